What follows belongs to an exercise in optimizing a design on an open flow for a short achievable clock period and few clock cycles; a production flow would make more cautious choices.
Only simulation tests tie the RTL to the original design; equivalence was not proved.
Order is by start time. A run may have started before the one above it ended, and the first run may already hold edits.
Not every run is shown, and edits may drop behaviour that the tests do not exercise.
No activity file was given, so power comes from the tool's default toggle rates.

===== design.v =====
localparam logic [4:0] LOAD     = 5'b00000;
localparam logic [4:0] STORE    = 5'b01000;
localparam logic [4:0] BRANCH   = 5'b11000;
localparam logic [4:0] JALR     = 5'b11001;
localparam logic [4:0] MISC_MEM = 5'b00011;
localparam logic [4:0] JAL      = 5'b11011;
localparam logic [4:0] OP_IMM   = 5'b00100;
localparam logic [4:0] OP       = 5'b01100;
localparam logic [4:0] SYSTEM   = 5'b11100;
localparam logic [4:0] AUIPC    = 5'b00101;
localparam logic [4:0] LUI      = 5'b01101;
module alu #(
    parameter XLEN = 32
)(
    input [2:0] funct3,
    input [6:0] funct7,
    input [XLEN-1:0] operand_1,
    input [XLEN-1:0] operand_2,
    output logic [XLEN-1:0] result
);
    localparam BASEOP = 7'b0000000;
    localparam ADD = 3'b000;  
    localparam SL = 3'b001;  
    localparam SLT = 3'b010;  
    localparam SLTU = 3'b011;  
    localparam XOR = 3'b100;  
    localparam SRL = 3'b101;  
    localparam OR = 3'b110;  
    localparam AND = 3'b111;  
    localparam ALTOP = 7'b0100000;
    localparam SUB = 3'b000;
    localparam SRA = 3'b101;
    localparam shamt_len = XLEN == 32 ? 5 : 6;
    always @(*) begin
        case({funct7, funct3})
        {BASEOP, ADD}: result = operand_1 + operand_2;
        {BASEOP, SL}: result = operand_1 << operand_2[shamt_len-1:0];
        {BASEOP, SLT}: result = {{(XLEN-1){1'b0}}, $signed(operand_1) < $signed(operand_2)};
        {BASEOP, SLTU}: result = {{(XLEN-1){1'b0}}, operand_1 < operand_2};
        {BASEOP, XOR}: result = operand_1 ^ operand_2;
        {BASEOP, SRL}: result = operand_1>>operand_2[shamt_len-1:0];
        {BASEOP, OR}: result = operand_1 | operand_2;
        {BASEOP, AND}: result = operand_1 & operand_2;
        {ALTOP, SUB}: result = operand_1 - operand_2;
        {ALTOP, SRA}: result = $unsigned($signed(operand_1)>>>operand_2[shamt_len-1:0]);
        default: result = 'x;
        endcase
    end
endmodule
module idu #(
    parameter XLEN = 32
)(
    input logic [31:2] instr,
    output logic [XLEN-1:0] imm,
    output logic [2:0] funct3,
    output logic [6:0] funct7,
    output logic op1_pc,
    output logic op1_zero,
    output logic op2_imm
);
localparam logic [4:0] LOAD     = 5'b00000;
localparam logic [4:0] STORE    = 5'b01000;
localparam logic [4:0] BRANCH   = 5'b11000;
localparam logic [4:0] JALR     = 5'b11001;
localparam logic [4:0] MISC_MEM = 5'b00011;
localparam logic [4:0] JAL      = 5'b11011;
localparam logic [4:0] OP_IMM   = 5'b00100;
localparam logic [4:0] OP       = 5'b01100;
localparam logic [4:0] SYSTEM   = 5'b11100;
localparam logic [4:0] AUIPC    = 5'b00101;
localparam logic [4:0] LUI      = 5'b01101;
    logic [4:0] opcode;
    assign opcode = instr[6:2];
    always @(*) begin
        op1_pc = 0;
        op1_zero = 0;
        op2_imm = 0;
        funct3 = instr[14:12];
        funct7 = 0;
        imm = 'x;
        case(opcode)
        LOAD: begin
            op2_imm = 1;
            funct3 = 'b000;  
            imm = {{(XLEN-11){instr[31]}}, instr[30:20]};
        end
        STORE: begin
            op2_imm = 1;
            funct3 = 'b000;  
            imm = {{(XLEN-11){instr[31]}}, instr[30:25], instr[11:7]};
        end
        BRANCH: begin
            op1_pc = 1;
            op2_imm = 1;
            funct3 = 'b000;  
            imm = {{(XLEN-12){instr[31]}}, instr[7], instr[30:25], instr[11:8], 1'b0};
        end
        JALR: begin
            op2_imm = 1;
            funct3 = 'b000;  
            imm = {{(XLEN-11){instr[31]}}, instr[30:20]};
        end
        MISC_MEM: ;  
        JAL: begin
            op1_pc = 1;
            op2_imm = 1;
            funct3 = 'b000;  
            imm = {{(XLEN-20){instr[31]}}, instr[19:12], instr[20], instr[30:21], 1'b0};
        end
        OP_IMM: begin
            op2_imm = 1;
            imm = {{(XLEN-11){instr[31]}}, instr[30:20]};
            if(funct3 == 'b101 | funct3 == 'b001) begin
                funct7 = XLEN==32?instr[31:25]:{instr[31:26], 1'b0};
                imm = XLEN==32?{{(XLEN-5){1'b0}}, instr[24:20]}:{{(XLEN-6){1'b0}}, instr[25:20]};
            end
        end
        OP: begin
            funct7 = instr[31:25];
        end
        SYSTEM: ;  
        AUIPC: begin
            op1_pc = 1;
            op2_imm = 1;
            funct3 = 'b000;  
            imm = {{(XLEN-31){instr[31]}}, instr[30:12], {12{1'b0}}};
        end
        LUI: begin
            op1_zero = 1;
            op2_imm = 1;
            funct3 = 'b000;  
            imm = {{(XLEN-31){instr[31]}}, instr[30:12], {12{1'b0}}};
        end
        default: ;
        endcase
    end
endmodule
module ieu #(
    parameter XLEN = 32
) (
    input logic clk,
    input logic [31:2] instr,
    input logic stall,
    input logic [XLEN-1:0] curr_pc,  
    input logic [XLEN-1:0] rs1_data,
    input logic [XLEN-1:0] rs2_data,
    output logic [XLEN-1:0] result
);
    logic [XLEN-1:0] imm_0, imm_1, operand_1, operand_2;
    logic [2:0] funct3_0, funct3_1;
    logic [6:0] funct7_0, funct7_1;
    logic op1_pc_0, op1_pc_1, op1_zero_0, op1_zero_1, op2_imm_0, op2_imm_1;
    assign operand_1 = op1_pc_1 ? curr_pc : (op1_zero_1 ? '0 : rs1_data);
    assign operand_2 = op2_imm_1 ? imm_1 : rs2_data;
    always @(posedge clk) begin
        if(!stall) begin
            imm_1 <= imm_0;
            funct3_1 <= funct3_0;
            funct7_1 <= funct7_0;
            op1_pc_1 <= op1_pc_0;
            op1_zero_1 <= op1_zero_0;
            op2_imm_1 <= op2_imm_0;
        end
    end
    idu #(
        .XLEN(XLEN)
    ) idu (
        .instr,
        .imm(imm_0),
        .funct3(funct3_0),
        .funct7(funct7_0),
        .op1_pc(op1_pc_0),
        .op1_zero(op1_zero_0),
        .op2_imm(op2_imm_0)
    );
    alu #(
        .XLEN(XLEN)
    ) alu (
        .funct3(funct3_1),
        .funct7(funct7_1),
        .operand_1,
        .operand_2,
        .result
    );
endmodule
module jbu #(
    parameter XLEN = 32
) (
    input logic [31:2] instr,
    input logic [XLEN-1:0] rs1_data,
    input logic [XLEN-1:0] rs2_data,
    output logic jack,
    output logic je
);
    localparam BEQ = 3'b000;
    localparam BNE = 3'b001;
    localparam BLT = 3'b100;
    localparam BGE = 3'b101;
    localparam BLTU = 3'b110;
    localparam BGEU = 3'b111;
localparam logic [4:0] LOAD     = 5'b00000;
localparam logic [4:0] STORE    = 5'b01000;
localparam logic [4:0] BRANCH   = 5'b11000;
localparam logic [4:0] JALR     = 5'b11001;
localparam logic [4:0] MISC_MEM = 5'b00011;
localparam logic [4:0] JAL      = 5'b11011;
localparam logic [4:0] OP_IMM   = 5'b00100;
localparam logic [4:0] OP       = 5'b01100;
localparam logic [4:0] SYSTEM   = 5'b11100;
localparam logic [4:0] AUIPC    = 5'b00101;
localparam logic [4:0] LUI      = 5'b01101;
    logic [4:0] opcode;
    logic [2:0] funct3;
    assign opcode = instr[6:2];
    assign funct3 = instr[14:12];
    always @(*) begin
        jack = 0;
        je = 0;
        case(opcode)
        BRANCH: begin
            jack = 1;
            case(funct3)
            BEQ: je = rs1_data == rs2_data;
            BNE: je = rs1_data != rs2_data;
            BLT: je = $signed(rs1_data) < $signed(rs2_data);
            BGE: je = $signed(rs1_data) >= $signed(rs2_data);
            BLTU: je = rs1_data < rs2_data;
            BGEU: je = rs1_data >= rs2_data;
            default: ;
            endcase
        end
        JALR: begin
            jack = 1;
            je = 1;
        end
        JAL: begin
            jack = 1;
            je = 1;
        end
        default: ;
        endcase
    end
endmodule
module hc #(
    parameter pipeline_length = 4
) (
    input logic [31:2] instr_1,
    input logic [31:2] instr_2,
    input logic [31:2] instr_3,
    output logic stall
);
localparam logic [4:0] LOAD     = 5'b00000;
localparam logic [4:0] STORE    = 5'b01000;
localparam logic [4:0] BRANCH   = 5'b11000;
localparam logic [4:0] JALR     = 5'b11001;
localparam logic [4:0] MISC_MEM = 5'b00011;
localparam logic [4:0] JAL      = 5'b11011;
localparam logic [4:0] OP_IMM   = 5'b00100;
localparam logic [4:0] OP       = 5'b01100;
localparam logic [4:0] SYSTEM   = 5'b11100;
localparam logic [4:0] AUIPC    = 5'b00101;
localparam logic [4:0] LUI      = 5'b01101;
    logic [4:0] rs1;
    logic [4:0] rs2;
    always @(*) begin
        rs1 = instr_1[19:15];
        rs2 = instr_1[24:20];
        case(instr_1[6:2])
        LOAD: begin
            rs2 = 0;
        end
        JALR: begin
            rs2 = 0;
        end
        OP_IMM: begin
            rs2 = 0;
        end
        SYSTEM: begin
            rs1 = 0;
            rs2 = 0;
        end
        AUIPC: begin
            rs1 = 0;
            rs2 = 0;
        end
        LUI: begin
            rs1 = 0;
            rs2 = 0;
        end
        default: ;
        endcase
    end
    logic [pipeline_length-1:2] hit;
    generate
        for (genvar i = 2; i < pipeline_length; i++) begin : gen_hazard
            logic [31:2] ins;
            logic [4:0] op, rd;
            assign ins = (i == 2) ? instr_2 : instr_3;
            assign op = ins[6:2];
            assign rd = ins[11:7];
            assign hit[i] = (op == LOAD | op == JALR | op == JAL | op == OP_IMM | op == OP | op == AUIPC | op == LUI)
                & (rd == rs1 | rd == rs2) & (rd != 0);
        end
    endgenerate
    assign stall = |hit;
endmodule
module sync_sram #(
    parameter XLEN = 32,
    parameter depth = 5
) (
    input logic clk,
    input logic rs_hold,
    input logic [depth-1:0] rs1_addr,
    input logic [depth-1:0] rs2_addr,
    input logic rd_we,
    input logic [depth-1:0] rd_addr,
    input logic [XLEN-1:0] rd_data,
    output logic [XLEN-1:0] rs1_data,
    output logic [XLEN-1:0] rs2_data
);
    logic [XLEN-1:0] ram [(1<<depth)-1:1];
    always @(posedge clk) begin
        if(rd_we && rd_addr != 0) ram[rd_addr] <= rd_data;
        if(!rs_hold) begin
            if(rs1_addr != 0) rs1_data <= ram[rs1_addr];
            else rs1_data <= 0;
            if(rs2_addr != 0) rs2_data <= ram[rs2_addr];
            else rs2_data <= 0;
        end
    end
endmodule
module rf #(
    parameter XLEN = 32
) (
    input logic clk,
    input logic rs_hold,
    input logic [31:2] rs_instr,
    input logic [31:2] rd_instr,
    input logic [XLEN-1:0] ieu_result,
    input logic [XLEN-1:0] lsu_data,
    input logic [XLEN-1:0] inc_pc,
    output logic [XLEN-1:0] rs1_data,
    output logic [XLEN-1:0] rs2_data
);
    logic rd_we;
localparam logic [4:0] LOAD     = 5'b00000;
localparam logic [4:0] STORE    = 5'b01000;
localparam logic [4:0] BRANCH   = 5'b11000;
localparam logic [4:0] JALR     = 5'b11001;
localparam logic [4:0] MISC_MEM = 5'b00011;
localparam logic [4:0] JAL      = 5'b11011;
localparam logic [4:0] OP_IMM   = 5'b00100;
localparam logic [4:0] OP       = 5'b01100;
localparam logic [4:0] SYSTEM   = 5'b11100;
localparam logic [4:0] AUIPC    = 5'b00101;
localparam logic [4:0] LUI      = 5'b01101;
    logic [4:0] rd_opcode;
    logic [XLEN-1:0] rd_data;
    logic [4:0] rs1_addr;
    logic [4:0] rs2_addr;
    logic [4:0] rd_addr;
    assign rd_opcode = rd_instr[6:2];
    assign rs1_addr = rs_instr[19:15];
    assign rs2_addr = rs_instr[24:20];
    assign rd_addr = rd_instr[11:7];
    always @(*) begin
        rd_we = 0;
        rd_data = 'x;
        case(rd_opcode)
        LOAD: begin
            rd_we = 1;
            rd_data = lsu_data;
        end
        JALR: begin
            rd_we = 1;
            rd_data = inc_pc;
        end
        JAL: begin
            rd_we = 1;
            rd_data = inc_pc;
        end
        OP_IMM: begin
            rd_we = 1;
            rd_data = ieu_result;
        end
        OP: begin
            rd_we = 1;
            rd_data = ieu_result;
        end
        AUIPC: begin
            rd_we = 1;
            rd_data = ieu_result;
        end
        LUI: begin
            rd_we = 1;
            rd_data = ieu_result;
        end
        default: ;
        endcase
    end
    sync_sram #(
        .XLEN(XLEN)
    ) irf (
        .clk,
        .rs_hold,
        .rs1_addr,
        .rs2_addr,
        .rd_we,
        .rd_addr,
        .rd_data,
        .rs1_data,
        .rs2_data
    );
endmodule
module decomp (
    input logic [31:0] instr_in,
    output logic compressed,
    output logic [31:2] instr_out
);
    always @(*) begin
        compressed = 0;
        if(instr_in[1:0] == 'b11) instr_out = instr_in[31:2];
        else begin
            compressed = 1;
            instr_out = 30'h4;  
        end
    end
endmodule
module pc #(
    parameter XLEN = 32
) (
    input logic clk,
    input logic rst,
    input logic stall,
    input logic compressed,
    input logic je,
    input logic [XLEN-1:0] ja,
    output logic [XLEN-1:0] curr_pc,
    output logic [XLEN-1:0] inc_pc,
    output logic [XLEN-1:0] next_pc
);
    assign inc_pc = curr_pc + (compressed?2:4);
    always_comb begin
        next_pc = inc_pc;
        if(je) begin
            next_pc = ja;
        end
        if(stall) begin
            next_pc = curr_pc;
        end
    end
    always @(posedge clk) begin
        if(rst) curr_pc <= 0;
        else curr_pc <= next_pc;
    end
endmodule
module ifu #(
    parameter XLEN = 32
) (
    input logic clk,
    input logic rst,
    output logic [XLEN-1:0] i_adr,
    output logic i_stb,
    input logic [XLEN-1:0] i_dat_r,
    input logic i_ack,
    input logic stall,
    input logic jack,
    input logic je,
    input logic [XLEN-1:0] ja,
    output logic stalled,
    output logic [31:2] instr_out,
    output logic [XLEN-1:0] curr_pc,
    output logic [XLEN-1:0] inc_pc
);
localparam logic [4:0] LOAD     = 5'b00000;
localparam logic [4:0] STORE    = 5'b01000;
localparam logic [4:0] BRANCH   = 5'b11000;
localparam logic [4:0] JALR     = 5'b11001;
localparam logic [4:0] MISC_MEM = 5'b00011;
localparam logic [4:0] JAL      = 5'b11011;
localparam logic [4:0] OP_IMM   = 5'b00100;
localparam logic [4:0] OP       = 5'b01100;
localparam logic [4:0] SYSTEM   = 5'b11100;
localparam logic [4:0] AUIPC    = 5'b00101;
localparam logic [4:0] LUI      = 5'b01101;
    localparam logic RUNNING = 1'b0;  
    localparam logic JUMP = 1'b1;  
    logic curr_state;
    logic next_state;
    logic [31:2] instr_decomp;
    logic [4:0] opcode;
    assign opcode = instr_out[6:2];
    logic compressed, pc_stall;
    always @(*) begin
        next_state = curr_state;
        stalled = 0;
        instr_out = instr_decomp;
        i_stb = 1;
        pc_stall = stall;
        if(!i_ack) begin
            pc_stall = 1;
            instr_out = 'h4;
        end
        case(curr_state)
        RUNNING: begin
            if((opcode == BRANCH | opcode == JALR | opcode == JAL) & !stall) begin
                pc_stall = 1;
                next_state = JUMP;
            end
        end
        JUMP: begin
            pc_stall = 1;
            instr_out = 'h4;
            if(jack) begin
                pc_stall = 0;
                next_state = RUNNING;
            end
        end
        endcase
    end
    always @(posedge clk) begin
        if(rst) curr_state <= RUNNING;
        else curr_state <= next_state;
    end
    pc #(
        .XLEN(XLEN)
    ) pc (
        .clk,
        .rst,
        .stall(pc_stall),
        .compressed(compressed & i_ack & (curr_state == RUNNING)),
        .je(je & (curr_state == JUMP)),
        .ja({ja[XLEN-1:1], 1'b0}),
        .curr_pc,
        .inc_pc,
        .next_pc(i_adr)
    );
    decomp decomp (
        .instr_in(i_dat_r),
        .compressed,
        .instr_out(instr_decomp)
    );
endmodule
module lsu #(
    parameter XLEN = 32
) (
    input logic clk,
    input logic rst,
    output logic [XLEN-1:0] d_adr,
    output logic [XLEN-1:0] d_dat_w,
    output logic [XLEN/8-1:0] d_sel,
    output logic d_we,
    output logic d_stb,
    input logic [XLEN-1:0] d_dat_r,
    input logic d_ack,
    input logic [31:2] instr,
    input logic [XLEN-1:0] ieu_result,
    input logic [XLEN-1:0] rs2_data,
    output logic stalled,
    output logic [XLEN-1:0] data
);
localparam logic [4:0] LOAD     = 5'b00000;
localparam logic [4:0] STORE    = 5'b01000;
localparam logic [4:0] BRANCH   = 5'b11000;
localparam logic [4:0] JALR     = 5'b11001;
localparam logic [4:0] MISC_MEM = 5'b00011;
localparam logic [4:0] JAL      = 5'b11011;
localparam logic [4:0] OP_IMM   = 5'b00100;
localparam logic [4:0] OP       = 5'b01100;
localparam logic [4:0] SYSTEM   = 5'b11100;
localparam logic [4:0] AUIPC    = 5'b00101;
localparam logic [4:0] LUI      = 5'b01101;
    localparam logic [1:0] IDLE = 2'd0;
    localparam logic [1:0] READ = 2'd1;
    localparam logic [1:0] WRITE = 2'd2;
    localparam BYTE = 2'b00;
    localparam HALF = 2'b01;
    localparam WORD = 2'b10;
    localparam SIGNED = 1'b0;
    localparam UNSIGNED = 1'b1;
    logic [1:0] curr_state;
    logic [1:0] next_state;
    logic [2:0] funct3;
    assign funct3 = instr[14:12];
    logic [XLEN-1:0] dat_r;
    assign dat_r = d_dat_r >> {ieu_result[1:0], 3'b000};
    assign d_adr = ieu_result;
    always @(*) begin
        case(funct3[1:0])
        BYTE: begin
            d_dat_w = {4{rs2_data[7:0]}};
            d_sel = 4'b0001 << ieu_result[1:0];
        end
        HALF: begin
            d_dat_w = {2{rs2_data[15:0]}};
            d_sel = ieu_result[1] ? 4'b1100 : 4'b0011;
        end
        default: begin
            d_dat_w = rs2_data;
            d_sel = 4'b1111;
        end
        endcase
    end
    always @(*) begin
        next_state = curr_state;
        stalled = 0;
        data = 'x;
        d_we = 0;
        d_stb = 0;
        case(curr_state)
        IDLE: begin
            stalled = 0;
            data = 'x;
            d_we = 0;
            d_stb = 0;
            if(instr[6:2] == LOAD) begin
                next_state = READ;
                stalled = 1;
                d_stb = 1;
            end
            if(instr[6:2] == STORE) begin
                next_state = WRITE;
                d_we = 1;
                stalled = 1;
                d_stb = 1;
            end
        end
        READ: begin
            stalled = 1;
            case(funct3)
                {SIGNED, BYTE}: data = {{(XLEN-7){dat_r[7]}}, dat_r[6:0]};
                {SIGNED, HALF}: data = {{(XLEN-15){dat_r[15]}}, dat_r[14:0]};
                {SIGNED, WORD}: data = {{(XLEN-31){dat_r[31]}}, dat_r[30:0]};
                {UNSIGNED, BYTE}: data = {{(XLEN-8){1'b0}}, dat_r[7:0]};
                {UNSIGNED, HALF}: data = {{(XLEN-16){1'b0}}, dat_r[15:0]};
                {UNSIGNED, WORD}: data = {{(XLEN-32){1'b0}}, dat_r[31:0]};
                default: data = 'x;
            endcase
            d_we = 0;
            d_stb = 1;
            if(d_ack) begin
                next_state = IDLE;
                stalled = 0;
                d_we = 0;
                d_stb = 0;
            end
        end
        WRITE: begin
            stalled = 1;
            data = 'x;
            d_we = 1;
            d_stb = 1;
            if(d_ack) begin
                next_state = IDLE;
                stalled = 0;
                d_we = 0;
                d_stb = 0;
            end
        end
        default: ;
        endcase
    end
    always @(posedge clk) begin
        if(rst) curr_state <= IDLE;
        else curr_state <= next_state;
    end
endmodule
/*verilator lint_off UNOPTFLAT*/
module core #(
    parameter XLEN = 32
) (
    input logic clk,
    input logic rst,
    output logic [XLEN-1:0] i_adr,
    output logic i_stb,
    input logic [XLEN-1:0] i_dat_r,
    input logic i_ack,
    output logic [XLEN-1:0] d_adr,
    output logic [XLEN-1:0] d_dat_w,
    output logic [XLEN/8-1:0] d_sel,
    output logic d_we,
    output logic d_stb,
    input logic [XLEN-1:0] d_dat_r,
    input logic d_ack
);
    localparam pipeline_length = 4;
    localparam NOP = 30'h4;
    logic [pipeline_length-1:0][31:2] instr;
    logic [pipeline_length-1:0][XLEN-1:0] curr_pc;
    logic [pipeline_length-1:0][XLEN-1:0] inc_pc;
    logic [XLEN-1:0] rs1_data_2, rs2_data_2, ieu_result_2;
    logic [XLEN-1:0] rs1_data_3, rs2_data_3, ieu_result_3, lsu_data;
    logic [pipeline_length-1:0] stalled;
    logic [pipeline_length-1:0] stall;
    logic je, jack;
    assign stalled[2] = 1'b0;
    generate
        for (genvar i = 0; i < pipeline_length; i++) begin : gen_stall
            if (i == pipeline_length - 1) begin: gen_final_stall
                assign stall[i] = stalled[i];
            end else begin: gen_prop_stall
                assign stall[i] = stalled[i] | stall[i+1];
            end
        end
    endgenerate
    generate
        for (genvar i = 1; i < pipeline_length; i++) begin : gen_pipe_regs
            always @(posedge clk) begin
                if (!stall[i]) begin
                    instr[i]   <= instr[i-1];
                    inc_pc[i]  <= inc_pc[i-1];
                    curr_pc[i] <= curr_pc[i-1];
                end
                if (stall[i-1] && !stall[i]) begin
                    instr[i] <= NOP;
                end
                if (rst) begin
                    instr[i] <= NOP;
                end
            end
        end
    endgenerate
    always @(posedge clk) begin
        if(!stall[3]) begin
            ieu_result_3 <= ieu_result_2;
            rs1_data_3 <= rs1_data_2;
            rs2_data_3 <= rs2_data_2;
        end
    end
    hc #(
        .pipeline_length(pipeline_length)
    ) hc (
        .instr_1(instr[1]),
        .instr_2(instr[2]),
        .instr_3(instr[3]),
        .stall(stalled[1])
    );
    rf #(
        .XLEN(XLEN)
    ) rf (
        .clk,
        .rs_hold(stall[2]),
        .rs_instr(instr[1]),
        .rd_instr(instr[3]),
        .ieu_result(ieu_result_3),
        .lsu_data,
        .inc_pc(inc_pc[3]),
        .rs1_data(rs1_data_2),
        .rs2_data(rs2_data_2)
    );
    ifu #(
        .XLEN(XLEN)
    ) ifu (
        .clk,
        .rst,
        .i_adr,
        .i_stb,
        .i_dat_r,
        .i_ack,
        .stall(stall[0]),
        .jack,
        .je,
        .ja(ieu_result_2),
        .stalled(stalled[0]),
        .instr_out(instr[0]),
        .curr_pc(curr_pc[0]),
        .inc_pc(inc_pc[0])
    );
    ieu #(
        .XLEN(XLEN)
    ) ieu (
        .clk,
        .instr(instr[1]),
        .stall(stall[2]),
        .curr_pc(curr_pc[2]),
        .rs1_data(rs1_data_2),
        .rs2_data(rs2_data_2),
        .result(ieu_result_2)
    );
    jbu #(
        .XLEN(XLEN)
    ) jbu (
        .instr(instr[2]),
        .rs1_data(rs1_data_2),
        .rs2_data(rs2_data_2),
        .jack,
        .je
    );
    lsu #(
        .XLEN(XLEN)
    ) lsu (
        .clk,
        .rst,
        .d_adr,
        .d_dat_w,
        .d_sel,
        .d_we,
        .d_stb,
        .d_dat_r,
        .d_ack,
        .instr(instr[3]),
        .ieu_result(ieu_result_3),
        .rs2_data(rs2_data_3),
        .stalled(stalled[3]),
        .data(lsu_data)
    );
endmodule
/*verilator lint_on UNOPTFLAT*/
module riscv_core #(
    parameter XLEN = 32
) (
    input logic clk,
    input logic rst,
    output logic [XLEN-1:0] i_adr,
    output logic i_stb,
    input logic [XLEN-1:0] i_dat_r,
    input logic i_ack,
    output logic [XLEN-1:0] d_adr,
    output logic [XLEN-1:0] d_dat_w,
    output logic [XLEN/8-1:0] d_sel,
    output logic d_we,
    output logic d_stb,
    input logic [XLEN-1:0] d_dat_r,
    input logic d_ack
);
    logic [XLEN-1:0] i_dat_r_q, d_dat_r_q;
    logic i_ack_q, d_ack_q;
    always @(posedge clk) begin
        i_dat_r_q <= i_dat_r;
        d_dat_r_q <= d_dat_r;
        if(rst) begin
            i_ack_q <= 0;
            d_ack_q <= 0;
        end else begin
            i_ack_q <= i_ack;
            d_ack_q <= d_ack;
        end
    end
    core #(
        .XLEN(XLEN)
    ) core (
        .clk,
        .rst,
        .i_adr,
        .i_stb,
        .i_dat_r(i_dat_r_q),
        .i_ack(i_ack_q),
        .d_adr,
        .d_dat_w,
        .d_sel,
        .d_we,
        .d_stb,
        .d_dat_r(d_dat_r_q),
        .d_ack(d_ack_q)
    );
endmodule

===== run.sh =====
#!/bin/bash
# synth_recipe.tcl (not shown) runs the flow's synth.tcl, then flattens the netlist and writes it again
# the make line also repeats each setting of config.mk as NAME=value (left out here)
make -C /OpenROAD-flow-scripts/flow DESIGN_CONFIG=/design/flow/config.mk WORK_HOME=/design/flow/orfs CLKGATE_MAP_FILE= SYNTH_SCRIPT=/design/flow/synth_recipe.tcl finish

===== config.mk =====
export PLATFORM = sky130hd
export DESIGN_NAME = riscv_core
export DESIGN_NICKNAME = riscv_core
export VERILOG_FILES = /design/flow/design.v
export SDC_FILE = /design/flow/constraint.sdc
export NUM_CORES = 4
export LEC_CHECK = 0
export CAP_MARGIN = 20
export CORE_MARGIN = 2
export CORE_UTILIZATION = 40
export PLACE_DENSITY = 0.6
export SLEW_MARGIN = 20

===== constraint.sdc =====
create_clock -name core_clock -period 10.0 [get_ports {clk}]
set_input_delay 2.0000 -clock core_clock [delete_from_list [all_inputs] [get_ports {clk}]]
set_output_delay 2.0000 -clock core_clock [all_outputs]
set_load 0.01 [all_outputs]

==> results.toml, run 1 <==
[synth]
synth_ff_type = "edfxtp_1"
yosysWarningCount = 13
async_flop_share_pct = 0
syn_inst = 5275
synth-seq-cells = 1480
synth_area_sq_um = 75400
synth_edf_count = 1323
yosysTopAreaCell = "edfxtp_1"
synth_top_area_share_pct = 52.7
seq_area_frac_synth_pct = 56.8
synth_area_leaders = "edfxtp_1 53%, mux4_2 17%, dfxtp_1 4.2%"
syn_area_per_cell_sq_um = 14.3
synth_cell_types = 99

[critical_path]
path_buf_inv = 4
r2r_start = "core.ieu.op2_imm_1$_DFFE_PN_"
crit_path_frequent_cell = "buf_4"
rr_worst_depth = 13
critical_path_required_ns = 8.00
slowest_delay_ns = 0.73
crit_arrival_ns = 6.96
crit_path_end_kind = "output pin"
reg2reg_slack_ns = 4.13
regToRegEndpoint = "core.ieu_result_3[0]$_DFFE_PN_"
path_depth = 17
crit_family = "compound AO/OA/AOI/OAI gates"
crit_path_end = "i_adr[30]"
cp_cell_sequence = "buf_4 > mux2i_4 > inv_6 > ha_1 > fa_1 > nor2b_1 > o21ai_0 > a31oi_1 > a221oi_1 > buf_4 > o21a_1 > o21ba_2 > nor2_1 > mux2i_1 > o221ai_1 > a221o_1 > clkdlybuf4s50_1"
slowest_stage = "mux2i_4"
path_class = "flip-flop to output pin"
start_kind = "flip-flop"
worstSetupStartpoint = "core.ieu.op2_imm_1$_DFFE_PN_"
cp_max_fo = 58

[timing]
max_slew.worst_pin.slew_ns = 1.15
skew_ns = 0.0676
slew_headroom_pct = 23.1
setup_ws_ns = 1.04
fin_crit_sh_pct = 89.6
min_period_ns = 8.96
fmax_ghz = 0.112
rsz0062_at_grt = "false"
slew_violations = 0
finalHoldViolCount = 0
fin_setup_tns_ns = 0
finalSetupViolCount = 0

[run_status]
status = "finished clean"

[final_layout]
finalNetCount = 5566
area_growth_pct = 13.4
drive_gt1_share_pct = 20.4
final_cell_mix = "1323 x edfxtp_1, 582 x mux4_2, 365 x nor2_1, 348 x nand2_1, 319 x a21oi_1"
design_area_sq_um = 85500
final_common_cell = "edfxtp_1"

[placed_design]
placed_cell_area_sq_um = 80200
globalplace.congestion = 0.972
hpwl_mm = 181
numPortBuffers = 169
place_ws_ns = 1.97

[die]
start_util_pct = 40.2
coreArea_sq_um = 188000
die-width_um = 438
die_area_sq_um = 192000
die_h_um = 438
ios = 171
num_rows = 159

[detailed_routing]
drtPass1Iterations = 6
drt-wirelength-per-cell_um = 34.3
viasPerCell = 6.36
drt.antenna.violating_nets = 0
vias = 50800
initialDrtViolationCount = 6453
drcViolationCount = 0
wirelength_mm = 274

[pwr]
leakage_nw = 27.7
p_per_area_nw_per_um2 = 295
irDropWorstVdd_mv = 0.265

[grt]
antenna_found_initial = 15
grt_max_degree = 175
grt_usage_pct = 28.1
grt_pass1_vias = 49100
grt_pass1_wl_mm = 381
grt_overflow = 0

[clocking]
clkTransAtPathRegs_ns = 0.06
insertion_delay_ns = 0.84
cts_root_buffer = "clkbuf_16"
hold_buffers = 0
cts_setup_buffers = 0
cts.repair.resized = 0
numCtsBuffers = 158
clockBufferDepth = 3
clock_sinks = 1480
cts_tree = "yes"
cts_max_level = 4

[hold_path]
worstHoldPathCells = 0
hp-class = "flip-flop to flip-flop"

[flow_run]
cap_viol_max_count = 0
==> sequential cells by signal, indices dropped and copies added (netlist names), 32 cells and up <==
signal / flops
core.rf.irf.ram: 992
core.inc_pc: 96
core.curr_pc: 62
core.instr: 56
core.ieu.imm_1: 32
core.ieu_result_3: 32
core.ifu.pc.curr_pc: 32
core.rf.irf.rs1_data: 32
core.rf.irf.rs2_data: 32
core.rs2_data_3: 32
d_dat_r_q: 32
i_dat_r_q: 32
==> area by class of cell <==
cell class,count,area (sq um)
Antenna cell,3,7.51
Multi-Input combinational cell,3246,30800
Sequential cell,1480,42900
Timing Repair Buffer,315,2840
Clock buffer,200,4240
Fill cell,16300,102000
Inverter,160,607
Tap cell,2495,3120
Clock inverter,80,1000
==> synthesized netlist by cell type (10+ instances only) <==
library cell,instances
o21bai_1,15
a31oi_1,36
nand2_1,348
clkbuf_1,256
nor3_1,79
a211oi_1,27
or2_2,13
and2_1,36
xnor2_1,31
and3_1,25
o31ai_1,14
buf_1,85
a221oi_1,15
nand4_1,23
a211o_1,10
o211ai_1,37
ha_1,134
o21a_1,29
a21o_1,30
o221ai_1,33
buf_2,33
dfxtp_1,157
inv_1,155
a22o_1,23
nor2b_1,61
edfxtp_1,1323
a221o_1,46
or3_1,14
o22ai_1,45
buf_4,11
mux2_2,45
xor2_1,22
mux2i_1,249
nand3_1,86
nor4_1,25
o21ai_0,184
nor2_1,398
a22oi_1,33
mux4_2,582
nand2b_1,24
a21oi_1,319
==> metal layers <==
| layer | GRT usage, % | part of all wire [%] | wire length (um) | vias up |
|---|---|---|---|---|
| li1 | - | - | - | 21100 |
| met2 | 44.8 | 47 | 129000 | 2573 |
| met3 | 5.51 | 8.4 | 23100 | 538 |
| met1 | 37.3 | 39 | 108000 | 26500 |
| met5 | 0 | 0.016 | 45 | - |
| met4 | 12.3 | 4.9 | 13500 | 6 |
==> stage by stage <==
step	total power [W]	util (%)	instances	hold WS, ns
floorplan	0.0137	-	5275	0.400
global placement	0.0191	42.8	7695	0.400
detailed placement	0.0191	42.8	7695	0.405
CTS	0.0251	45.6	7975	0.410
global route	0.0261	45.6	7976	0.421
finish	0.0252	45.6	7979	0.408
==> kinds of logic (layout without fill, tap and decap cells) <==
kind of cell / Yosys count / count (layout) / share of synthesized area [%]
simple gates: 1171 / 1171 / 7.11
compound gates: 1002 / 1002 / 8.70
other cells: 1 / 4 / 0.00497
flops: 1480 / 1480 / 56.8
fa+ha+maj: 137 / 137 / 2.30
buf+inv: 549 / 755 / 2.88
mux: 882 / 882 / 21.6
xor+xnor: 53 / 53 / 0.615
==> worst min path at each step <==
stage / start / to / slack, ns
floorplan: core.curr_pc[33]$_DFFE_PN_ / core.curr_pc[65]$_DFFE_PN_ / 0.40
global placement: core.inc_pc[55]$_DFFE_PN_ / core.inc_pc[87]$_DFFE_PN_ / 0.40
detailed placement: core.curr_pc[43]$_DFFE_PN_ / core.curr_pc[75]$_DFFE_PN_ / 0.40
CTS: core.inc_pc[92]$_DFFE_PN_ / core.inc_pc[124]$_DFFE_PN_ / 0.41
global route: core.inc_pc[95]$_DFFE_PN_ / core.inc_pc[127]$_DFFE_PN_ / 0.42
finish: core.inc_pc[70]$_DFFE_PN_ / core.inc_pc[102]$_DFFE_PN_ / 0.41
==> power by group <==
| group | leakage [nW] | internal [W] | switching, W |
|---|---|---|---|
| Clock | 2.55 | 0.00344 | 0.00252 |
| Combinational | 11.2 | 0.00290 | 0.00683 |
| Sequential | 13.9 | 0.00870 | 0.000838 |
Testbench counts, summed over its fixed seeds: cycles 42,610.
==> run 2, diff against run 1 <==
==> design.v (replaced) <==
localparam logic [4:0] LOAD     = 5'b00000;
localparam logic [4:0] STORE    = 5'b01000;
localparam logic [4:0] BRANCH   = 5'b11000;
localparam logic [4:0] JALR     = 5'b11001;
localparam logic [4:0] MISC_MEM = 5'b00011;
localparam logic [4:0] JAL      = 5'b11011;
localparam logic [4:0] OP_IMM   = 5'b00100;
localparam logic [4:0] OP       = 5'b01100;
localparam logic [4:0] SYSTEM   = 5'b11100;
localparam logic [4:0] AUIPC    = 5'b00101;
localparam logic [4:0] LUI      = 5'b01101;
module riscv_core #(
    parameter XLEN = 32
) (
    input logic clk,
    input logic rst,
    output logic [XLEN-1:0] i_adr,
    output logic i_stb,
    input logic [XLEN-1:0] i_dat_r,
    input logic i_ack,
    output logic [XLEN-1:0] d_adr,
    output logic [XLEN-1:0] d_dat_w,
    output logic [XLEN/8-1:0] d_sel,
    output logic d_we,
    output logic d_stb,
    input logic [XLEN-1:0] d_dat_r,
    input logic d_ack
);
localparam logic [4:0] LOAD     = 5'b00000;
localparam logic [4:0] STORE    = 5'b01000;
localparam logic [4:0] BRANCH   = 5'b11000;
localparam logic [4:0] JALR     = 5'b11001;
localparam logic [4:0] MISC_MEM = 5'b00011;
localparam logic [4:0] JAL      = 5'b11011;
localparam logic [4:0] OP_IMM   = 5'b00100;
localparam logic [4:0] OP       = 5'b01100;
localparam logic [4:0] SYSTEM   = 5'b11100;
localparam logic [4:0] AUIPC    = 5'b00101;
localparam logic [4:0] LUI      = 5'b01101;
    logic [31:2] pc_f;
    logic        v_d;
    logic [31:0] ir_d;
    logic [31:2] pc_d;
    logic        ex_wr, ex_load, ex_store, ex_branch, ex_jalr, ex_pred;
    logic [4:0]  ex_rd;
    logic [2:0]  ex_f3;
    logic [31:0] ex_a, ex_b, ex_sd, ex_link;
    logic [31:2] ex_alt;
    logic        ex_fa_m, ex_fa_w, ex_fb_m, ex_fb_w, ex_fs_m, ex_fs_w;
    logic        ex_inv, ex_s_sum, ex_s_slt, ex_s_sltu, ex_s_xor, ex_s_or, ex_s_and,
                 ex_s_sll, ex_s_sr, ex_arith, ex_s_link;
    logic        mem_wr, mem_load, mem_memop;
    logic [4:0]  mem_rd;
    logic [2:0]  mem_f3;
    logic [31:0] mem_res, mem_sd;
    logic [3:0]  mem_sel;
    logic        wb_wr;
    logic [4:0]  wb_rd;
    logic [31:0] wb_res;
    logic [31:0] rf [1:31];
    assign i_adr   = {pc_f, 2'b00};
    assign i_stb   = 1'b1;
    assign d_adr   = mem_res;
    assign d_dat_w = mem_sd;
    assign d_sel   = mem_sel;
    assign d_we    = !mem_load;
    assign d_stb   = mem_memop;
    logic freeze;
    assign freeze = mem_memop & !d_ack;
    logic [4:0] opc_d, rs1_d, rs2_d, rd_d;
    logic [2:0] f3_d;
    assign opc_d = ir_d[6:2];
    assign rs1_d = ir_d[19:15];
    assign rs2_d = ir_d[24:20];
    assign rd_d  = ir_d[11:7];
    assign f3_d  = ir_d[14:12];
    logic d_lui, d_auipc, d_jal, d_jalr, d_branch, d_load, d_store, d_opimm, d_op;
    assign d_lui    = opc_d == LUI;
    assign d_auipc  = opc_d == AUIPC;
    assign d_jal    = opc_d == JAL;
    assign d_jalr   = opc_d == JALR;
    assign d_branch = opc_d == BRANCH;
    assign d_load   = opc_d == LOAD;
    assign d_store  = opc_d == STORE;
    assign d_opimm  = opc_d == OP_IMM;
    assign d_op     = opc_d == OP;
    logic use1_d, use2_d, wr_d;
    assign use1_d = d_jalr | d_branch | d_load | d_store | d_opimm | d_op;
    assign use2_d = d_branch | d_store | d_op;
    assign wr_d   = (d_lui | d_auipc | d_jal | d_jalr | d_load | d_opimm | d_op) & (rd_d != 5'd0);
    logic [31:0] imm_i, imm_s, imm_b, imm_u, imm_j;
    assign imm_i = {{21{ir_d[31]}}, ir_d[30:20]};
    assign imm_s = {{21{ir_d[31]}}, ir_d[30:25], ir_d[11:7]};
    assign imm_b = {{20{ir_d[31]}}, ir_d[7], ir_d[30:25], ir_d[11:8], 1'b0};
    assign imm_u = {ir_d[31:12], 12'b0};
    assign imm_j = {{12{ir_d[31]}}, ir_d[19:12], ir_d[20], ir_d[30:21], 1'b0};
    logic [31:2] tgt_d, pc4_d;
    logic        b_next_d;       
    assign tgt_d = pc_d + (d_jal ? imm_j[31:2] : imm_b[31:2]);
    assign pc4_d = pc_d + 30'd1;
    assign b_next_d = imm_b == 32'd4;
    logic br_d, pred_d;
    assign br_d   = d_branch & !b_next_d;
    assign pred_d = br_d & ir_d[31];           
    logic [31:0] r1_d, r2_d;
    always_comb begin
        r1_d = (rs1_d == 5'd0) ? 32'd0 : rf[rs1_d];
        r2_d = (rs2_d == 5'd0) ? 32'd0 : rf[rs2_d];
        if (wb_wr && wb_rd == rs1_d) r1_d = wb_res;
        if (wb_wr && wb_rd == rs2_d) r2_d = wb_res;
    end
    logic fa_m, fa_w, fb_m, fb_w, f1_m, f1_w, f2_m, f2_w;
    assign f1_m = ex_wr && !ex_load && ex_rd == rs1_d;
    assign f1_w = mem_wr && mem_rd == rs1_d;
    assign f2_m = ex_wr && !ex_load && ex_rd == rs2_d;
    assign f2_w = mem_wr && mem_rd == rs2_d;
    logic ld_stall;
    assign ld_stall = v_d && ex_load && ex_wr &&
                      ((use1_d && ex_rd == rs1_d) || (use2_d && ex_rd == rs2_d));
    logic a_rs1_d, b_rs2_d;
    logic [31:0] a_d, b_d, imm_d;
    assign a_rs1_d = !(d_lui | d_auipc);
    assign b_rs2_d = d_op | d_branch;
    always_comb begin
        if (d_lui | d_auipc) imm_d = imm_u;
        else if (d_store) imm_d = imm_s;
        else imm_d = imm_i;
        if (d_lui) a_d = 32'd0;
        else if (d_auipc) a_d = {pc_d, 2'b00};
        else a_d = r1_d;
        b_d = b_rs2_d ? r2_d : imm_d;
    end
    logic s_sum, s_slt, s_sltu, s_xor, s_or, s_and, s_sll, s_sr, inv_d, arith_d, s_link;
    always_comb begin
        s_sum = 0; s_slt = 0; s_sltu = 0; s_xor = 0; s_or = 0; s_and = 0;
        s_sll = 0; s_sr = 0; inv_d = 0; arith_d = ir_d[30]; s_link = 0;
        if (d_op | d_opimm) begin
            case (f3_d)
            3'b000: begin s_sum = 1; inv_d = d_op & ir_d[30]; end
            3'b001: s_sll = 1;
            3'b010: begin s_slt = 1; inv_d = 1; end
            3'b011: begin s_sltu = 1; inv_d = 1; end
            3'b100: s_xor = 1;
            3'b101: s_sr = 1;
            3'b110: s_or = 1;
            default: s_and = 1;
            endcase
        end else if (d_jal | d_jalr) begin
            s_link = 1;
        end else if (d_branch) begin
            inv_d = 1;
        end else begin
            s_sum = 1;
        end
    end
    logic ex_redirect;
    logic [31:2] ex_tgt;
    logic id_ok;          
    logic id_redirect;
    assign id_ok = v_d && !ld_stall && !ex_redirect;
    assign id_redirect = v_d && !ld_stall && (d_jal || pred_d);
    always @(posedge clk) begin
        if (rst) begin
            pc_f <= '0;
            v_d <= 1'b0;
        end else if (!freeze) begin
            if (ex_redirect) begin
                pc_f <= ex_tgt;
                v_d <= 1'b0;
            end else if (ld_stall) begin
            end else if (id_redirect) begin
                pc_f <= tgt_d;
                v_d <= 1'b0;
            end else begin
                v_d <= i_ack;
                ir_d <= i_dat_r;
                pc_d <= pc_f;
                if (i_ack) pc_f <= pc_f + 30'd1;
            end
        end
    end
    always @(posedge clk) begin
        if (rst) begin
            ex_wr <= 0; ex_load <= 0; ex_store <= 0; ex_branch <= 0; ex_jalr <= 0;
        end else if (!freeze) begin
            ex_wr     <= id_ok & wr_d;
            ex_load   <= id_ok & d_load;
            ex_store  <= id_ok & d_store;
            ex_branch <= id_ok & br_d;
            ex_jalr   <= id_ok & d_jalr;
        end
        if (!freeze) begin
            ex_pred  <= pred_d;
            ex_rd    <= rd_d;
            ex_f3    <= f3_d;
            ex_a     <= a_d;
            ex_b     <= b_d;
            ex_sd    <= r2_d;
            ex_link  <= {pc4_d, 2'b00};
            ex_alt   <= pred_d ? pc4_d : tgt_d;
            ex_fa_m  <= a_rs1_d & f1_m;
            ex_fa_w  <= a_rs1_d & !f1_m & f1_w;
            ex_fb_m  <= b_rs2_d & f2_m;
            ex_fb_w  <= b_rs2_d & !f2_m & f2_w;
            ex_fs_m  <= f2_m;
            ex_fs_w  <= !f2_m & f2_w;
            ex_inv   <= inv_d;
            ex_s_sum <= s_sum;
            ex_s_slt <= s_slt;
            ex_s_sltu <= s_sltu;
            ex_s_xor <= s_xor;
            ex_s_or  <= s_or;
            ex_s_and <= s_and;
            ex_s_sll <= s_sll;
            ex_s_sr  <= s_sr;
            ex_arith <= arith_d;
            ex_s_link <= s_link;
        end
    end
    logic [31:0] a, b, sd;
    assign a  = ex_fa_m ? mem_res : (ex_fa_w ? wb_res : ex_a);
    assign b  = ex_fb_m ? mem_res : (ex_fb_w ? wb_res : ex_b);
    assign sd = ex_fs_m ? mem_res : (ex_fs_w ? wb_res : ex_sd);
    logic [32:0] sum;
    assign sum = {1'b0, a} + {1'b0, ex_inv ? ~b : b} + {32'd0, ex_inv};
    logic ltu, lt, eq;
    assign ltu = !sum[32];
    assign lt  = (a[31] ^ b[31]) ? a[31] : sum[31];
    assign eq  = a == b;
    logic [31:0] sll, sr;
    assign sll = a << b[4:0];
    assign sr  = $unsigned($signed({ex_arith & a[31], a}) >>> b[4:0]);
    logic [31:0] res;
    assign res = ({32{ex_s_sum}} & sum[31:0])
               | ({32{ex_s_slt}} & {31'd0, lt})
               | ({32{ex_s_sltu}} & {31'd0, ltu})
               | ({32{ex_s_xor}} & (a ^ b))
               | ({32{ex_s_or}} & (a | b))
               | ({32{ex_s_and}} & (a & b))
               | ({32{ex_s_sll}} & sll)
               | ({32{ex_s_sr}} & sr)
               | ({32{ex_s_link}} & ex_link);
    logic taken;
    always_comb begin
        case (ex_f3)
        3'b000: taken = eq;
        3'b001: taken = !eq;
        3'b100: taken = lt;
        3'b101: taken = !lt;
        3'b110: taken = ltu;
        default: taken = !ltu;
        endcase
    end
    assign ex_redirect = (ex_branch & (taken ^ ex_pred)) | ex_jalr;
    assign ex_tgt = ex_jalr ? sum[31:2] : ex_alt;
    logic [31:0] sd_w;
    logic [3:0]  sel_w;
    always_comb begin
        case (ex_f3[1:0])
        2'b00: begin sd_w = {4{sd[7:0]}};  sel_w = 4'b0001 << sum[1:0]; end
        2'b01: begin sd_w = {2{sd[15:0]}}; sel_w = sum[1] ? 4'b1100 : 4'b0011; end
        default: begin sd_w = sd;          sel_w = 4'b1111; end
        endcase
    end
    always @(posedge clk) begin
        if (rst) begin
            mem_wr <= 0; mem_load <= 0; mem_memop <= 0;
        end else if (!freeze) begin
            mem_wr    <= ex_wr;
            mem_load  <= ex_load;
            mem_memop <= ex_load | ex_store;
        end
        if (!freeze) begin
            mem_rd  <= ex_rd;
            mem_f3  <= ex_f3;
            mem_res <= res;
            mem_sd  <= sd_w;
            mem_sel <= sel_w;
        end
    end
    logic [31:0] ld_sh, ld_v;
    assign ld_sh = d_dat_r >> {mem_res[1:0], 3'b000};
    always_comb begin
        case (mem_f3)
        3'b000: ld_v = {{24{ld_sh[7]}}, ld_sh[7:0]};
        3'b001: ld_v = {{16{ld_sh[15]}}, ld_sh[15:0]};
        3'b100: ld_v = {24'd0, ld_sh[7:0]};
        3'b101: ld_v = {16'd0, ld_sh[15:0]};
        default: ld_v = ld_sh;
        endcase
    end
    always @(posedge clk) begin
        if (rst) begin
            wb_wr <= 0;
        end else if (!freeze) begin
            wb_wr <= mem_wr;
        end
        if (!freeze) begin
            wb_rd  <= mem_rd;
            wb_res <= mem_load ? ld_v : mem_res;
        end
    end
    always @(posedge clk) begin
        if (wb_wr) rf[wb_rd] <= wb_res;
    end
endmodule
==> run 2 against run 1 <==
Net effect:
- design area shrank 1.3%
- utilization down 0.082 points
- worst hold slack improved by 0.051 ns
- largest cell class unchanged
- largest power group is now sequential cells
- synthesized cell count increased by 0.78%
- wire length fell by 3.6%
- final cell count is 0.21% higher
- global-route usage decreased by 0.85 points
- sequential share of layout area is 1.0 points lower
- via count about the same
==> results.toml, run 2 <==
[clocking]
insertion_delay_ns = 0.85
cts_max_level = 4
cts_root_buffer = "clkbuf_16"
cts.repair.resized = 0
clkTransAtPathRegs_ns = 0.06
clockBufferDepth = 3
clock_sinks = 1397
cts_tree = "yes"
cts_setup_buffers = 0
hold_buffers = 0
numCtsBuffers = 152

[synth]
synth_area_leaders = "edfxtp_1 54%, mux4_2 17%, mux2i_1 4.4%"
seq_area_frac_synth_pct = 55.6
synth_edf_count = 1347
synthTopCellsByCount = "1347 x edfxtp_1, 553 x mux4_2, 413 x nor2_1, 401 x nand2_1, 327 x mux2i_1"
synth_ff_type = "edfxtp_1"
synth.most_common_cell = "edfxtp_1"
syn_inst = 5316
yosys.area_share.adder_pct = 2.18
synthMuxAreaShare_pct = 21.6
yosysTopAreaCell = "edfxtp_1"
synth-seq-cells = 1397
synth_cell_types = 88
yosysWarningCount = 1
synth_area_sq_um = 74600
syn_area_per_cell_sq_um = 14.0
async_flop_share_pct = 0
synth_top_area_share_pct = 54.2
synthSimpleGateAreaFrac_pct = 6.57
synth_compound_area_share_pct = 9.25
synth_xor_area_share_pct = 2.07
synth_top_family_by_area = "multiplexers"

[final_layout]
regMostFlops = "rf"
final_cell_mix = "1347 x edfxtp_1, 553 x mux4_2, 401 x nand2_1, 380 x nor2_1, 327 x mux2i_1"
area_growth_pct = 13.1
final_cells = 7996
design_area_sq_um = 84400
largest_reg_flops = 992
drive_gt1_share_pct = 19.0
final_common_cell = "edfxtp_1"
finalNetCount = 5583

[placed_design]
hpwl_mm = 172
placed_cells = 7712
placed_cell_area_sq_um = 79300
numPortBuffers = 165
globalplace.congestion = 0.967
place_ws_ns = 2.92

[hold_path]
min_to = "ex_store$_SDFFE_PP0N_"
worstHoldPathCells = 2
hp-class = "flip-flop to flip-flop"
worstHoldStart = "ex_store$_SDFFE_PP0N_"

[grt]
use_met1_pct = 37.6
use_met2_pct = 41.9
antenna_found_initial = 14
grt_pass1_wl_mm = 369
grt_most_used_layer = "met2"
grt_use_met3_pct = 5.54
grt_max_degree = 161
grt_overflow = 0
grt_usage_pct = 27.2
grt_pass1_vias = 48200

[die]
die_area_sq_um = 190000
ios = 171
start_util_pct = 40.2
num_rows = 158
coreArea_sq_um = 185000
die-width_um = 436
die_h_um = 436

[flow_run]
cap_viol_max_count = 0

[timing]
skew_ns = 0.0820
finalHoldViolCount = 0
max_slew.worst_pin.slew_ns = 1.18
finalSetupViolCount = 0
fin_crit_sh_pct = 73.6
slew_violations = 0
fmax_ghz = 0.136
min_period_ns = 7.36
fin_setup_tns_ns = 0
setup_ws_ns = 2.64
rsz0062_at_grt = "false"
slew_headroom_pct = 21.3

[critical_path]
reg2reg_slack_ns = 2.64
crit_path_end_kind = "flip-flop"
crit_path_frequent_cell = "buf_4"
crit_arrival_ns = 8.02
path_buf_inv = 4
rr_worst_depth = 18
slowest_stage = "buf_4"
crit_family = "compound AO/OA/AOI/OAI gates"
path_class = "flip-flop to flip-flop"
cp_cell_sequence = "buf_4 > mux2i_1 > o21ai_0 > inv_1 > ha_1 > nor4_1 > nand4_1 > nor2_1 > xnor2_1 > xnor2_1 > o21ai_0 > a32oi_1 > o41ai_4 > buf_4 > o21a_4 > nor4bb_4 > buf_4 > mux2_1"
r2r_start = "ex_fa_w$_DFFE_PN_"
start_kind = "flip-flop"
slowest_delay_ns = 0.85
cp_max_fo = 71
critical_path_required_ns = 10.66

[detailed_routing]
drcViolationCount = 0
drtPass1Iterations = 6
viasPerCell = 6.35
initialDrtViolationCount = 6963
vias = 50800
drt.antenna.violating_nets = 0
wirelength_mm = 264
drt-wirelength-per-cell_um = 33.0

[pwr]
irDropWorstVdd_mv = 0.189
p_per_area_nw_per_um2 = 213
leakage_nw = 28.3

[run_status]
status = "finished clean"
==> run 2: cell types whose count changed after synthesis, moves of 45 or more <==
cell	before	now
dfxtp_1	157	50
mux2i_1	249	327
xnor2_1	31	122
a211oi_1	27	106
nand2_1	348	401
o21ai_0	184	265
nor3_1	79	34
==> run 2: worst max path at each step <==
stage | slack (ns) | startpoint | cells past startpoint | to
6_report | 2.64 | ex_fa_w$_DFFE_PN_ | 18 | flip-flop
5_1_grt | 2.48 | ex_fa_w$_DFFE_PN_ | 18 | flip-flop
4_1_cts | 2.83 | ex_fa_w$_DFFE_PN_ | 18 | flip-flop
3_5_place_dp | 2.92 | ex_fa_w$_DFFE_PN_ | 18 | flip-flop
3_3_place_gp | 3.05 | ex_fa_w$_DFFE_PN_ | 18 | flip-flop
2_1_floorplan | 2.86 | d_ack | 6 | v_d$_SDFFE_PP0P_
==> run 2: through the flow <==
stage	utilization [%]	total power (W)	hold slack [ns]
6_report	45.5	0.0179	0.458
4_1_cts	45.5	0.0179	0.458
5_1_grt	45.5	0.0184	0.476
3_3_place_gp	42.8	0.0122	0.446
2_1_floorplan	-	0.0101	0.424
3_5_place_dp	42.8	0.0122	0.445
==> run 2: power breakdown <==
part           switching (W)  internal, W  total (W)
Combinational        0.00291      0.00142    0.00433
Sequential          0.000505      0.00741    0.00792
Clock                0.00250      0.00320    0.00570
==> run 2: final cells by class <==
cell class / count / area [sq um]
Fill cell: 16400 / 101000
Sequential cell: 1397 / 41500
Multi-Input combinational cell: 3401 / 31400
Clock buffer: 197 / 4040
Tap cell: 2480 / 3100
Timing Repair Buffer: 316 / 2870
Clock inverter: 85 / 1020
Inverter: 118 / 450
Antenna cell: 2 / 5.00
==> run 2: logic make-up after synthesis <==
logic type	after synthesis
AO/OA/AOI/OAI	1065
XOR/XNOR	176
adder cells (fa/ha/maj)	129
buffers and inverters	519
flip-flops	1397
multiplexers	915
other	2
AND/OR/NAND/NOR	1113
==> run 2: worst min-delay path, stage by stage, from the launching register on <==
cell and delay [ns]:
dfxtp_1 0.32, nand2_1 0.05, o21ai_0 0.06
==> run 2: routing by layer <==
layer | share of wire (%) | wire length, um
met1 | 40 | 104000
met2 | 46 | 120000
met3 | 10 | 26300
met4 | 4.9 | 12900
met5 | 0.020 | 52
Testbench counts for the RTL of run 2, summed over its fixed seeds: cycles 24,431.
==> run 3, diff against run 2 <==
--- a/config.mk
+++ b/config.mk
@@ -5,8 +5,10 @@
 export SDC_FILE = /design/flow/constraint.sdc
 export NUM_CORES = 4
 export LEC_CHECK = 0
+export ABC_CLOCK_PERIOD_IN_PS = 3000
 export CAP_MARGIN = 20
 export CORE_MARGIN = 2
 export CORE_UTILIZATION = 40
 export PLACE_DENSITY = 0.6
+export SETUP_SLACK_MARGIN = 5
 export SLEW_MARGIN = 20
==> run 3 against run 2 <==
Net effect:
- still clean on timing, DRC and antenna
- first-iteration DRC count grew 4.6%
- via count increased by 2.3%
- global-route usage up 0.51 points
- design area increased by 2.9%
- largest cell class unchanged
- wire length grew 2.4%
==> results.toml, run 3 <==
[synth]
async_flop_share_pct = 0
synth.most_common_cell = "edfxtp_1"
synth_top_area_share_pct = 54.2
seq_area_frac_synth_pct = 55.6
synth_edf_count = 1347
synth_area_leaders = "edfxtp_1 54%, mux4_2 17%, mux2i_1 4.4%"
syn_area_per_cell_sq_um = 14.0
synthTopCellsByCount = "1347 x edfxtp_1, 553 x mux4_2, 413 x nor2_1, 401 x nand2_1, 327 x mux2i_1"
synth_area_sq_um = 74600
synth_cell_types = 88
synth_ff_type = "edfxtp_1"
synth-seq-cells = 1397
yosysWarningCount = 1
syn_inst = 5316
yosysTopAreaCell = "edfxtp_1"

[critical_path]
r2r_start = "ex_fb_w$_DFFE_PN_"
slowest_delay_ns = 0.54
start_kind = "flip-flop"
critical_path_required_ns = 10.66
cp_max_fo = 8
rr_worst_depth = 23
cp_cell_sequence = "buf_6 > buf_6 > buf_16 > mux2i_2 > nor2_2 > a21oi_4 > buf_12 > xnor2_2 > ha_2 > nand2_1 > nor3_1 > inv_1 > o21ai_2 > a21oi_4 > a32oi_2 > o41ai_4 > buf_12 > o21a_4 > nor4bb_4 > buf_6 > buf_12 > buf_12 > mux2_4"
crit_path_frequent_cell = "buf_12"
path_class = "flip-flop to flip-flop"
crit_path_end_kind = "flip-flop"
slowest_stage = "nor3_1"
reg2reg_slack_ns = 4.94
crit_arrival_ns = 5.72

[pwr]
irDropWorstVdd_mv = 0.165
finalPower_w = 0.0183
leakage_nw = 29.3
p_per_area_nw_per_um2 = 211

[detailed_routing]
wirelength_mm = 270
viasPerCell = 6.41
drtPass1Iterations = 6
drt-wirelength-per-cell_um = 33.3
vias = 52000
initialDrtViolationCount = 7283
drcViolationCount = 0
drt.antenna.violating_nets = 0

[clocking]
clkTransAtPathRegs_ns = 0.06
cts_tree = "yes"
clock_sinks = 1397
numCtsBuffers = 148
cts_max_level = 4
insertion_delay_ns = 0.82
cts_root_buffer = "clkbuf_16"
clockBufferDepth = 3

[final_layout]
final_common_cell = "edfxtp_1"
regMostFlops = "rf"
post-route-util_pct = 46.8
final_cell_mix = "1347 x edfxtp_1, 553 x mux4_2, 400 x nand2_1, 370 x nor2_1, 314 x mux2i_1"
final_cells = 8107
finalNetCount = 5702
largest_reg_flops = 992
drive_gt1_share_pct = 23.2
area_growth_pct = 16.3

[timing]
slew_headroom_pct = 19.0
fmax_ghz = 0.198
finalSetupViolCount = 0
fin_crit_sh_pct = 50.6
max_slew.worst_pin.slew_ns = 1.21
fin_setup_tns_ns = 0
skew_ns = 0.0642
rsz0062_at_grt = "true"
min_period_ns = 5.06
finalHoldViolCount = 0
slew_violations = 0

[die]
start_util_pct = 40.2
die-width_um = 436
die_h_um = 436
coreArea_sq_um = 185000
die_area_sq_um = 190000
ios = 171
num_rows = 158

[placed_design]
globalplace.congestion = 0.979
placed_cells = 7712
numPortBuffers = 165
hpwl_mm = 171

[grt]
grt_pass1_wl_mm = 376
grt_pass1_vias = 49600
antenna_found_initial = 14
grt_max_degree = 195
grt_overflow = 0
grt_usage_pct = 27.7

[hold_path]
worstHoldPathCells = 2
worstHoldStart = "ex_store$_SDFFE_PP0N_"
min_to = "ex_store$_SDFFE_PP0N_"
hp-class = "flip-flop to flip-flop"

[run_status]
status = "finished clean"

[flow_run]
cap_viol_max_count = 0
run 3: cell counts after synthesis:
No cell type changed its count.
run 3: area by class of cell:
type	count	area, sq um
fill	16200	98600
inverter	118	454
clock buffer	184	3860
sequential	1397	41500
tap	2480	3100
timing repair buffer	436	4410
antenna	6	15.0
clock inverter	82	1020
multi-input combinational	3404	32400
run 3: worst max-delay path by stage:
| stage | end | slack, ns | depth (start not counted) | from |
|---|---|---|---|---|
| final | flip-flop | 4.94 | 23 | ex_fb_w$_DFFE_PN_ |
| after global placement | flip-flop | 3.45 | 18 | wb_res[0]$_DFFE_PN_ |
| after CTS | flip-flop | 4.98 | 21 | ex_fb_w$_DFFE_PN_ |
| after detailed placement | flip-flop | 3.43 | 17 | ex_fb_m$_DFFE_PN_ |
| after floorplan | v_d$_SDFFE_PP0P_ | 5.00 | 6 | d_ack |
| after global routing | flip-flop | 4.84 | 24 | ex_fb_w$_DFFE_PN_ |
run 3: stage by stage:
stage	cell area (sq um)	worst slack (ns)	hold WS, ns
floorplan	74600	5.00	0.424
global placement	79300	3.45	0.446
detailed placement	79300	3.43	0.455
CTS	86000	4.98	0.469
global route	86800	4.84	0.516
finish	86800	4.94	0.470
run 3: cells by family (layout without fill, tap and decap cells):
logic type | Yosys count | after routing | share of synthesized area, %
adders and majority gates | 129 | 129 | 2.18
other | 2 | 9 | 0.0101
muxes | 915 | 915 | 21.6
DFF | 1397 | 1397 | 55.6
xor gates and xnor gates | 176 | 176 | 2.07
buffers and inverters | 519 | 820 | 2.74
and+or+nand+nor | 1113 | 1113 | 6.57
AOI/OAI and AO/OA | 1065 | 1068 | 9.25
run 3: power by group:
group	internal (W)	total, W	switching, W
Combinational	0.00166	0.00476	0.00311
Sequential	0.00741	0.00794	0.000535
Clock	0.00314	0.00559	0.00244
run 3: what timing repair did:
action / 4_1_cts / 5_1_grt
gates resized for setup: 211 / 83
hold endpoints to repair: 0 / 0
hold buffers: 0 / 0
setup endpoints to repair: 119 / 110
pin swaps: 55 / 46
cloned: 14 / 4
buffers inserted: 74 / 31
run 3: layer usage:
layer / vias to the layer above / GRT usage, % / part of all wire, % / wire length [um]
met2: 3229 / 42.5 / 45 / 122000
met5: - / 0 / 0.012 / 32
li1: 21400 / - / - / -
met4: 6 / 12.6 / 5.4 / 14500
met1: 26700 / 38.2 / 39 / 106000
met3: 579 / 5.58 / 10 / 28000
run 3: critical path: cells and delay by family, from the launching register on:
kind                       cells  cell delay [ns]
buffers and inverters          9             1.32
adders and majority gates      1             0.42
and+or+nand+nor                4             1.11
muxes                          2             0.46
DFF                            1             0.44
xor gates and xnor gates       1             0.13
AOI/OAI and AO/OA              6             1.02
==> run 4, diff against run 3 <==
--- a/design.v
+++ b/design.v
@@ -41,7 +41,8 @@
     logic        v_d;
     logic [31:0] ir_d;
     logic [31:2] pc_d;
-    logic        ex_wr, ex_load, ex_store, ex_branch, ex_jalr, ex_pred;
+    logic        ex_wr, ex_load, ex_store, ex_jalr;
+    logic        ex_c_eq, ex_c_ne, ex_c_lt, ex_c_ge, ex_c_ltu, ex_c_geu;
     logic [4:0]  ex_rd;
     logic [2:0]  ex_f3;
     logic [31:0] ex_a, ex_b, ex_sd, ex_link;
@@ -153,44 +154,72 @@
             s_sum = 1;
         end
     end
+    logic c_eq, c_ne, c_lt, c_ge, c_ltu, c_geu;
+    always_comb begin
+        c_eq = 0; c_ne = 0; c_lt = 0; c_ge = 0; c_ltu = 0; c_geu = 0;
+        case (f3_d)
+        3'b000: if (pred_d) c_ne = 1; else c_eq = 1;
+        3'b001: if (pred_d) c_eq = 1; else c_ne = 1;
+        3'b100: if (pred_d) c_ge = 1; else c_lt = 1;
+        3'b101: if (pred_d) c_lt = 1; else c_ge = 1;
+        3'b110: if (pred_d) c_geu = 1; else c_ltu = 1;
+        3'b111: if (pred_d) c_ltu = 1; else c_geu = 1;
+        default: ;
+        endcase
+    end
     logic ex_redirect;
     logic [31:2] ex_tgt;
     logic id_ok;          
     logic id_redirect;
     assign id_ok = v_d && !ld_stall && !ex_redirect;
     assign id_redirect = v_d && !ld_stall && (d_jal || pred_d);
+    logic [31:2] pc_nx_id, pc_nx;
+    always_comb begin
+        if (ld_stall) pc_nx_id = pc_f;
+        else if (id_redirect) pc_nx_id = tgt_d;
+        else if (i_ack) pc_nx_id = pc_f + 30'd1;
+        else pc_nx_id = pc_f;
+    end
+    assign pc_nx = ex_redirect ? ex_tgt : pc_nx_id;
+    always @(posedge clk) begin
+        if (rst) pc_f <= '0;
+        else if (!freeze) pc_f <= pc_nx;
+    end
     always @(posedge clk) begin
         if (rst) begin
-            pc_f <= '0;
             v_d <= 1'b0;
         end else if (!freeze) begin
             if (ex_redirect) begin
-                pc_f <= ex_tgt;
                 v_d <= 1'b0;
             end else if (ld_stall) begin
             end else if (id_redirect) begin
-                pc_f <= tgt_d;
                 v_d <= 1'b0;
             end else begin
                 v_d <= i_ack;
-                ir_d <= i_dat_r;
-                pc_d <= pc_f;
-                if (i_ack) pc_f <= pc_f + 30'd1;
             end
         end
+        if (!freeze && !ld_stall) begin
+            ir_d <= i_dat_r;
+            pc_d <= pc_f;
+        end
     end
     always @(posedge clk) begin
         if (rst) begin
-            ex_wr <= 0; ex_load <= 0; ex_store <= 0; ex_branch <= 0; ex_jalr <= 0;
+            ex_wr <= 0; ex_load <= 0; ex_store <= 0; ex_jalr <= 0;
+            ex_c_eq <= 0; ex_c_ne <= 0; ex_c_lt <= 0; ex_c_ge <= 0; ex_c_ltu <= 0; ex_c_geu <= 0;
         end else if (!freeze) begin
             ex_wr     <= id_ok & wr_d;
             ex_load   <= id_ok & d_load;
             ex_store  <= id_ok & d_store;
-            ex_branch <= id_ok & br_d;
+            ex_c_eq   <= id_ok & br_d & c_eq;
+            ex_c_ne   <= id_ok & br_d & c_ne;
+            ex_c_lt   <= id_ok & br_d & c_lt;
+            ex_c_ge   <= id_ok & br_d & c_ge;
+            ex_c_ltu  <= id_ok & br_d & c_ltu;
+            ex_c_geu  <= id_ok & br_d & c_geu;
             ex_jalr   <= id_ok & d_jalr;
         end
         if (!freeze) begin
-            ex_pred  <= pred_d;
             ex_rd    <= rd_d;
             ex_f3    <= f3_d;
             ex_a     <= a_d;
@@ -223,10 +252,28 @@
     assign sd = ex_fs_m ? mem_res : (ex_fs_w ? wb_res : ex_sd);
     logic [32:0] sum;
     assign sum = {1'b0, a} + {1'b0, ex_inv ? ~b : b} + {32'd0, ex_inv};
-    logic ltu, lt, eq;
-    assign ltu = !sum[32];
-    assign lt  = (a[31] ^ b[31]) ? a[31] : sum[31];
-    assign eq  = a == b;
+    logic [30:0] lt_l0, eq_l0;
+    logic lt_lo, eq_lo;
+    assign lt_l0 = ~a[30:0] & b[30:0];
+    assign eq_l0 = ~(a[30:0] ^ b[30:0]);
+    always_comb begin
+        logic [31:0] l, e;
+        l = {1'b0, lt_l0};
+        e = {1'b1, eq_l0};
+        for (int w = 1; w < 32; w = w * 2) begin
+            for (int i = 0; i < 32; i += 2 * w) begin
+                l[i] = l[i + w] | (e[i + w] & l[i]);
+                e[i] = e[i + w] & e[i];
+            end
+        end
+        lt_lo = l[0];
+        eq_lo = e[0];
+    end
+    logic ltu, lt, eq, eq31;
+    assign eq31 = a[31] ~^ b[31];
+    assign ltu = (!a[31] & b[31]) | (eq31 & lt_lo);
+    assign lt  = (a[31] & !b[31]) | (eq31 & lt_lo);
+    assign eq  = eq31 & eq_lo;
     logic [31:0] sll, sr;
     assign sll = a << b[4:0];
     assign sr  = $unsigned($signed({ex_arith & a[31], a}) >>> b[4:0]);
@@ -240,18 +287,8 @@
                | ({32{ex_s_sll}} & sll)
                | ({32{ex_s_sr}} & sr)
                | ({32{ex_s_link}} & ex_link);
-    logic taken;
-    always_comb begin
-        case (ex_f3)
-        3'b000: taken = eq;
-        3'b001: taken = !eq;
-        3'b100: taken = lt;
-        3'b101: taken = !lt;
-        3'b110: taken = ltu;
-        default: taken = !ltu;
-        endcase
-    end
-    assign ex_redirect = (ex_branch & (taken ^ ex_pred)) | ex_jalr;
+    assign ex_redirect = ex_jalr | (ex_c_eq & eq) | (ex_c_ne & !eq) | (ex_c_lt & lt) | (ex_c_ge & !lt)
+                       | (ex_c_ltu & ltu) | (ex_c_geu & !ltu);
     assign ex_tgt = ex_jalr ? sum[31:2] : ex_alt;
     logic [31:0] sd_w;
     logic [3:0]  sel_w;
==> run 4 against run 3 <==
Net effect:
- fmax grew 1.5%
- design area fell by 1.6%
- area after synthesis is 0.49% higher
- first-iteration DRC count fell by 8.2%
- clock-buffer cell count grew 2
- non-clock buffer count shrank 103
- clock skew is essentially flat
- via count down 1.7%
- worst setup slack improved by 0.074 ns
- worst hold slack worse by 0.047 ns
==> results.toml, run 4 <==
[die]
num_rows = 158
die_area_sq_um = 191000
ios = 171
die-width_um = 437
start_util_pct = 40.3
die_h_um = 437
coreArea_sq_um = 186000

[clocking]
clockBufferDepth = 3
insertion_delay_ns = 0.84
cts_max_level = 4
hold_buffers = 0
cts_tree = "yes"
cts_root_buffer = "clkbuf_16"
numCtsBuffers = 152
clkTransAtPathRegs_ns = 0.06
clock_sinks = 1401

[synth]
synth_area_leaders = "edfxtp_1 54%, mux4_2 17%, mux2i_1 4.9%"
synthTopCellsByCount = "1346 x edfxtp_1, 552 x mux4_2, 439 x nand2_1, 420 x nor2_1, 390 x a21oi_1"
seq_area_frac_synth_pct = 55.4
synth_area_sq_um = 75000
syn_inst = 5385
synth_top_area_share_pct = 53.9
synth_ff_type = "edfxtp_1"
syn_area_per_cell_sq_um = 13.9
synth_edf_count = 1346
yosysTopAreaCell = "edfxtp_1"
async_flop_share_pct = 0
synth_cell_types = 79
yosysWarningCount = 1
synth.most_common_cell = "edfxtp_1"
synth-seq-cells = 1401

[detailed_routing]
drt.antenna.violating_nets = 0
wirelength_mm = 267
drcViolationCount = 0
drtPass1Iterations = 6
viasPerCell = 6.32
drt-wirelength-per-cell_um = 33.0
initialDrtViolationCount = 6686
vias = 51100

[critical_path]
rr_worst_depth = 16
critical_path_required_ns = 10.69
path_class = "flip-flop to flip-flop"
crit_path_end_kind = "flip-flop"
start_kind = "flip-flop"
regToRegEndpoint = "pc_f[29]$_SDFFE_PP0P_"
r2r_start = "ex_fa_w$_DFFE_PN_"
crit_family = "compound AO/OA/AOI/OAI gates"
reg2reg_slack_ns = 5.01
path_buf_inv = 3
slowest_stage = "or3_1"
crit_path_frequent_cell = "or3_1"
crit_arrival_ns = 5.67
cp_cell_sequence = "buf_12 > mux2_2 > mux2i_4 > inv_1 > ha_1 > nand2_1 > or3_1 > or3_1 > o211a_1 > o21a_1 > o211ai_1 > buf_4 > a41oi_1 > xnor2_2 > a211oi_1 > a2111oi_0"
slowest_delay_ns = 0.45
cp_max_fo = 32

[pwr]
irDropWorstVdd_mv = 0.167
leakage_nw = 29.4
p_per_area_nw_per_um2 = 202

[final_layout]
regMostFlops = "rf"
final_cell_mix = "1346 x edfxtp_1, 552 x mux4_2, 439 x nand2_1, 386 x nor2_1, 382 x a21oi_1"
drive_gt1_share_pct = 18.9
largest_reg_flops = 992
finalNetCount = 5705
area_growth_pct = 13.9
final_common_cell = "edfxtp_1"
design_area_sq_um = 85400

[timing]
max_slew.worst_pin.slew_ns = 1.05
slew_headroom_pct = 28.2
min_period_ns = 4.99
finalHoldViolCount = 0
rsz0062_at_grt = "true"
finalSetupViolCount = 0
fin_setup_tns_ns = 0
setup_ws_ns = 5.01
skew_ns = 0.0637
fin_crit_sh_pct = 49.9
fmax_ghz = 0.201
slew_violations = 0

[grt]
grt_usage_pct = 27.4
grt_max_degree = 149
grt_pass1_wl_mm = 372
antenna_found_initial = 9
grt_overflow = 0
grt_pass1_vias = 49500

[hold_path]
worstHoldStart = "ex_f3[2]$_DFFE_PN_"
min_to = "mem_f3[2]$_DFFE_PN_"
worstHoldPathCells = 0
hp-class = "flip-flop to flip-flop"

[run_status]
status = "finished clean"

[placed_design]
numPortBuffers = 165
hpwl_mm = 171
globalplace.congestion = 0.996
place_ws_ns = 3.63
placed_cell_area_sq_um = 79700

[flow_run]
cap_viol_max_count = 0
-- run 4: cell type report --
type	count	area (sq um)
Fill cell	16400	100000
Sequential cell	1401	41600
Multi-Input combinational cell	3477	32000
Clock buffer	186	3970
Timing Repair Buffer	333	3120
Tap cell	2480	3100
Clock inverter	91	1180
Inverter	111	429
Antenna cell	5	12.5
-- run 4: logic make-up (layout without fill, tap and decap cells) --
family | after synthesis | in the layout | synth area share (%)
xor gates and xnor gates | 175 | 175 | 2.04
AOI/OAI and AO/OA | 1061 | 1062 | 8.95
and+or+nand+nor | 1134 | 1135 | 6.48
DFF | 1401 | 1401 | 55.4
other | 2 | 8 | 0.0100
muxes | 941 | 941 | 21.8
buffers and inverters | 510 | 721 | 2.60
adders and majority gates | 161 | 161 | 2.71
-- run 4: what timing repair did --
action                                  4_1_cts  5_1_grt
pin swaps                                     7        4
resized for setup                            48       30
buffers inserted                              8       12
gates cloned                                  1        1
endpoints found under the setup margin       61       50
-- run 4: power by group --
| part | internal [W] | switching (W) | leakage, nW | total, W |
|---|---|---|---|---|
| Clock | 0.00333 | 0.00251 | 2.46 | 0.00584 |
| Sequential | 0.00735 | 0.000455 | 13.3 | 0.00780 |
| Combinational | 0.00118 | 0.00247 | 13.6 | 0.00365 |
-- run 4: stage by stage --
step                      instances  hold slack (ns)  total power (W)  utilization [%]
after detailed placement       7779            0.406           0.0114             42.9
final                          8084            0.423           0.0173             46.0
after floorplan                5386            0.400          0.00955                -
after global routing           8080            0.428           0.0177             46.0
after global placement         7776            0.406           0.0113             42.9
after CTS                      8065            0.425           0.0172             45.8
-- run 4: worst max path at each step --
stage | from | to | slack, ns | cells after the start
after global routing | ex_fb_w$_DFFE_PN_ | pc_f[29]$_SDFFE_PP0P_ | 4.88 | 19
after global placement | ex_fb_w$_DFFE_PN_ | ex_jalr$_SDFFE_PP0N_ | 3.69 | 16
after CTS | ex_fb_w$_DFFE_PN_ | ex_jalr$_SDFFE_PP0N_ | 4.95 | 18
after detailed placement | ex_fb_w$_DFFE_PN_ | ex_jalr$_SDFFE_PP0N_ | 3.63 | 16
after floorplan | ex_fb_w$_DFFE_PN_ | ex_jalr$_SDFFE_PP0N_ | 5.03 | 18
final | ex_fa_w$_DFFE_PN_ | pc_f[29]$_SDFFE_PP0P_ | 5.01 | 16
-- run 4: routing by layer --
metal / wire (um) / GRT usage, %
met5: 13 / 0
met4: 14500 / 13.1
met3: 24200 / 5.11
met2: 122000 / 42.6
met1: 106000 / 37.0
Testbench counts for the RTL of run 4, summed over its fixed seeds: cycles 24,431.
==> run 5, diff against run 4 <==
--- a/design.v
+++ b/design.v
@@ -47,7 +47,6 @@
     logic [2:0]  ex_f3;
     logic [31:0] ex_a, ex_b, ex_sd, ex_link;
     logic [31:2] ex_alt;
-    logic        ex_fa_m, ex_fa_w, ex_fb_m, ex_fb_w, ex_fs_m, ex_fs_w;
     logic        ex_inv, ex_s_sum, ex_s_slt, ex_s_sltu, ex_s_xor, ex_s_or, ex_s_and,
                  ex_s_sll, ex_s_sr, ex_arith, ex_s_link;
     logic        mem_wr, mem_load, mem_memop;
@@ -110,11 +109,16 @@
         if (wb_wr && wb_rd == rs1_d) r1_d = wb_res;
         if (wb_wr && wb_rd == rs2_d) r2_d = wb_res;
     end
-    logic fa_m, fa_w, fb_m, fb_w, f1_m, f1_w, f2_m, f2_w;
+    logic f1_m, f1_w, f2_m, f2_w;
+    logic [31:0] res, wbv, r1_f, r2_f;
     assign f1_m = ex_wr && !ex_load && ex_rd == rs1_d;
     assign f1_w = mem_wr && mem_rd == rs1_d;
     assign f2_m = ex_wr && !ex_load && ex_rd == rs2_d;
     assign f2_w = mem_wr && mem_rd == rs2_d;
+    always_comb begin
+        r1_f = f1_m ? res : (f1_w ? wbv : r1_d);
+        r2_f = f2_m ? res : (f2_w ? wbv : r2_d);
+    end
     logic ld_stall;
     assign ld_stall = v_d && ex_load && ex_wr &&
                       ((use1_d && ex_rd == rs1_d) || (use2_d && ex_rd == rs2_d));
@@ -128,8 +132,8 @@
         else imm_d = imm_i;
         if (d_lui) a_d = 32'd0;
         else if (d_auipc) a_d = {pc_d, 2'b00};
-        else a_d = r1_d;
-        b_d = b_rs2_d ? r2_d : imm_d;
+        else a_d = r1_f;
+        b_d = b_rs2_d ? r2_f : imm_d;
     end
     logic s_sum, s_slt, s_sltu, s_xor, s_or, s_and, s_sll, s_sr, inv_d, arith_d, s_link;
     always_comb begin
@@ -224,15 +228,9 @@
             ex_f3    <= f3_d;
             ex_a     <= a_d;
             ex_b     <= b_d;
-            ex_sd    <= r2_d;
+            ex_sd    <= r2_f;
             ex_link  <= {pc4_d, 2'b00};
             ex_alt   <= pred_d ? pc4_d : tgt_d;
-            ex_fa_m  <= a_rs1_d & f1_m;
-            ex_fa_w  <= a_rs1_d & !f1_m & f1_w;
-            ex_fb_m  <= b_rs2_d & f2_m;
-            ex_fb_w  <= b_rs2_d & !f2_m & f2_w;
-            ex_fs_m  <= f2_m;
-            ex_fs_w  <= !f2_m & f2_w;
             ex_inv   <= inv_d;
             ex_s_sum <= s_sum;
             ex_s_slt <= s_slt;
@@ -247,11 +245,25 @@
         end
     end
     logic [31:0] a, b, sd;
-    assign a  = ex_fa_m ? mem_res : (ex_fa_w ? wb_res : ex_a);
-    assign b  = ex_fb_m ? mem_res : (ex_fb_w ? wb_res : ex_b);
-    assign sd = ex_fs_m ? mem_res : (ex_fs_w ? wb_res : ex_sd);
-    logic [32:0] sum;
-    assign sum = {1'b0, a} + {1'b0, ex_inv ? ~b : b} + {32'd0, ex_inv};
+    assign a  = ex_a;
+    assign b  = ex_b;
+    assign sd = ex_sd;
+    logic [31:0] sum;
+    always_comb begin
+        logic [31:0] bb, p0, g, p;
+        bb = ex_inv ? ~b : b;
+        p0 = a ^ bb;
+        g = a & bb;
+        g[0] = g[0] | (p0[0] & ex_inv);
+        p = p0;
+        for (int d = 1; d < 32; d = d * 2) begin
+            for (int i = 31; i >= d; i--) begin
+                g[i] = g[i] | (p[i] & g[i - d]);
+                p[i] = p[i] & p[i - d];
+            end
+        end
+        sum = p0 ^ {g[30:0], ex_inv};
+    end
     logic [30:0] lt_l0, eq_l0;
     logic lt_lo, eq_lo;
     assign lt_l0 = ~a[30:0] & b[30:0];
@@ -277,8 +289,7 @@
     logic [31:0] sll, sr;
     assign sll = a << b[4:0];
     assign sr  = $unsigned($signed({ex_arith & a[31], a}) >>> b[4:0]);
-    logic [31:0] res;
-    assign res = ({32{ex_s_sum}} & sum[31:0])
+    assign res = ({32{ex_s_sum}} & sum)
                | ({32{ex_s_slt}} & {31'd0, lt})
                | ({32{ex_s_sltu}} & {31'd0, ltu})
                | ({32{ex_s_xor}} & (a ^ b))
@@ -326,6 +337,7 @@
         default: ld_v = ld_sh;
         endcase
     end
+    assign wbv = mem_load ? ld_v : mem_res;
     always @(posedge clk) begin
         if (rst) begin
             wb_wr <= 0;
@@ -334,7 +346,7 @@
         end
         if (!freeze) begin
             wb_rd  <= mem_rd;
-            wb_res <= mem_load ? ld_v : mem_res;
+            wb_res <= wbv;
         end
     end
     always @(posedge clk) begin
==> flow/run.sh (new file) <==
#!/bin/bash
set -e
export SETUP_SLACK_MARGIN=7
bash standard.sh > standard.log 2>&1
==> standard.sh (new file) <==
#!/bin/bash
# synth_recipe.tcl (not shown) runs the flow's synth.tcl, then flattens the netlist and writes it again
# the make line also repeats each setting of config.mk as NAME=value (left out here)
make -C /OpenROAD-flow-scripts/flow DESIGN_CONFIG=/design/flow/config.mk WORK_HOME=/design/flow/orfs CLKGATE_MAP_FILE= SYNTH_SCRIPT=/design/flow/synth_recipe.tcl "${@:-finish}"
--- a/config.mk
+++ b/config.mk
@@ -10,5 +10,4 @@
 export CORE_MARGIN = 2
 export CORE_UTILIZATION = 40
 export PLACE_DENSITY = 0.6
-export SETUP_SLACK_MARGIN = 5
 export SLEW_MARGIN = 20
removed: run.sh
==> run 5 against run 4 <==
Net effect:
- worst setup slack better by 0.77 ns
- power is 4.6% higher
- combinational power is about 20% higher
- still clean on timing, DRC and antenna
- clock-buffer cell count is 4 higher
- fmax is 18% higher
- largest cell class unchanged
- non-clock buffer count is 393 higher
==> results.toml, run 5 <==
[pwr]
leakage_nw = 32.5
p_int_w = 0.0125
power_frac_clock_pct = 31.7
irDropWorstVdd_mv = 0.146
p_per_area_nw_per_um2 = 195
comb_power_share_pct = 24.1
p_sw_w = 0.00563
finalPower_w = 0.0181
power_frac_seq_pct = 44.2
power.share.switching_pct = 31.1

[placed_design]
numPortBuffers = 165
globalplace.congestion = 0.975
placed_cell_area_sq_um = 79400
hpwl_mm = 166

[final_layout]
final_common_cell = "edfxtp_1"
design_area_sq_um = 92900
post-route-util_pct = 50.2
regMostFlops = "rf"
largest_reg_flops = 992
finalNetCount = 5843
final_cell_mix = "1340 x edfxtp_1, 622 x mux4_2, 331 x buf_4, 322 x nand2_1, 305 x nor2_1"
drive_gt1_share_pct = 37.0
fillers = 15400
area_growth_pct = 24.9

[detailed_routing]
drt.antenna.violating_nets = 0
initialDrtViolationCount = 6492
drtPass1Iterations = 6
drt-wirelength-per-cell_um = 34.4
wirelength_mm = 283
drcViolationCount = 0
vias = 52900
viasPerCell = 6.43

[critical_path]
crit_path_end = "ex_b[30]$_DFFE_PN_"
cp_cell_sequence = "buf_12 > mux2_4 > fa_2 > a21o_1 > a311o_1 > a211o_1 > o21ai_4 > o31ai_4 > a41o_4 > a41oi_4 > xor2_4 > o21bai_4 > o2bb2ai_4 > o21a_1"
slowest_stage = "edfxtp_1"
reg2reg_slack_ns = 5.79
worstSetupStartpoint = "ex_inv$_DFFE_PN_"
rr_worst_depth = 14
slowest_delay_ns = 0.47
regToRegEndpoint = "ex_b[30]$_DFFE_PN_"
crit_path_end_kind = "flip-flop"
start_kind = "flip-flop"
critical_path_required_ns = 10.54
crit_arrival_ns = 4.75
r2r_start = "ex_inv$_DFFE_PN_"
path_class = "flip-flop to flip-flop"
cp_max_fo = 5

[synth]
synth.most_common_cell = "edfxtp_1"
synth-seq-cells = 1395
syn_area_per_cell_sq_um = 14.5
synth_area_leaders = "edfxtp_1 54%, mux4_2 19%, ha_1 2.7%"
synth_top_area_share_pct = 54.1
synth_edf_count = 1340
synth_cell_types = 81
synth_area_sq_um = 74400
seq_area_frac_synth_pct = 55.6
async_flop_share_pct = 0
synth_ff_type = "edfxtp_1"
synthTopCellsByCount = "1340 x edfxtp_1, 622 x mux4_2, 367 x nor2_1, 355 x nand2_1, 319 x a21oi_1"
yosysTopAreaCell = "edfxtp_1"
syn_inst = 5117
yosysWarningCount = 1

[flow_run]
cap_viol_max_count = 0

[timing]
fmax_ghz = 0.237
finalHoldViolCount = 0
rsz0062_at_grt = "true"
finalSetupViolCount = 0
min_period_ns = 4.21
slew_violations = 0
max_slew.worst_pin.slew_ns = 1.11
fin_setup_tns_ns = 0
skew_ns = 0.0617
holdWs_ns = 0.423
slew_headroom_pct = 26.3
fin_crit_sh_pct = 42.1

[clocking]
hold_buffers = 0
numCtsBuffers = 153
cts_tree = "yes"
clock_sinks = 1395
clockBufferDepth = 3
cts_root_buffer = "clkbuf_16"
insertion_delay_ns = 0.81
cts_max_level = 4
clkTransAtPathRegs_ns = 0.06

[die]
ios = 171
die_h_um = 435
die-width_um = 435
start_util_pct = 40.2
die_area_sq_um = 189000
coreArea_sq_um = 185000
num_rows = 158

[grt]
grt_usage_pct = 29.0
grt_pass1_wl_mm = 390
grt_max_degree = 69
antenna_found_initial = 8
grt_pass1_vias = 51500
grt_overflow = 0

[run_status]
status = "finished clean"

[hold_path]
hp-class = "flip-flop to flip-flop"
run 5: changes by cell type after synthesis, moves of 36 or more:
cell      change
mux2i_1     -169
nand2_1      -84
a21oi_1      -71
mux4_2       +70
o211ai_1     +57
nor2_1       -53
buf_1        -40
xnor2_1      -36
run 5: how the worst min path moves through the flow:
stage                                endpoint  cells past startpoint          startpoint
after CTS                 mem_f3[2]$_DFFE_PN_                      0  ex_f3[2]$_DFFE_PN_
after detailed placement  mem_f3[2]$_DFFE_PN_                      0  ex_f3[2]$_DFFE_PN_
after global placement    mem_f3[2]$_DFFE_PN_                      0  ex_f3[2]$_DFFE_PN_
after global routing      mem_f3[2]$_DFFE_PN_                      0  ex_f3[2]$_DFFE_PN_
final                     mem_f3[2]$_DFFE_PN_                      0  ex_f3[2]$_DFFE_PN_
after floorplan           mem_f3[2]$_DFFE_PN_                      0  ex_f3[2]$_DFFE_PN_
run 5: kinds of logic (layout without fill, tap and decap cells):
logic type,Yosys count,after routing,synth area share (%)
buffers and inverters,500,1118,2.63
adders and majority gates,161,161,2.73
other,2,4,0.0101
and+or+nand+nor,986,987,5.84
xor gates and xnor gates,172,172,2.03
muxes,872,872,22.3
DFF,1395,1395,55.6
AOI/OAI and AO/OA,1029,1029,8.90
run 5: final cells by class:
| type | count | area, sq um | share of cell area, % |
|---|---|---|---|
| timing repair buffer | 726 | 8230 | 8.86 |
| clock inverter | 88 | 1010 | 1.09 |
| inverter | 112 | 454 | 0.489 |
| clock buffer | 190 | 4020 | 4.33 |
| multi-input combinational | 3224 | 34600 | 37.2 |
| tap | 2480 | 3100 | 3.34 |
| antenna | 1 | 2.50 | 0.00269 |
| timing repair inverter | 2 | 16.3 | 0.0175 |
| sequential | 1395 | 41500 | 44.6 |
run 5: power by group through the flow:
stage	Combinational [W]	Clock [W]	Sequential (W)
floorplan	0.00164	0	0.00791
global placement	0.00266	0	0.00842
detailed placement	0.00267	0	0.00845
CTS	0.00353	0.00579	0.00825
global route	0.00452	0.00602	0.00800
finish	0.00437	0.00573	0.00799
run 5: worst max-delay path, delay by kind of cell (launching register included):
family,cells,cell delay [ns]
xor gates and xnor gates,1,0.25
adders and majority gates,1,0.37
buffers and inverters,1,0.18
AOI/OAI and AO/OA,10,2.36
DFF,1,0.47
muxes,1,0.29
run 5: stage by stage:
stage | setup WS, ns | cells
2_1_floorplan | 3.00 | 5118
3_3_place_gp | 4.44 | 7485
3_5_place_dp | 4.37 | 7485
4_1_cts | 5.86 | 8089
5_1_grt | 5.74 | 8217
6_report | 5.79 | 8218
run 5: layer usage:
metal | share of wire [%] | vias up | track usage [%] | wire (um)
met5 | 0.0088 | - | 0 | 25
met1 | 35 | 27400 | 34.6 | 97900
met2 | 48 | 3137 | 47.4 | 136000
met4 | 8.6 | 4 | 21.0 | 24300
met3 | 8.7 | 800 | 5.33 | 24500
li1 | - | 21500 | - | -
run 5: what timing repair did:
item                       4_1_cts  5_1_grt
setup endpoints to repair      774      430
buffers inserted               276      102
resized for setup             1104      232
gates cloned                    50        4
pin swaps                      162      150
Testbench counts for the RTL of run 5, summed over its fixed seeds: cycles 24,431.
==> run 6, diff against run 5 <==
--- a/design.v
+++ b/design.v
@@ -39,6 +39,8 @@
 localparam logic [4:0] LUI      = 5'b01101;
     logic [31:2] pc_f;
     logic        v_d;
+    logic        hit_d;          
+    logic [31:2] off_d;          
     logic [31:0] ir_d;
     logic [31:2] pc_d;
     logic        ex_wr, ex_load, ex_store, ex_jalr;
@@ -96,7 +98,7 @@
     assign imm_j = {{12{ir_d[31]}}, ir_d[19:12], ir_d[20], ir_d[30:21], 1'b0};
     logic [31:2] tgt_d, pc4_d;
     logic        b_next_d;       
-    assign tgt_d = pc_d + (d_jal ? imm_j[31:2] : imm_b[31:2]);
+    assign tgt_d = pc_d + off_d;
     assign pc4_d = pc_d + 30'd1;
     assign b_next_d = imm_b == 32'd4;
     logic br_d, pred_d;
@@ -116,14 +118,18 @@
     assign f2_m = ex_wr && !ex_load && ex_rd == rs2_d;
     assign f2_w = mem_wr && mem_rd == rs2_d;
     always_comb begin
-        r1_f = f1_m ? res : (f1_w ? wbv : r1_d);
-        r2_f = f2_m ? res : (f2_w ? wbv : r2_d);
+        r1_f = f1_m ? res : (f1_w ? mem_res : r1_d);
+        r2_f = f2_m ? res : (f2_w ? mem_res : r2_d);
     end
     logic ld_stall;
     assign ld_stall = v_d && ex_load && ex_wr &&
                       ((use1_d && ex_rd == rs1_d) || (use2_d && ex_rd == rs2_d));
     logic a_rs1_d, b_rs2_d;
-    logic [31:0] a_d, b_d, imm_d;
+    logic [31:0] a_d, b_d, sd_d, imm_d;
+    logic ld1_d, ld2_d;         
+    logic [31:0] ld_v;
+    assign ld1_d = a_rs1_d && !f1_m && f1_w && mem_load;
+    assign ld2_d = !f2_m && f2_w && mem_load;
     assign a_rs1_d = !(d_lui | d_auipc);
     assign b_rs2_d = d_op | d_branch;
     always_comb begin
@@ -134,6 +140,12 @@
         else if (d_auipc) a_d = {pc_d, 2'b00};
         else a_d = r1_f;
         b_d = b_rs2_d ? r2_f : imm_d;
+        sd_d = r2_f;
+        if (ld1_d) a_d = ld_v;
+        if (ld2_d) begin
+            sd_d = ld_v;
+            if (b_rs2_d) b_d = ld_v;
+        end
     end
     logic s_sum, s_slt, s_sltu, s_xor, s_or, s_and, s_sll, s_sr, inv_d, arith_d, s_link;
     always_comb begin
@@ -176,12 +188,48 @@
     logic id_ok;          
     logic id_redirect;
     assign id_ok = v_d && !ld_stall && !ex_redirect;
-    assign id_redirect = v_d && !ld_stall && (d_jal || pred_d);
+    logic take_d;
+    logic [31:2] nx_d;
+    assign take_d = d_jal || pred_d;
+    assign nx_d = take_d ? tgt_d : pc4_d;
+    assign id_redirect = v_d && !ld_stall && (hit_d ^ take_d);
+    localparam NBTB = 4;
+    logic [NBTB-1:0] btb_v;
+    logic [31:2] btb_tag [NBTB];
+    logic [31:2] btb_tgt [NBTB];
+    logic [1:0] btb_ptr;
+    logic btb_hit;
+    logic [31:2] btb_t;
+    always_comb begin
+        btb_hit = 0;
+        btb_t = '0;
+        for (int i = 0; i < NBTB; i++) begin
+            if (btb_v[i] && btb_tag[i] == pc_f) begin
+                btb_hit = 1;
+                btb_t = btb_t | btb_tgt[i];
+            end
+        end
+    end
+    logic btb_wr;
+    assign btb_wr = v_d && !ld_stall && take_d && !hit_d;
+    always @(posedge clk) begin
+        if (rst) begin
+            btb_v <= '0;
+            btb_ptr <= '0;
+        end else if (btb_wr) begin
+            btb_v[btb_ptr] <= 1'b1;
+            btb_ptr <= btb_ptr + 1'b1;
+        end
+        if (btb_wr) begin
+            btb_tag[btb_ptr] <= pc_d;
+            btb_tgt[btb_ptr] <= tgt_d;
+        end
+    end
     logic [31:2] pc_nx_id, pc_nx;
     always_comb begin
         if (ld_stall) pc_nx_id = pc_f;
-        else if (id_redirect) pc_nx_id = tgt_d;
-        else if (i_ack) pc_nx_id = pc_f + 30'd1;
+        else if (id_redirect) pc_nx_id = nx_d;
+        else if (i_ack) pc_nx_id = btb_hit ? btb_t : pc_f + 30'd1;
         else pc_nx_id = pc_f;
     end
     assign pc_nx = ex_redirect ? ex_tgt : pc_nx_id;
@@ -203,7 +251,10 @@
             end
         end
         if (!freeze && !ld_stall) begin
+            hit_d <= btb_hit;
             ir_d <= i_dat_r;
+            off_d <= (i_dat_r[6:2] == JAL) ? {{12{i_dat_r[31]}}, i_dat_r[19:12], i_dat_r[20], i_dat_r[30:22]}
+                                           : {{20{i_dat_r[31]}}, i_dat_r[7], i_dat_r[30:25], i_dat_r[11:9]};
             pc_d <= pc_f;
         end
     end
@@ -228,7 +279,7 @@
             ex_f3    <= f3_d;
             ex_a     <= a_d;
             ex_b     <= b_d;
-            ex_sd    <= r2_f;
+            ex_sd    <= sd_d;
             ex_link  <= {pc4_d, 2'b00};
             ex_alt   <= pred_d ? pc4_d : tgt_d;
             ex_inv   <= inv_d;
@@ -326,7 +377,7 @@
             mem_sel <= sel_w;
         end
     end
-    logic [31:0] ld_sh, ld_v;
+    logic [31:0] ld_sh;
     assign ld_sh = d_dat_r >> {mem_res[1:0], 3'b000};
     always_comb begin
         case (mem_f3)
==> run 6 against run 5 <==
Net effect:
- still clean on timing, DRC and antenna
- design area increased by 18%
- combinational power grew 59%
- power is 27% higher
- utilization grew 0.70 points
- synthesized cell count up 15%
- worst hold slack improved by 0.0024 ns
- first-iteration DRC count grew 47%
- flip-flop and latch count up 259
- non-clock buffer count up 237
- final cell count increased by 17%
- critical endpoint is now pc_f[23]$_SDFFE_PP0P_
==> results.toml, run 6 <==
[final_layout]
largest_reg_flops = 992
final_cell_mix = "1593 x edfxtp_1, 623 x mux4_2, 510 x buf_4, 345 x nand2_1, 329 x nor2_1"
final_cells = 9638
drive_gt1_share_pct = 37.8
finalNetCount = 6861
top_regs = "rf x992, btb_tag x120, btb_tgt x120"
seq_area_sq_um = 49200
area_growth_pct = 26.5
multi_input_area_sq_um = 39500
fillers = 17600
regMostFlops = "rf"
final_common_cell = "edfxtp_1"
post-route-util_pct = 50.9

[synth]
synthTopCellsByCount = "1593 x edfxtp_1, 623 x mux4_2, 394 x nor2_1, 361 x nand2_1, 279 x a21oi_1"
seq_area_frac_synth_pct = 56.8
synth.most_common_cell = "edfxtp_1"
syn_inst = 5903
synth_ff_type = "edfxtp_1"
yosysWarningCount = 1
syn_area_per_cell_sq_um = 14.6
synth_area_leaders = "edfxtp_1 55%, mux4_2 16%, ha_1 2.4%"
synth_top_area_share_pct = 55.4
synth-seq-cells = 1654
synth_cell_types = 105
synth_area_sq_um = 86400
yosysTopAreaCell = "edfxtp_1"
async_flop_share_pct = 0
synth_edf_count = 1593

[detailed_routing]
vias = 63100
drt.antenna.violating_nets = 0
drtPass1Iterations = 6
viasPerCell = 6.54
drt-wirelength-per-cell_um = 36.8
drcViolationCount = 0
initialDrtViolationCount = 9517
wirelength_mm = 354

[clocking]
insertion_delay_ns = 0.85
cts_tree = "yes"
clock_sinks = 1654
hold_buffers = 0
clkTransAtPathRegs_ns = 0.07
cts_max_level = 4
clockBufferDepth = 3
numCtsBuffers = 177
cts_root_buffer = "clkbuf_16"

[timing]
slew_headroom_pct = 17.1
finalSetupViolCount = 0
fin_crit_sh_pct = 41.1
max_slew.worst_pin.slew_ns = 1.24
min_period_ns = 4.11
rsz0062_at_grt = "true"
finalHoldViolCount = 0
slew_violations = 0
skew_ns = 0.0670
fin_setup_tns_ns = 0
fmax_ghz = 0.243

[grt]
grt_max_degree = 67
grt_overflow = 0
grt_usage_pct = 31.4
grt_pass1_vias = 60200
antenna_found_initial = 27
grt_pass1_wl_mm = 480

[placed_design]
placed_cells = 8668
numPortBuffers = 165
hpwl_mm = 209
globalplace.congestion = 1.00

[pwr]
leakage_nw = 37.6
finalPower_w = 0.0230
p_per_area_nw_per_um2 = 210
irDropWorstVdd_mv = 0.163

[critical_path]
path_buf_inv = 11
rr_worst_depth = 20
slowest_delay_ns = 0.60
start_kind = "flip-flop"
crit_path_end_kind = "flip-flop"
path_class = "flip-flop to flip-flop"
reg2reg_slack_ns = 5.89
crit_family = "buffers and inverters"
path_depth = 20
cp_cell_sequence = "buf_4 > buf_4 > inv_1 > ha_4 > inv_1 > a21oi_2 > a21oi_4 > a2111oi_4 > o31a_1 > buf_4 > a2111oi_4 > or3b_4 > buf_12 > a41oi_4 > buf_6 > buf_8 > buf_4 > buf_12 > buf_16 > a311oi_2"
crit_arrival_ns = 4.80
cp_max_fo = 5
r2r_start = "ex_b[3]$_DFFE_PN_"
regToRegEndpoint = "pc_f[23]$_SDFFE_PP0P_"
crit_path_frequent_cell = "buf_4"
slowest_stage = "edfxtp_1"
critical_path_required_ns = 10.69

[run_status]
status = "finished clean"

[die]
die_h_um = 469
die-width_um = 469
num_rows = 170
start_util_pct = 40.3
die_area_sq_um = 220000
coreArea_sq_um = 215000
ios = 171

[hold_path]
min_to = "mem_f3[2]$_DFFE_PN_"
hp-class = "flip-flop to flip-flop"
worstHoldStart = "ex_f3[2]$_DFFE_PN_"
worstHoldPathCells = 0

[flow_run]
cap_viol_max_count = 0
## run 6: changes by cell type after synthesis, moves of 44 or more
cell and change:
xnor2_1 +129, buf_2 +83, edfxtp_1 +253, nand3_1 +45
clkbuf_1 -45, nand4_1 +50, inv_1 +44
## run 6: power breakdown
group	total [W]	switching (W)	internal [W]	leakage, nW
clock	0.00653	0.00290	0.00364	2.77
combinational	0.00694	0.00403	0.00291	19.3
sequential	0.00952	0.000748	0.00877	15.6
total	0.0230	0.00767	0.0153	37.6
## run 6: layout make-up
type / count / area share (%)
Antenna cell: 19 / 0.0435
Clock inverter: 114 / 0.983
Inverter: 160 / 0.625
Timing Repair inverter: 3 / 0.0309
Multi-Input combinational cell: 3667 / 36.1
Clock buffer: 220 / 4.28
Tap cell: 2838 / 3.25
Sequential cell: 1654 / 45.0
Timing Repair Buffer: 963 / 9.68
## run 6: what timing repair did
| item | 4_1_cts | 5_1_grt |
|---|---|---|
| resized for setup | 1461 | 277 |
| pin swaps | 200 | 142 |
| setup buffers | 415 | 114 |
| endpoints found under the setup margin | 1049 | 883 |
| hold endpoints to repair | 0 | 0 |
| cloned | 64 | 7 |
## run 6: cell families after synthesis
kind of cell	after synthesis	share of synthesized area (%)
flip-flops	1654	56.8
AND/OR/NAND/NOR	1209	6.64
AO/OA/AOI/OAI	1086	8.61
multiplexers	894	19.5
buffers and inverters	596	3.04
XOR/XNOR	295	3.00
adder cells (fa/ha/maj)	167	2.44
other	2	0.00869
## run 6: metal layers
layer	vias to the layer above	GRT usage (%)	wire, um
met5	-	0	96
met1	32400	40.9	128000
met2	4459	47.3	157000
li1	25200	-	-
met3	1068	7.24	40900
met4	14	20.5	28600
## run 6: worst max-delay path by stage
stage,slack [ns],start,endpoint
2_1_floorplan,5.54,d_ack,pc_f[10]$_SDFFE_PP0P_
3_3_place_gp,3.99,d_dat_r[31],ex_b[21]$_DFFE_PN_
6_report,5.89,ex_b[3]$_DFFE_PN_,pc_f[23]$_SDFFE_PP0P_
3_5_place_dp,3.92,d_ack,pc_f[24]$_SDFFE_PP0P_
5_1_grt,5.82,ex_b[4]$_DFFE_PN_,pc_f[4]$_SDFFE_PP0P_
4_1_cts,6.03,ex_b[19]$_DFFE_PN_,pc_f[25]$_SDFFE_PP0P_
## run 6: worst reg2reg max path, cell delays in order, from the launching register on
cell	delay, ns
edfxtp_1	0.60
buf_4	0.20
buf_4	0.11
inv_1	0.07
ha_4	0.29
inv_1	0.05
a21oi_2	0.18
a21oi_4	0.08
a2111oi_4	0.31
o31a_1	0.35
buf_4	0.18
a2111oi_4	0.06
or3b_4	0.45
buf_12	0.16
a41oi_4	0.20
buf_6	0.14
buf_8	0.09
buf_4	0.11
buf_12	0.11
buf_16	0.13
a311oi_2	0.09
## run 6: through the flow
step	setup slack (ns)	instance area (sq um)	hold WS (ns)
floorplan	5.54	86500	0.400
global placement	3.99	91600	0.411
detailed placement	3.92	91600	0.405
CTS	6.03	107000	0.420
global route	5.82	109000	0.437
finish	5.89	109000	0.426
Testbench counts for the RTL of run 6, summed over its fixed seeds: cycles 23,919.
==> run 7, diff against run 6 <==
--- a/design.v
+++ b/design.v
@@ -40,10 +40,14 @@
     logic [31:2] pc_f;
     logic        v_d;
     logic        hit_d;          
+    logic [2:0]  idx_d;          
     logic [31:2] off_d;          
     logic [31:0] ir_d;
     logic [31:2] pc_d;
     logic        ex_wr, ex_load, ex_store, ex_jalr;
+    logic        ex_fnt, ex_ft;              
+    logic [2:0]  ex_idx;
+    logic [31:2] ex_pc;
     logic        ex_c_eq, ex_c_ne, ex_c_lt, ex_c_ge, ex_c_ltu, ex_c_geu;
     logic [4:0]  ex_rd;
     logic [2:0]  ex_f3;
@@ -103,7 +107,7 @@
     assign b_next_d = imm_b == 32'd4;
     logic br_d, pred_d;
     assign br_d   = d_branch & !b_next_d;
-    assign pred_d = br_d & ir_d[31];           
+    assign pred_d = br_d & (ir_d[31] | hit_d);
     logic [31:0] r1_d, r2_d;
     always_comb begin
         r1_d = (rs1_d == 5'd0) ? 32'd0 : rf[rs1_d];
@@ -155,8 +159,8 @@
             case (f3_d)
             3'b000: begin s_sum = 1; inv_d = d_op & ir_d[30]; end
             3'b001: s_sll = 1;
-            3'b010: begin s_slt = 1; inv_d = 1; end
-            3'b011: begin s_sltu = 1; inv_d = 1; end
+            3'b010: s_slt = 1;
+            3'b011: s_sltu = 1;
             3'b100: s_xor = 1;
             3'b101: s_sr = 1;
             3'b110: s_or = 1;
@@ -165,7 +169,6 @@
         end else if (d_jal | d_jalr) begin
             s_link = 1;
         end else if (d_branch) begin
-            inv_d = 1;
         end else begin
             s_sum = 1;
         end
@@ -194,33 +197,46 @@
     assign nx_d = take_d ? tgt_d : pc4_d;
     assign id_redirect = v_d && !ld_stall && (hit_d ^ take_d);
     localparam NBTB = 4;
+    localparam BW = 2;    
     logic [NBTB-1:0] btb_v;
     logic [31:2] btb_tag [NBTB];
     logic [31:2] btb_tgt [NBTB];
-    logic [1:0] btb_ptr;
+    logic [BW-1:0] btb_ptr;
     logic btb_hit;
     logic [31:2] btb_t;
+    logic [BW-1:0] btb_idx;
     always_comb begin
         btb_hit = 0;
         btb_t = '0;
+        btb_idx = '0;
         for (int i = 0; i < NBTB; i++) begin
             if (btb_v[i] && btb_tag[i] == pc_f) begin
                 btb_hit = 1;
                 btb_t = btb_t | btb_tgt[i];
+                btb_idx = btb_idx | BW'(i);
             end
         end
     end
+    logic        u_ins, u_del;
+    logic [BW-1:0] u_idx;
+    logic [31:2] u_pc, u_tgt;
     logic btb_wr;
     assign btb_wr = v_d && !ld_stall && take_d && !hit_d;
     always @(posedge clk) begin
         if (rst) begin
             btb_v <= '0;
             btb_ptr <= '0;
-        end else if (btb_wr) begin
-            btb_v[btb_ptr] <= 1'b1;
-            btb_ptr <= btb_ptr + 1'b1;
+        end else begin
+            if (u_del) btb_v[u_idx] <= 1'b0;
+            if (u_ins || btb_wr) begin
+                btb_v[btb_ptr] <= 1'b1;
+                btb_ptr <= btb_ptr + 1'b1;
+            end
         end
-        if (btb_wr) begin
+        if (u_ins) begin
+            btb_tag[btb_ptr] <= u_pc;
+            btb_tgt[btb_ptr] <= u_tgt;
+        end else if (btb_wr) begin
             btb_tag[btb_ptr] <= pc_d;
             btb_tgt[btb_ptr] <= tgt_d;
         end
@@ -252,6 +268,7 @@
         end
         if (!freeze && !ld_stall) begin
             hit_d <= btb_hit;
+            idx_d <= btb_idx;
             ir_d <= i_dat_r;
             off_d <= (i_dat_r[6:2] == JAL) ? {{12{i_dat_r[31]}}, i_dat_r[19:12], i_dat_r[20], i_dat_r[30:22]}
                                            : {{20{i_dat_r[31]}}, i_dat_r[7], i_dat_r[30:25], i_dat_r[11:9]};
@@ -261,11 +278,14 @@
     always @(posedge clk) begin
         if (rst) begin
             ex_wr <= 0; ex_load <= 0; ex_store <= 0; ex_jalr <= 0;
+            ex_fnt <= 0; ex_ft <= 0;
             ex_c_eq <= 0; ex_c_ne <= 0; ex_c_lt <= 0; ex_c_ge <= 0; ex_c_ltu <= 0; ex_c_geu <= 0;
         end else if (!freeze) begin
             ex_wr     <= id_ok & wr_d;
             ex_load   <= id_ok & d_load;
             ex_store  <= id_ok & d_store;
+            ex_fnt    <= id_ok & br_d & !ir_d[31] & !hit_d;
+            ex_ft     <= id_ok & br_d & !ir_d[31] & hit_d;
             ex_c_eq   <= id_ok & br_d & c_eq;
             ex_c_ne   <= id_ok & br_d & c_ne;
             ex_c_lt   <= id_ok & br_d & c_lt;
@@ -277,10 +297,12 @@
         if (!freeze) begin
             ex_rd    <= rd_d;
             ex_f3    <= f3_d;
-            ex_a     <= a_d;
+            ex_a     <= inv_d ? ~a_d : a_d;    
             ex_b     <= b_d;
             ex_sd    <= sd_d;
             ex_link  <= {pc4_d, 2'b00};
+            ex_pc    <= pc_d;
+            ex_idx   <= idx_d;
             ex_alt   <= pred_d ? pc4_d : tgt_d;
             ex_inv   <= inv_d;
             ex_s_sum <= s_sum;
@@ -301,11 +323,10 @@
     assign sd = ex_sd;
     logic [31:0] sum;
     always_comb begin
-        logic [31:0] bb, p0, g, p;
-        bb = ex_inv ? ~b : b;
-        p0 = a ^ bb;
-        g = a & bb;
-        g[0] = g[0] | (p0[0] & ex_inv);
+        logic [31:0] aa, p0, g, p;
+        aa = a;
+        p0 = aa ^ b;
+        g = aa & b;
         p = p0;
         for (int d = 1; d < 32; d = d * 2) begin
             for (int i = 31; i >= d; i--) begin
@@ -313,7 +334,7 @@
                 p[i] = p[i] & p[i - d];
             end
         end
-        sum = p0 ^ {g[30:0], ex_inv};
+        sum = p0 ^ {g[30:0], 1'b0} ^ {32{ex_inv}};
     end
     logic [30:0] lt_l0, eq_l0;
     logic lt_lo, eq_lo;
@@ -363,6 +384,17 @@
     end
     always @(posedge clk) begin
         if (rst) begin
+            u_ins <= 0; u_del <= 0;
+        end else begin
+            u_ins <= !freeze && ex_fnt && ex_redirect;
+            u_del <= !freeze && ex_ft && ex_redirect;
+        end
+        u_idx <= ex_idx;
+        u_pc  <= ex_pc;
+        u_tgt <= ex_alt;
+    end
+    always @(posedge clk) begin
+        if (rst) begin
             mem_wr <= 0; mem_load <= 0; mem_memop <= 0;
         end else if (!freeze) begin
             mem_wr    <= ex_wr;
==> run 7 against run 6 <==
Net effect:
- global-route usage down 0.051 points
- power down 4.0%
- worst hold slack worse by 0.13 ns
- flip-flop and latch count up 100
- critical path type unchanged
- largest cell class unchanged
==> results.toml, run 7 <==
[pwr]
power_frac_clock_pct = 32.0
comb_power_share_pct = 24.5
finalPower_w = 0.0221
irDropWorstVdd_mv = 0.198
power.share.switching_pct = 31.0
p_int_w = 0.0152
p_per_area_nw_per_um2 = 190
p_sw_w = 0.00683
leakage_nw = 40.6
power_frac_seq_pct = 43.5

[synth]
async_flop_share_pct = 0
synth_area_leaders = "edfxtp_1 54%, mux4_2 16%, dfxtp_1 2.8%"
synth_edf_count = 1627
synth_top_area_share_pct = 54.5
synth_cell_types = 89
synth_ff_type = "edfxtp_1"
yosysWarningCount = 1
seq_area_frac_synth_pct = 57.3
syn_area_per_cell_sq_um = 14.2
synth-seq-cells = 1754
synth.most_common_cell = "edfxtp_1"
synth_area_sq_um = 89700
synthTopCellsByCount = "1627 x edfxtp_1, 636 x mux4_2, 477 x nand2_1, 410 x nor2_1, 383 x a21oi_1"
syn_inst = 6320
yosysTopAreaCell = "edfxtp_1"

[critical_path]
start_kind = "flip-flop"
cp_max_fo = 8
crit_arrival_ns = 4.72
critical_path_required_ns = 10.79
path_class = "flip-flop to flip-flop"
crit_path_end_kind = "flip-flop"

[die]
die_area_sq_um = 228000
num_rows = 173
ios = 171
die-width_um = 478
coreArea_sq_um = 223000
start_util_pct = 40.3
die_h_um = 478

[grt]
grt_pass1_vias = 63400
grt_pass1_wl_mm = 503
grt_overflow = 0
antenna_found_initial = 16
grt_usage_pct = 31.4
grt_max_degree = 67

[detailed_routing]
drcViolationCount = 0
drt-wirelength-per-cell_um = 35.8
viasPerCell = 6.43
initialDrtViolationCount = 8923
drt.antenna.violating_nets = 0
drtPass1Iterations = 9
vias = 66000
wirelength_mm = 368

[clocking]
cts_root_buffer = "clkbuf_16"
insertion_delay_ns = 0.89
clkTransAtPathRegs_ns = 0.06
clock_sinks = 1754
clockBufferDepth = 3
cts_tree = "yes"
hold_buffers = 0
numCtsBuffers = 185
cts_max_level = 4

[final_layout]
top_regs = "rf x992, btb_tag x120, btb_tgt x120"
largest_reg_flops = 992
regMostFlops = "rf"
final_cell_mix = "1627 x edfxtp_1, 636 x mux4_2, 553 x buf_4, 431 x nand2_1, 334 x nor2_1"
drive_gt1_share_pct = 38.7
finalNetCount = 7343
final_common_cell = "edfxtp_1"
area_growth_pct = 29.5

[hold_path]
hp-class = "flip-flop to flip-flop"

[timing]
skew_ns = 0.0960
fmax_ghz = 0.254
slew_headroom_pct = 20.0
slew_violations = 0
min_period_ns = 3.94
finalSetupViolCount = 0
finalHoldViolCount = 0
setup_ws_ns = 6.06
rsz0062_at_grt = "true"
fin_setup_tns_ns = 0
fin_crit_sh_pct = 39.4
max_slew.worst_pin.slew_ns = 1.19

[placed_design]
numPortBuffers = 165
hpwl_mm = 212
globalplace.congestion = 0.973
place_ws_ns = 4.13

[run_status]
status = "finished clean"

[flow_run]
cap_viol_max_count = 0
run 7: cell types whose count changed after synthesis, sizes merged, moves of 39 or more:
cell / previous run / this run
a22oi: 39 / 78
a21oi: 281 / 383
dfxtp: 61 / 127
o21ai: 215 / 295
clkbuf: 227 / 268
nand2: 361 / 477
run 7: worst paths after layout:
check / start / endpoint / slack (ns) / cells after the start
worst max-delay path: ex_b[18]$_DFFE_PN_ / pc_f[19]$_SDFFE_PP0P_ / 6.06 / 16
worst min register to register: ex_pc[24]$_DFFE_PN_ / u_pc[24]$_DFF_P_ / 0.30 / 0
worst max register to register: ex_b[18]$_DFFE_PN_ / pc_f[19]$_SDFFE_PP0P_ / 6.06 / 16
worst min-delay path: ex_pc[24]$_DFFE_PN_ / u_pc[24]$_DFF_P_ / 0.30 / 0
run 7: cells by family after synthesis:
kind of cell    Yosys count  share of synthesized area (%)
compound gates         1252                           8.90
mux                     891                           18.9
buf+inv                 633                           2.98
fa+ha+maj               135                           1.90
xor+xnor                323                           3.21
other cells               2                        0.00837
flops                  1754                           57.3
simple gates           1330                           6.79
run 7: through the flow:
stage | instances | instance area (sq um) | util [%] | hold slack (ns)
4_1_cts | 10100 | 113000 | 50.6 | 0.289
3_5_place_dp | 9150 | 95000 | 42.7 | 0.327
6_report | 10300 | 116000 | 52.2 | 0.296
5_1_grt | 10300 | 116000 | 52.2 | 0.317
3_3_place_gp | 9150 | 95000 | 42.7 | 0.324
2_1_floorplan | 6321 | 90200 | - | 0.323
run 7: worst max-delay path, stage by stage, from the launching register on:
cell      delay, ns
edfxtp_1       0.57
inv_2          0.09
ha_4           0.27
nor4_4         0.33
nand4_1        0.17
buf_6          0.17
nor4_4         0.55
mux2i_1        0.19
nor3b_2        0.20
mux2i_4        0.24
nor2_4         0.07
buf_12         0.16
buf_12         0.14
buf_12         0.15
a211oi_1       0.27
a211oi_2       0.07
a211oi_1       0.19
run 7: layout make-up:
class | instances | area, sq um
well taps | 2975 | 3720
clock inverters | 99 | 1190
inverters | 152 | 703
clock buffers | 238 | 4990
repair inverters | 6 | 56.3
fillers | 18300 | 106000
flip-flops and latches | 1754 | 51500
repair buffers | 1103 | 12900
diodes | 7 | 17.5
multi-input cells | 3938 | 41000
run 7: what timing repair did:
| action | in CTS | in global routing |
|---|---|---|
| endpoints found under the hold margin | 0 | 0 |
| gates resized for setup | 1643 | 359 |
| pin swaps | 225 | 193 |
| setup buffers | 507 | 164 |
| endpoints found under the setup margin | 1231 | 938 |
| gates cloned | 81 | 8 |
run 7: power by group through the flow:
stage | Combinational [W] | Clock (W) | Sequential (W)
global placement | 0.00316 | 0 | 0.00999
floorplan | 0.00184 | 0 | 0.00958
detailed placement | 0.00317 | 0 | 0.0100
global route | 0.00556 | 0.00740 | 0.00961
CTS | 0.00449 | 0.00712 | 0.00979
finish | 0.00540 | 0.00707 | 0.00960
run 7: routing by layer:
| layer | vias to the layer above | wire length [um] | track usage (%) | share of wire [%] |
|---|---|---|---|---|
| met2 | 4364 | 168000 | 48.7 | 46 |
| met5 | - | 32 | 0 | 0.0087 |
| li1 | 26600 | - | - | - |
| met3 | 1049 | 39800 | 7.47 | 11 |
| met1 | 33900 | 131000 | 39.3 | 36 |
| met4 | 4 | 29500 | 20.8 | 8.0 |
Testbench counts for the RTL of run 7, summed over its fixed seeds: cycles 23,492.
==> run 8, diff against run 7 <==
--- a/design.v
+++ b/design.v
@@ -44,7 +44,9 @@
     logic [31:2] off_d;          
     logic [31:0] ir_d;
     logic [31:2] pc_d;
-    logic        ex_wr, ex_load, ex_store, ex_jalr;
+    logic        ex_v;                       
+    logic        ex_kill;                    
+    logic        ex_wr, ex_load, ex_store, ex_jalr, ex_auipc;
     logic        ex_fnt, ex_ft;              
     logic [2:0]  ex_idx;
     logic [31:2] ex_pc;
@@ -166,7 +168,7 @@
             3'b110: s_or = 1;
             default: s_and = 1;
             endcase
-        end else if (d_jal | d_jalr) begin
+        end else if (d_jal | d_jalr | d_auipc) begin
             s_link = 1;
         end else if (d_branch) begin
         end else begin
@@ -190,12 +192,20 @@
     logic [31:2] ex_tgt;
     logic id_ok;          
     logic id_redirect;
-    assign id_ok = v_d && !ld_stall && !ex_redirect;
+    assign id_ok = v_d && !ld_stall;
     logic take_d;
     logic [31:2] nx_d;
-    assign take_d = d_jal || pred_d;
-    assign nx_d = take_d ? tgt_d : pc4_d;
+    logic fuse_d;
+    logic [31:2] jtgt_d;
+    logic [31:0] jsum_d;
+    assign fuse_d = d_jalr && ex_auipc && ex_rd == rs1_d;
+    assign jsum_d = ex_link + imm_i;
+    assign jtgt_d = jsum_d[31:2];
+    assign take_d = d_jal || pred_d || fuse_d;
+    assign nx_d = fuse_d ? jtgt_d : (take_d ? tgt_d : pc4_d);
     assign id_redirect = v_d && !ld_stall && (hit_d ^ take_d);
+    logic [31:0] link_d;
+    assign link_d = d_auipc ? {pc_d[31:12] + ir_d[31:12], pc_d[11:2], 2'b00} : {pc4_d, 2'b00};
     localparam NBTB = 4;
     localparam BW = 2;    
     logic [NBTB-1:0] btb_v;
@@ -221,7 +231,7 @@
     logic [BW-1:0] u_idx;
     logic [31:2] u_pc, u_tgt;
     logic btb_wr;
-    assign btb_wr = v_d && !ld_stall && take_d && !hit_d;
+    assign btb_wr = v_d && !ld_stall && (d_jal || pred_d) && !hit_d;
     always @(posedge clk) begin
         if (rst) begin
             btb_v <= '0;
@@ -248,15 +258,20 @@
         else if (i_ack) pc_nx_id = btb_hit ? btb_t : pc_f + 30'd1;
         else pc_nx_id = pc_f;
     end
-    assign pc_nx = ex_redirect ? ex_tgt : pc_nx_id;
+    logic [31:2] restart, pc_nx_nf;
+    assign restart = (ex_v && !ex_kill) ? ex_pc : (v_d ? pc_d : pc_f);
+    assign pc_nx_nf = freeze ? restart : pc_nx_id;
+    logic [31:2] tgt_nf;
+    assign tgt_nf = freeze ? restart : ex_tgt;
+    assign pc_nx = ex_redirect ? tgt_nf : pc_nx_nf;
     always @(posedge clk) begin
         if (rst) pc_f <= '0;
-        else if (!freeze) pc_f <= pc_nx;
+        else pc_f <= pc_nx;
     end
     always @(posedge clk) begin
-        if (rst) begin
+        if (rst || freeze) begin
             v_d <= 1'b0;
-        end else if (!freeze) begin
+        end else begin
             if (ex_redirect) begin
                 v_d <= 1'b0;
             end else if (ld_stall) begin
@@ -266,7 +281,7 @@
                 v_d <= i_ack;
             end
         end
-        if (!freeze && !ld_stall) begin
+        if (!ld_stall) begin
             hit_d <= btb_hit;
             idx_d <= btb_idx;
             ir_d <= i_dat_r;
@@ -277,10 +292,20 @@
     end
     always @(posedge clk) begin
         if (rst) begin
-            ex_wr <= 0; ex_load <= 0; ex_store <= 0; ex_jalr <= 0;
+            ex_v <= 0;
+            ex_kill <= 0;
+            ex_wr <= 0; ex_load <= 0; ex_store <= 0; ex_jalr <= 0; ex_auipc <= 0;
             ex_fnt <= 0; ex_ft <= 0;
             ex_c_eq <= 0; ex_c_ne <= 0; ex_c_lt <= 0; ex_c_ge <= 0; ex_c_ltu <= 0; ex_c_geu <= 0;
-        end else if (!freeze) begin
+        end else if (freeze) begin
+            ex_v <= 0;
+            ex_kill <= 0;
+            ex_wr <= 0; ex_load <= 0; ex_store <= 0; ex_jalr <= 0; ex_auipc <= 0;
+            ex_fnt <= 0; ex_ft <= 0;
+            ex_c_eq <= 0; ex_c_ne <= 0; ex_c_lt <= 0; ex_c_ge <= 0; ex_c_ltu <= 0; ex_c_geu <= 0;
+        end else begin
+            ex_v      <= id_ok;
+            ex_kill   <= ex_redirect;
             ex_wr     <= id_ok & wr_d;
             ex_load   <= id_ok & d_load;
             ex_store  <= id_ok & d_store;
@@ -292,15 +317,16 @@
             ex_c_ge   <= id_ok & br_d & c_ge;
             ex_c_ltu  <= id_ok & br_d & c_ltu;
             ex_c_geu  <= id_ok & br_d & c_geu;
-            ex_jalr   <= id_ok & d_jalr;
+            ex_jalr   <= id_ok & d_jalr & !fuse_d;
+            ex_auipc  <= id_ok & d_auipc & wr_d;
         end
-        if (!freeze) begin
+        begin
             ex_rd    <= rd_d;
             ex_f3    <= f3_d;
             ex_a     <= inv_d ? ~a_d : a_d;    
             ex_b     <= b_d;
             ex_sd    <= sd_d;
-            ex_link  <= {pc4_d, 2'b00};
+            ex_link  <= link_d;
             ex_pc    <= pc_d;
             ex_idx   <= idx_d;
             ex_alt   <= pred_d ? pc4_d : tgt_d;
@@ -370,8 +396,8 @@
                | ({32{ex_s_sll}} & sll)
                | ({32{ex_s_sr}} & sr)
                | ({32{ex_s_link}} & ex_link);
-    assign ex_redirect = ex_jalr | (ex_c_eq & eq) | (ex_c_ne & !eq) | (ex_c_lt & lt) | (ex_c_ge & !lt)
-                       | (ex_c_ltu & ltu) | (ex_c_geu & !ltu);
+    assign ex_redirect = !ex_kill & (ex_jalr | (ex_c_eq & eq) | (ex_c_ne & !eq) | (ex_c_lt & lt) | (ex_c_ge & !lt)
+                                     | (ex_c_ltu & ltu) | (ex_c_geu & !ltu));
     assign ex_tgt = ex_jalr ? sum[31:2] : ex_alt;
     logic [31:0] sd_w;
     logic [3:0]  sel_w;
@@ -397,9 +423,9 @@
         if (rst) begin
             mem_wr <= 0; mem_load <= 0; mem_memop <= 0;
         end else if (!freeze) begin
-            mem_wr    <= ex_wr;
-            mem_load  <= ex_load;
-            mem_memop <= ex_load | ex_store;
+            mem_wr    <= ex_wr & !ex_kill;
+            mem_load  <= ex_load & !ex_kill;
+            mem_memop <= (ex_load | ex_store) & !ex_kill;
         end
         if (!freeze) begin
             mem_rd  <= ex_rd;
==> run 8 against run 7 <==
Net effect:
- combinational power down 6.5%
- clock skew decreased by 0.0028 ns
- first-iteration DRC count is 18% higher
- flip-flop and latch count increased by 3
- global-route usage increased by 0.93 points
- wire length is 4.7% higher
- power is 1.6% lower
- design area is 3.3% higher
- clock-buffer cell count grew 10
==> results.toml, run 8 <==
[run_status]
status = "finished clean"

[grt]
grt_pass1_vias = 66800
grt_overflow = 0
grt_pass1_wl_mm = 524
antenna_found_initial = 26
grt_max_degree = 78
grt_usage_pct = 32.3

[timing]
min_period_ns = 3.71
finalHoldViolCount = 0
skew_ns = 0.0932
fin_setup_tns_ns = 0
setup_ws_ns = 6.29
finalSetupViolCount = 0
max_slew.worst_pin.slew_ns = 1.20
slew_headroom_pct = 17.7
fin_crit_sh_pct = 37.1
slew_violations = 0
holdWs_ns = 0.300
fmax_ghz = 0.270
rsz0062_at_grt = "true"

[clocking]
cts_root_buffer = "clkbuf_16"
clkTransAtPathRegs_ns = 0.07
clockBufferDepth = 3
insertion_delay_ns = 0.90
numCtsBuffers = 191
cts_max_level = 4
clock_sinks = 1757
cts_tree = "yes"

[detailed_routing]
vias = 70400
drtPass1Iterations = 6
wirelength_mm = 385
drt.antenna.violating_nets = 0
initialDrtViolationCount = 10600
viasPerCell = 6.56
drcViolationCount = 0
drt-wirelength-per-cell_um = 35.9

[synth]
yosysWarningCount = 1
synth_xor_area_share_pct = 3.46
synth_area_sq_um = 90900
synthMuxAreaShare_pct = 19.4
synth_compound_area_share_pct = 10.1
synth_top_area_share_pct = 46.9
synthSimpleGateAreaFrac_pct = 7.11
synthTopCellsByCount = "1420 x edfxtp_1, 619 x mux4_2, 511 x nor2_1, 395 x a21oi_1, 358 x nand2_1"
syn_inst = 6693
yosys.area_share.adder_pct = 2.58
async_flop_share_pct = 0
yosysTopAreaCell = "edfxtp_1"
synth_edf_count = 1420
synth.most_common_cell = "edfxtp_1"
synth-seq-cells = 1757
synth_top_family_by_area = "multiplexers"
synth_area_leaders = "edfxtp_1 47%, mux4_2 15%, dfxtp_1 7.4%"
seq_area_frac_synth_pct = 54.3
synth_cell_types = 100
syn_area_per_cell_sq_um = 13.6
synth_ff_type = "edfxtp_1"

[pwr]
irDropWorstVdd_mv = 0.166
leakage_nw = 42.5
p_per_area_nw_per_um2 = 181

[die]
num_rows = 174
die-width_um = 481
coreArea_sq_um = 225000
start_util_pct = 40.3
ios = 171
die_h_um = 481
die_area_sq_um = 231000

[critical_path]
path_buf_inv = 1
slowest_stage = "edfxtp_1"
cp_cell_sequence = "buf_2"
cp_max_fo = 3
start_kind = "flip-flop"
crit_arrival_ns = 1.71
slowest_delay_ns = 0.60
path_class = "flip-flop to output pin"
crit_family = "flip-flops"
crit_path_end_kind = "output pin"
critical_path_required_ns = 8.00

[final_layout]
top_regs = "rf x992, btb_tag x120, btb_tgt x120"
final_common_cell = "edfxtp_1"
final_cells = 10700
final_cell_mix = "1420 x edfxtp_1, 619 x mux4_2, 536 x buf_4, 437 x nor2_1, 311 x nand2_1"
finalNetCount = 7822
largest_reg_flops = 992
drive_gt1_share_pct = 39.3
regMostFlops = "rf"
area_growth_pct = 32.0

[placed_design]
place_ws_ns = 4.65
hpwl_mm = 221
placed_cells = 9503
globalplace.congestion = 1.01
numPortBuffers = 165

[hold_path]
hp-class = "flip-flop to flip-flop"

[flow_run]
cap_viol_max_count = 0
## run 8: per-stage QoR
stage | total power (W) | instance area, sq um | util, %
floorplan | 0.0111 | 91900 | -
finish | 0.0217 | 120000 | 53.3
global placement | 0.0127 | 96300 | 42.7
global route | 0.0222 | 120000 | 53.3
CTS | 0.0211 | 117000 | 51.7
detailed placement | 0.0127 | 96300 | 42.8
## run 8: logic make-up after synthesis
kind of cell | count (synthesis)
compound gates | 1406
xor+xnor | 359
simple gates | 1371
flops | 1757
fa+ha+maj | 185
buf+inv | 640
other cells | 2
mux | 973
## run 8: repair_timing
item / CTS / global route
endpoints found under the hold margin: 0 / 0
setup buffers: 550 / 167
pin swaps: 305 / 231
endpoints found under the setup margin: 1062 / 945
resized for setup: 1850 / 350
cloned: 114 / 13
hold buffers: 0 / 0
## run 8: report_power, final
part / switching [W] / internal, W / total [W]
logic: 0.00290 / 0.00215 / 0.00505
clock network: 0.00315 / 0.00423 / 0.00738
registers: 0.000570 / 0.00871 / 0.00928
total: 0.00661 / 0.0151 / 0.0217
## run 8: metal layers
layer	up-vias	wire, um	part of all wire [%]	global-route usage (%)
met5	-	80	0.021	0
met4	12	28100	7.3	19.0
met3	1156	46000	12	7.76
met2	5090	171000	44	49.1
met1	35900	140000	36	42.1
li1	28200	-	-	-
## run 8: layout make-up
cell class              count  area (sq um)
repair buffers           1171         14300
clock buffers             248          5270
clock inverters           111          1240
inverters                 130           611
well taps                2992          3740
fillers                 18000        105000
repair inverters            6          51.3
multi-input cells        4312         45100
flip-flops and latches   1757         49700
diodes                      9          22.5
## run 8: final timing paths
check | to | from | cells past startpoint | slack, ns
setup / recovery | d_adr[7] | mem_res[7]$_DFFE_PN_ | 1 | 6.29
hold / removal | u_tgt[13]$_DFF_P_ | ex_alt[13]$_DFF_P_ | 0 | 0.30
setup reg to reg | pc_f[25]$_SDFFE_PP0P_ | ex_a[8]$_DFF_P_ | 15 | 6.30
hold reg to reg | u_tgt[13]$_DFF_P_ | ex_alt[13]$_DFF_P_ | 0 | 0.30
Testbench counts for the RTL of run 8, summed over its fixed seeds: cycles 23,244.
==> run 9, diff against run 8 <==
--- a/design.v
+++ b/design.v
@@ -38,7 +38,10 @@
 localparam logic [4:0] AUIPC    = 5'b00101;
 localparam logic [4:0] LUI      = 5'b01101;
     logic [31:2] pc_f;
+    logic [31:0] d_adr_q;        
     logic        v_d;
+    logic        hitf_d;         
+    logic [31:14] hi_d;          
     logic        hit_d;          
     logic [2:0]  idx_d;          
     logic [31:2] off_d;          
@@ -47,6 +50,8 @@
     logic        ex_v;                       
     logic        ex_kill;                    
     logic        ex_wr, ex_load, ex_store, ex_jalr, ex_auipc;
+    logic        jr_q;
+    logic [31:2] jt_q;
     logic        ex_fnt, ex_ft;              
     logic [2:0]  ex_idx;
     logic [31:2] ex_pc;
@@ -68,7 +73,7 @@
     logic [31:0] rf [1:31];
     assign i_adr   = {pc_f, 2'b00};
     assign i_stb   = 1'b1;
-    assign d_adr   = mem_res;
+    assign d_adr   = d_adr_q;
     assign d_dat_w = mem_sd;
     assign d_sel   = mem_sel;
     assign d_we    = !mem_load;
@@ -203,7 +208,8 @@
     assign jtgt_d = jsum_d[31:2];
     assign take_d = d_jal || pred_d || fuse_d;
     assign nx_d = fuse_d ? jtgt_d : (take_d ? tgt_d : pc4_d);
-    assign id_redirect = v_d && !ld_stall && (hit_d ^ take_d);
+    assign hit_d = hitf_d && (hi_d == pc_d[31:14]);
+    assign id_redirect = v_d && !ld_stall && (hitf_d ? !(hit_d && take_d) : take_d);
     logic [31:0] link_d;
     assign link_d = d_auipc ? {pc_d[31:12] + ir_d[31:12], pc_d[11:2], 2'b00} : {pc4_d, 2'b00};
     localparam NBTB = 4;
@@ -215,14 +221,17 @@
     logic btb_hit;
     logic [31:2] btb_t;
     logic [BW-1:0] btb_idx;
+    logic [31:14] btb_hi;
     always_comb begin
         btb_hit = 0;
         btb_t = '0;
         btb_idx = '0;
+        btb_hi = '0;
         for (int i = 0; i < NBTB; i++) begin
-            if (btb_v[i] && btb_tag[i] == pc_f) begin
+            if (btb_v[i] && btb_tag[i][13:2] == pc_f[13:2]) begin
                 btb_hit = 1;
                 btb_t = btb_t | btb_tgt[i];
+                btb_hi = btb_hi | btb_tag[i][31:14];
                 btb_idx = btb_idx | BW'(i);
             end
         end
@@ -260,19 +269,22 @@
     end
     logic [31:2] restart, pc_nx_nf;
     assign restart = (ex_v && !ex_kill) ? ex_pc : (v_d ? pc_d : pc_f);
-    assign pc_nx_nf = freeze ? restart : pc_nx_id;
+    assign pc_nx_nf = freeze ? restart : (jr_q ? jt_q : pc_nx_id);
     logic [31:2] tgt_nf;
     assign tgt_nf = freeze ? restart : ex_tgt;
     assign pc_nx = ex_redirect ? tgt_nf : pc_nx_nf;
     always @(posedge clk) begin
         if (rst) pc_f <= '0;
         else pc_f <= pc_nx;
+        if (rst) jr_q <= 1'b0;
+        else jr_q <= ex_jalr && !ex_kill && !freeze;
+        jt_q <= sum[31:2];
     end
     always @(posedge clk) begin
         if (rst || freeze) begin
             v_d <= 1'b0;
         end else begin
-            if (ex_redirect) begin
+            if (ex_redirect || jr_q) begin
                 v_d <= 1'b0;
             end else if (ld_stall) begin
             end else if (id_redirect) begin
@@ -282,7 +294,8 @@
             end
         end
         if (!ld_stall) begin
-            hit_d <= btb_hit;
+            hitf_d <= btb_hit;
+            hi_d <= btb_hi;
             idx_d <= btb_idx;
             ir_d <= i_dat_r;
             off_d <= (i_dat_r[6:2] == JAL) ? {{12{i_dat_r[31]}}, i_dat_r[19:12], i_dat_r[20], i_dat_r[30:22]}
@@ -305,7 +318,7 @@
             ex_c_eq <= 0; ex_c_ne <= 0; ex_c_lt <= 0; ex_c_ge <= 0; ex_c_ltu <= 0; ex_c_geu <= 0;
         end else begin
             ex_v      <= id_ok;
-            ex_kill   <= ex_redirect;
+            ex_kill   <= ex_redirect || (ex_jalr && !ex_kill) || jr_q;
             ex_wr     <= id_ok & wr_d;
             ex_load   <= id_ok & d_load;
             ex_store  <= id_ok & d_store;
@@ -396,9 +409,9 @@
                | ({32{ex_s_sll}} & sll)
                | ({32{ex_s_sr}} & sr)
                | ({32{ex_s_link}} & ex_link);
-    assign ex_redirect = !ex_kill & (ex_jalr | (ex_c_eq & eq) | (ex_c_ne & !eq) | (ex_c_lt & lt) | (ex_c_ge & !lt)
+    assign ex_redirect = !ex_kill & ((ex_c_eq & eq) | (ex_c_ne & !eq) | (ex_c_lt & lt) | (ex_c_ge & !lt)
                                      | (ex_c_ltu & ltu) | (ex_c_geu & !ltu));
-    assign ex_tgt = ex_jalr ? sum[31:2] : ex_alt;
+    assign ex_tgt = ex_alt;
     logic [31:0] sd_w;
     logic [3:0]  sel_w;
     always_comb begin
@@ -431,6 +444,7 @@
             mem_rd  <= ex_rd;
             mem_f3  <= ex_f3;
             mem_res <= res;
+            d_adr_q <= (ex_load | ex_store) ? res : 32'd0;
             mem_sd  <= sd_w;
             mem_sel <= sel_w;
         end
==> run 9 against run 8 <==
Net effect:
- still clean on timing, DRC and antenna
- flip-flop and latch count increased by 81
- worst hold slack is essentially flat
- register-to-register slack lost 0.17 ns
- critical path type is now flip-flop to flip-flop
==> results.toml, run 9 <==
[run_status]
status = "finished clean"

[synth]
synth.most_common_cell = "edfxtp_1"
synth_area_sq_um = 93000
synth_cell_types = 97
async_flop_share_pct = 0
synth-seq-cells = 1838
synth_edf_count = 1470
synthTopCellsByCount = "1470 x edfxtp_1, 634 x mux4_2, 524 x nand2_1, 512 x nor2_1, 368 x dfxtp_1"
synth_ff_type = "edfxtp_1"
synth_area_leaders = "edfxtp_1 47%, mux4_2 15%, dfxtp_1 7.9%"
syn_area_per_cell_sq_um = 13.5
yosysWarningCount = 1
yosysTopAreaCell = "edfxtp_1"
seq_area_frac_synth_pct = 55.4
syn_inst = 6874
synth_top_area_share_pct = 47.5

[clocking]
cts_tree = "yes"
cts_max_level = 4
cts_root_buffer = "clkbuf_16"
insertion_delay_ns = 0.91
hold_buffers = 0
clkTransAtPathRegs_ns = 0.06
clockBufferDepth = 3
numCtsBuffers = 194
clock_sinks = 1838

[final_layout]
seq_area_sq_um = 51800
regMostFlops = "rf"
largest_reg_flops = 992
final_common_cell = "edfxtp_1"
fillers = 18800
final_cell_mix = "1470 x edfxtp_1, 634 x mux4_2, 450 x buf_4, 436 x nor2_1, 390 x nand2_1"
top_regs = "rf x992, btb_tag x120, btb_tgt x120"
multi_input_area_sq_um = 44900
finalNetCount = 7926
drive_gt1_share_pct = 37.6
area_growth_pct = 29.9

[timing]
slew_headroom_pct = 21.1
fin_crit_sh_pct = 38.7
holdWs_ns = 0.300
skew_ns = 0.108
rsz0062_at_grt = "true"
slew_violations = 0
max_slew.worst_pin.slew_ns = 1.18
finalHoldViolCount = 0
fin_setup_tns_ns = 0
finalSetupViolCount = 0
min_period_ns = 3.87
fmax_ghz = 0.258

[critical_path]
critical_path_required_ns = 10.77
slowest_delay_ns = 0.43
crit_path_frequent_cell = "buf_6"
slowest_stage = "dfxtp_4"
cp_cell_sequence = "inv_1 > ha_2 > nor3_4 > nand3_4 > a31oi_4 > o41ai_4 > a211o_2 > a2111oi_4 > buf_6 > buf_6 > o31ai_4 > nor2_4 > buf_12 > nand2_2 > a311oi_1"
path_class = "flip-flop to flip-flop"
start_kind = "flip-flop"
crit_arrival_ns = 4.64
cp_max_fo = 10
crit_path_end_kind = "flip-flop"

[pwr]
p_sw_w = 0.00778
leakage_nw = 43.1
p_per_area_nw_per_um2 = 200
irDropWorstVdd_mv = 0.202
p_int_w = 0.0164
comb_power_share_pct = 27.0
power.share.switching_pct = 32.2
power_frac_seq_pct = 42.4
power_frac_clock_pct = 30.7

[flow_run]
cap_viol_max_count = 0

[die]
die-width_um = 486
die_h_um = 486
ios = 171
coreArea_sq_um = 232000
start_util_pct = 40.1
num_rows = 177
die_area_sq_um = 236000

[detailed_routing]
wirelength_mm = 382
initialDrtViolationCount = 10300
drcViolationCount = 0
drt.antenna.violating_nets = 0
vias = 70800
viasPerCell = 6.51
drt-wirelength-per-cell_um = 35.1
drtPass1Iterations = 8

[grt]
antenna_found_initial = 22
use_met2_pct = 48.6
grt_use_met3_pct = 6.60
grt_pass1_wl_mm = 514
use_met1_pct = 38.6
grt_overflow = 0
grt_max_degree = 67
grt_pass1_vias = 66900
grt_most_used_layer = "met2"
grt_usage_pct = 30.7

[placed_design]
hpwl_mm = 222
numPortBuffers = 165
globalplace.congestion = 0.998

[hold_path]
hp-class = "flip-flop to flip-flop"
==> run 9: cell count changes after synthesis, moves of 26 or more <==
cell,previous run,this run
a21oi_1,395,359
a22oi_1,61,93
a311oi_1,6,32
buf_2,128,98
clkbuf_1,285,343
dfxtp_1,337,368
edfxtp_1,1420,1470
inv_1,124,152
mux2_2,93,45
nand2_1,358,524
nand4_1,86,44
xnor2_1,275,202
==> run 9: through the flow <==
step	area (sq um)	utilization, %	power, W	setup WS, ns	instances
floorplan	93800	-	0.0125	6.28	6875
global placement	98600	42.5	0.0145	4.46	9746
detailed placement	98600	42.5	0.0145	4.43	9747
CTS	116000	49.9	0.0232	6.22	10600
global route	121000	52.1	0.0248	6.06	10900
finish	121000	52.1	0.0242	6.13	10900
==> run 9: cells by family (layout without fill, tap and decap cells) <==
| logic type | Yosys count | in the layout | share of synthesized area, % |
|---|---|---|---|
| flops | 1838 | 1838 | 55.4 |
| simple gates | 1501 | 1521 | 7.24 |
| compound gates | 1442 | 1442 | 10.4 |
| mux | 933 | 933 | 18.6 |
| buf+inv | 682 | 1622 | 3.05 |
| xor+xnor | 291 | 291 | 2.74 |
| fa+ha+maj | 185 | 185 | 2.52 |
| other cells | 2 | 11 | 0.00807 |
==> run 9: worst paths after layout <==
check	cells after the start	start	endpoint	slack [ns]
hold / removal	0	ex_pc[19]$_DFF_P_	u_pc[19]$_DFF_P_	0.30
setup / recovery	15	ex_a[11]$_DFF_P_	pc_f[17]$_SDFFE_PP0P_	6.13
setup reg to reg	15	ex_a[11]$_DFF_P_	pc_f[17]$_SDFFE_PP0P_	6.13
hold reg to reg	0	ex_pc[19]$_DFF_P_	u_pc[19]$_DFF_P_	0.30
==> run 9: cell type report <==
class	count	area share, %
Timing Repair inverter	6	0.0404
Multi-Input combinational cell	4375	37.2
Clock inverter	110	1.05
Timing Repair Buffer	1101	10.8
Sequential cell	1838	42.9
Inverter	157	0.549
Tap cell	3043	3.15
Antenna cell	8	0.0166
Clock buffer	248	4.33
==> run 9: metal layers <==
layer	vias up	wire, um
met5	-	89
met4	12	30400
met3	1268	41900
met2	4995	175000
met1	36000	135000
li1	28600	-
==> run 9: power by group through the flow <==
stage	registers [W]	clock network (W)	logic [W]
finish	0.0102	0.00741	0.00652
global route	0.0103	0.00777	0.00673
CTS	0.0104	0.00746	0.00533
detailed placement	0.0107	0	0.00386
global placement	0.0106	0	0.00382
floorplan	0.0100	0	0.00252
==> run 9: timing repair <==
item | in CTS | in global routing
pin swaps | 242 | 283
setup buffers | 430 | 212
gates resized for setup | 1706 | 564
endpoints found under the setup margin | 1099 | 819
gates cloned | 82 | 29
==> run 9: critical path, delay by kind of cell, from the launching register on <==
| family | cells | cell delay, ns |
|---|---|---|
| flops | 1 | 0.43 |
| fa+ha+maj | 1 | 0.37 |
| buf+inv | 4 | 0.55 |
| simple gates | 4 | 0.80 |
| compound gates | 6 | 1.61 |
Testbench counts for the RTL of run 9, summed over its fixed seeds: cycles 23,244.
==> run 10, diff against run 9 <==
--- a/design.v
+++ b/design.v
@@ -123,40 +123,33 @@
         if (wb_wr && wb_rd == rs2_d) r2_d = wb_res;
     end
     logic f1_m, f1_w, f2_m, f2_w;
-    logic [31:0] res, wbv, r1_f, r2_f;
+    logic [31:0] res, wbv;
     assign f1_m = ex_wr && !ex_load && ex_rd == rs1_d;
     assign f1_w = mem_wr && mem_rd == rs1_d;
     assign f2_m = ex_wr && !ex_load && ex_rd == rs2_d;
     assign f2_w = mem_wr && mem_rd == rs2_d;
-    always_comb begin
-        r1_f = f1_m ? res : (f1_w ? mem_res : r1_d);
-        r2_f = f2_m ? res : (f2_w ? mem_res : r2_d);
-    end
     logic ld_stall;
     assign ld_stall = v_d && ex_load && ex_wr &&
                       ((use1_d && ex_rd == rs1_d) || (use2_d && ex_rd == rs2_d));
-    logic a_rs1_d, b_rs2_d;
-    logic [31:0] a_d, b_d, sd_d, imm_d;
+    logic b_rs2_d;
+    logic [31:0] b_d, sd_d, imm_d;
     logic ld1_d, ld2_d;         
     logic [31:0] ld_v;
-    assign ld1_d = a_rs1_d && !f1_m && f1_w && mem_load;
-    assign ld2_d = !f2_m && f2_w && mem_load;
-    assign a_rs1_d = !(d_lui | d_auipc);
+    assign ld1_d = f1_w && mem_load;
+    assign ld2_d = f2_w && mem_load;
     assign b_rs2_d = d_op | d_branch;
+    logic [31:0] a_o, b_o, sd_o;
+    logic fa_m, fb_m;
+    assign fa_m = f1_m;
+    assign fb_m = b_rs2_d && f2_m;
     always_comb begin
-        if (d_lui | d_auipc) imm_d = imm_u;
-        else if (d_store) imm_d = imm_s;
+        if (d_store) imm_d = imm_s;
         else imm_d = imm_i;
-        if (d_lui) a_d = 32'd0;
-        else if (d_auipc) a_d = {pc_d, 2'b00};
-        else a_d = r1_f;
-        b_d = b_rs2_d ? r2_f : imm_d;
-        sd_d = r2_f;
-        if (ld1_d) a_d = ld_v;
-        if (ld2_d) begin
-            sd_d = ld_v;
-            if (b_rs2_d) b_d = ld_v;
-        end
+        a_o = ld1_d ? ld_v : (f1_w ? mem_res : r1_d);
+        sd_o = ld2_d ? ld_v : (f2_w ? mem_res : r2_d);
+        b_o = b_rs2_d ? sd_o : imm_d;
+        b_d = fb_m ? res : b_o;
+        sd_d = f2_m ? res : sd_o;
     end
     logic s_sum, s_slt, s_sltu, s_xor, s_or, s_and, s_sll, s_sr, inv_d, arith_d, s_link;
     always_comb begin
@@ -173,7 +166,7 @@
             3'b110: s_or = 1;
             default: s_and = 1;
             endcase
-        end else if (d_jal | d_jalr | d_auipc) begin
+        end else if (d_jal | d_jalr | d_auipc | d_lui) begin
             s_link = 1;
         end else if (d_branch) begin
         end else begin
@@ -210,8 +203,12 @@
     assign nx_d = fuse_d ? jtgt_d : (take_d ? tgt_d : pc4_d);
     assign hit_d = hitf_d && (hi_d == pc_d[31:14]);
     assign id_redirect = v_d && !ld_stall && (hitf_d ? !(hit_d && take_d) : take_d);
-    logic [31:0] link_d;
-    assign link_d = d_auipc ? {pc_d[31:12] + ir_d[31:12], pc_d[11:2], 2'b00} : {pc4_d, 2'b00};
+    logic [31:0] link_d;    
+    always_comb begin
+        if (d_lui) link_d = imm_u;
+        else if (d_auipc) link_d = {pc_d[31:12] + ir_d[31:12], pc_d[11:2], 2'b00};
+        else link_d = {pc4_d, 2'b00};
+    end
     localparam NBTB = 4;
     localparam BW = 2;    
     logic [NBTB-1:0] btb_v;
@@ -336,7 +333,7 @@
         begin
             ex_rd    <= rd_d;
             ex_f3    <= f3_d;
-            ex_a     <= inv_d ? ~a_d : a_d;    
+            ex_a     <= fa_m ? (inv_d ? ~res : res) : (inv_d ? ~a_o : a_o);    
             ex_b     <= b_d;
             ex_sd    <= sd_d;
             ex_link  <= link_d;
==> run 10 against run 9 <==
Net effect:
- global-route usage decreased by 1.4 points
- clock skew decreased by 0.028 ns
- synthesized cell count decreased by 0.93%
- register-to-register slack got worse by 0.05 ns
- via count decreased by 2.3%
- area after synthesis decreased by 0.96%
- utilization increased by 0.061 points
- non-clock buffer count decreased by 38
- clock-buffer cell count decreased by 6
- flip-flop and latch count unchanged
- worst setup slack got worse by 0.049 ns
- highest routed layer unchanged
- fmax decreased by 1.2%
==> results.toml, run 10 <==
[pwr]
p_int_w = 0.0157
p_sw_w = 0.00706
comb_power_share_pct = 24.1
power_frac_clock_pct = 32.5
irDropWorstVdd_mv = 0.158
leakage_nw = 42.8
p_per_area_nw_per_um2 = 190
power_frac_seq_pct = 43.4
power.share.switching_pct = 31.0

[timing]
skew_ns = 0.0808
fmax_ghz = 0.255
finalSetupViolCount = 0
fin_crit_sh_pct = 39.2
min_period_ns = 3.92
slew_headroom_pct = 13.7
slew_violations = 0
rsz0062_at_grt = "true"
finalHoldViolCount = 0
fin_setup_tns_ns = 0
max_slew.worst_pin.slew_ns = 1.29

[critical_path]
slowest_delay_ns = 0.35
critical_path_required_ns = 10.75
path_class = "flip-flop to flip-flop"
reg2reg_slack_ns = 6.08
regToRegEndpoint = "pc_f[30]$_SDFFE_PP0P_"
path_buf_inv = 6
crit_family = "simple AND/OR/NAND/NOR gates"
crit_arrival_ns = 4.67
cp_max_fo = 11
rr_worst_depth = 16
cp_cell_sequence = "inv_1 > ha_4 > nor4_4 > nand4b_1 > buf_6 > nor4_4 > mux2_4 > a221o_1 > o311a_4 > buf_16 > buf_4 > nor2_4 > buf_6 > nand3_4 > buf_12 > a311oi_1"
r2r_start = "ex_b[8]$_DFF_P_"
crit_path_end_kind = "flip-flop"
slowest_stage = "nor4_4"
start_kind = "flip-flop"

[synth]
synthSimpleGateAreaFrac_pct = 6.89
synth_area_leaders = "edfxtp_1 48%, mux4_2 14%, dfxtp_1 8.0%"
synth_area_sq_um = 92100
syn_area_per_cell_sq_um = 13.5
syn_inst = 6810
synth_compound_area_share_pct = 10.9
async_flop_share_pct = 0
synthTopCellsByCount = "1470 x edfxtp_1, 591 x mux4_2, 498 x nor2_1, 449 x nand2_1, 379 x a21oi_1"
synth_xor_area_share_pct = 2.91
seq_area_frac_synth_pct = 55.9
synth_cell_types = 104
yosysWarningCount = 1
synth_top_family_by_area = "multiplexers"
synth.most_common_cell = "edfxtp_1"
synth_edf_count = 1470
yosys.area_share.adder_pct = 2.55
synth-seq-cells = 1838
synth_ff_type = "edfxtp_1"
synthMuxAreaShare_pct = 17.7
yosysTopAreaCell = "edfxtp_1"
synth_top_area_share_pct = 47.9

[final_layout]
final_common_cell = "edfxtp_1"
largest_reg_flops = 992
finalNetCount = 7834
design_area_sq_um = 120000
top_regs = "rf x992, btb_tag x120, btb_tgt x120"
final_cells = 10800
final_cell_mix = "1470 x edfxtp_1, 591 x mux4_2, 482 x buf_4, 425 x nor2_1, 320 x nand2_1"
drive_gt1_share_pct = 38.0
regMostFlops = "rf"
area_growth_pct = 29.9

[clocking]
cts_max_level = 4
clkTransAtPathRegs_ns = 0.07
hold_buffers = 0
insertion_delay_ns = 0.90
clockBufferDepth = 3
cts_root_buffer = "clkbuf_16"
numCtsBuffers = 194
cts_tree = "yes"
clock_sinks = 1838

[hold_path]
hp-class = "flip-flop to flip-flop"
min_to = "u_idx[0]$_DFF_P_"
worstHoldStart = "ex_idx[0]$_DFF_P_"
worstHoldPathCells = 0

[placed_design]
hpwl_mm = 207
numPortBuffers = 165
globalplace.congestion = 0.982
placed_cell_area_sq_um = 97500
placed_cells = 9657

[die]
die-width_um = 484
die_area_sq_um = 234000
num_rows = 176
die_h_um = 484
ios = 171
coreArea_sq_um = 229000
start_util_pct = 40.1

[run_status]
status = "finished clean"

[grt]
grt_overflow = 0
grt_usage_pct = 29.4
grt_pass1_wl_mm = 495
grt_max_degree = 61
grt_pass1_vias = 66000
antenna_found_initial = 31

[detailed_routing]
wirelength_mm = 364
initialDrtViolationCount = 9704
vias = 69200
drt-wirelength-per-cell_um = 33.8
drtPass1Iterations = 8
drt.antenna.violating_nets = 0
drcViolationCount = 0
viasPerCell = 6.42

[flow_run]
cap_viol_max_count = 0
==> run 10: cell count changes after synthesis, sizes merged, moves of 18 or more <==
cell | previous run | this run
a211oi | 102 | 219
nand2 | 524 | 449
clkbuf | 343 | 289
o21ai | 289 | 338
mux4 | 634 | 591
buf | 182 | 216
o211ai | 98 | 68
a21o | 82 | 56
inv | 153 | 178
a21oi | 359 | 381
a311oi | 32 | 10
a221oi | 70 | 50
a221o | 33 | 15
==> run 10: what timing repair did <==
action / CTS / global route
cloned: 80 / 42
gates resized for setup: 1619 / 648
buffers inserted: 390 / 225
setup endpoints to repair: 1128 / 1079
pin swaps: 215 / 269
==> run 10: how the worst max path moves through the flow <==
stage	start	endpoint	slack [ns]	cells past startpoint
2_1_floorplan	ex_b[2]$_DFF_P_	pc_f[28]$_SDFFE_PP0P_	6.31	16
3_3_place_gp	ex_a[15]$_DFF_P_	pc_f[22]$_SDFFE_PP0P_	4.49	14
3_5_place_dp	ex_a[15]$_DFF_P_	pc_f[22]$_SDFFE_PP0P_	4.47	14
4_1_cts	ir_d[23]$_DFFE_PN_	pc_f[28]$_SDFFE_PP0P_	6.08	13
5_1_grt	ex_b[13]$_DFF_P_	pc_f[12]$_SDFFE_PP0P_	5.99	16
6_report	ex_b[8]$_DFF_P_	pc_f[30]$_SDFFE_PP0P_	6.08	16
==> run 10: through the flow <==
stage	power, W	hold WS, ns	utilization (%)	setup WS [ns]
floorplan	0.0120	0.310	-	6.31
global placement	0.0135	0.314	42.5	4.49
detailed placement	0.0136	0.315	42.5	4.47
CTS	0.0220	0.329	49.6	6.08
global route	0.0233	0.337	52.2	5.99
finish	0.0228	0.327	52.2	6.08
==> run 10: kinds of logic (layout without fill, tap and decap cells) <==
family | count (synthesis) | in the layout
flip-flops | 1838 | 1838
other | 2 | 12
AO/OA/AOI/OAI | 1524 | 1524
AND/OR/NAND/NOR | 1387 | 1399
adder cells (fa/ha/maj) | 185 | 185
multiplexers | 883 | 883
buffers and inverters | 685 | 1611
XOR/XNOR | 306 | 306
==> run 10: power groups by stage <==
stage	Clock [W]	Combinational [W]	Sequential, W
floorplan	0	0.00220	0.00978
global placement	0	0.00329	0.0102
detailed placement	0	0.00337	0.0102
CTS	0.00744	0.00455	0.00999
global route	0.00774	0.00569	0.00989
finish	0.00740	0.00548	0.00987
==> run 10: layout make-up <==
cell class / instances / area (sq um)
Fill cell: 18700 / 110000
Clock buffer: 242 / 5140
Timing Repair inverter: 4 / 48.8
Antenna cell: 9 / 22.5
Inverter: 180 / 771
Timing Repair Buffer: 1063 / 12800
Clock inverter: 122 / 1330
Multi-Input combinational cell: 4300 / 44000
Sequential cell: 1838 / 51800
Tap cell: 3026 / 3790
==> run 10: per-layer routing <==
metal	global-route usage [%]	share of wire [%]	routed length (um)	up-vias
met2	46.8	46	169000	4466
met5	0	0.030	110	-
met3	6.75	11	39300	1104
met4	16.3	6.8	24800	12
met1	37.1	36	131000	35400
li1	-	-	-	28300
Testbench counts for the RTL of run 10, summed over its fixed seeds: cycles 23,244.

[re-timing with driven ports]
The results above use ideal ports. As a check the final layouts listed here were re-extracted and re-timed, cells and wires unchanged.
Step 1 assumes that a clkbuf_16 drives the clock port and a buf_2 every other input.
Step 2 also shifts input and output timing later by t, the mid clock arrival at the registers, as if the neighbouring blocks saw the same clock.
Slacks: ideal ports / drivers / drivers and shift; pairs: ideal ports / drivers.
run | t (ns) | slack for setup (ns) | worst hold slack (ns)
run 1 | 0.898 | 1.039 / 0.946 / 1.844 | 0.408 / 0.408 / 0.408
run 2 | 0.902 | 2.637 / 2.637 / 2.637 | 0.458 / 0.458 / 0.458
run 3 | 0.871 | 4.941 / 4.941 / 4.941 | 0.470 / 0.470 / 0.470
run 4 | 0.895 | 5.015 / 5.015 / 4.849 | 0.423 / 0.423 / 0.423
run 5 | 0.871 | 5.788 / 5.788 / 5.404 | 0.423 / 0.423 / 0.423
run 6 | 0.920 | 5.889 / 5.889 / 5.134 | 0.426 / 0.426 / 0.426
run 7 | 0.933 | 6.065 / 6.065 / 5.436 | 0.296 / 0.296 / 0.296
run 8 | 0.948 | 6.295 / 6.203 / 5.593 | 0.300 / 0.300 / 0.300
run 9 | 0.958 | 6.130 / 6.130 / 5.584 | 0.300 / 0.300 / 0.300
run 10 | 0.946 | 6.081 / 6.081 / 5.547 | 0.327 / 0.327 / 0.327
After both steps every run listed still meets setup and hold. For run 6, which loses most, drivers alone change the setup slack by 0.000 ns; drivers and shift together by -0.755 ns.
